Background: an optimization exercise with open tools, aiming at a short achievable clock period and few clock cycles. Do not read the settings as production practice.
At most, simulation tests tie the RTL to the original design; equivalence was not proved.
Order is by start time. A run may have started before the one above it ended, and the first run may already hold edits.
The series may have gaps, and a smaller design here may also do less where the tests do not look.
No functional check of the RTL was part of runs 2 to 4, 6, 9, 11, 14 and 15.
Power figures rest on the tool's default switching activity, not on a simulated workload.

<file path="flow/run.sh">
#!/bin/bash
# synth_recipe.tcl (not shown) runs the flow's synth.tcl, then flattens the netlist and writes it again
# the make line also repeats each setting of config.mk as NAME=value (left out here)
make -C /OpenROAD-flow-scripts/flow DESIGN_CONFIG=/design/flow/config.mk WORK_HOME=/design/flow/orfs CLKGATE_MAP_FILE= SYNTH_SCRIPT=/design/flow/synth_recipe.tcl finish
</file>
<file path="flow/config.mk">
export PLATFORM = sky130hd
export DESIGN_NAME = pipelined_cpu
export DESIGN_NICKNAME = pipelined_cpu
export VERILOG_FILES = /design/flow/design.v
export SDC_FILE = /design/flow/constraint.sdc
export NUM_CORES = 4
export LEC_CHECK = 0
export CAP_MARGIN = 20
export CORE_MARGIN = 2
export CORE_UTILIZATION = 40
export SLEW_MARGIN = 20
</file>
<file path="flow/constraint.sdc">
create_clock -name core_clock -period 8.0 [get_ports {clk}]
set_input_delay 1.6000 -clock core_clock [delete_from_list [all_inputs] [get_ports {clk}]]
set_output_delay 1.6000 -clock core_clock [all_outputs]
set_load 0.01 [all_outputs]
</file>
<file path="flow/design.v">
`timescale 1ns / 1ps
module main_control(
    input [5:0] opcode,
    output RegDst,
    output ALUSrc,
    output MemtoReg,
    output RegWrite,
    output MemRead,
    output MemWrite,
    output Branch,
    output [2:0] ALUOp,
    output JumpSrc
    );
    assign RegDst = (opcode == 6'b100000) ? 1'b1 :  
                    (opcode == 6'b100010) ? 1'b1 :  
                    (opcode == 6'b100100) ? 1'b1 :  
                    (opcode == 6'b100101) ? 1'b1 :  
                    (opcode == 6'b101010) ? 1'b1 :  
                    (opcode == 6'b100011) ? 1'b0 :  
                    (opcode == 6'b101011) ? 1'b0 :  
                    (opcode == 6'b000100) ? 1'b0 :  
                    (opcode == 6'b000010) ? 1'b0 :  
                    (opcode == 6'b001000) ? 1'b0 :  
                    (opcode == 6'b001100) ? 1'b0 :  
                    (opcode == 6'b000000) ? 1'b0 :  
                    1'b0;  
    assign ALUSrc = (opcode == 6'b100000) ? 1'b0 :  
                    (opcode == 6'b100010) ? 1'b0 :  
                    (opcode == 6'b100100) ? 1'b0 :  
                    (opcode == 6'b100101) ? 1'b0 :  
                    (opcode == 6'b101010) ? 1'b0 :  
                    (opcode == 6'b100011) ? 1'b1 :  
                    (opcode == 6'b101011) ? 1'b1 :  
                    (opcode == 6'b000100) ? 1'b0 :  
                    (opcode == 6'b000010) ? 1'b0 :  
                    (opcode == 6'b001000) ? 1'b1 :  
                    (opcode == 6'b001100) ? 1'b1 :  
                    (opcode == 6'b000000) ? 1'b0 :  
                    1'b1;  
    assign MemtoReg = (opcode == 6'b100000) ? 1'b0 :  
                    (opcode == 6'b100010) ? 1'b0 :  
                    (opcode == 6'b100100) ? 1'b0 :  
                    (opcode == 6'b100101) ? 1'b0 :  
                    (opcode == 6'b101010) ? 1'b0 :  
                    (opcode == 6'b100011) ? 1'b1 :  
                    (opcode == 6'b101011) ? 1'b0 :  
                    (opcode == 6'b000100) ? 1'b0 :  
                    (opcode == 6'b000010) ? 1'b0 :  
                    (opcode == 6'b001000) ? 1'b0 :  
                    (opcode == 6'b001100) ? 1'b0 :  
                    (opcode == 6'b000000) ? 1'b0 :  
                    1'b0;  
    assign RegWrite = (opcode == 6'b100000) ? 1'b1 :  
                    (opcode == 6'b100010) ? 1'b1 :  
                    (opcode == 6'b100100) ? 1'b1 :  
                    (opcode == 6'b100101) ? 1'b1 :  
                    (opcode == 6'b101010) ? 1'b1 :  
                    (opcode == 6'b100011) ? 1'b1 :  
                    (opcode == 6'b101011) ? 1'b0 :  
                    (opcode == 6'b000100) ? 1'b0 :  
                    (opcode == 6'b000010) ? 1'b0 :  
                    (opcode == 6'b001000) ? 1'b1 :  
                    (opcode == 6'b001100) ? 1'b1 :  
                    (opcode == 6'b000000) ? 1'b1 :  
                    1'b1;  
    assign MemRead = (opcode == 6'b100000) ? 1'b0 :  
                    (opcode == 6'b100010) ? 1'b0 :  
                    (opcode == 6'b100100) ? 1'b0 :  
                    (opcode == 6'b100101) ? 1'b0:  
                    (opcode == 6'b101010) ? 1'b0 :  
                    (opcode == 6'b100011) ? 1'b1 :  
                    (opcode == 6'b101011) ? 1'b0 :  
                    (opcode == 6'b000100) ? 1'b0 :  
                    (opcode == 6'b000010) ? 1'b0 :  
                    (opcode == 6'b001000) ? 1'b0 :  
                    (opcode == 6'b001100) ? 1'b0 :  
                    (opcode == 6'b000000) ? 1'b0 :  
                    1'b0;  
    assign MemWrite = (opcode == 6'b100000) ? 1'b0 :  
                    (opcode == 6'b100010) ? 1'b0 :  
                    (opcode == 6'b100100) ? 1'b0 :  
                    (opcode == 6'b100101) ? 1'b0 :  
                    (opcode == 6'b101010) ? 1'b0 :  
                    (opcode == 6'b100011) ? 1'b0 :  
                    (opcode == 6'b101011) ? 1'b1 :  
                    (opcode == 6'b000100) ? 1'b0 :  
                    (opcode == 6'b000010) ? 1'b0 :  
                    (opcode == 6'b001000) ? 1'b0 :  
                    (opcode == 6'b001100) ? 1'b0 :  
                    (opcode == 6'b000000) ? 1'b0 :  
                    1'b0;  
    assign Branch = (opcode == 6'b100000) ? 1'b0 :  
                    (opcode == 6'b100010) ? 1'b0 :  
                    (opcode == 6'b100100) ? 1'b0 :  
                    (opcode == 6'b100101) ? 1'b0 :  
                    (opcode == 6'b101010) ? 1'b0 :  
                    (opcode == 6'b100011) ? 1'b0 :  
                    (opcode == 6'b101011) ? 1'b0 :  
                    (opcode == 6'b000100) ? 1'b1 :  
                    (opcode == 6'b000010) ? 1'b0 :  
                    (opcode == 6'b001000) ? 1'b0 :  
                    (opcode == 6'b001100) ? 1'b0 :  
                    (opcode == 6'b000000) ? 1'b0 :  
                    1'b0;  
    assign ALUOp = (opcode == 6'b100000) ? 3'b010 :  
                    (opcode == 6'b100010) ? 3'b010 :  
                    (opcode == 6'b100100) ? 3'b010 :  
                    (opcode == 6'b100101) ? 3'b010 :  
                    (opcode == 6'b101010) ? 3'b010 :  
                    (opcode == 6'b100011) ? 3'b000 :  
                    (opcode == 6'b101011) ? 3'b000 :  
                    (opcode == 6'b000100) ? 3'b001 :  
                    (opcode == 6'b000010) ? 3'b000 :  
                    (opcode == 6'b001000) ? 3'b100 :  
                    (opcode == 6'b001100) ? 3'b101 :  
                    (opcode == 6'b000000) ? 3'b110 :  
                    3'b111;  
    assign JumpSrc = (opcode == 6'b100000) ? 1'b0 :  
                    (opcode == 6'b100010) ? 1'b0 :  
                    (opcode == 6'b100100) ? 1'b0 :  
                    (opcode == 6'b100101) ? 1'b0 :  
                    (opcode == 6'b101010) ? 1'b0 :  
                    (opcode == 6'b100011) ? 1'b0 :  
                    (opcode == 6'b101011) ? 1'b0 :  
                    (opcode == 6'b000100) ? 1'b0 :  
                    (opcode == 6'b000010) ? 1'b1 :  
                    (opcode == 6'b001000) ? 1'b0 :  
                    (opcode == 6'b001100) ? 1'b0 :  
                    (opcode == 6'b000000) ? 1'b0 :  
                    1'b0;  
endmodule
module alu_control(
    input [2:0] ALUOp,
    input [5:0] f,
    output [2:0] op
    );
    assign op = (ALUOp == 3'b000) ? 3'b010 :
                (ALUOp == 3'b001) ? 3'b110 :
                ((ALUOp == 3'b010) | (ALUOp == 3'b011)) ? (
                    (f[3:0] == 4'b0000) ? 3'b010 :
                    (f[3:0] == 4'b0010) ? 3'b110 :
                    (f[3:0] == 4'b0100) ? 3'b000 :
                    (f[3:0] == 4'b0101) ? 3'b001 :
                    3'b111) :
                (ALUOp == 3'b100) ? 3'b010 :
                (ALUOp == 3'b101) ? 3'b000 : 
                (ALUOp == 3'b110) ? 3'b101 :
                3'b001; 
endmodule
module forwarding(
    input ex_mem_regwrite,
    input [4:0] ex_mem_rd,
    input [4:0] id_ex_rs,
    input [4:0] id_ex_rt,
    input mem_wb_regwrite,
    input [4:0] mem_wb_rd,
    output [1:0] fw_a,
    output [1:0] fw_b
);
    assign fw_a =   (ex_mem_regwrite & ~(ex_mem_rd == 5'd0) & (ex_mem_rd == id_ex_rs)) ? 2'b10 :
                    (mem_wb_regwrite & ~(mem_wb_rd == 5'd0) & (mem_wb_rd == id_ex_rs)) ? 2'b01 :
                    2'b00;
    assign fw_b =   (ex_mem_regwrite & ~(ex_mem_rd == 5'd0) & (ex_mem_rd == id_ex_rt)) ? 2'b10 :
                    (mem_wb_regwrite & ~(mem_wb_rd == 5'd0) & (mem_wb_rd == id_ex_rt)) ? 2'b01 :
                    2'b00;
endmodule
module hazard_detection(
    input id_ex_memread,
    input [4:0] id_ex_rt,
    input [4:0] if_id_rs,
    input [4:0] if_id_rt,
    output [2:0] stall
);
    assign stall = (id_ex_memread & ((id_ex_rt == if_id_rs) | (id_ex_rt == if_id_rt))) ? 3'b001 : 3'b110;
endmodule
`timescale 1ns / 1ps
module alu(
    input [31:0] a,
    input [31:0] b,
    input [2:0] c,
    output [31:0] o,
    output z
    );
    wire [31:0]w1;
    wire [31:0]w2;
    wire [31:0]w3;                
    wire [31:0]w4;
    wire [31:0]w5;
    wire [31:0]w6;
    wire z1,z2;
    wire of1,of2;
    and32 and1(a,b,w1);
    add32 add1(a,b,w2,of1);
    or32 or1(a,b,w3);
    sub32 sub1(a,b,w4,of2);
    sll32 sll1(a,b,w5);
    assign w6 = {31'd0, (a[31] != b[31]) ? a[31] : w4[31]};
    assign z1 = (o==32'd0)?1'b1:1'b0;
    assign z2 = (o>32'd0)?1'b0:1'b1;
    mux32_8 mux_32_8_alu(w1,w3,w2,32'h00000000, 32'h00000000, w5, w4,w6, {c[2],c[1],c[0]},o);
    mux1_8 mux1_8_alu(z1,z1,z1,1'b0,1'b0,1'b0,z1,z2,c[2:0],z);
endmodule
module sll32(
    input [31:0] a,
    input [31:0] shamt,
    output [31:0] o
);
    assign o = a << shamt;
endmodule
module add32(
    input signed [31:0] a,
    input signed [31:0] b,
    output signed [31:0] o,
   output of
    );
    assign o = a+b;
    assign of = (a[31] == b[31]) & (a[31] != o[31]);
endmodule
module sub32(
    input signed [31:0] a,
    input signed [31:0] b,
    output signed [31:0] o,
   output of
    );
    assign o = a-b;
   assign of = (a[31] != b[31]) & (a[31] != o[31]);
endmodule
module and32(
    input [31:0] a,
    input [31:0] b,
    output [31:0] o
    );
    assign o = a&b;
endmodule
module or32(
    input [31:0] a,
    input [31:0] b,
    output [31:0] o
    );
    assign o = a|b;
endmodule
module sign_extend(
    input [15:0] data,
    output [31:0] exdata
    );
    wire signed [31:0] w1;
    assign w1[31:16] = data;
    assign w1[15:0] = 16'd0;
    assign exdata = w1>>>16;
endmodule 
module mux5_2(input [4:0]in0,input [4:0]in1,input sel,output [4:0]out);
    assign out = sel ? in1 : in0;
endmodule
module mux32_2(input [31:0]in0,input [31:0]in1, input sel, output [31:0] out);
    assign out = sel ? in1 : in0;
endmodule
module mux32_4(input [31:0]in0, input [31:0]in1, input [31:0]in2, input [31:0]in3, input [1:0]sel, output [31:0] out);
    assign out = sel[1] ? (sel[0] ? in3 : in2) : (sel[0]? in1 : in0);
endmodule
module mux32_8(input [31:0]in0, input [31:0]in1, input [31:0]in2, input [31:0]in3, input [31:0]in4, input [31:0]in5, input [31:0]in6, input [31:0]in7,  input [2:0]sel, output [31:0] out);
    assign out = sel[2] ? (sel[1] ? (sel[0] ? in7 : in6) : (sel[0]? in5 : in4)) : (sel[1] ? (sel[0] ? in3 : in2) : (sel[0]? in1 : in0));
endmodule
module mux1_8(input in0, input in1, input in2, input in3, input in4, input in5, input in6, input in7,  input [2:0]sel, output out);
    assign out = sel[2] ? (sel[1] ? (sel[0] ? in7 : in6) : (sel[0]? in5 : in4)) : (sel[1] ? (sel[0] ? in3 : in2) : (sel[0]? in1 : in0));
endmodule
`timescale 1ns / 1ps
module reg_mem(
    input clk,
    input RegWrite,
    input [4:0] ReadReg1,
    input [4:0] ReadReg2,
    input [4:0] WriteReg,
    input [31:0] WriteData,
    output [31:0] ReadData1,
    output [31:0] ReadData2
    );
    reg [31:0] mem[31:0];
    wire bypass1, bypass2;
    assign bypass1 = RegWrite & (WriteReg == ReadReg1);
    assign bypass2 = RegWrite & (WriteReg == ReadReg2);
    assign ReadData1 = (ReadReg1 == 5'd0) ? 32'd0 : bypass1 ? WriteData : mem[ReadReg1];
    assign ReadData2 = (ReadReg2 == 5'd0) ? 32'd0 : bypass2 ? WriteData : mem[ReadReg2];
    always @(posedge clk) begin
        if (RegWrite) begin
            mem[WriteReg] <= WriteData;
        end
    end
endmodule
module reg32_cond(
    input clk,
    input rst,
    input cond,
    input [31:0] datain,
    output [31:0] dataout
);
    reg [31:0] reg32_data;
    always @(posedge clk) begin
        if (rst) begin
            reg32_data <= 32'd0;
        end
        else if (cond) begin
            reg32_data <= datain;
        end
    end
    assign dataout = reg32_data;
endmodule
`timescale 1ns / 1ps
module pipelined_cpu(
    input clk,
    input rst,
    output [31:0] imem_addr,
    input [31:0] imem_rdata,
    output [31:0] dmem_addr,
    output [31:0] dmem_wdata,
    output dmem_we,
    input [31:0] dmem_rdata
    );
    localparam [31:0] NOP = 32'h08000000;
    wire RegDst;
    wire ALUSrc;
    wire Branch;
    wire JumpSrc;
    wire MemtoReg;
    wire RegWrite;
    wire MemRead;
    wire MemWrite;
    wire [2:0] ALUOp;
    wire [31:0] New_PC;
    wire [31:0] PC_out;
    wire [31:0] inst;
    wire [31:0] PC_plus4;
    wire PC_of;
    wire [31:0] ReadData1;
    wire [31:0] ReadData2;
    wire [31:0] sign_extend_out;
    wire [31:0] Branch_target;
    wire [31:0] sign_extend_ls2;
    wire Branch_target_of;
    wire [31:0] ALU_result;
    wire ALU_zero;
    wire [2:0] op;
    wire [4:0] write_register_addr;
    wire PCSrc;
    wire [31:0] mem_read_data;
    wire [31:0] write_reg_data;
    reg [63:0] IF_ID;
    reg [153:0] ID_EX;
    reg [106:0] EX_MEM;
    reg [70:0] MEM_WB;
    wire PC_write, IF_ID_write, clear_control;
    hazard_detection hzd(ID_EX[144], ID_EX[9:5], IF_ID[25:21], IF_ID[20:16], {PC_write, IF_ID_write, clear_control});
    wire [1:0] fw_a, fw_b;
    wire [31:0] ALU_in_1;
    wire [31:0] ALU_in_2;
    wire [31:0] fw_rt_data;
    wire kill;
    forwarding fw_logic(EX_MEM[105], EX_MEM[4:0], ID_EX[153:149], ID_EX[9:5], MEM_WB[70], MEM_WB[4:0], fw_a, fw_b);
    mux32_2 PC_mux(PC_plus4, EX_MEM[101:70],PCSrc, New_PC);
    reg32_cond PC(clk, rst, PC_write | PCSrc, New_PC, PC_out);
    assign imem_addr = PC_out;
    assign inst = imem_rdata;
    add32 PC_increment(PC_out, 32'd4, PC_plus4, PC_of);
    reg_mem reg_mem_1(clk, MEM_WB[70], IF_ID[25:21], IF_ID[20:16], MEM_WB[4:0], write_reg_data, ReadData1, ReadData2);
    sign_extend sign_extend_1(IF_ID[15:0], sign_extend_out);
    main_control mc1(IF_ID[31:26],RegDst, ALUSrc, MemtoReg, RegWrite, MemRead, MemWrite, Branch, ALUOp, JumpSrc);
    assign sign_extend_ls2 = ID_EX[41:10] << 2;
    add32 branch_target_calculator(ID_EX[137:106], sign_extend_ls2, Branch_target, Branch_target_of);
    mux32_4 FW_1_sel(ID_EX[105:74], write_reg_data, EX_MEM[68:37], 32'h00000000, fw_a, ALU_in_1);
    mux32_4 FW_2_sel(ID_EX[73:42], write_reg_data, EX_MEM[68:37], 32'h00000000, fw_b, fw_rt_data);
    mux32_2 ALUSrc_sel(fw_rt_data, ID_EX[41:10], ID_EX[147], ALU_in_2);
    alu_control alu_control_1(ID_EX[141:139], ID_EX[15:10], op);
    alu alu_1(ALU_in_1, ALU_in_2, op, ALU_result, ALU_zero);
    mux5_2 RegDst_sel(ID_EX[9:5], ID_EX[4:0], ID_EX[148], write_register_addr);
    assign PCSrc = EX_MEM[69] & EX_MEM[102];
    assign kill = rst | PCSrc;
    assign dmem_addr = EX_MEM[68:37];
    assign dmem_wdata = EX_MEM[36:5];
    assign dmem_we = EX_MEM[103];
    assign mem_read_data = dmem_rdata;
    mux32_2 MemtoReg_sel(MEM_WB[36:5], MEM_WB[68:37], MEM_WB[69], write_reg_data);
    always @(posedge clk) begin
        if (kill) begin
            IF_ID <= {PC_plus4, NOP};
        end
        else if (IF_ID_write) begin
            IF_ID <= {PC_plus4, inst};
        end
        if (kill | clear_control) begin
            ID_EX <= {IF_ID[25:21], 11'd0, IF_ID[63:32], ReadData1, ReadData2, sign_extend_out, IF_ID[20:11]};
        end
        else begin
            ID_EX <= {IF_ID[25:21], RegDst, ALUSrc, MemtoReg, RegWrite, MemRead, MemWrite, Branch, ALUOp, JumpSrc, IF_ID[63:32], ReadData1, ReadData2, sign_extend_out, IF_ID[20:11]};
        end
        if (kill) begin
            EX_MEM <= {5'd0, Branch_target, ALU_zero, ALU_result, fw_rt_data, write_register_addr};
        end
        else begin
            EX_MEM <= {ID_EX[146], ID_EX[145], ID_EX[144], ID_EX[143], ID_EX[142], Branch_target, ALU_zero, ALU_result, fw_rt_data, write_register_addr};
        end
        if (rst) begin
            MEM_WB <= {2'b00, mem_read_data, EX_MEM[68:37], EX_MEM[4:0]};
        end
        else begin
            MEM_WB <= {EX_MEM[105], EX_MEM[106], mem_read_data, EX_MEM[68:37], EX_MEM[4:0]};
        end
    end
endmodule
</file>
==> run_summary.xml, run 1 <==
<?xml version="1.0" encoding="UTF-8"?>
<metrics>
  <group name="drt">
    <metric name="total_routed_length" unit="mm">234</metric>
    <metric name="drc_errors" unit="">0</metric>
    <metric name="post_drt_via_cell_ratio" unit="">6.30</metric>
    <metric name="firstDrtPassIters" unit="">6</metric>
    <metric name="maxUsedRoutingLayer" unit="">met5</metric>
    <metric name="route.vias.total" unit="">47400</metric>
    <metric name="met2RoutedLength" unit="mm">108</metric>
    <metric name="met3_length" unit="mm">22.9</metric>
    <metric name="routedLengthMet1" unit="mm">94.7</metric>
    <metric name="postRouteAntennaNets" unit="">0</metric>
    <metric name="drt-initial-drc-count" unit="">6352</metric>
    <metric name="avgRoutedWirePerCell" unit="µm">31.1</metric>
  </group>
  <group name="power">
    <metric name="ir_worst_vdd" unit="mV">0.177</metric>
    <metric name="comb_power_share" unit="%">21.7</metric>
    <metric name="power.internal" unit="mW">14.5</metric>
    <metric name="power.total" unit="mW">21.0</metric>
    <metric name="power.share.sequential" unit="%">44.8</metric>
    <metric name="clockPowerShare" unit="%">33.4</metric>
    <metric name="netSwitchingPower" unit="mW">6.48</metric>
    <metric name="power_per_standard_cell_area" unit="nW/µm²">263</metric>
    <metric name="power_leakage" unit="nW">26.7</metric>
    <metric name="power_switching_share" unit="%">30.8</metric>
  </group>
  <group name="global_route">
    <metric name="grt_first_pass_wirelength" unit="mm">333</metric>
    <metric name="grt_pass1_vias" unit="">46000</metric>
    <metric name="grt_max_degree" unit="">96</metric>
    <metric name="globalRouteTotalUtil" unit="%">25.7</metric>
    <metric name="gr-total-overflow" unit="">0</metric>
    <metric name="antenna_found_initial" unit="">7</metric>
  </group>
  <group name="sta">
    <metric name="report.final.setup_viol" unit="">0</metric>
    <metric name="slew-limit-headroom" unit="%">17.5</metric>
    <metric name="fmaxAchievable" unit="MHz">130</metric>
    <metric name="post-route-min-period" unit="ps">7670</metric>
    <metric name="timing.final.max_slew_violations" unit="">0</metric>
    <metric name="worst_pin_slew" unit="ps">1230</metric>
    <metric name="period_share" unit="%">95.9</metric>
    <metric name="worst_clock_skew" unit="ps">40.5</metric>
    <metric name="hold_violations" unit="">0</metric>
  </group>
  <group name="layout">
    <metric name="n_fill_cell" unit="">15300</metric>
    <metric name="final_cell_count_no_fill" unit="">7520</metric>
    <metric name="nets" unit="">5266</metric>
    <metric name="most-common-layout-cells" unit="">1,056 x sky130_fd_sc_hd__edfxtp_1, 485 x sky130_fd_sc_hd__mux4_2, 361 x sky130_fd_sc_hd__dfxtp_1, 272 x sky130_fd_sc_hd__nor2_1, 265 x sky130_fd_sc_hd__mux2i_1</metric>
    <metric name="drive_above_1_share" unit="%">22.5</metric>
    <metric name="syn2layout_area_growth" unit="%">14.3</metric>
    <metric name="final_common_cell" unit="">sky130_fd_sc_hd__edfxtp_1</metric>
  </group>
  <group name="cts">
    <metric name="numCtsBuffers" unit="">152</metric>
    <metric name="clkTransAtPathRegs" unit="ps">60</metric>
    <metric name="cts_htree_levels" unit="">4</metric>
    <metric name="cts_sinks" unit="">1428</metric>
    <metric name="cts_post_setup_buffers_inserted" unit="">0</metric>
    <metric name="insertion_delay" unit="ps">790</metric>
    <metric name="clock_tree_buf_depth" unit="">3</metric>
    <metric name="cts_root_buf" unit="">sky130_fd_sc_hd__clkbuf_16</metric>
    <metric name="hold_buffers" unit="">0</metric>
    <metric name="tritoncts_clock_tree" unit="">yes</metric>
  </group>
  <group name="floorplan">
    <metric name="design.die.area" unit="µm²">178000</metric>
    <metric name="die_height" unit="µm">422</metric>
    <metric name="initial_utilization" unit="%">40.3</metric>
    <metric name="core_region_area" unit="µm²">174000</metric>
    <metric name="placementRows" unit="">153</metric>
    <metric name="dieWidth" unit="µm">422</metric>
    <metric name="i_o_pin_count" unit="">163</metric>
  </group>
  <group name="synthesis">
    <metric name="synth-seq-cells" unit="">1428</metric>
    <metric name="gate_count_after_technology_mapping" unit="">4933</metric>
    <metric name="synth-seq-area-share" unit="%">56.0</metric>
    <metric name="avgSynthCellArea" unit="µm²">14.2</metric>
    <metric name="async_reset_ff_share" unit="%">0</metric>
    <metric name="count_of_different_cell_masters_after_synthesis" unit="">87</metric>
    <metric name="synth_enable_flop_cells" unit="">1056</metric>
    <metric name="ys.warnings.count" unit="">3</metric>
    <metric name="synth.cell_area" unit="µm²">70000</metric>
    <metric name="synthFlopType" unit="">sky130_fd_sc_hd__edfxtp_1</metric>
  </group>
  <group name="status">
    <metric name="status" unit="">complete, no violations</metric>
  </group>
  <group name="placed_design">
    <metric name="placed_cells_incl_taps" unit="">7241</metric>
    <metric name="port_buffers" unit="">162</metric>
    <metric name="hpwl" unit="mm">146</metric>
    <metric name="placer_congestion_estimate" unit="">0.962</metric>
  </group>
  <group name="setup_path">
    <metric name="worstReg2RegStart" unit="">MEM_WB[2]</metric>
    <metric name="worst-path-buf-inv" unit="">3</metric>
    <metric name="worst_r2r_path_depth" unit="">32</metric>
    <metric name="slowest_stage" unit="">sky130_fd_sc_hd__or4_4</metric>
    <metric name="cpLargestDelayFamily" unit="">simple AND/OR/NAND/NOR gates</metric>
    <metric name="most_common_cell_on_crit_path" unit="">sky130_fd_sc_hd__buf_4</metric>
    <metric name="critical-path-max-stage-delay" unit="ps">580</metric>
    <metric name="timing.rr.end" unit="">EX_MEM[69]</metric>
    <metric name="timing.critical_path.from_type" unit="">flop</metric>
    <metric name="timing.reg2reg.setup_slack" unit="ps">330</metric>
    <metric name="cp-end-kind" unit="">flop</metric>
    <metric name="cp.arrival" unit="ps">8380</metric>
    <metric name="timing.critical_path.fanout_max" unit="">5</metric>
    <metric name="worstSetupPathType" unit="">reg2reg</metric>
    <metric name="crit_required" unit="ps">8710</metric>
    <metric name="setup.worst_path.start" unit="">MEM_WB[2]</metric>
  </group>
  <group name="hold_path">
    <metric name="worst_hold_path.num_cells" unit="">0</metric>
    <metric name="min-delay-path-class" unit="">reg2reg</metric>
    <metric name="hold_path_end" unit="">EX_MEM[71]</metric>
    <metric name="worstHoldStart" unit="">ID_EX[107]</metric>
  </group>
  <group name="run">
    <metric name="cap_viol_max_count" unit="">0</metric>
  </group>
</metrics>
## state kept, by name, summed over array words and instances, names as in the netlist
name and flops:
EX_MEM 106, ID_EX 131, IF_ID 64, MEM_WB 71, PC.reg32_data 32, reg_mem_1.mem 1024
## cell usage after synthesis, types with 20 or more instances
master / count / area share (%)
sky130_fd_sc_hd__a221oi_1: 48 / 0.60
sky130_fd_sc_hd__nor2b_1: 23 / 0.21
sky130_fd_sc_hd__a31oi_1: 20 / 0.18
sky130_fd_sc_hd__o22ai_1: 67 / 0.60
sky130_fd_sc_hd__buf_4: 66 / 0.71
sky130_fd_sc_hd__nor4_1: 37 / 0.33
sky130_fd_sc_hd__o31ai_1: 47 / 0.50
sky130_fd_sc_hd__clkbuf_1: 249 / 1.3
sky130_fd_sc_hd__a22o_1: 33 / 0.41
sky130_fd_sc_hd__a221o_1: 21 / 0.30
sky130_fd_sc_hd__or3_1: 41 / 0.37
sky130_fd_sc_hd__nor3_1: 114 / 0.82
sky130_fd_sc_hd__a21oi_1: 199 / 1.4
sky130_fd_sc_hd__ha_1: 125 / 2.2
sky130_fd_sc_hd__and3_1: 24 / 0.21
sky130_fd_sc_hd__xor2_1: 51 / 0.64
sky130_fd_sc_hd__xnor2_1: 87 / 1.1
sky130_fd_sc_hd__buf_1: 85 / 0.46
sky130_fd_sc_hd__o211ai_1: 39 / 0.42
sky130_fd_sc_hd__nand3_1: 47 / 0.34
sky130_fd_sc_hd__nand2b_1: 46 / 0.41
sky130_fd_sc_hd__o21ai_0: 144 / 1.0
sky130_fd_sc_hd__inv_1: 114 / 0.61
sky130_fd_sc_hd__mux2_2: 95 / 1.5
sky130_fd_sc_hd__a211oi_1: 117 / 1.3
sky130_fd_sc_hd__nand4_1: 32 / 0.29
sky130_fd_sc_hd__dfxtp_1: 372 / 11
sky130_fd_sc_hd__o221ai_1: 38 / 0.48
sky130_fd_sc_hd__edfxtp_1: 1056 / 45
sky130_fd_sc_hd__and2_1: 22 / 0.20
sky130_fd_sc_hd__mux4_2: 485 / 16
sky130_fd_sc_hd__nand2_1: 174 / 0.93
sky130_fd_sc_hd__mux2i_1: 266 / 3.8
sky130_fd_sc_hd__nor2_1: 307 / 1.6
## what timing repair did
item | in CTS | in global routing
gates resized for setup | 4 | 13
pin swaps | 0 | 5
setup endpoints to repair | 1 | 1
gates cloned | 0 | 0
## worst max path at each step
stage                  to  slack [ps]  cells after the start
5_1_grt        EX_MEM[69]         -20                     32
6_report       EX_MEM[69]         330                     32
2_1_floorplan  EX_MEM[69]         190                     33
3_5_place_dp   EX_MEM[69]        -380                     31
4_1_cts        EX_MEM[69]          50                     31
3_3_place_gp   EX_MEM[69]        -250                     31
## logic make-up (layout without fill, tap and decap cells)
kind of cell    count (synthesis)  in the layout  synth area share [%]
fa+ha+maj                     129            129                  2.35
buf+inv                       532            792                  3.26
flops                        1428           1428                  56.0
other cells                     0              2                     0
simple gates                  917            917                  6.31
mux                           848            848                  21.0
xor+xnor                      138            138                  1.73
compound gates                941            941                  9.40
## routing by layer
layer / global-route usage, % / vias up
met5: 0 / -
met4: 8.64 / 2
met3: 5.00 / 449
met2: 40.4 / 2622
met1: 35.7 / 24400
li1: - / 19900
## power by group through the flow
| stage | logic, mW | clock network [mW] | registers, mW |
|---|---|---|---|
| finish | 4.56 | 7.03 | 9.41 |
| global route | 4.86 | 7.39 | 9.42 |
| CTS | 4.47 | 7.11 | 9.40 |
| detailed placement | 4.45 | 0 | 9.54 |
| global placement | 4.42 | 0 | 9.55 |
| floorplan | 2.79 | 0 | 9.28 |
## area by class of cell
class                      count  area, µm²  area share [%]
clock buffer                 199       4190            5.23
timing repair buffer         398       3490            4.36
clock inverter                77        768           0.961
sequential                  1428      39200            49.0
multi-input combinational   2973      29000            36.2
tap                         2325       2910            3.64
antenna                        2       5.00         0.00626
inverter                     118        445           0.557
## per-stage QoR
stage / hold slack [ps] / worst slack [ps] / util (%) / setup TNS, ps / instance area [µm²]
floorplan: 310 / 194 / - / 0 / 70000
global placement: 310 / -246 / 43.1 / -246 / 74900
detailed placement: 312 / -379 / 43.1 / -379 / 74900
CTS: 326 / 45.8 / 45.9 / 0 / 79900
global route: 342 / -21.7 / 46.0 / -21.7 / 80000
finish: 326 / 332 / 46.0 / 0 / 80000
Testbench counts, summed over its fixed seeds: cycles 50,440.
==> run 2: changes to the inputs <==
==> flow/design.v (replaced) <==
`timescale 1ns / 1ps
module decode(
    input  [31:0] inst,
    output        uses_rs,
    output        uses_rt,
    output        alusrc,       
    output        is_load,
    output        is_store,
    output        is_branch,
    output        wr,           
    output [4:0]  dest,
    output [5:0]  fn            
    );
    wire [5:0] op = inst[31:26];
    wire [3:0] f  = inst[3:0];
    wire is_r    = (op == 6'b100000) | (op == 6'b100010) | (op == 6'b100100) |
                   (op == 6'b100101) | (op == 6'b101010);
    wire is_lw   = (op == 6'b100011);
    wire is_sw   = (op == 6'b101011);
    wire is_beq  = (op == 6'b000100);
    wire is_j    = (op == 6'b000010);
    wire is_addi = (op == 6'b001000);
    wire is_andi = (op == 6'b001100);
    wire is_sll  = (op == 6'b000000);
    wire is_ori  = ~(is_r | is_lw | is_sw | is_beq | is_j | is_addi | is_andi | is_sll);
    wire r_add = is_r & (f == 4'b0000);
    wire r_sub = is_r & (f == 4'b0010);
    wire r_and = is_r & (f == 4'b0100);
    wire r_or  = is_r & (f == 4'b0101);
    wire r_slt = is_r & ~(f == 4'b0000) & ~(f == 4'b0010) & ~(f == 4'b0100) & ~(f == 4'b0101);
    assign uses_rs   = ~is_j;
    assign uses_rt   = is_r | is_sw | is_beq | is_sll;
    assign alusrc    = is_lw | is_sw | is_addi | is_andi | is_ori;
    assign is_load   = is_lw;
    assign is_store  = is_sw;
    assign is_branch = is_beq;
    assign dest      = is_r ? inst[15:11] : inst[20:16];
    assign wr        = (is_r | is_lw | is_addi | is_andi | is_ori | is_sll) & (dest != 5'd0);
    assign fn        = {is_sll, r_slt, r_or | is_ori, r_and | is_andi, r_sub,
                        r_add | is_lw | is_sw | is_addi};
endmodule
`timescale 1ns / 1ps
module alu(
    input  [31:0] a,
    input  [31:0] b,
    input  [31:0] c,
    input  [5:0]  fn,
    output [31:0] o
    );
    wire [31:0] add, diff;
    add32k add_1(a, b, 1'b0, add);
    add32k sub_1(a, ~b, 1'b1, diff);
    wire        lt   = (a[31] != b[31]) ? a[31] : diff[31];
    wire [31:0] sh  = (c[31:5] != 27'd0) ? 32'd0 : (a << c[4:0]);
    assign o = ({32{fn[0]}} & add) |
               ({32{fn[1]}} & diff) |
               ({32{fn[2]}} & (a & b)) |
               ({32{fn[3]}} & (a | b)) |
               ({32{fn[4]}} & {31'd0, lt}) |
               ({32{fn[5]}} & sh);
endmodule
module add32k(
    input  [31:0] a,
    input  [31:0] b,
    input         cin,
    output [31:0] s
    );
    wire [31:0] p = a ^ b;
    wire [31:0] g0 = a & b;
    wire [31:0] g = {g0[31:1], g0[0] | (p[0] & cin)};
    wire [31:0] g1, p1, g2, p2, g3, p3, g4, p4, g5;
    genvar i;
    generate
        for (i = 0; i < 32; i = i + 1) begin : l1
            if (i >= 1) begin : x
                assign g1[i] = g[i] | (p[i] & g[i-1]);
                assign p1[i] = p[i] & p[i-1];
            end else begin : y
                assign g1[i] = g[i];
                assign p1[i] = p[i];
            end
        end
        for (i = 0; i < 32; i = i + 1) begin : l2
            if (i >= 2) begin : x
                assign g2[i] = g1[i] | (p1[i] & g1[i-2]);
                assign p2[i] = p1[i] & p1[i-2];
            end else begin : y
                assign g2[i] = g1[i];
                assign p2[i] = p1[i];
            end
        end
        for (i = 0; i < 32; i = i + 1) begin : l3
            if (i >= 4) begin : x
                assign g3[i] = g2[i] | (p2[i] & g2[i-4]);
                assign p3[i] = p2[i] & p2[i-4];
            end else begin : y
                assign g3[i] = g2[i];
                assign p3[i] = p2[i];
            end
        end
        for (i = 0; i < 32; i = i + 1) begin : l4
            if (i >= 8) begin : x
                assign g4[i] = g3[i] | (p3[i] & g3[i-8]);
                assign p4[i] = p3[i] & p3[i-8];
            end else begin : y
                assign g4[i] = g3[i];
                assign p4[i] = p3[i];
            end
        end
        for (i = 0; i < 32; i = i + 1) begin : l5
            if (i >= 16) begin : x
                assign g5[i] = g4[i] | (p4[i] & g4[i-16]);
            end else begin : y
                assign g5[i] = g4[i];
            end
        end
    endgenerate
    wire [31:0] c = {g5[30:0], cin};
    assign s = p ^ c;
endmodule
`timescale 1ns / 1ps
module reg_mem(
    input         clk,
    input         we,
    input  [4:0]  wa,
    input  [31:0] wd,
    input  [4:0]  ra1,
    input  [4:0]  ra2,
    output [31:0] rd1,
    output [31:0] rd2
    );
    reg [31:0] mem [31:1];
    always @(posedge clk) begin
        if (we & (wa != 5'd0)) mem[wa] <= wd;
    end
    assign rd1 = (ra1 == 5'd0) ? 32'd0 : (we & (wa == ra1)) ? wd : mem[ra1];
    assign rd2 = (ra2 == 5'd0) ? 32'd0 : (we & (wa == ra2)) ? wd : mem[ra2];
endmodule
module btb(
    input         clk,
    input         rst,
    input  [31:0] pc,
    output        pred_taken,
    output        hit,
    output [1:0]  ctr_out,
    output [31:0] pred_target,
    input         upd,          
    input  [31:0] upd_pc,
    input         upd_taken,
    input         upd_hit,      
    input  [1:0]  upd_ctr,      
    input  [31:0] upd_target
    );
    reg        valid [0:15];
    reg [1:0]  ctr   [0:15];
    reg [3:0]  tag   [0:15];
    reg [11:0] tgt   [0:15];    
    wire [3:0] ri = pc[5:2];
    wire [3:0] wi = upd_pc[5:2];
    assign hit         = valid[ri] & (tag[ri] == pc[9:6]);
    assign ctr_out     = ctr[ri];
    assign pred_taken  = hit & ctr[ri][1];
    assign pred_target = {pc[31:14], tgt[ri], 2'b00};
    wire [1:0] c     = upd_ctr;
    wire       alloc = upd & ~upd_hit & upd_taken;
    integer k;
    always @(posedge clk) begin
        if (upd & upd_taken) tgt[wi] <= upd_target[13:2];
        if (alloc) tag[wi] <= upd_pc[9:6];
        if (alloc) ctr[wi] <= 2'b10;
        else if (upd & upd_hit) begin
            if (upd_taken) ctr[wi] <= (c == 2'b11) ? 2'b11 : c + 2'b01;
            else           ctr[wi] <= (c == 2'b00) ? 2'b00 : c - 2'b01;
        end
        if (rst) begin
            for (k = 0; k < 16; k = k + 1) valid[k] <= 1'b0;
        end
        else if (alloc) valid[wi] <= 1'b1;
    end
endmodule
`timescale 1ns / 1ps
module pipelined_cpu(
    input clk,
    input rst,
    output [31:0] imem_addr,
    input [31:0] imem_rdata,
    output [31:0] dmem_addr,
    output [31:0] dmem_wdata,
    output dmem_we,
    input [31:0] dmem_rdata
    );
    reg [31:0] pc;
    reg        d_valid;
    reg [31:0] d_inst;
    reg [31:0] d_pc;
    reg        d_pred, d_hit;
    reg [1:0]  d_ctr;
    reg [31:0] d_ptgt;
    reg        e_valid;
    reg        e_load, e_store, e_branch, e_wr;
    reg [5:0]  e_fn;
    reg [4:0]  e_dest;
    reg [31:0] e_a, e_b, e_sd;
    reg        e_fa, e_fb, e_fs;
    reg        e_la, e_lb, e_ls;
    reg        e_pred, e_hit;
    reg [1:0]  e_ctr;
    reg [31:0] e_ptgt;
    reg [31:0] e_pc, e_pc4, e_target;
    reg        m_wr, m_load, m_store;
    reg [4:0]  m_dest;
    reg [31:0] m_res, m_sd;
    reg        m_branch, m_taken, m_hit;
    reg [1:0]  m_ctr;
    reg [31:0] m_pc, m_target;
    wire [31:0] m_wd = m_load ? dmem_rdata : m_res;
    assign dmem_addr  = m_res;
    assign dmem_wdata = m_sd;
    assign dmem_we    = m_store;
    wire [31:0] a  = e_la ? dmem_rdata : e_fa ? m_res : e_a;
    wire [31:0] b  = e_lb ? dmem_rdata : e_fb ? m_res : e_b;
    wire [31:0] sd = e_ls ? dmem_rdata : e_fs ? m_res : e_sd;
    wire [31:0] res;
    alu alu_1(a, b, sd, e_fn, res);
    wire eq       = (a == sd);    
    wire taken    = e_branch & eq;
    wire e_tgt_ok = (e_ptgt == e_target);
    wire mispred  = e_valid & (e_pred ? ~(taken & e_tgt_ok) : taken);
    wire [31:0] redirect = taken ? e_target : e_pc4;
    wire d_uses_rs, d_uses_rt, d_alusrc, d_load, d_store, d_branch, d_wr;
    wire [4:0] d_dest;
    wire [5:0] d_fn;
    decode dec(d_inst, d_uses_rs, d_uses_rt, d_alusrc, d_load, d_store, d_branch, d_wr,
               d_dest, d_fn);
    wire [4:0] rs = d_inst[25:21];
    wire [4:0] rt = d_inst[20:16];
    wire [31:0] rd1, rd2;
    reg_mem rf(clk, m_wr, m_dest, m_wd, rs, rt, rd1, rd2);
    wire [31:0] imm    = {{16{d_inst[15]}}, d_inst[15:0]};
    wire [31:0] d_pc4  = d_pc + 32'd4;
    wire [31:0] d_tgt  = d_pc4 + {imm[29:0], 2'b00};
    wire e_fwd_ok = e_valid & e_wr;
    wire hit_rs   = e_fwd_ok & (e_dest == rs);
    wire hit_rt   = e_fwd_ok & (e_dest == rt);
    wire        f_pred, f_hit;
    wire [1:0]  f_ctr;
    wire [31:0] f_ptgt;
    btb bp(clk, rst, pc, f_pred, f_hit, f_ctr, f_ptgt,
           m_branch, m_pc, m_taken, m_hit, m_ctr, m_target);
    assign imem_addr = pc;
    wire [31:0] pc4 = pc + 32'd4;
    always @(posedge clk) begin
        if (rst)          pc <= 32'd0;
        else if (mispred) pc <= redirect;
        else if (f_pred)  pc <= f_ptgt;
        else              pc <= pc4;
        if (rst | mispred) d_valid <= 1'b0;
        else               d_valid <= 1'b1;
        d_inst <= imem_rdata;
        d_pc   <= pc;
        d_pred <= f_pred;
        d_hit  <= f_hit;
        d_ctr  <= f_ctr;
        d_ptgt <= f_ptgt;
        e_valid  <= ~rst & ~mispred & d_valid;
        e_load   <= d_load;
        e_store  <= d_store;
        e_branch <= d_branch;
        e_wr     <= d_wr;
        e_fn     <= d_fn;
        e_dest   <= d_dest;
        e_a      <= rd1;
        e_b      <= d_alusrc ? imm : rd2;
        e_sd     <= rd2;
        e_fa     <= hit_rs & ~e_load;
        e_fb     <= hit_rt & ~e_load & ~d_alusrc;
        e_fs     <= hit_rt & ~e_load;
        e_la     <= hit_rs & e_load;
        e_lb     <= hit_rt & e_load & ~d_alusrc;
        e_ls     <= hit_rt & e_load;
        e_pred   <= d_pred;
        e_ptgt   <= d_ptgt;
        e_hit    <= d_hit;
        e_ctr    <= d_ctr;
        e_pc     <= d_pc;
        e_pc4    <= d_pc4;
        e_target <= d_tgt;
        m_wr     <= ~rst & e_valid & e_wr;
        m_load   <= e_load;
        m_store  <= ~rst & e_valid & e_store;
        m_branch <= ~rst & e_valid & e_branch;
        m_taken  <= taken;
        m_hit    <= e_hit;
        m_ctr    <= e_ctr;
        m_dest   <= e_dest;
        m_res    <= res;
        m_sd     <= sd;
        m_pc     <= e_pc;
        m_target <= e_target;
    end
endmodule
--- a/flow/config.mk
+++ b/flow/config.mk
@@ -5,7 +5,9 @@
 export SDC_FILE = /design/flow/constraint.sdc
 export NUM_CORES = 4
 export LEC_CHECK = 0
+export ABC_CLOCK_PERIOD_IN_PS = 2500
 export CAP_MARGIN = 20
 export CORE_MARGIN = 2
 export CORE_UTILIZATION = 40
+export SETUP_SLACK_MARGIN = 5
 export SLEW_MARGIN = 20
==> run 2 against run 1 <==
Effect of this change: still clean on timing, DRC and antenna; hold slack got worse by 4.7 ps; clock power rose by 24%; global-route usage fell by 0.56 points; count of clock-buffer cells in the layout rose by 42; worst setup slack improved by 3300 ps; die area rose by 15%; combinational power fell by 23%; clock skew rose by 19 ps; design area rose by 23%; largest power group unchanged.
==> run_summary.xml, run 2 <==
<?xml version="1.0" encoding="UTF-8"?>
<metrics>
  <group name="layout">
    <metric name="biggestRegsByFlops" unit="">rf.mem: 992 flops, bp.tgt: 192 flops, bp.tag: 64 flops</metric>
    <metric name="drive_above_1_share" unit="%">36.3</metric>
    <metric name="final_common_cell" unit="">sky130_fd_sc_hd__edfxtp_1</metric>
    <metric name="nets" unit="">5934</metric>
    <metric name="n_fill_cell" unit="">16900</metric>
    <metric name="final_cell_area" unit="µm²">98200</metric>
    <metric name="most-common-layout-cells" unit="">1,280 x sky130_fd_sc_hd__edfxtp_1, 625 x sky130_fd_sc_hd__mux4_2, 354 x sky130_fd_sc_hd__dfxtp_1, 340 x sky130_fd_sc_hd__nor2_1, 303 x sky130_fd_sc_hd__buf_4</metric>
    <metric name="syn2layout_area_growth" unit="%">21.4</metric>
    <metric name="top_register" unit="">rf.mem</metric>
    <metric name="largest_register_ff_count" unit="">992</metric>
  </group>
  <group name="global_route">
    <metric name="gr-total-overflow" unit="">0</metric>
    <metric name="grt_first_pass_wirelength" unit="mm">373</metric>
    <metric name="grt_pass1_vias" unit="">51300</metric>
    <metric name="grt_max_degree" unit="">96</metric>
    <metric name="antenna_found_initial" unit="">14</metric>
    <metric name="globalRouteTotalUtil" unit="%">25.1</metric>
  </group>
  <group name="cts">
    <metric name="clock_tree_buf_depth" unit="">3</metric>
    <metric name="numCtsBuffers" unit="">184</metric>
    <metric name="cts_htree_levels" unit="">4</metric>
    <metric name="cts_root_buf" unit="">sky130_fd_sc_hd__clkbuf_16</metric>
    <metric name="clkTransAtPathRegs" unit="ps">70</metric>
    <metric name="hold_buffers" unit="">0</metric>
    <metric name="cts_sinks" unit="">1728</metric>
    <metric name="insertion_delay" unit="ps">830</metric>
    <metric name="tritoncts_clock_tree" unit="">yes</metric>
  </group>
  <group name="synthesis">
    <metric name="synth.cell_area" unit="µm²">80900</metric>
    <metric name="ys.warnings.count" unit="">3</metric>
    <metric name="cell_types_with_the_highest_counts_after_synthesis" unit="">1,280 x sky130_fd_sc_hd__edfxtp_1, 625 x sky130_fd_sc_hd__mux4_2, 448 x sky130_fd_sc_hd__dfxtp_1</metric>
    <metric name="netlist.top_cell.by_area" unit="">sky130_fd_sc_hd__edfxtp_1</metric>
    <metric name="synth_top_area_share" unit="%">47.5</metric>
    <metric name="avgSynthCellArea" unit="µm²">15.2</metric>
    <metric name="synth-seq-area-share" unit="%">58.6</metric>
    <metric name="post-synth-top-count-cell" unit="">sky130_fd_sc_hd__edfxtp_1</metric>
    <metric name="count_of_different_cell_masters_after_synthesis" unit="">87</metric>
    <metric name="synthFlopType" unit="">sky130_fd_sc_hd__edfxtp_1</metric>
    <metric name="synth-seq-cells" unit="">1728</metric>
    <metric name="synth_enable_flop_cells" unit="">1280</metric>
    <metric name="ys_top_cells_by_area" unit="">sky130_fd_sc_hd__edfxtp_1 48%, sky130_fd_sc_hd__mux4_2 17%, sky130_fd_sc_hd__dfxtp_1 11%, sky130_fd_sc_hd__mux2i_1 4.0%, sky130_fd_sc_hd__ha_1 2.0%</metric>
    <metric name="async_reset_ff_share" unit="%">0</metric>
    <metric name="gate_count_after_technology_mapping" unit="">5316</metric>
  </group>
  <group name="setup_path">
    <metric name="cp-end-kind" unit="">flop</metric>
    <metric name="setup.worst_path.end" unit="">m_res[31]</metric>
    <metric name="worstSetupPathType" unit="">in2reg</metric>
    <metric name="worst_r2r_path_depth" unit="">16</metric>
    <metric name="timing.reg2reg.setup_slack" unit="ps">3660</metric>
    <metric name="timing.critical_path.fanout_max" unit="">4</metric>
    <metric name="crit_required" unit="ps">8720</metric>
    <metric name="timing.rr.end" unit="">m_res[31]</metric>
    <metric name="worstReg2RegStart" unit="">e_fb</metric>
    <metric name="timing.critical_path.from_type" unit="">primary input</metric>
    <metric name="setup.worst_path.start" unit="">dmem_rdata[4]</metric>
    <metric name="cp.arrival" unit="ps">5100</metric>
  </group>
  <group name="power">
    <metric name="ir_worst_vdd" unit="mV">0.179</metric>
    <metric name="power_switching_share" unit="%">26.7</metric>
    <metric name="power_leakage" unit="nW">33.4</metric>
    <metric name="comb_power_share" unit="%">15.6</metric>
    <metric name="netSwitchingPower" unit="mW">6.01</metric>
    <metric name="power_per_standard_cell_area" unit="nW/µm²">229</metric>
    <metric name="power.internal" unit="mW">16.5</metric>
    <metric name="power.share.sequential" unit="%">45.7</metric>
    <metric name="clockPowerShare" unit="%">38.6</metric>
  </group>
  <group name="drt">
    <metric name="drc_errors" unit="">0</metric>
    <metric name="post_drt_via_cell_ratio" unit="">6.12</metric>
    <metric name="postRouteAntennaNets" unit="">0</metric>
    <metric name="firstDrtPassIters" unit="">8</metric>
    <metric name="drt-initial-drc-count" unit="">6557</metric>
    <metric name="avgRoutedWirePerCell" unit="µm">30.8</metric>
    <metric name="route.vias.total" unit="">52500</metric>
    <metric name="total_routed_length" unit="mm">264</metric>
  </group>
  <group name="floorplan">
    <metric name="design.die.area" unit="µm²">206000</metric>
    <metric name="placementRows" unit="">165</metric>
    <metric name="core_region_area" unit="µm²">201000</metric>
    <metric name="i_o_pin_count" unit="">163</metric>
    <metric name="initial_utilization" unit="%">40.1</metric>
    <metric name="die_height" unit="µm">454</metric>
    <metric name="dieWidth" unit="µm">454</metric>
  </group>
  <group name="sta">
    <metric name="post-route-min-period" unit="ps">4380</metric>
    <metric name="report.final.setup_viol" unit="">0</metric>
    <metric name="fmaxAchievable" unit="MHz">228</metric>
    <metric name="grt_setup_unrepaired" unit="">true</metric>
    <metric name="slew-limit-headroom" unit="%">26.2</metric>
    <metric name="period_share" unit="%">54.7</metric>
    <metric name="worst_clock_skew" unit="ps">59.5</metric>
    <metric name="timing.final.max_slew_violations" unit="">0</metric>
    <metric name="setup-tns-final" unit="ps">0</metric>
    <metric name="hold_violations" unit="">0</metric>
    <metric name="worst_pin_slew" unit="ps">1100</metric>
  </group>
  <group name="placed_design">
    <metric name="hpwl" unit="mm">157</metric>
    <metric name="port_buffers" unit="">162</metric>
    <metric name="placer_congestion_estimate" unit="">0.916</metric>
    <metric name="detailed_place.area" unit="µm²">85700</metric>
  </group>
  <group name="hold_path">
    <metric name="min-delay-path-class" unit="">reg2reg</metric>
  </group>
  <group name="run">
    <metric name="cap_viol_max_count" unit="">0</metric>
  </group>
  <group name="status">
    <metric name="status" unit="">complete, no violations</metric>
  </group>
</metrics>
-- run 2: cell count changes after synthesis, sizes merged, moves of 59 or more --
cell / change
mux2i: +64
o22ai: -59
nand2: +99
mux4: +140
nor3: -90
dfxtp: +76
nor2: +86
edfxtp: +224
-- run 2: metrics by stage --
| stage | hold slack, ps | cells | worst slack (ps) | power (mW) | util [%] |
|---|---|---|---|---|---|
| after floorplan | 310 | 5316 | 3020 | 12.2 | - |
| after global placement | 310 | 7874 | 1800 | 13.3 | 42.5 |
| after detailed placement | 312 | 7875 | 1710 | 13.3 | 42.5 |
| after CTS | 324 | 8487 | 3760 | 22.4 | 47.9 |
| after global routing | 324 | 8576 | 3590 | 23.2 | 48.7 |
| final | 321 | 8579 | 3620 | 22.5 | 48.7 |
-- run 2: area by class of cell --
cell class | count | area (µm²) | share of cell area [%]
sequential | 1728 | 47700 | 48.6
multi-input combinational | 3075 | 34300 | 34.9
antenna | 6 | 15.0 | 0.0153
timing repair buffer | 597 | 6050 | 6.16
clock buffer | 241 | 5050 | 5.14
tap | 2672 | 3340 | 3.40
clock inverter | 109 | 1140 | 1.16
inverter | 149 | 599 | 0.610
timing repair inverter | 2 | 10.0 | 0.0102
-- run 2: timing repair --
item / CTS / global route
setup endpoints to repair: 778 / 307
pin swaps: 109 / 94
setup buffers: 241 / 76
gates resized for setup: 1088 / 188
gates cloned: 21 / 8
-- run 2: worst min-delay path by stage --
| stage | start | to | slack [ps] | cells past startpoint |
|---|---|---|---|---|
| 2_1_floorplan | d_ctr[0] | e_ctr[0] | 310 | 0 |
| 3_5_place_dp | d_ptgt[2] | e_ptgt[2] | 310 | 0 |
| 5_1_grt | e_pc[2] | m_pc[2] | 320 | 0 |
| 4_1_cts | e_pc[2] | m_pc[2] | 320 | 0 |
| 6_report | e_pc[2] | m_pc[2] | 320 | 0 |
| 3_3_place_gp | e_ctr[1] | m_ctr[1] | 310 | 0 |
-- run 2: kinds of logic (layout without fill, tap and decap cells) --
kind of cell	after synthesis	in the layout	share of synthesized area [%]
AO/OA/AOI/OAI	757	760	6.30
XOR/XNOR	182	182	1.99
adder cells (fa/ha/maj)	132	132	2.08
buffers and inverters	518	1098	2.77
flip-flops	1728	1728	58.6
multiplexers	1060	1060	23.0
other	0	6	0
AND/OR/NAND/NOR	939	941	5.23
-- run 2: power groups by stage --
| stage | registers, mW | logic (mW) | clock network (mW) |
|---|---|---|---|
| 5_1_grt | 10.3 | 3.70 | 9.19 |
| 3_5_place_dp | 10.5 | 2.82 | 0 |
| 2_1_floorplan | 10.4 | 1.84 | 0 |
| 4_1_cts | 10.3 | 3.29 | 8.81 |
| 3_3_place_gp | 10.5 | 2.81 | 0 |
| 6_report | 10.3 | 3.52 | 8.69 |
-- run 2: critical path, cell delays in order --
cell and delay [ps]:
sky130_fd_sc_hd__buf_8 110, sky130_fd_sc_hd__nand2_2 40, sky130_fd_sc_hd__o21a_1 190, sky130_fd_sc_hd__ha_4 250, sky130_fd_sc_hd__nor3_4 170, sky130_fd_sc_hd__o21ai_2 110, sky130_fd_sc_hd__a31oi_4 210, sky130_fd_sc_hd__a221o_1 210
sky130_fd_sc_hd__a311o_2 270, sky130_fd_sc_hd__a211oi_4 100, sky130_fd_sc_hd__nor4b_2 320, sky130_fd_sc_hd__nor2_1 70, sky130_fd_sc_hd__o41a_1 460, sky130_fd_sc_hd__fa_2 560, sky130_fd_sc_hd__o221ai_1 110, sky130_fd_sc_hd__a221o_1 310
-- run 2: per-layer routing --
layer	vias up	global-route usage, %	routed length (µm)
met1	27500	35.1	107000
met5	-	0	13
met4	4	8.05	9410
met2	2707	39.2	122000
li1	21900	-	-
met3	483	5.32	25100
==> run 3: changes to the inputs <==
--- a/flow/design.v
+++ b/flow/design.v
@@ -202,7 +202,6 @@
     reg [4:0]  e_dest;
     reg [31:0] e_a, e_b, e_sd;
     reg        e_fa, e_fb, e_fs;
-    reg        e_la, e_lb, e_ls;
     reg        e_pred, e_hit;
     reg [1:0]  e_ctr;
     reg [31:0] e_ptgt;
@@ -217,16 +216,17 @@
     assign dmem_addr  = m_res;
     assign dmem_wdata = m_sd;
     assign dmem_we    = m_store;
-    wire [31:0] a  = e_la ? dmem_rdata : e_fa ? m_res : e_a;
-    wire [31:0] b  = e_lb ? dmem_rdata : e_fb ? m_res : e_b;
-    wire [31:0] sd = e_ls ? dmem_rdata : e_fs ? m_res : e_sd;
+    wire [31:0] a  = e_fa ? m_res : e_a;
+    wire [31:0] b  = e_fb ? m_res : e_b;
+    wire [31:0] sd = e_fs ? m_res : e_sd;
     wire [31:0] res;
     alu alu_1(a, b, sd, e_fn, res);
     wire eq       = (a == sd);    
     wire taken    = e_branch & eq;
     wire e_tgt_ok = (e_ptgt == e_target);
-    wire mispred  = e_valid & (e_pred ? ~(taken & e_tgt_ok) : taken);
-    wire [31:0] redirect = taken ? e_target : e_pc4;
+    wire mp_eq  = e_valid & (e_pred ? ~(e_branch & e_tgt_ok) : e_branch);
+    wire mp_ne  = e_valid & e_pred;
+    wire mispred = eq ? mp_eq : mp_ne;
     wire d_uses_rs, d_uses_rt, d_alusrc, d_load, d_store, d_branch, d_wr;
     wire [4:0] d_dest;
     wire [5:0] d_fn;
@@ -239,30 +239,35 @@
     wire [31:0] imm    = {{16{d_inst[15]}}, d_inst[15:0]};
     wire [31:0] d_pc4  = d_pc + 32'd4;
     wire [31:0] d_tgt  = d_pc4 + {imm[29:0], 2'b00};
-    wire e_fwd_ok = e_valid & e_wr;
+    wire e_fwd_ok = e_valid & e_wr & ~e_load;
     wire hit_rs   = e_fwd_ok & (e_dest == rs);
     wire hit_rt   = e_fwd_ok & (e_dest == rt);
+    wire stall = e_valid & e_load & e_wr &
+                 ((d_uses_rs & (e_dest == rs)) | (d_uses_rt & (e_dest == rt)));
     wire        f_pred, f_hit;
     wire [1:0]  f_ctr;
     wire [31:0] f_ptgt;
     btb bp(clk, rst, pc, f_pred, f_hit, f_ctr, f_ptgt,
            m_branch, m_pc, m_taken, m_hit, m_ctr, m_target);
     assign imem_addr = pc;
-    wire [31:0] pc4 = pc + 32'd4;
+    wire [31:0] pc4   = pc + 32'd4;
+    wire [31:0] fpath = stall ? pc : f_pred ? f_ptgt : pc4;
+    wire [31:0] npc_eq = mp_eq ? (e_branch ? e_target : e_pc4) : fpath;
+    wire [31:0] npc_ne = mp_ne ? e_pc4 : fpath;
     always @(posedge clk) begin
-        if (rst)          pc <= 32'd0;
-        else if (mispred) pc <= redirect;
-        else if (f_pred)  pc <= f_ptgt;
-        else              pc <= pc4;
+        if (rst) pc <= 32'd0;
+        else     pc <= {eq ? npc_eq[31:2] : npc_ne[31:2], 2'b00};
         if (rst | mispred) d_valid <= 1'b0;
-        else               d_valid <= 1'b1;
-        d_inst <= imem_rdata;
-        d_pc   <= pc;
-        d_pred <= f_pred;
-        d_hit  <= f_hit;
-        d_ctr  <= f_ctr;
-        d_ptgt <= f_ptgt;
-        e_valid  <= ~rst & ~mispred & d_valid;
+        else if (~stall)   d_valid <= 1'b1;
+        if (~stall) begin
+            d_inst <= imem_rdata;
+            d_pc   <= pc;
+            d_pred <= f_pred;
+            d_hit  <= f_hit;
+            d_ctr  <= f_ctr;
+            d_ptgt <= f_ptgt;
+        end
+        e_valid  <= ~rst & ~mispred & ~stall & d_valid;
         e_load   <= d_load;
         e_store  <= d_store;
         e_branch <= d_branch;
@@ -272,12 +277,9 @@
         e_a      <= rd1;
         e_b      <= d_alusrc ? imm : rd2;
         e_sd     <= rd2;
-        e_fa     <= hit_rs & ~e_load;
-        e_fb     <= hit_rt & ~e_load & ~d_alusrc;
-        e_fs     <= hit_rt & ~e_load;
-        e_la     <= hit_rs & e_load;
-        e_lb     <= hit_rt & e_load & ~d_alusrc;
-        e_ls     <= hit_rt & e_load;
+        e_fa     <= hit_rs;
+        e_fb     <= hit_rt & ~d_alusrc;
+        e_fs     <= hit_rt;
         e_pred   <= d_pred;
         e_ptgt   <= d_ptgt;
         e_hit    <= d_hit;
==> run 3 against run 2 <==
Effect of this change: count of clock-buffer cells in the layout grew 9; largest power group unchanged; total power increased by 1.2%; highest routed layer unchanged; critical path depth grew 1; largest cell class unchanged; sequential power about the same; routed wire length up 4.8%; cell count is 0.29% lower; non-clock buffer count increased by 17; register-to-register slack better by 250 ps; core utilization grew 0.31 points; clock skew is 29 ps lower.
==> run_summary.xml, run 3 <==
<?xml version="1.0" encoding="UTF-8"?>
<metrics>
  <group name="layout">
    <metric name="most-common-layout-cells" unit="">1,358 x sky130_fd_sc_hd__edfxtp_1, 638 x sky130_fd_sc_hd__mux4_2, 307 x sky130_fd_sc_hd__buf_4, 293 x sky130_fd_sc_hd__dfxtp_1, 268 x sky130_fd_sc_hd__nor2_1</metric>
    <metric name="top_register" unit="">rf.mem</metric>
    <metric name="nets" unit="">5923</metric>
    <metric name="drive_above_1_share" unit="%">34.6</metric>
    <metric name="largest_register_ff_count" unit="">992</metric>
    <metric name="syn2layout_area_growth" unit="%">21.7</metric>
    <metric name="final_common_cell" unit="">sky130_fd_sc_hd__edfxtp_1</metric>
    <metric name="biggestRegsByFlops" unit="">rf.mem: 992 flops, bp.tgt: 192 flops, bp.tag: 64 flops</metric>
  </group>
  <group name="synthesis">
    <metric name="cell_types_with_the_highest_counts_after_synthesis" unit="">1,358 x sky130_fd_sc_hd__edfxtp_1, 638 x sky130_fd_sc_hd__mux4_2, 366 x sky130_fd_sc_hd__dfxtp_1</metric>
    <metric name="netlist.top_cell.by_area" unit="">sky130_fd_sc_hd__edfxtp_1</metric>
    <metric name="ys_top_cells_by_area" unit="">sky130_fd_sc_hd__edfxtp_1 50%, sky130_fd_sc_hd__mux4_2 18%, sky130_fd_sc_hd__dfxtp_1 9.0%, sky130_fd_sc_hd__mux2i_1 3.4%, sky130_fd_sc_hd__ha_1 1.9%</metric>
    <metric name="synth-seq-cells" unit="">1724</metric>
    <metric name="synth-seq-area-share" unit="%">59.0</metric>
    <metric name="synth_top_area_share" unit="%">50.0</metric>
    <metric name="gate_count_after_technology_mapping" unit="">5284</metric>
    <metric name="avgSynthCellArea" unit="µm²">15.4</metric>
    <metric name="synth.cell_area" unit="µm²">81500</metric>
    <metric name="async_reset_ff_share" unit="%">0</metric>
    <metric name="post-synth-top-count-cell" unit="">sky130_fd_sc_hd__edfxtp_1</metric>
    <metric name="synth_enable_flop_cells" unit="">1358</metric>
    <metric name="ys.warnings.count" unit="">3</metric>
    <metric name="count_of_different_cell_masters_after_synthesis" unit="">99</metric>
    <metric name="synthFlopType" unit="">sky130_fd_sc_hd__edfxtp_1</metric>
  </group>
  <group name="run">
    <metric name="cap_viol_max_count" unit="">0</metric>
  </group>
  <group name="setup_path">
    <metric name="slowest_stage" unit="">sky130_fd_sc_hd__fa_1</metric>
    <metric name="path_cells" unit="">buf_4 -&gt; buf_12 -&gt; mux2i_4 -&gt; ha_4 -&gt; or3_4 -&gt; a211oi_4 -&gt; o31ai_4 -&gt; a31oi_4 -&gt; o31ai_4 -&gt; o211ai_1 -&gt; a221oi_2 -&gt; fa_1 -&gt; o22ai_1 -&gt; a221oi_1 -&gt; o21ai_1 -&gt; a21oi_1 -&gt; o21ai_1</metric>
    <metric name="setup.worst_path.start" unit="">e_fa</metric>
    <metric name="critical-path-max-stage-delay" unit="ps">490</metric>
    <metric name="worstReg2RegStart" unit="">e_fa</metric>
    <metric name="crit_required" unit="ps">8710</metric>
    <metric name="worstSetupPathType" unit="">reg2reg</metric>
    <metric name="cp-end-kind" unit="">flop</metric>
    <metric name="timing.reg2reg.setup_slack" unit="ps">3910</metric>
    <metric name="worst_r2r_path_depth" unit="">17</metric>
    <metric name="cp.arrival" unit="ps">4800</metric>
    <metric name="timing.critical_path.from_type" unit="">flop</metric>
    <metric name="timing.rr.end" unit="">m_res[31]</metric>
    <metric name="timing.critical_path.fanout_max" unit="">6</metric>
    <metric name="worst-path-buf-inv" unit="">2</metric>
    <metric name="cpLargestDelayFamily" unit="">compound AO/OA/AOI/OAI gates</metric>
  </group>
  <group name="sta">
    <metric name="fmaxAchievable" unit="MHz">244</metric>
    <metric name="setup-tns-final" unit="ps">0</metric>
    <metric name="post-route-min-period" unit="ps">4090</metric>
    <metric name="timing.final.max_slew_violations" unit="">0</metric>
    <metric name="worst_clock_skew" unit="ps">30.6</metric>
    <metric name="period_share" unit="%">51.2</metric>
    <metric name="hold_violations" unit="">0</metric>
    <metric name="slew-limit-headroom" unit="%">18.1</metric>
    <metric name="worst_pin_slew" unit="ps">1230</metric>
    <metric name="grt_setup_unrepaired" unit="">true</metric>
    <metric name="report.final.setup_viol" unit="">0</metric>
  </group>
  <group name="drt">
    <metric name="total_routed_length" unit="mm">277</metric>
    <metric name="avgRoutedWirePerCell" unit="µm">32.4</metric>
    <metric name="firstDrtPassIters" unit="">7</metric>
    <metric name="drc_errors" unit="">0</metric>
    <metric name="postRouteAntennaNets" unit="">0</metric>
    <metric name="drt-initial-drc-count" unit="">6825</metric>
    <metric name="post_drt_via_cell_ratio" unit="">6.23</metric>
    <metric name="route.vias.total" unit="">53300</metric>
  </group>
  <group name="power">
    <metric name="power.internal" unit="mW">16.7</metric>
    <metric name="power_per_standard_cell_area" unit="nW/µm²">229</metric>
    <metric name="power_leakage" unit="nW">33.8</metric>
    <metric name="power_switching_share" unit="%">26.7</metric>
    <metric name="power.total" unit="mW">22.8</metric>
    <metric name="clockPowerShare" unit="%">38.7</metric>
    <metric name="power.share.sequential" unit="%">45.9</metric>
    <metric name="netSwitchingPower" unit="mW">6.08</metric>
    <metric name="comb_power_share" unit="%">15.4</metric>
    <metric name="ir_worst_vdd" unit="mV">0.160</metric>
  </group>
  <group name="hold_path">
    <metric name="min-delay-path-class" unit="">reg2reg</metric>
    <metric name="hold_path_end" unit="">m_pc[8]</metric>
    <metric name="worstHoldStart" unit="">e_pc[8]</metric>
    <metric name="worst_hold_path.num_cells" unit="">0</metric>
  </group>
  <group name="floorplan">
    <metric name="design.die.area" unit="µm²">207000</metric>
    <metric name="core_region_area" unit="µm²">202000</metric>
    <metric name="initial_utilization" unit="%">40.3</metric>
    <metric name="i_o_pin_count" unit="">163</metric>
    <metric name="die_height" unit="µm">456</metric>
    <metric name="placementRows" unit="">165</metric>
    <metric name="dieWidth" unit="µm">456</metric>
  </group>
  <group name="cts">
    <metric name="cts_htree_levels" unit="">4</metric>
    <metric name="cts_sinks" unit="">1724</metric>
    <metric name="clock_tree_buf_depth" unit="">3</metric>
    <metric name="cts_root_buf" unit="">sky130_fd_sc_hd__clkbuf_16</metric>
    <metric name="numCtsBuffers" unit="">181</metric>
    <metric name="tritoncts_clock_tree" unit="">yes</metric>
    <metric name="clkTransAtPathRegs" unit="ps">70</metric>
    <metric name="insertion_delay" unit="ps">850</metric>
  </group>
  <group name="global_route">
    <metric name="grt_max_degree" unit="">72</metric>
    <metric name="antenna_found_initial" unit="">12</metric>
    <metric name="grt_first_pass_wirelength" unit="mm">389</metric>
    <metric name="gr-total-overflow" unit="">0</metric>
    <metric name="globalRouteTotalUtil" unit="%">26.0</metric>
    <metric name="grt_pass1_vias" unit="">52100</metric>
  </group>
  <group name="placed_design">
    <metric name="placer_congestion_estimate" unit="">0.926</metric>
    <metric name="port_buffers" unit="">160</metric>
    <metric name="hpwl" unit="mm">162</metric>
  </group>
  <group name="status">
    <metric name="status" unit="">complete, no violations</metric>
  </group>
</metrics>
==> run 3: per-layer routing <==
layer | part of all wire, % | track usage [%] | up-vias
met5 | 0.016 | 0 | -
met3 | 9.2 | 4.85 | 542
met2 | 48 | 42.1 | 2884
met1 | 39 | 34.7 | 27900
met4 | 4.4 | 10.3 | 8
li1 | - | - | 22000
==> run 3: repair_timing <==
action / CTS / global route
hold buffers: 0 / 0
gates cloned: 27 / 9
setup endpoints to repair: 658 / 399
buffers inserted: 254 / 65
resized for setup: 1076 / 138
pin swaps: 150 / 110
==> run 3: final cells by class <==
| cell class | instances | area, µm² |
|---|---|---|
| multi-input cells | 3027 | 34100 |
| clock buffers | 250 | 5110 |
| flip-flops and latches | 1724 | 48400 |
| clock inverters | 86 | 1110 |
| diodes | 3 | 7.51 |
| fillers | 16800 | 103000 |
| repair buffers | 614 | 6470 |
| well taps | 2672 | 3340 |
| repair inverters | 4 | 25.0 |
| inverters | 174 | 677 |
==> run 3: stage by stage <==
step / utilization (%) / setup slack, ps / area, µm² / hold WS (ps) / std cells
CTS: 48.4 / 3960 / 97900 / 331 / 8476
finish: 49.0 / 3910 / 99200 / 331 / 8554
floorplan: - / 4010 / 81800 / 310 / 5285
detailed placement: 42.7 / 2760 / 86300 / 319 / 7859
global placement: 42.6 / 2700 / 86300 / 315 / 7858
global route: 49.0 / 3710 / 99200 / 343 / 8552
==> run 3: worst max path at each step <==
stage	cells after the start	slack, ps	end
final	17	3910	m_res[31]
after detailed placement	16	2760	m_res[31]
after CTS	16	3960	m_res[31]
after floorplan	21	4010	m_res[31]
after global placement	10	2700	pc[10]
after global routing	17	3710	m_res[31]
==> run 3: power groups by stage <==
stage,clock [mW],combinational (mW),sequential [mW]
2_1_floorplan,0,1.82,10.5
3_3_place_gp,0,2.78,10.6
3_5_place_dp,0,2.80,10.7
4_1_cts,8.90,3.32,10.4
5_1_grt,9.26,3.69,10.4
6_report,8.81,3.51,10.4
==> run 3: cells by family (layout without fill, tap and decap cells) <==
family	after synthesis	in the layout	share of synthesized area, %
DFF	1724	1724	59.0
adders and majority gates	132	132	2.06
buffers and inverters	540	1128	2.87
other	1	5	0.00460
xor gates and xnor gates	177	177	1.91
AOI/OAI and AO/OA	844	844	7.23
and+or+nand+nor	898	904	5.10
muxes	968	968	21.8
==> run 4: changes to the inputs <==
--- a/flow/design.v
+++ b/flow/design.v
@@ -52,12 +52,11 @@
     add32k sub_1(a, ~b, 1'b1, diff);
     wire        lt   = (a[31] != b[31]) ? a[31] : diff[31];
     wire [31:0] sh  = (c[31:5] != 27'd0) ? 32'd0 : (a << c[4:0]);
-    assign o = ({32{fn[0]}} & add) |
-               ({32{fn[1]}} & diff) |
-               ({32{fn[2]}} & (a & b)) |
-               ({32{fn[3]}} & (a | b)) |
-               ({32{fn[4]}} & {31'd0, lt}) |
-               ({32{fn[5]}} & sh);
+    wire [31:0] early = ({32{fn[2]}} & (a & b)) |
+                        ({32{fn[3]}} & (a | b)) |
+                        ({32{fn[4]}} & {31'd0, lt}) |
+                        ({32{fn[5]}} & sh);
+    assign o = fn[0] ? add : fn[1] ? diff : early;
 endmodule
 module add32k(
     input  [31:0] a,
@@ -116,7 +115,11 @@
         end
     endgenerate
     wire [31:0] c = {g5[30:0], cin};
-    assign s = p ^ c;
+    generate
+        for (i = 0; i < 32; i = i + 1) begin : sm
+            assign s[i] = c[i] ? ~p[i] : p[i];
+        end
+    endgenerate
 endmodule
 `timescale 1ns / 1ps
 module reg_mem(
@@ -189,10 +192,10 @@
     output dmem_we,
     input [31:0] dmem_rdata
     );
-    reg [31:0] pc;
+    reg [31:2] pc;      
     reg        d_valid;
     reg [31:0] d_inst;
-    reg [31:0] d_pc;
+    reg [31:0] d_pc, d_pc4;
     reg        d_pred, d_hit;
     reg [1:0]  d_ctr;
     reg [31:0] d_ptgt;
@@ -237,7 +240,6 @@
     wire [31:0] rd1, rd2;
     reg_mem rf(clk, m_wr, m_dest, m_wd, rs, rt, rd1, rd2);
     wire [31:0] imm    = {{16{d_inst[15]}}, d_inst[15:0]};
-    wire [31:0] d_pc4  = d_pc + 32'd4;
     wire [31:0] d_tgt  = d_pc4 + {imm[29:0], 2'b00};
     wire e_fwd_ok = e_valid & e_wr & ~e_load;
     wire hit_rs   = e_fwd_ok & (e_dest == rs);
@@ -247,21 +249,22 @@
     wire        f_pred, f_hit;
     wire [1:0]  f_ctr;
     wire [31:0] f_ptgt;
-    btb bp(clk, rst, pc, f_pred, f_hit, f_ctr, f_ptgt,
+    btb bp(clk, rst, {pc, 2'b00}, f_pred, f_hit, f_ctr, f_ptgt,
            m_branch, m_pc, m_taken, m_hit, m_ctr, m_target);
-    assign imem_addr = pc;
-    wire [31:0] pc4   = pc + 32'd4;
-    wire [31:0] fpath = stall ? pc : f_pred ? f_ptgt : pc4;
+    assign imem_addr = {pc, 2'b00};
+    wire [31:0] pc4   = {pc + 30'd1, 2'b00};
+    wire [31:0] fpath = stall ? {pc, 2'b00} : f_pred ? f_ptgt : pc4;
     wire [31:0] npc_eq = mp_eq ? (e_branch ? e_target : e_pc4) : fpath;
     wire [31:0] npc_ne = mp_ne ? e_pc4 : fpath;
     always @(posedge clk) begin
-        if (rst) pc <= 32'd0;
-        else     pc <= {eq ? npc_eq[31:2] : npc_ne[31:2], 2'b00};
+        if (rst) pc <= 30'd0;
+        else     pc <= eq ? npc_eq[31:2] : npc_ne[31:2];
         if (rst | mispred) d_valid <= 1'b0;
         else if (~stall)   d_valid <= 1'b1;
         if (~stall) begin
             d_inst <= imem_rdata;
-            d_pc   <= pc;
+            d_pc   <= {pc, 2'b00};
+            d_pc4  <= pc4;
             d_pred <= f_pred;
             d_hit  <= f_hit;
             d_ctr  <= f_ctr;
==> run 4 against run 3 <==
Effect of this change: cell count is 0.30% lower; critical endpoint unchanged; die area is 0.33% higher; sequential power hardly changed; hold slack worse by 31 ps; synthesized cell count hardly changed; first-iteration DRC count is 4.4% lower; critical path type unchanged; sequential share of layout area is 1.3 points higher; clock skew is 43 ps higher; core utilization is 0.84 points lower; flip-flop and latch count is 26 higher; critical path depth is 1 higher; highest routed layer unchanged.
==> run_summary.xml, run 4 <==
<?xml version="1.0" encoding="UTF-8"?>
<metrics>
  <group name="cts">
    <metric name="cts_htree_levels" unit="">4</metric>
    <metric name="clkTransAtPathRegs" unit="ps">60</metric>
    <metric name="cts_root_buf" unit="">sky130_fd_sc_hd__clkbuf_16</metric>
    <metric name="clock_tree_buf_depth" unit="">3</metric>
    <metric name="numCtsBuffers" unit="">183</metric>
    <metric name="hold_buffers" unit="">0</metric>
    <metric name="cts_sinks" unit="">1750</metric>
    <metric name="tritoncts_clock_tree" unit="">yes</metric>
    <metric name="insertion_delay" unit="ps">860</metric>
  </group>
  <group name="synthesis">
    <metric name="post-synth-top-count-cell" unit="">sky130_fd_sc_hd__edfxtp_1</metric>
    <metric name="count_of_different_cell_masters_after_synthesis" unit="">88</metric>
    <metric name="ys.warnings.count" unit="">3</metric>
    <metric name="synth.cell_area" unit="µm²">81800</metric>
    <metric name="cell_types_with_the_highest_counts_after_synthesis" unit="">1,384 x sky130_fd_sc_hd__edfxtp_1, 651 x sky130_fd_sc_hd__mux4_2, 388 x sky130_fd_sc_hd__nor2_1</metric>
    <metric name="avgSynthCellArea" unit="µm²">15.5</metric>
    <metric name="synth-seq-area-share" unit="%">59.8</metric>
    <metric name="async_reset_ff_share" unit="%">0</metric>
    <metric name="synthFlopType" unit="">sky130_fd_sc_hd__edfxtp_1</metric>
    <metric name="netlist.top_cell.by_area" unit="">sky130_fd_sc_hd__edfxtp_1</metric>
    <metric name="synth-seq-cells" unit="">1750</metric>
    <metric name="gate_count_after_technology_mapping" unit="">5279</metric>
    <metric name="synth_top_area_share" unit="%">50.8</metric>
    <metric name="ys_top_cells_by_area" unit="">sky130_fd_sc_hd__edfxtp_1 51%, sky130_fd_sc_hd__mux4_2 18%, sky130_fd_sc_hd__dfxtp_1 9.0%, sky130_fd_sc_hd__mux2i_1 2.9%, sky130_fd_sc_hd__ha_1 1.9%</metric>
    <metric name="synth_enable_flop_cells" unit="">1384</metric>
  </group>
  <group name="placed_design">
    <metric name="detailed_place.area" unit="µm²">86800</metric>
    <metric name="placer_congestion_estimate" unit="">0.891</metric>
    <metric name="port_buffers" unit="">160</metric>
    <metric name="placed_cells_incl_taps" unit="">7875</metric>
    <metric name="hpwl" unit="mm">163</metric>
  </group>
  <group name="global_route">
    <metric name="grt_pass1_vias" unit="">51800</metric>
    <metric name="grt_max_degree" unit="">153</metric>
    <metric name="gr-total-overflow" unit="">0</metric>
    <metric name="antenna_found_initial" unit="">9</metric>
    <metric name="grt_first_pass_wirelength" unit="mm">388</metric>
    <metric name="globalRouteTotalUtil" unit="%">25.9</metric>
  </group>
  <group name="power">
    <metric name="ir_worst_vdd" unit="mV">0.239</metric>
    <metric name="power_per_standard_cell_area" unit="nW/µm²">233</metric>
    <metric name="power_leakage" unit="nW">33.6</metric>
  </group>
  <group name="sta">
    <metric name="grt_setup_unrepaired" unit="">true</metric>
    <metric name="worst_pin_slew" unit="ps">1270</metric>
    <metric name="post-route-min-period" unit="ps">4270</metric>
    <metric name="period_share" unit="%">53.4</metric>
    <metric name="fmaxAchievable" unit="MHz">234</metric>
    <metric name="slew-limit-headroom" unit="%">14.8</metric>
    <metric name="report.final.setup_viol" unit="">0</metric>
    <metric name="hold_violations" unit="">0</metric>
    <metric name="setup-tns-final" unit="ps">0</metric>
    <metric name="timing.final.max_slew_violations" unit="">0</metric>
    <metric name="worst_clock_skew" unit="ps">73.8</metric>
  </group>
  <group name="drt">
    <metric name="postRouteAntennaNets" unit="">0</metric>
    <metric name="drc_errors" unit="">0</metric>
    <metric name="route.vias.total" unit="">53000</metric>
    <metric name="drt-initial-drc-count" unit="">6528</metric>
    <metric name="post_drt_via_cell_ratio" unit="">6.22</metric>
    <metric name="avgRoutedWirePerCell" unit="µm">32.6</metric>
    <metric name="total_routed_length" unit="mm">278</metric>
    <metric name="firstDrtPassIters" unit="">6</metric>
  </group>
  <group name="status">
    <metric name="status" unit="">complete, no violations</metric>
  </group>
  <group name="hold_path">
    <metric name="min-delay-path-class" unit="">reg2reg</metric>
    <metric name="worst_hold_path.num_cells" unit="">0</metric>
  </group>
  <group name="floorplan">
    <metric name="die_height" unit="µm">456</metric>
    <metric name="initial_utilization" unit="%">40.1</metric>
    <metric name="dieWidth" unit="µm">456</metric>
    <metric name="placementRows" unit="">166</metric>
    <metric name="design.die.area" unit="µm²">208000</metric>
    <metric name="i_o_pin_count" unit="">163</metric>
    <metric name="core_region_area" unit="µm²">204000</metric>
  </group>
  <group name="run">
    <metric name="cap_viol_max_count" unit="">0</metric>
  </group>
  <group name="layout">
    <metric name="nets" unit="">5883</metric>
    <metric name="final_cell_count_no_fill" unit="">8528</metric>
    <metric name="top_register" unit="">rf.mem</metric>
    <metric name="final_cell_area" unit="µm²">98300</metric>
    <metric name="final_common_cell" unit="">sky130_fd_sc_hd__edfxtp_1</metric>
    <metric name="largest_register_ff_count" unit="">992</metric>
    <metric name="syn2layout_area_growth" unit="%">20.2</metric>
    <metric name="most-common-layout-cells" unit="">1,384 x sky130_fd_sc_hd__edfxtp_1, 651 x sky130_fd_sc_hd__mux4_2, 335 x sky130_fd_sc_hd__nor2_1, 301 x sky130_fd_sc_hd__buf_4, 292 x sky130_fd_sc_hd__dfxtp_1</metric>
    <metric name="biggestRegsByFlops" unit="">rf.mem: 992 flops, bp.tgt: 192 flops, bp.tag: 64 flops</metric>
    <metric name="drive_above_1_share" unit="%">33.7</metric>
  </group>
  <group name="setup_path">
    <metric name="worstSetupPathType" unit="">reg2reg</metric>
    <metric name="timing.critical_path.fanout_max" unit="">5</metric>
    <metric name="worst_r2r_path_depth" unit="">18</metric>
    <metric name="cp.arrival" unit="ps">5060</metric>
    <metric name="cp-end-kind" unit="">flop</metric>
    <metric name="crit_required" unit="ps">8790</metric>
    <metric name="timing.critical_path.from_type" unit="">flop</metric>
  </group>
</metrics>
run 4: per-stage QoR:
step / hold slack (ps) / util, % / setup slack (ps) / power, mW
floorplan: 310 / - / 3810 / 12.6
global placement: 312 / 42.6 / 2660 / 13.9
detailed placement: 313 / 42.6 / 2650 / 13.9
CTS: 295 / 47.4 / 3710 / 22.7
global route: 327 / 48.2 / 3610 / 23.5
finish: 300 / 48.2 / 3730 / 22.9
run 4: what timing repair did:
action,4_1_cts,5_1_grt
gates cloned,24,11
setup buffers,199,81
gates resized for setup,901,168
endpoints found under the hold margin,0,0
pin swaps,72,68
setup endpoints to repair,707,319
run 4: report_power, final:
part           internal, mW  total [mW]  switching [mW]
registers              10.3        10.7           0.336
clock network          4.75        8.51            3.75
logic                  1.47        3.69            2.21
run 4: final cells by class:
| type | instances | area (µm²) |
|---|---|---|
| antenna | 1 | 2.50 |
| clock buffer | 225 | 4880 |
| clock inverter | 112 | 1070 |
| fill | 17200 | 106000 |
| inverter | 163 | 632 |
| multi-input combinational | 3005 | 33100 |
| sequential | 1750 | 49200 |
| tap | 2688 | 3360 |
| timing repair buffer | 583 | 6150 |
| timing repair inverter | 1 | 7.51 |
run 4: critical path, stage by stage, from the launching register on:
cell and delay [ps]:
sky130_fd_sc_hd__dfxtp_4 390, sky130_fd_sc_hd__buf_12 140, sky130_fd_sc_hd__buf_6 170, sky130_fd_sc_hd__mux2i_4 340
sky130_fd_sc_hd__inv_1 140, sky130_fd_sc_hd__ha_1 270, sky130_fd_sc_hd__nor3_2 220, sky130_fd_sc_hd__o221ai_1 170
sky130_fd_sc_hd__o311ai_1 140, sky130_fd_sc_hd__nor2_1 70, sky130_fd_sc_hd__a311o_1 410, sky130_fd_sc_hd__a211oi_4 330
sky130_fd_sc_hd__a21boi_1 110, sky130_fd_sc_hd__or3b_4 400, sky130_fd_sc_hd__a21oi_4 140, sky130_fd_sc_hd__fa_2 440
sky130_fd_sc_hd__a32oi_1 170, sky130_fd_sc_hd__nor2_1 60, sky130_fd_sc_hd__a21oi_1 120
run 4: path summary, 6_finish.rpt:
path / startpoint / end / slack, ps
max: e_fa / m_res[31] / 3730
max reg2reg: e_fa / m_res[31] / 3730
min: d_ptgt[7] / e_ptgt[7] / 300
min reg2reg: d_ptgt[7] / e_ptgt[7] / 300
run 4: logic make-up after synthesis:
logic type / count (synthesis) / share of synthesized area, %
adders and majority gates: 131 / 2.04
AOI/OAI and AO/OA: 864 / 6.92
muxes: 971 / 22.0
xor gates and xnor gates: 163 / 1.74
and+or+nand+nor: 868 / 4.77
DFF: 1750 / 59.8
buffers and inverters: 531 / 2.72
other: 1 / 0.00458
run 4: routing by layer:
metal,global-route usage [%],share of wire [%],vias to the layer above
li1,-,-,21900
met1,34.6,39,27800
met5,0,0.014,-
met3,5.28,9.1,585
met4,11.1,4.9,6
met2,41.3,47,2773
==> run 5: changes to the inputs <==
==> flow/design.v (replaced) <==
`timescale 1ns / 1ps
module decode(
    input  [31:0] inst,
    output        uses_rs,
    output        uses_rt,
    output        alusrc,       
    output        is_load,
    output        is_store,
    output        is_branch,
    output        wr,           
    output [4:0]  dest,
    output [4:0]  fn            
    ,output       sub           
    );
    wire [5:0] op = inst[31:26];
    wire [3:0] f  = inst[3:0];
    wire is_r    = (op == 6'b100000) | (op == 6'b100010) | (op == 6'b100100) |
                   (op == 6'b100101) | (op == 6'b101010);
    wire is_lw   = (op == 6'b100011);
    wire is_sw   = (op == 6'b101011);
    wire is_beq  = (op == 6'b000100);
    wire is_j    = (op == 6'b000010);
    wire is_addi = (op == 6'b001000);
    wire is_andi = (op == 6'b001100);
    wire is_sll  = (op == 6'b000000);
    wire is_ori  = ~(is_r | is_lw | is_sw | is_beq | is_j | is_addi | is_andi | is_sll);
    wire r_add = is_r & (f == 4'b0000);
    wire r_sub = is_r & (f == 4'b0010);
    wire r_and = is_r & (f == 4'b0100);
    wire r_or  = is_r & (f == 4'b0101);
    wire r_slt = is_r & ~(f == 4'b0000) & ~(f == 4'b0010) & ~(f == 4'b0100) & ~(f == 4'b0101);
    assign uses_rs   = ~is_j;
    assign uses_rt   = is_r | is_sw | is_beq | is_sll;
    assign alusrc    = is_lw | is_sw | is_addi | is_andi | is_ori;
    assign is_load   = is_lw;
    assign is_store  = is_sw;
    assign is_branch = is_beq;
    assign dest      = is_r ? inst[15:11] : inst[20:16];
    assign wr        = (is_r | is_lw | is_addi | is_andi | is_ori | is_sll) & (dest != 5'd0);
    assign sub       = r_sub | r_slt;
    assign fn        = {is_sll, r_slt, r_or | is_ori, r_and | is_andi,
                        r_add | r_sub | is_lw | is_sw | is_addi};
endmodule
`timescale 1ns / 1ps
module alu(
    input  [31:0] a,
    input  [31:0] b,
    input  [4:0]  fn,
    input         sub,
    output [31:0] o
    );
    wire [31:0] bx  = sub ? ~b : b;
    wire [31:0] sum = a + bx + {31'd0, sub};
    wire        lt  = (a[31] != b[31]) ? a[31] : sum[31];
    wire [31:0] sh  = (b[31:5] != 27'd0) ? 32'd0 : (a << b[4:0]);
    assign o = ({32{fn[0]}} & sum) |
               ({32{fn[1]}} & (a & b)) |
               ({32{fn[2]}} & (a | b)) |
               ({32{fn[3]}} & {31'd0, lt}) |
               ({32{fn[4]}} & sh);
endmodule
`timescale 1ns / 1ps
module reg_mem(
    input         clk,
    input         we,
    input  [4:0]  wa,
    input  [31:0] wd,
    input  [4:0]  ra1,
    input  [4:0]  ra2,
    output [31:0] rd1,
    output [31:0] rd2
    );
    reg [31:0] mem [31:1];
    always @(posedge clk) begin
        if (we & (wa != 5'd0)) mem[wa] <= wd;
    end
    assign rd1 = (ra1 == 5'd0) ? 32'd0 : (we & (wa == ra1)) ? wd : mem[ra1];
    assign rd2 = (ra2 == 5'd0) ? 32'd0 : (we & (wa == ra2)) ? wd : mem[ra2];
endmodule
module btb(
    input         clk,
    input         rst,
    input  [31:0] pc,
    output        pred_taken,
    output [31:0] pred_target,
    input         upd,          
    input  [31:0] upd_pc,
    input         upd_taken,
    input  [31:0] upd_target
    );
    reg        valid [0:15];
    reg [1:0]  ctr   [0:15];
    reg [7:0]  tag   [0:15];
    reg [29:0] tgt   [0:15];
    wire [3:0] ri = pc[5:2];
    wire [3:0] wi = upd_pc[5:2];
    assign pred_taken  = valid[ri] & ctr[ri][1] & (tag[ri] == pc[13:6]);
    assign pred_target = {tgt[ri], 2'b00};
    wire       hit = valid[wi] & (tag[wi] == upd_pc[13:6]);
    wire [1:0] c   = ctr[wi];
    integer k;
    always @(posedge clk) begin
        if (rst) begin
            for (k = 0; k < 16; k = k + 1) valid[k] <= 1'b0;
        end
        else if (upd) begin
            if (hit) begin
                if (upd_taken) ctr[wi] <= (c == 2'b11) ? 2'b11 : c + 2'b01;
                else           ctr[wi] <= (c == 2'b00) ? 2'b00 : c - 2'b01;
            end
            else if (upd_taken) begin
                valid[wi] <= 1'b1;
                ctr[wi]   <= 2'b10;
                tag[wi]   <= upd_pc[13:6];
            end
            if (upd_taken) tgt[wi] <= upd_target[31:2];
        end
    end
endmodule
`timescale 1ns / 1ps
module pipelined_cpu(
    input clk,
    input rst,
    output [31:0] imem_addr,
    input [31:0] imem_rdata,
    output [31:0] dmem_addr,
    output [31:0] dmem_wdata,
    output dmem_we,
    input [31:0] dmem_rdata
    );
    reg [31:0] pc;
    reg        d_valid;
    reg [31:0] d_inst;
    reg [31:0] d_pc;
    reg        d_pred;
    reg [31:0] d_ptgt;
    reg        e_valid;
    reg        e_load, e_store, e_branch, e_wr, e_sub;
    reg [4:0]  e_fn;
    reg [4:0]  e_dest;
    reg [31:0] e_a, e_b, e_sd;
    reg        e_fa, e_fb, e_fs;
    reg        e_pred, e_tgt_ok;
    reg [31:0] e_pc, e_pc4, e_target;
    reg        m_wr, m_load, m_store;
    reg [4:0]  m_dest;
    reg [31:0] m_res, m_sd;
    reg        m_branch, m_taken;
    reg [31:0] m_pc, m_target;
    wire [31:0] m_wd = m_load ? dmem_rdata : m_res;
    assign dmem_addr  = m_res;
    assign dmem_wdata = m_sd;
    assign dmem_we    = m_store;
    wire [31:0] a  = e_fa ? m_res : e_a;
    wire [31:0] b  = e_fb ? m_res : e_b;
    wire [31:0] sd = e_fs ? m_res : e_sd;
    wire [31:0] res;
    alu alu_1(a, b, e_fn, e_sub, res);
    wire eq       = (a == b);
    wire taken    = e_branch & eq;
    wire mispred  = e_valid & (e_pred ? ~(taken & e_tgt_ok) : taken);
    wire [31:0] redirect = taken ? e_target : e_pc4;
    wire d_uses_rs, d_uses_rt, d_alusrc, d_load, d_store, d_branch, d_wr, d_sub;
    wire [4:0] d_dest, d_fn;
    decode dec(d_inst, d_uses_rs, d_uses_rt, d_alusrc, d_load, d_store, d_branch, d_wr,
               d_dest, d_fn, d_sub);
    wire [4:0] rs = d_inst[25:21];
    wire [4:0] rt = d_inst[20:16];
    wire [31:0] rd1, rd2;
    reg_mem rf(clk, m_wr, m_dest, m_wd, rs, rt, rd1, rd2);
    wire [31:0] imm    = {{16{d_inst[15]}}, d_inst[15:0]};
    wire [31:0] d_pc4  = d_pc + 32'd4;
    wire [31:0] d_tgt  = d_pc4 + {imm[29:0], 2'b00};
    wire e_fwd_ok = e_valid & e_wr & ~e_load;
    wire hit_rs   = e_fwd_ok & (e_dest == rs);
    wire hit_rt   = e_fwd_ok & (e_dest == rt);
    wire stall = e_valid & e_load & e_wr &
                 ((d_uses_rs & (e_dest == rs)) | (d_uses_rt & (e_dest == rt)));
    wire        f_pred;
    wire [31:0] f_ptgt;
    btb bp(clk, rst, pc, f_pred, f_ptgt, m_branch, m_pc, m_taken, m_target);
    assign imem_addr = pc;
    wire [31:0] pc4 = pc + 32'd4;
    always @(posedge clk) begin
        if (rst)          pc <= 32'd0;
        else if (mispred) pc <= redirect;
        else if (stall)   pc <= pc;
        else if (f_pred)  pc <= f_ptgt;
        else              pc <= pc4;
        if (rst | mispred) d_valid <= 1'b0;
        else if (~stall)   d_valid <= 1'b1;
        if (~stall) begin
            d_inst <= imem_rdata;
            d_pc   <= pc;
            d_pred <= f_pred;
            d_ptgt <= f_ptgt;
        end
        e_valid  <= ~rst & ~mispred & ~stall & d_valid;
        e_load   <= d_load;
        e_store  <= d_store;
        e_branch <= d_branch;
        e_wr     <= d_wr;
        e_sub    <= d_sub;
        e_fn     <= d_fn;
        e_dest   <= d_dest;
        e_a      <= rd1;
        e_b      <= d_alusrc ? imm : rd2;
        e_sd     <= rd2;
        e_fa     <= hit_rs;
        e_fb     <= hit_rt & ~d_alusrc;
        e_fs     <= hit_rt;
        e_pred   <= d_pred;
        e_tgt_ok <= (d_ptgt == d_tgt);
        e_pc     <= d_pc;
        e_pc4    <= d_pc4;
        e_target <= d_tgt;
        m_wr     <= ~rst & e_valid & e_wr;
        m_load   <= e_load;
        m_store  <= ~rst & e_valid & e_store;
        m_branch <= ~rst & e_valid & e_branch;
        m_taken  <= taken;
        m_dest   <= e_dest;
        m_res    <= res;
        m_sd     <= sd;
        m_pc     <= e_pc;
        m_target <= e_target;
    end
endmodule
==> run 5 against run 4 <==
Effect of this change: largest power group unchanged; combinational power about the same; largest cell class unchanged; critical path type unchanged; sequential power up 17%; critical endpoint is now e_tgt_ok; sequential share of layout area increased by 0.24 points; cell count up 13%.
==> run_summary.xml, run 5 <==
<?xml version="1.0" encoding="UTF-8"?>
<metrics>
  <group name="sta">
    <metric name="timing.hold.ws" unit="ps">326</metric>
    <metric name="post-route-min-period" unit="ps">4040</metric>
    <metric name="period_share" unit="%">50.6</metric>
    <metric name="fmaxAchievable" unit="MHz">247</metric>
    <metric name="setup-tns-final" unit="ps">0</metric>
    <metric name="timing.final.max_slew_violations" unit="">0</metric>
    <metric name="worst_clock_skew" unit="ps">74.6</metric>
    <metric name="hold_violations" unit="">0</metric>
    <metric name="report.final.setup_viol" unit="">0</metric>
    <metric name="slew-limit-headroom" unit="%">19.7</metric>
    <metric name="grt_setup_unrepaired" unit="">true</metric>
    <metric name="worst_pin_slew" unit="ps">1200</metric>
  </group>
  <group name="synthesis">
    <metric name="synth_top_area_share" unit="%">54.8</metric>
    <metric name="post_synth_fa_ha_maj_area_fraction" unit="%">1.76</metric>
    <metric name="ys.warnings.count" unit="">3</metric>
    <metric name="post_synth_mux_area_share" unit="%">22.8</metric>
    <metric name="synth-xor-area-share" unit="%">1.99</metric>
    <metric name="avgSynthCellArea" unit="µm²">16.8</metric>
    <metric name="largest_family_of_logic_cells_by_synthesized_area" unit="">multiplexers</metric>
    <metric name="synth.cell_area" unit="µm²">94600</metric>
    <metric name="synthFlopType" unit="">sky130_fd_sc_hd__edfxtp_1</metric>
    <metric name="synth-seq-area-share" unit="%">62.5</metric>
    <metric name="synth_enable_flop_cells" unit="">1727</metric>
    <metric name="netlist.top_cell.by_area" unit="">sky130_fd_sc_hd__edfxtp_1</metric>
    <metric name="gate_count_after_technology_mapping" unit="">5641</metric>
    <metric name="post-synth-top-count-cell" unit="">sky130_fd_sc_hd__edfxtp_1</metric>
    <metric name="async_reset_ff_share" unit="%">0</metric>
    <metric name="synthSimpleGateAreaFrac" unit="%">4.04</metric>
    <metric name="synth-seq-cells" unit="">2092</metric>
    <metric name="count_of_different_cell_masters_after_synthesis" unit="">83</metric>
    <metric name="cell_types_with_the_highest_counts_after_synthesis" unit="">1,727 x sky130_fd_sc_hd__edfxtp_1, 798 x sky130_fd_sc_hd__mux4_2, 365 x sky130_fd_sc_hd__dfxtp_1</metric>
    <metric name="compound_cell_area_share_of_the_yosys_netlist" unit="%">4.86</metric>
    <metric name="ys_top_cells_by_area" unit="">sky130_fd_sc_hd__edfxtp_1 55%, sky130_fd_sc_hd__mux4_2 19%, sky130_fd_sc_hd__dfxtp_1 7.7%, sky130_fd_sc_hd__mux2i_1 2.5%, sky130_fd_sc_hd__ha_1 1.7%</metric>
  </group>
  <group name="drt">
    <metric name="route.vias.total" unit="">59700</metric>
    <metric name="avgRoutedWirePerCell" unit="µm">33.7</metric>
    <metric name="post_drt_via_cell_ratio" unit="">6.22</metric>
    <metric name="postRouteAntennaNets" unit="">0</metric>
    <metric name="total_routed_length" unit="mm">323</metric>
    <metric name="drt-initial-drc-count" unit="">7719</metric>
    <metric name="drc_errors" unit="">0</metric>
    <metric name="firstDrtPassIters" unit="">7</metric>
  </group>
  <group name="layout">
    <metric name="drive_above_1_share" unit="%">41.0</metric>
    <metric name="final_cell_area" unit="µm²">118000</metric>
    <metric name="n_fill_cell" unit="">19000</metric>
    <metric name="top_register" unit="">rf.mem</metric>
    <metric name="syn2layout_area_growth" unit="%">25.1</metric>
    <metric name="most-common-layout-cells" unit="">1,727 x sky130_fd_sc_hd__edfxtp_1, 798 x sky130_fd_sc_hd__mux4_2, 356 x sky130_fd_sc_hd__buf_4, 267 x sky130_fd_sc_hd__dfxtp_1, 259 x sky130_fd_sc_hd__nor2_1</metric>
    <metric name="final_common_cell" unit="">sky130_fd_sc_hd__edfxtp_1</metric>
    <metric name="final_cell_count_no_fill" unit="">9601</metric>
    <metric name="largest_register_ff_count" unit="">992</metric>
    <metric name="nets" unit="">6452</metric>
    <metric name="seqCellArea" unit="µm²">59500</metric>
    <metric name="biggestRegsByFlops" unit="">rf.mem: 992 flops, bp.tgt: 480 flops, bp.tag: 128 flops</metric>
    <metric name="multi_input_comb_area" unit="µm²">38200</metric>
  </group>
  <group name="cts">
    <metric name="hold_buffers" unit="">0</metric>
    <metric name="numCtsBuffers" unit="">215</metric>
    <metric name="cts_htree_levels" unit="">4</metric>
    <metric name="insertion_delay" unit="ps">910</metric>
    <metric name="clock_tree_buf_depth" unit="">3</metric>
    <metric name="cts_sinks" unit="">2092</metric>
    <metric name="tritoncts_clock_tree" unit="">yes</metric>
    <metric name="cts_root_buf" unit="">sky130_fd_sc_hd__clkbuf_16</metric>
    <metric name="clkTransAtPathRegs" unit="ps">70</metric>
  </group>
  <group name="status">
    <metric name="status" unit="">complete, no violations</metric>
  </group>
  <group name="floorplan">
    <metric name="i_o_pin_count" unit="">163</metric>
    <metric name="dieWidth" unit="µm">490</metric>
    <metric name="core_region_area" unit="µm²">235000</metric>
    <metric name="placementRows" unit="">178</metric>
    <metric name="design.die.area" unit="µm²">240000</metric>
    <metric name="initial_utilization" unit="%">40.2</metric>
    <metric name="die_height" unit="µm">490</metric>
  </group>
  <group name="power">
    <metric name="power_per_standard_cell_area" unit="nW/µm²">227</metric>
    <metric name="power_leakage" unit="nW">39.3</metric>
    <metric name="ir_worst_vdd" unit="mV">0.212</metric>
  </group>
  <group name="placed_design">
    <metric name="hpwl" unit="mm">187</metric>
    <metric name="detailed_place.area" unit="µm²">101000</metric>
    <metric name="port_buffers" unit="">162</metric>
    <metric name="placer_congestion_estimate" unit="">0.924</metric>
    <metric name="placed_cells_incl_taps" unit="">8691</metric>
  </group>
  <group name="global_route">
    <metric name="globalRouteTotalUtil" unit="%">25.9</metric>
    <metric name="antenna_found_initial" unit="">6</metric>
    <metric name="grt_first_pass_wirelength" unit="mm">443</metric>
    <metric name="grt_pass1_vias" unit="">57600</metric>
    <metric name="grt_max_degree" unit="">93</metric>
    <metric name="gr-total-overflow" unit="">0</metric>
  </group>
  <group name="setup_path">
    <metric name="timing.critical_path.from_type" unit="">flop</metric>
    <metric name="cp.arrival" unit="ps">4860</metric>
    <metric name="worstSetupPathType" unit="">reg2reg</metric>
    <metric name="timing.critical_path.fanout_max" unit="">6</metric>
    <metric name="crit_required" unit="ps">8820</metric>
    <metric name="cp-end-kind" unit="">flop</metric>
  </group>
  <group name="run">
    <metric name="cap_viol_max_count" unit="">0</metric>
  </group>
  <group name="hold_path">
    <metric name="min-delay-path-class" unit="">reg2reg</metric>
  </group>
</metrics>
run 5: cell types whose count changed after synthesis, moves of 29 or more:
cell,previous run,this run
sky130_fd_sc_hd__mux2_2,68,105
sky130_fd_sc_hd__a22oi_1,45,5
sky130_fd_sc_hd__o21ai_0,173,124
sky130_fd_sc_hd__edfxtp_1,1384,1727
sky130_fd_sc_hd__clkbuf_1,221,250
sky130_fd_sc_hd__a221o_1,46,8
sky130_fd_sc_hd__nand2_1,193,240
sky130_fd_sc_hd__xnor2_1,102,135
sky130_fd_sc_hd__mux4_2,651,798
sky130_fd_sc_hd__nor2_1,388,359
run 5: critical path: stages, from the launching register on:
cell and delay, ps:
sky130_fd_sc_hd__edfxtp_1 470, sky130_fd_sc_hd__nand3_4 130, sky130_fd_sc_hd__nor3_4 260, sky130_fd_sc_hd__and2_4 240, sky130_fd_sc_hd__nand4_1 150, sky130_fd_sc_hd__xnor2_2 210, sky130_fd_sc_hd__ha_4 340, sky130_fd_sc_hd__nand2_1 100
sky130_fd_sc_hd__o211ai_1 390, sky130_fd_sc_hd__inv_1 110, sky130_fd_sc_hd__and3_1 180, sky130_fd_sc_hd__or4_1 560, sky130_fd_sc_hd__a311oi_2 270, sky130_fd_sc_hd__nand4_1 180, sky130_fd_sc_hd__nor4_2 160, sky130_fd_sc_hd__and4b_1 210
run 5: kinds of logic after synthesis:
logic type      count (synthesis)
compound gates                714
xor+xnor                      205
fa+ha+maj                     132
buf+inv                       501
flops                        2092
mux                          1141
simple gates                  856
run 5: path summary, 6_finish.rpt:
kind | end | slack, ps | from | cells past startpoint
worst max-delay path | e_tgt_ok | 3960 | d_pc[2] | 15
worst min-delay path | m_pc[11] | 330 | e_pc[11] | 0
worst max register to register | e_tgt_ok | 3960 | d_pc[2] | 15
worst min register to register | m_pc[11] | 330 | e_pc[11] | 0
run 5: area by class of cell:
cell class / instances / share of cell area, %
clock inverter: 122 / 1.43
timing repair inverter: 3 / 0.0169
timing repair buffer: 757 / 7.33
multi-input combinational: 3056 / 32.2
sequential: 2092 / 50.2
antenna: 5 / 0.0106
clock buffer: 287 / 5.00
tap: 3150 / 3.33
inverter: 129 / 0.425
run 5: metrics by stage:
stage	total power [mW]	utilization (%)	setup WS, ps
after floorplan	14.4	-	4450
after global placement	15.6	42.9	2810
after detailed placement	15.6	42.9	2670
after CTS	26.6	48.9	4110
after global routing	27.6	50.4	3750
final	26.9	50.4	3960
run 5: power by group:
part	switching [mW]	internal, mW	leakage, nW
Clock	4.51	6.17	3.70
Sequential	0.299	12.2	18.6
Combinational	2.11	1.56	16.9
run 5: routing by layer:
metal / up-vias / GRT usage, % / share of wire (%)
met5: - / 0 / 0
met4: 0 / 10.4 / 4.7
met3: 590 / 4.42 / 9.6
met2: 3352 / 39.7 / 46
met1: 31700 / 36.8 / 40
li1: 24100 / - / -
run 5: what timing repair did:
item,4_1_cts,5_1_grt
buffers inserted,294,144
setup endpoints to repair,1375,821
gates cloned,39,19
endpoints found under the hold margin,0,0
resized for setup,1169,372
pin swaps,125,131
Testbench counts for the RTL of run 5, summed over its fixed seeds: cycles 37,505.
==> run 6: changes to the inputs <==
==> flow/design.v (replaced) <==
`timescale 1ns / 1ps
module decode(
    input  [31:0] inst,
    output        uses_rs,
    output        uses_rt,
    output        alusrc,       
    output        is_load,
    output        is_store,
    output        is_branch,
    output        wr,           
    output [4:0]  dest,
    output [5:0]  fn            
    );
    wire [5:0] op = inst[31:26];
    wire [3:0] f  = inst[3:0];
    wire is_r    = (op == 6'b100000) | (op == 6'b100010) | (op == 6'b100100) |
                   (op == 6'b100101) | (op == 6'b101010);
    wire is_lw   = (op == 6'b100011);
    wire is_sw   = (op == 6'b101011);
    wire is_beq  = (op == 6'b000100);
    wire is_j    = (op == 6'b000010);
    wire is_addi = (op == 6'b001000);
    wire is_andi = (op == 6'b001100);
    wire is_sll  = (op == 6'b000000);
    wire is_ori  = ~(is_r | is_lw | is_sw | is_beq | is_j | is_addi | is_andi | is_sll);
    wire r_add = is_r & (f == 4'b0000);
    wire r_sub = is_r & (f == 4'b0010);
    wire r_and = is_r & (f == 4'b0100);
    wire r_or  = is_r & (f == 4'b0101);
    wire r_slt = is_r & ~(f == 4'b0000) & ~(f == 4'b0010) & ~(f == 4'b0100) & ~(f == 4'b0101);
    assign uses_rs   = ~is_j;
    assign uses_rt   = is_r | is_sw | is_beq | is_sll;
    assign alusrc    = is_lw | is_sw | is_addi | is_andi | is_ori;
    assign is_load   = is_lw;
    assign is_store  = is_sw;
    assign is_branch = is_beq;
    assign dest      = is_r ? inst[15:11] : inst[20:16];
    assign wr        = (is_r | is_lw | is_addi | is_andi | is_ori | is_sll) & (dest != 5'd0);
    assign fn        = {is_sll, r_slt, r_or | is_ori, r_and | is_andi, r_sub,
                        r_add | is_lw | is_sw | is_addi};
endmodule
`timescale 1ns / 1ps
module alu(
    input  [31:0] a,
    input  [31:0] b,
    input  [5:0]  fn,
    output [31:0] o,
    output        eq
    );
    wire        sub  = fn[1] | fn[4];
    wire [31:0] sum  = a + (sub ? ~b : b) + {31'd0, sub};
    wire        lt   = (a[31] != b[31]) ? a[31] : sum[31];
    wire [31:0] sh   = (b[31:5] != 27'd0) ? 32'd0 : (a << b[4:0]);
    wire [31:0] early = ({32{fn[2]}} & (a & b)) |
                        ({32{fn[3]}} & (a | b)) |
                        ({32{fn[4]}} & {31'd0, lt}) |
                        ({32{fn[5]}} & sh);
    assign o  = (fn[0] | fn[1]) ? sum : early;
    assign eq = (a == b);
endmodule
`timescale 1ns / 1ps
module reg_mem(
    input         clk,
    input         we,
    input  [4:0]  wa,
    input  [31:0] wd,
    input  [4:0]  ra1,
    input  [4:0]  ra2,
    output [31:0] rd1,
    output [31:0] rd2
    );
    reg [31:0] mem [31:1];
    always @(posedge clk) begin
        if (we & (wa != 5'd0)) mem[wa] <= wd;
    end
    assign rd1 = (ra1 == 5'd0) ? 32'd0 : (we & (wa == ra1)) ? wd : mem[ra1];
    assign rd2 = (ra2 == 5'd0) ? 32'd0 : (we & (wa == ra2)) ? wd : mem[ra2];
endmodule
module btb(
    input         clk,
    input         rst,
    input  [31:0] pc,
    output        pred_taken,
    output        hit,
    output [1:0]  ctr_out,
    output [31:0] pred_target,
    input         upd,          
    input  [31:0] upd_pc,
    input         upd_taken,
    input         upd_hit,      
    input  [1:0]  upd_ctr,      
    input  [31:0] upd_target
    );
    reg        valid [0:15];
    reg [1:0]  ctr   [0:15];
    reg [3:0]  tag   [0:15];
    reg [11:0] tgt   [0:15];    
    wire [3:0] ri = pc[5:2];
    wire [3:0] wi = upd_pc[5:2];
    assign hit         = valid[ri] & (tag[ri] == pc[9:6]);
    assign ctr_out     = ctr[ri];
    assign pred_taken  = hit & ctr[ri][1];
    assign pred_target = {pc[31:14], tgt[ri], 2'b00};
    wire [1:0] c     = upd_ctr;
    wire       alloc = upd & ~upd_hit & upd_taken;
    integer k;
    always @(posedge clk) begin
        if (upd & upd_taken) tgt[wi] <= upd_target[13:2];
        if (alloc) tag[wi] <= upd_pc[9:6];
        if (alloc) ctr[wi] <= 2'b10;
        else if (upd & upd_hit) begin
            if (upd_taken) ctr[wi] <= (c == 2'b11) ? 2'b11 : c + 2'b01;
            else           ctr[wi] <= (c == 2'b00) ? 2'b00 : c - 2'b01;
        end
        if (rst) begin
            for (k = 0; k < 16; k = k + 1) valid[k] <= 1'b0;
        end
        else if (alloc) valid[wi] <= 1'b1;
    end
endmodule
`timescale 1ns / 1ps
module pipelined_cpu(
    input clk,
    input rst,
    output [31:0] imem_addr,
    input [31:0] imem_rdata,
    output [31:0] dmem_addr,
    output [31:0] dmem_wdata,
    output dmem_we,
    input [31:0] dmem_rdata
    );
    reg [31:2] pc;      
    reg        d_valid;
    reg [31:0] d_inst;
    reg [31:0] d_pc, d_pc4;
    reg        d_pred, d_hit;
    reg [1:0]  d_ctr;
    reg [31:0] d_ptgt;
    reg        e_valid;
    reg        e_load, e_store, e_branch, e_wr;
    reg [5:0]  e_fn;
    reg [4:0]  e_dest;
    reg [31:0] e_a, e_b, e_sd;
    reg        e_fa, e_fb, e_fs;
    reg        e_pred, e_hit;
    reg [1:0]  e_ctr;
    reg [31:0] e_ptgt;
    reg [31:0] e_pc, e_pc4, e_target;
    reg        m_wr, m_load, m_store;
    reg [4:0]  m_dest;
    reg [31:0] m_res, m_sd;
    reg        m_branch, m_taken, m_hit;
    reg [1:0]  m_ctr;
    reg [31:0] m_pc, m_target;
    wire [31:0] m_wd = m_load ? dmem_rdata : m_res;
    assign dmem_addr  = m_res;
    assign dmem_wdata = m_sd;
    assign dmem_we    = m_store;
    wire [31:0] a  = e_fa ? m_res : e_a;
    wire [31:0] b  = e_fb ? m_res : e_b;
    wire [31:0] sd = e_fs ? m_res : e_sd;
    wire [31:0] res;
    wire        eq;
    alu alu_1(a, b, e_fn, res, eq);
    wire taken    = e_branch & eq;
    wire e_tgt_ok = (e_ptgt == e_target);
    wire mp_eq  = e_valid & (e_pred ? ~(e_branch & e_tgt_ok) : e_branch);
    wire mp_ne  = e_valid & e_pred;
    wire mispred = eq ? mp_eq : mp_ne;
    wire d_uses_rs, d_uses_rt, d_alusrc, d_load, d_store, d_branch, d_wr;
    wire [4:0] d_dest;
    wire [5:0] d_fn;
    decode dec(d_inst, d_uses_rs, d_uses_rt, d_alusrc, d_load, d_store, d_branch, d_wr,
               d_dest, d_fn);
    wire [4:0] rs = d_inst[25:21];
    wire [4:0] rt = d_inst[20:16];
    wire [31:0] rd1, rd2;
    reg_mem rf(clk, m_wr, m_dest, m_wd, rs, rt, rd1, rd2);
    wire [31:0] imm    = {{16{d_inst[15]}}, d_inst[15:0]};
    wire [31:0] d_tgt  = d_pc4 + {imm[29:0], 2'b00};
    wire e_fwd_ok = e_valid & e_wr & ~e_load;
    wire hit_rs   = e_fwd_ok & (e_dest == rs);
    wire hit_rt   = e_fwd_ok & (e_dest == rt);
    wire stall = e_valid & e_load & e_wr &
                 ((d_uses_rs & (e_dest == rs)) | (d_uses_rt & (e_dest == rt)));
    wire        f_pred, f_hit;
    wire [1:0]  f_ctr;
    wire [31:0] f_ptgt;
    btb bp(clk, rst, {pc, 2'b00}, f_pred, f_hit, f_ctr, f_ptgt,
           m_branch, m_pc, m_taken, m_hit, m_ctr, m_target);
    assign imem_addr = {pc, 2'b00};
    wire [31:0] pc4   = {pc + 30'd1, 2'b00};
    wire [31:0] fpath = stall ? {pc, 2'b00} : f_pred ? f_ptgt : pc4;
    wire [31:0] npc_eq = mp_eq ? (e_branch ? e_target : e_pc4) : fpath;
    wire [31:0] npc_ne = mp_ne ? e_pc4 : fpath;
    always @(posedge clk) begin
        if (rst) pc <= 30'd0;
        else     pc <= eq ? npc_eq[31:2] : npc_ne[31:2];
        if (rst | mispred) d_valid <= 1'b0;
        else if (~stall)   d_valid <= 1'b1;
        if (~stall) begin
            d_inst <= imem_rdata;
            d_pc   <= {pc, 2'b00};
            d_pc4  <= pc4;
            d_pred <= f_pred;
            d_hit  <= f_hit;
            d_ctr  <= f_ctr;
            d_ptgt <= f_ptgt;
        end
        e_valid  <= ~rst & ~mispred & ~stall & d_valid;
        e_load   <= d_load;
        e_store  <= d_store;
        e_branch <= d_branch;
        e_wr     <= d_wr;
        e_fn     <= d_fn;
        e_dest   <= d_dest;
        e_a      <= rd1;
        e_b      <= d_alusrc ? imm : rd2;
        e_sd     <= rd2;
        e_fa     <= hit_rs;
        e_fb     <= hit_rt & ~d_alusrc;
        e_fs     <= hit_rt;
        e_pred   <= d_pred;
        e_ptgt   <= d_ptgt;
        e_hit    <= d_hit;
        e_ctr    <= d_ctr;
        e_pc     <= d_pc;
        e_pc4    <= d_pc4;
        e_target <= d_tgt;
        m_wr     <= ~rst & e_valid & e_wr;
        m_load   <= e_load;
        m_store  <= ~rst & e_valid & e_store;
        m_branch <= ~rst & e_valid & e_branch;
        m_taken  <= taken;
        m_hit    <= e_hit;
        m_ctr    <= e_ctr;
        m_dest   <= e_dest;
        m_res    <= res;
        m_sd     <= sd;
        m_pc     <= e_pc;
        m_target <= e_target;
    end
endmodule
==> run 6 against run 5 <==
Effect of this change: still clean on timing, DRC and antenna; non-clock buffer count decreased by 176; sequential power shrank 16%; combinational power is 12% lower; cell count shrank 14%; total power decreased by 17%; routed wire length down 17%; critical path depth did not move; via count decreased by 15%; flip-flop and latch count decreased by 342; highest routed layer is now met5.
==> run_summary.xml, run 6 <==
<?xml version="1.0" encoding="UTF-8"?>
<metrics>
  <group name="setup_path">
    <metric name="slowest_stage" unit="">sky130_fd_sc_hd__dfxtp_4</metric>
    <metric name="timing.critical_path.from_type" unit="">flop</metric>
    <metric name="timing.critical_path.fanout_max" unit="">9</metric>
    <metric name="critical-path-max-stage-delay" unit="ps">370</metric>
    <metric name="worst-path-buf-inv" unit="">5</metric>
    <metric name="cp.arrival" unit="ps">4250</metric>
    <metric name="path_cells" unit="">buf_12 -&gt; buf_16 -&gt; buf_4 -&gt; mux2i_2 -&gt; ha_1 -&gt; nor4_4 -&gt; nand2_2 -&gt; nor4_4 -&gt; o32ai_4 -&gt; buf_6 -&gt; o21bai_4 -&gt; buf_12 -&gt; nor2_4 -&gt; o21ai_1 -&gt; o211ai_1</metric>
    <metric name="worstSetupPathType" unit="">reg2reg</metric>
    <metric name="cpLargestDelayFamily" unit="">simple AND/OR/NAND/NOR gates</metric>
    <metric name="crit_required" unit="ps">8660</metric>
    <metric name="cp-end-kind" unit="">flop</metric>
  </group>
  <group name="placed_design">
    <metric name="port_buffers" unit="">160</metric>
    <metric name="hpwl" unit="mm">156</metric>
    <metric name="placer_congestion_estimate" unit="">0.922</metric>
  </group>
  <group name="layout">
    <metric name="nets" unit="">5680</metric>
    <metric name="top_register" unit="">rf.mem</metric>
    <metric name="most-common-layout-cells" unit="">1,384 x sky130_fd_sc_hd__edfxtp_1, 595 x sky130_fd_sc_hd__mux4_2, 302 x sky130_fd_sc_hd__buf_4, 286 x sky130_fd_sc_hd__dfxtp_1, 279 x sky130_fd_sc_hd__nor2_1</metric>
    <metric name="largest_register_ff_count" unit="">992</metric>
    <metric name="final_common_cell" unit="">sky130_fd_sc_hd__edfxtp_1</metric>
    <metric name="postLayoutCoreUtil" unit="%">48.6</metric>
    <metric name="n_fill_cell" unit="">16600</metric>
    <metric name="biggestRegsByFlops" unit="">rf.mem: 992 flops, bp.tgt: 192 flops, bp.tag: 64 flops</metric>
    <metric name="drive_above_1_share" unit="%">33.5</metric>
    <metric name="syn2layout_area_growth" unit="%">21.1</metric>
    <metric name="multi_input_comb_area" unit="µm²">31700</metric>
    <metric name="seqCellArea" unit="µm²">49200</metric>
  </group>
  <group name="synthesis">
    <metric name="ys.warnings.count" unit="">3</metric>
    <metric name="synth.cell_area" unit="µm²">80000</metric>
    <metric name="synthFlopType" unit="">sky130_fd_sc_hd__edfxtp_1</metric>
    <metric name="netlist.top_cell.by_area" unit="">sky130_fd_sc_hd__edfxtp_1</metric>
    <metric name="ys_top_cells_by_area" unit="">sky130_fd_sc_hd__edfxtp_1 52%, sky130_fd_sc_hd__mux4_2 17%, sky130_fd_sc_hd__dfxtp_1 9.2%, sky130_fd_sc_hd__mux2i_1 4.2%, sky130_fd_sc_hd__ha_1 2.0%</metric>
    <metric name="synth_enable_flop_cells" unit="">1384</metric>
    <metric name="synth-seq-area-share" unit="%">61.1</metric>
    <metric name="avgSynthCellArea" unit="µm²">15.8</metric>
    <metric name="async_reset_ff_share" unit="%">0</metric>
    <metric name="synth-seq-cells" unit="">1750</metric>
    <metric name="cell_types_with_the_highest_counts_after_synthesis" unit="">1,384 x sky130_fd_sc_hd__edfxtp_1, 595 x sky130_fd_sc_hd__mux4_2, 366 x sky130_fd_sc_hd__dfxtp_1</metric>
    <metric name="count_of_different_cell_masters_after_synthesis" unit="">85</metric>
    <metric name="synth_top_area_share" unit="%">52.0</metric>
    <metric name="post-synth-top-count-cell" unit="">sky130_fd_sc_hd__edfxtp_1</metric>
    <metric name="gate_count_after_technology_mapping" unit="">5060</metric>
  </group>
  <group name="global_route">
    <metric name="antenna_found_initial" unit="">13</metric>
    <metric name="grt_first_pass_wirelength" unit="mm">370</metric>
    <metric name="globalRouteTotalUtil" unit="%">25.4</metric>
    <metric name="gr-total-overflow" unit="">0</metric>
    <metric name="grt_max_degree" unit="">91</metric>
    <metric name="grt_pass1_vias" unit="">49200</metric>
  </group>
  <group name="power">
    <metric name="power_leakage" unit="nW">33.1</metric>
    <metric name="power_per_standard_cell_area" unit="nW/µm²">231</metric>
    <metric name="ir_worst_vdd" unit="mV">0.217</metric>
  </group>
  <group name="sta">
    <metric name="grt_setup_unrepaired" unit="">true</metric>
    <metric name="slew-limit-headroom" unit="%">26.6</metric>
    <metric name="hold_violations" unit="">0</metric>
    <metric name="post-route-min-period" unit="ps">3590</metric>
    <metric name="worst_clock_skew" unit="ps">73.1</metric>
    <metric name="fmaxAchievable" unit="MHz">279</metric>
    <metric name="setup-tns-final" unit="ps">0</metric>
    <metric name="timing.final.max_slew_violations" unit="">0</metric>
    <metric name="report.final.setup_viol" unit="">0</metric>
    <metric name="worst_pin_slew" unit="ps">1100</metric>
    <metric name="period_share" unit="%">44.9</metric>
  </group>
  <group name="floorplan">
    <metric name="i_o_pin_count" unit="">163</metric>
    <metric name="initial_utilization" unit="%">40.1</metric>
    <metric name="placementRows" unit="">164</metric>
    <metric name="core_region_area" unit="µm²">199000</metric>
    <metric name="dieWidth" unit="µm">451</metric>
    <metric name="design.die.area" unit="µm²">204000</metric>
    <metric name="die_height" unit="µm">451</metric>
  </group>
  <group name="drt">
    <metric name="postRouteAntennaNets" unit="">0</metric>
    <metric name="drt-initial-drc-count" unit="">6321</metric>
    <metric name="drc_errors" unit="">0</metric>
    <metric name="firstDrtPassIters" unit="">6</metric>
    <metric name="route.vias.total" unit="">50700</metric>
    <metric name="total_routed_length" unit="mm">268</metric>
    <metric name="avgRoutedWirePerCell" unit="µm">32.3</metric>
    <metric name="post_drt_via_cell_ratio" unit="">6.11</metric>
  </group>
  <group name="cts">
    <metric name="cts_htree_levels" unit="">4</metric>
    <metric name="insertion_delay" unit="ps">830</metric>
    <metric name="numCtsBuffers" unit="">184</metric>
    <metric name="clkTransAtPathRegs" unit="ps">60</metric>
    <metric name="clock_tree_buf_depth" unit="">3</metric>
    <metric name="tritoncts_clock_tree" unit="">yes</metric>
    <metric name="cts_sinks" unit="">1750</metric>
    <metric name="cts_root_buf" unit="">sky130_fd_sc_hd__clkbuf_16</metric>
  </group>
  <group name="status">
    <metric name="status" unit="">complete, no violations</metric>
  </group>
  <group name="run">
    <metric name="cap_viol_max_count" unit="">0</metric>
  </group>
  <group name="hold_path">
    <metric name="min-delay-path-class" unit="">reg2reg</metric>
  </group>
</metrics>
-- run 6: cell count changes after synthesis, sizes merged, moves of 43 or more --
cell,delta
a211oi,+65
a21oi,-55
mux2i,+96
mux2,-43
xnor2,-57
edfxtp,-343
mux4,-203
-- run 6: cells by family after synthesis --
| kind of cell | Yosys count | synth area share (%) |
|---|---|---|
| buffers and inverters | 462 | 2.47 |
| AND/OR/NAND/NOR | 841 | 4.72 |
| XOR/XNOR | 180 | 1.97 |
| AO/OA/AOI/OAI | 707 | 5.90 |
| flip-flops | 1750 | 61.1 |
| multiplexers | 991 | 21.8 |
| adder cells (fa/ha/maj) | 128 | 2.02 |
| other | 1 | 0.00469 |
-- run 6: power by group --
part           internal [mW]  total [mW]  switching, mW
Sequential              10.2        10.5          0.276
Clock                   4.89        8.60           3.71
Combinational           1.33        3.22           1.89
Total                   16.5        22.3           5.87
-- run 6: final timing paths --
kind,from,endpoint,slack (ps),cells past startpoint
hold reg to reg,e_pc[5],bp.upd_pc[5],310,0
setup / recovery,e_fa,pc[8],4410,15
setup reg to reg,e_fa,pc[8],4410,15
hold / removal,e_pc[5],bp.upd_pc[5],310,0
-- run 6: through the flow --
step / instance area (µm²) / setup WS (ps) / instances / hold slack (ps) / total power [mW]
after floorplan: 80300 / 4750 / 5061 / 310 / 12.2
after global placement: 84900 / 2890 / 7633 / 311 / 13.2
after detailed placement: 84900 / 2890 / 7635 / 312 / 13.2
after CTS: 94800 / 4440 / 8197 / 315 / 22.2
after global routing: 96900 / 4300 / 8296 / 327 / 23.0
final: 96900 / 4410 / 8298 / 310 / 22.3
-- run 6: what timing repair did --
| item | in CTS | in global routing |
|---|---|---|
| buffers inserted | 204 | 81 |
| resized for setup | 890 | 218 |
| setup endpoints to repair | 696 | 417 |
| gates cloned | 20 | 17 |
| pin swaps | 61 | 61 |
| hold buffers | 0 | 0 |
-- run 6: worst register-to-register path: cells and delay by family, from the launching register on --
family	cells	cell delay, ps
compound gates	4	740
fa+ha+maj	1	350
buf+inv	5	760
flops	1	370
mux	1	280
simple gates	4	910
-- run 6: layer usage --
metal	share of wire (%)	track usage [%]	up-vias
li1	-	-	21000
met1	39	33.9	26600
met2	48	41.5	2549
met3	8.4	4.47	483
met4	4.1	9.34	8
met5	0.091	0.734	-
-- run 6: area by class of cell --
class	instances	share of cell area (%)
clock inverters	92	0.970
well taps	2656	3.43
flip-flops and latches	1750	50.7
repair buffers	581	6.28
inverters	112	0.492
multi-input cells	2851	32.7
clock buffers	246	5.30
repair inverters	7	0.0529
diodes	3	0.00775
==> run 7: changes to the inputs <==
--- a/flow/design.v
+++ b/flow/design.v
@@ -44,8 +44,7 @@
     input  [31:0] a,
     input  [31:0] b,
     input  [5:0]  fn,
-    output [31:0] o,
-    output        eq
+    output [31:0] o
     );
     wire        sub  = fn[1] | fn[4];
     wire [31:0] sum  = a + (sub ? ~b : b) + {31'd0, sub};
@@ -56,7 +55,6 @@
                         ({32{fn[4]}} & {31'd0, lt}) |
                         ({32{fn[5]}} & sh);
     assign o  = (fn[0] | fn[1]) ? sum : early;
-    assign eq = (a == b);
 endmodule
 `timescale 1ns / 1ps
 module reg_mem(
@@ -141,7 +139,7 @@
     reg [5:0]  e_fn;
     reg [4:0]  e_dest;
     reg [31:0] e_a, e_b, e_sd;
-    reg        e_fa, e_fb, e_fs;
+    reg        e_fa, e_fb, e_fs, e_eq;
     reg        e_pred, e_hit;
     reg [1:0]  e_ctr;
     reg [31:0] e_ptgt;
@@ -160,8 +158,8 @@
     wire [31:0] b  = e_fb ? m_res : e_b;
     wire [31:0] sd = e_fs ? m_res : e_sd;
     wire [31:0] res;
-    wire        eq;
-    alu alu_1(a, b, e_fn, res, eq);
+    alu alu_1(a, b, e_fn, res);
+    wire eq = e_fa ? (e_fs ? 1'b1 : (m_res == e_sd)) : (e_fs ? (e_a == m_res) : e_eq);
     wire taken    = e_branch & eq;
     wire e_tgt_ok = (e_ptgt == e_target);
     wire mp_eq  = e_valid & (e_pred ? ~(e_branch & e_tgt_ok) : e_branch);
@@ -217,6 +215,7 @@
         e_a      <= rd1;
         e_b      <= d_alusrc ? imm : rd2;
         e_sd     <= rd2;
+        e_eq     <= (rd1 == rd2);
         e_fa     <= hit_rs;
         e_fb     <= hit_rt & ~d_alusrc;
         e_fs     <= hit_rt;
==> run 7 against run 6 <==
Effect of this change: still clean; count of clock-buffer cells in the layout decreased by 5; via count grew 5.8%; clock skew fell by 12 ps; register-to-register slack improved by 80 ps; critical endpoint is now e_eq.
==> run_summary.xml, run 7 <==
<?xml version="1.0" encoding="UTF-8"?>
<metrics>
  <group name="status">
    <metric name="status" unit="">complete, no violations</metric>
  </group>
  <group name="synthesis">
    <metric name="post-synth-top-count-cell" unit="">sky130_fd_sc_hd__edfxtp_1</metric>
    <metric name="cell_types_with_the_highest_counts_after_synthesis" unit="">1,384 x sky130_fd_sc_hd__edfxtp_1, 478 x sky130_fd_sc_hd__mux4_2, 372 x sky130_fd_sc_hd__dfxtp_1</metric>
    <metric name="synth_top_area_share" unit="%">51.7</metric>
    <metric name="synthFlopType" unit="">sky130_fd_sc_hd__edfxtp_1</metric>
    <metric name="synth-seq-area-share" unit="%">61.0</metric>
    <metric name="synth.cell_area" unit="µm²">80400</metric>
    <metric name="ys_top_cells_by_area" unit="">sky130_fd_sc_hd__edfxtp_1 52%, sky130_fd_sc_hd__mux4_2 13%, sky130_fd_sc_hd__dfxtp_1 9.3%, sky130_fd_sc_hd__mux2i_1 2.7%, sky130_fd_sc_hd__mux2_2 2.3%</metric>
    <metric name="netlist.top_cell.by_area" unit="">sky130_fd_sc_hd__edfxtp_1</metric>
    <metric name="synth-seq-cells" unit="">1756</metric>
    <metric name="gate_count_after_technology_mapping" unit="">5300</metric>
    <metric name="avgSynthCellArea" unit="µm²">15.2</metric>
    <metric name="ys.warnings.count" unit="">3</metric>
    <metric name="count_of_different_cell_masters_after_synthesis" unit="">88</metric>
    <metric name="async_reset_ff_share" unit="%">0</metric>
    <metric name="synth_enable_flop_cells" unit="">1384</metric>
  </group>
  <group name="placed_design">
    <metric name="detailed_place.area" unit="µm²">84900</metric>
    <metric name="placed_cells_incl_taps" unit="">7853</metric>
    <metric name="port_buffers" unit="">160</metric>
    <metric name="dp_slack" unit="ps">3440</metric>
    <metric name="placer_congestion_estimate" unit="">0.932</metric>
    <metric name="hpwl" unit="mm">162</metric>
  </group>
  <group name="setup_path">
    <metric name="timing.critical_path.fanout_max" unit="">45</metric>
    <metric name="crit_required" unit="ps">8730</metric>
    <metric name="timing.critical_path.from_type" unit="">flop</metric>
    <metric name="worstSetupPathType" unit="">reg2reg</metric>
    <metric name="cp.arrival" unit="ps">4250</metric>
    <metric name="cp-end-kind" unit="">flop</metric>
  </group>
  <group name="sta">
    <metric name="timing.hold.ws" unit="ps">328</metric>
    <metric name="post-route-min-period" unit="ps">3510</metric>
    <metric name="fmaxAchievable" unit="MHz">285</metric>
    <metric name="worst_pin_slew" unit="ps">1080</metric>
    <metric name="setup_ws" unit="ps">4490</metric>
    <metric name="worst_clock_skew" unit="ps">61.1</metric>
    <metric name="slew-limit-headroom" unit="%">27.7</metric>
    <metric name="report.final.setup_viol" unit="">0</metric>
    <metric name="hold_violations" unit="">0</metric>
    <metric name="grt_setup_unrepaired" unit="">true</metric>
    <metric name="timing.final.max_slew_violations" unit="">0</metric>
    <metric name="setup-tns-final" unit="ps">0</metric>
    <metric name="period_share" unit="%">43.9</metric>
  </group>
  <group name="layout">
    <metric name="postLayoutCoreUtil" unit="%">49.0</metric>
    <metric name="biggestRegsByFlops" unit="">rf.mem: 992 flops, bp.tgt: 192 flops, bp.tag: 64 flops</metric>
    <metric name="top_register" unit="">rf.mem</metric>
    <metric name="nets" unit="">5911</metric>
    <metric name="most-common-layout-cells" unit="">1,384 x sky130_fd_sc_hd__edfxtp_1, 478 x sky130_fd_sc_hd__mux4_2, 324 x sky130_fd_sc_hd__buf_4, 290 x sky130_fd_sc_hd__dfxtp_1, 263 x sky130_fd_sc_hd__nor2_1</metric>
    <metric name="final_cell_area" unit="µm²">97900</metric>
    <metric name="final_common_cell" unit="">sky130_fd_sc_hd__edfxtp_1</metric>
    <metric name="largest_register_ff_count" unit="">992</metric>
    <metric name="drive_above_1_share" unit="%">34.1</metric>
    <metric name="syn2layout_area_growth" unit="%">21.8</metric>
    <metric name="final_cell_count_no_fill" unit="">8594</metric>
  </group>
  <group name="cts">
    <metric name="clkTransAtPathRegs" unit="ps">60</metric>
    <metric name="tritoncts_clock_tree" unit="">yes</metric>
    <metric name="insertion_delay" unit="ps">820</metric>
    <metric name="cts_sinks" unit="">1756</metric>
    <metric name="clock_tree_buf_depth" unit="">3</metric>
    <metric name="cts_root_buf" unit="">sky130_fd_sc_hd__clkbuf_16</metric>
    <metric name="cts_htree_levels" unit="">4</metric>
    <metric name="numCtsBuffers" unit="">180</metric>
  </group>
  <group name="global_route">
    <metric name="grt_max_degree" unit="">73</metric>
    <metric name="globalRouteTotalUtil" unit="%">26.7</metric>
    <metric name="grt_first_pass_wirelength" unit="mm">390</metric>
    <metric name="grt_pass1_vias" unit="">52700</metric>
    <metric name="antenna_found_initial" unit="">9</metric>
    <metric name="gr-total-overflow" unit="">0</metric>
  </group>
  <group name="floorplan">
    <metric name="dieWidth" unit="µm">452</metric>
    <metric name="core_region_area" unit="µm²">200000</metric>
    <metric name="initial_utilization" unit="%">40.3</metric>
    <metric name="placementRows" unit="">164</metric>
    <metric name="die_height" unit="µm">452</metric>
    <metric name="i_o_pin_count" unit="">163</metric>
    <metric name="design.die.area" unit="µm²">205000</metric>
  </group>
  <group name="drt">
    <metric name="route.vias.total" unit="">53600</metric>
    <metric name="post_drt_via_cell_ratio" unit="">6.24</metric>
    <metric name="drt-initial-drc-count" unit="">6634</metric>
    <metric name="avgRoutedWirePerCell" unit="µm">32.6</metric>
    <metric name="firstDrtPassIters" unit="">6</metric>
    <metric name="total_routed_length" unit="mm">280</metric>
    <metric name="postRouteAntennaNets" unit="">0</metric>
    <metric name="drc_errors" unit="">0</metric>
  </group>
  <group name="power">
    <metric name="power_per_standard_cell_area" unit="nW/µm²">228</metric>
    <metric name="power_switching_share" unit="%">27.1</metric>
    <metric name="clockPowerShare" unit="%">36.8</metric>
    <metric name="power.total" unit="mW">22.3</metric>
    <metric name="power_leakage" unit="nW">33.3</metric>
    <metric name="power.share.sequential" unit="%">47.3</metric>
    <metric name="power.internal" unit="mW">16.2</metric>
    <metric name="netSwitchingPower" unit="mW">6.03</metric>
    <metric name="ir_worst_vdd" unit="mV">0.230</metric>
    <metric name="comb_power_share" unit="%">15.9</metric>
  </group>
  <group name="hold_path">
    <metric name="min-delay-path-class" unit="">reg2reg</metric>
  </group>
  <group name="run">
    <metric name="cap_viol_max_count" unit="">0</metric>
  </group>
</metrics>
-- run 7: changes by cell type after synthesis, moves of 56 or more --
| cell | previous run | this run |
|---|---|---|
| sky130_fd_sc_hd__o22ai_1 | 33 | 112 |
| sky130_fd_sc_hd__mux2i_1 | 334 | 213 |
| sky130_fd_sc_hd__ha_1 | 125 | 65 |
| sky130_fd_sc_hd__a22o_1 | 7 | 76 |
| sky130_fd_sc_hd__xnor2_1 | 78 | 177 |
| sky130_fd_sc_hd__mux2_2 | 62 | 165 |
| sky130_fd_sc_hd__a22oi_1 | 40 | 96 |
| sky130_fd_sc_hd__mux4_2 | 595 | 478 |
-- run 7: path summary, 6_finish.rpt --
kind,from,to,slack [ps],cells past startpoint
setup / recovery,flop,e_eq,4490,10
hold / removal,e_pc[2],bp.upd_pc[2],330,0
setup reg to reg,flop,e_eq,4490,10
hold reg to reg,e_pc[2],bp.upd_pc[2],330,0
-- run 7: per-layer routing --
metal  up-vias  track usage (%)  share of wire [%]
met5         -                0                  0
met4         0             15.7                6.6
met3       727             5.46                9.5
met2      3153             41.8                 46
met1     27600             34.4                 38
li1      22100                -                  -
-- run 7: worst max-delay path, cell delays in order (launching register included) --
cell                       delay, ps
sky130_fd_sc_hd__dfxtp_4         460
sky130_fd_sc_hd__buf_12          330
sky130_fd_sc_hd__nand2b_1        360
sky130_fd_sc_hd__buf_6           320
sky130_fd_sc_hd__o22ai_1         140
sky130_fd_sc_hd__o31ai_2         420
sky130_fd_sc_hd__o21a_1          350
sky130_fd_sc_hd__xor2_1          110
sky130_fd_sc_hd__nor4_1          240
sky130_fd_sc_hd__nand4_1         290
sky130_fd_sc_hd__nor4_2          340
-- run 7: cells by family after synthesis --
family | synth area share, %
DFF | 61.0
AOI/OAI and AO/OA | 8.81
muxes | 18.4
and+or+nand+nor | 4.87
buffers and inverters | 2.88
xor gates and xnor gates | 3.00
adders and majority gates | 1.07
other | 0.00467
-- run 7: layout make-up --
class / instances / area (µm²)
flip-flops and latches: 1756 / 49300
well taps: 2656 / 3320
clock inverters: 93 / 832
multi-input cells: 3090 / 31800
diodes: 8 / 20.0
clock buffers: 241 / 4850
repair buffers: 667 / 7450
repair inverters: 7 / 51.3
inverters: 76 / 344
fillers: 16700 / 102000
-- run 7: repair_timing --
action	4_1_cts	5_1_grt
hold buffers	0	0
setup buffers	268	73
pin swaps	89	142
endpoints found under the setup margin	507	285
gates cloned	50	7
resized for setup	994	207
-- run 7: power by group through the flow --
stage,combinational [mW],sequential [mW],clock (mW)
global placement,2.63,10.8,0
detailed placement,2.64,10.8,0
CTS,3.30,10.5,8.29
finish,3.54,10.5,8.20
floorplan,1.73,10.6,0
global route,3.67,10.5,8.64
Testbench counts for the RTL of run 7, summed over its fixed seeds: cycles 37,505.
==> run 8: changes to the inputs <==
--- a/flow/design.v
+++ b/flow/design.v
@@ -140,6 +140,7 @@
     reg [4:0]  e_dest;
     reg [31:0] e_a, e_b, e_sd;
     reg        e_fa, e_fb, e_fs, e_eq;
+    reg        e_la, e_lb, e_ls;
     reg        e_pred, e_hit;
     reg [1:0]  e_ctr;
     reg [31:0] e_ptgt;
@@ -154,12 +155,15 @@
     assign dmem_addr  = m_res;
     assign dmem_wdata = m_sd;
     assign dmem_we    = m_store;
-    wire [31:0] a  = e_fa ? m_res : e_a;
-    wire [31:0] b  = e_fb ? m_res : e_b;
-    wire [31:0] sd = e_fs ? m_res : e_sd;
+    wire [31:0] a  = e_la ? dmem_rdata : e_fa ? m_res : e_a;
+    wire [31:0] b  = e_lb ? dmem_rdata : e_fb ? m_res : e_b;
+    wire [31:0] sd = e_ls ? dmem_rdata : e_fs ? m_res : e_sd;
     wire [31:0] res;
     alu alu_1(a, b, e_fn, res);
-    wire eq = e_fa ? (e_fs ? 1'b1 : (m_res == e_sd)) : (e_fs ? (e_a == m_res) : e_eq);
+    wire eq = e_fa ? (e_fs ? 1'b1 : (m_res == e_sd)) :
+              e_la ? (e_ls ? 1'b1 : (dmem_rdata == e_sd)) :
+              e_fs ? (e_a == m_res) :
+              e_ls ? (e_a == dmem_rdata) : e_eq;
     wire taken    = e_branch & eq;
     wire e_tgt_ok = (e_ptgt == e_target);
     wire mp_eq  = e_valid & (e_pred ? ~(e_branch & e_tgt_ok) : e_branch);
@@ -176,11 +180,9 @@
     reg_mem rf(clk, m_wr, m_dest, m_wd, rs, rt, rd1, rd2);
     wire [31:0] imm    = {{16{d_inst[15]}}, d_inst[15:0]};
     wire [31:0] d_tgt  = d_pc4 + {imm[29:0], 2'b00};
-    wire e_fwd_ok = e_valid & e_wr & ~e_load;
+    wire e_fwd_ok = e_valid & e_wr;
     wire hit_rs   = e_fwd_ok & (e_dest == rs);
     wire hit_rt   = e_fwd_ok & (e_dest == rt);
-    wire stall = e_valid & e_load & e_wr &
-                 ((d_uses_rs & (e_dest == rs)) | (d_uses_rt & (e_dest == rt)));
     wire        f_pred, f_hit;
     wire [1:0]  f_ctr;
     wire [31:0] f_ptgt;
@@ -188,15 +190,15 @@
            m_branch, m_pc, m_taken, m_hit, m_ctr, m_target);
     assign imem_addr = {pc, 2'b00};
     wire [31:0] pc4   = {pc + 30'd1, 2'b00};
-    wire [31:0] fpath = stall ? {pc, 2'b00} : f_pred ? f_ptgt : pc4;
+    wire [31:0] fpath = f_pred ? f_ptgt : pc4;
     wire [31:0] npc_eq = mp_eq ? (e_branch ? e_target : e_pc4) : fpath;
     wire [31:0] npc_ne = mp_ne ? e_pc4 : fpath;
     always @(posedge clk) begin
         if (rst) pc <= 30'd0;
         else     pc <= eq ? npc_eq[31:2] : npc_ne[31:2];
         if (rst | mispred) d_valid <= 1'b0;
-        else if (~stall)   d_valid <= 1'b1;
-        if (~stall) begin
+        else               d_valid <= 1'b1;
+        begin
             d_inst <= imem_rdata;
             d_pc   <= {pc, 2'b00};
             d_pc4  <= pc4;
@@ -205,7 +207,7 @@
             d_ctr  <= f_ctr;
             d_ptgt <= f_ptgt;
         end
-        e_valid  <= ~rst & ~mispred & ~stall & d_valid;
+        e_valid  <= ~rst & ~mispred & d_valid;
         e_load   <= d_load;
         e_store  <= d_store;
         e_branch <= d_branch;
@@ -216,9 +218,12 @@
         e_b      <= d_alusrc ? imm : rd2;
         e_sd     <= rd2;
         e_eq     <= (rd1 == rd2);
-        e_fa     <= hit_rs;
-        e_fb     <= hit_rt & ~d_alusrc;
-        e_fs     <= hit_rt;
+        e_fa     <= hit_rs & ~e_load;
+        e_fb     <= hit_rt & ~e_load & ~d_alusrc;
+        e_fs     <= hit_rt & ~e_load;
+        e_la     <= hit_rs & e_load;
+        e_lb     <= hit_rt & e_load & ~d_alusrc;
+        e_ls     <= hit_rt & e_load;
         e_pred   <= d_pred;
         e_ptgt   <= d_ptgt;
         e_hit    <= d_hit;
==> run 8 against run 7 <==
Effect of this change: clock skew down 20 ps; die area is 1.5% higher; sequential share of layout area shrank 1.7 points; non-clock buffer count is 34 higher; critical endpoint unchanged; sequential power is essentially flat; first-iteration DRC count increased by 26%; global-route usage is 2.7 points higher; synthesized cell count rose by 9.3%.
==> run_summary.xml, run 8 <==
<?xml version="1.0" encoding="UTF-8"?>
<metrics>
  <group name="status">
    <metric name="status" unit="">complete, no violations</metric>
  </group>
  <group name="layout">
    <metric name="largest_register_ff_count" unit="">992</metric>
    <metric name="biggestRegsByFlops" unit="">rf.mem: 992 flops, bp.tgt: 192 flops, bp.tag: 64 flops</metric>
    <metric name="syn2layout_area_growth" unit="%">21.3</metric>
    <metric name="drive_above_1_share" unit="%">31.1</metric>
    <metric name="final_common_cell" unit="">sky130_fd_sc_hd__edfxtp_1</metric>
    <metric name="most-common-layout-cells" unit="">1,280 x sky130_fd_sc_hd__edfxtp_1, 390 x sky130_fd_sc_hd__mux4_2, 381 x sky130_fd_sc_hd__buf_4, 380 x sky130_fd_sc_hd__mux2i_1, 379 x sky130_fd_sc_hd__dfxtp_1</metric>
    <metric name="nets" unit="">6386</metric>
    <metric name="final_cell_count_no_fill" unit="">9079</metric>
    <metric name="top_register" unit="">rf.mem</metric>
  </group>
  <group name="sta">
    <metric name="period_share" unit="%">44.4</metric>
    <metric name="timing.final.max_slew_violations" unit="">0</metric>
    <metric name="worst_clock_skew" unit="ps">41.2</metric>
    <metric name="fmaxAchievable" unit="MHz">282</metric>
    <metric name="timing.hold.ws" unit="ps">319</metric>
    <metric name="setup-tns-final" unit="ps">0</metric>
    <metric name="grt_setup_unrepaired" unit="">true</metric>
    <metric name="hold_violations" unit="">0</metric>
    <metric name="worst_pin_slew" unit="ps">1120</metric>
    <metric name="slew-limit-headroom" unit="%">23.4</metric>
    <metric name="report.final.setup_viol" unit="">0</metric>
    <metric name="post-route-min-period" unit="ps">3550</metric>
    <metric name="setup_ws" unit="ps">4450</metric>
  </group>
  <group name="drt">
    <metric name="route.vias.total" unit="">58600</metric>
    <metric name="drc_errors" unit="">0</metric>
    <metric name="avgRoutedWirePerCell" unit="µm">34.7</metric>
    <metric name="post_drt_via_cell_ratio" unit="">6.46</metric>
    <metric name="total_routed_length" unit="mm">315</metric>
    <metric name="drt-initial-drc-count" unit="">8331</metric>
    <metric name="postRouteAntennaNets" unit="">0</metric>
    <metric name="firstDrtPassIters" unit="">8</metric>
  </group>
  <group name="setup_path">
    <metric name="setup.worst_path.end" unit="">e_eq</metric>
    <metric name="timing.rr.end" unit="">e_eq</metric>
    <metric name="worst_r2r_path_depth" unit="">11</metric>
    <metric name="worstReg2RegStart" unit="">d_inst[22]</metric>
    <metric name="critical-path-max-stage-delay" unit="ps">590</metric>
    <metric name="cp.arrival" unit="ps">4300</metric>
    <metric name="slowest_stage" unit="">sky130_fd_sc_hd__a211oi_2</metric>
    <metric name="worstSetupPathType" unit="">reg2reg</metric>
    <metric name="path_cells" unit="">buf_4 -&gt; nand2b_4 -&gt; buf_8 -&gt; o221ai_1 -&gt; a21oi_1 -&gt; nor3_1 -&gt; nor3_1 -&gt; a211oi_2 -&gt; xnor2_1 -&gt; nand4_1 -&gt; nor4_2</metric>
    <metric name="cp-end-kind" unit="">flop</metric>
    <metric name="most_common_cell_on_crit_path" unit="">sky130_fd_sc_hd__nor3_1</metric>
    <metric name="timing.reg2reg.setup_slack" unit="ps">4450</metric>
    <metric name="timing.critical_path.from_type" unit="">flop</metric>
    <metric name="setup.worst_path.start" unit="">d_inst[22]</metric>
    <metric name="timing.critical_path.fanout_max" unit="">17</metric>
    <metric name="crit_required" unit="ps">8750</metric>
  </group>
  <group name="synthesis">
    <metric name="post-synth-top-count-cell" unit="">sky130_fd_sc_hd__edfxtp_1</metric>
    <metric name="avgSynthCellArea" unit="µm²">14.1</metric>
    <metric name="netlist.top_cell.by_area" unit="">sky130_fd_sc_hd__edfxtp_1</metric>
    <metric name="synth.cell_area" unit="µm²">81600</metric>
    <metric name="synthSimpleGateAreaFrac" unit="%">6.22</metric>
    <metric name="post_synth_fa_ha_maj_area_fraction" unit="%">1.06</metric>
    <metric name="ys_top_cells_by_area" unit="">sky130_fd_sc_hd__edfxtp_1 47%, sky130_fd_sc_hd__dfxtp_1 12%, sky130_fd_sc_hd__mux4_2 11%, sky130_fd_sc_hd__mux2i_1 5.1%, sky130_fd_sc_hd__xnor2_1 2.1%</metric>
    <metric name="synth-xor-area-share" unit="%">3.63</metric>
    <metric name="count_of_different_cell_masters_after_synthesis" unit="">107</metric>
    <metric name="largest_family_of_logic_cells_by_synthesized_area" unit="">multiplexers</metric>
    <metric name="cell_types_with_the_highest_counts_after_synthesis" unit="">1,280 x sky130_fd_sc_hd__edfxtp_1, 469 x sky130_fd_sc_hd__dfxtp_1, 412 x sky130_fd_sc_hd__mux2i_1</metric>
    <metric name="synth_enable_flop_cells" unit="">1280</metric>
    <metric name="synth-seq-area-share" unit="%">58.6</metric>
    <metric name="ys.warnings.count" unit="">3</metric>
    <metric name="synthFlopType" unit="">sky130_fd_sc_hd__edfxtp_1</metric>
    <metric name="async_reset_ff_share" unit="%">0</metric>
    <metric name="post_synth_mux_area_share" unit="%">17.9</metric>
    <metric name="synth_top_area_share" unit="%">47.1</metric>
    <metric name="gate_count_after_technology_mapping" unit="">5791</metric>
    <metric name="compound_cell_area_share_of_the_yosys_netlist" unit="%">9.02</metric>
    <metric name="synth-seq-cells" unit="">1749</metric>
  </group>
  <group name="global_route">
    <metric name="grt_first_pass_wirelength" unit="mm">434</metric>
    <metric name="globalRouteTotalUtil" unit="%">29.4</metric>
    <metric name="grt_pass1_vias" unit="">56700</metric>
    <metric name="antenna_found_initial" unit="">6</metric>
    <metric name="gr-total-overflow" unit="">0</metric>
    <metric name="grt_max_degree" unit="">68</metric>
  </group>
  <group name="cts">
    <metric name="insertion_delay" unit="ps">860</metric>
    <metric name="cts_sinks" unit="">1749</metric>
    <metric name="hold_buffers" unit="">0</metric>
    <metric name="tritoncts_clock_tree" unit="">yes</metric>
    <metric name="cts_htree_levels" unit="">4</metric>
    <metric name="clkTransAtPathRegs" unit="ps">60</metric>
    <metric name="clock_tree_buf_depth" unit="">3</metric>
    <metric name="cts_root_buf" unit="">sky130_fd_sc_hd__clkbuf_16</metric>
    <metric name="numCtsBuffers" unit="">174</metric>
  </group>
  <group name="floorplan">
    <metric name="die_height" unit="µm">456</metric>
    <metric name="core_region_area" unit="µm²">203000</metric>
    <metric name="dieWidth" unit="µm">456</metric>
    <metric name="i_o_pin_count" unit="">163</metric>
    <metric name="initial_utilization" unit="%">40.3</metric>
    <metric name="design.die.area" unit="µm²">208000</metric>
    <metric name="placementRows" unit="">165</metric>
  </group>
  <group name="placed_design">
    <metric name="hpwl" unit="mm">185</metric>
    <metric name="port_buffers" unit="">160</metric>
    <metric name="dp_slack" unit="ps">1950</metric>
    <metric name="placed_cells_incl_taps" unit="">8345</metric>
    <metric name="placer_congestion_estimate" unit="">0.958</metric>
  </group>
  <group name="run">
    <metric name="cap_viol_max_count" unit="">0</metric>
  </group>
  <group name="power">
    <metric name="power_leakage" unit="nW">34.1</metric>
    <metric name="ir_worst_vdd" unit="mV">0.198</metric>
    <metric name="power_per_standard_cell_area" unit="nW/µm²">227</metric>
    <metric name="power.total" unit="mW">22.5</metric>
  </group>
  <group name="hold_path">
    <metric name="min-delay-path-class" unit="">reg2reg</metric>
  </group>
</metrics>
[run 8: timing repair]
item / 4_1_cts / 5_1_grt
pin swaps: 124 / 100
setup buffers: 271 / 80
setup endpoints to repair: 864 / 155
gates resized for setup: 1178 / 179
gates cloned: 47 / 6
[run 8: final cells by class]
| type | instances | area, µm² |
|---|---|---|
| Fill cell | 17100 | 104000 |
| Sequential cell | 1749 | 48100 |
| Multi-Input combinational cell | 3534 | 33600 |
| Timing Repair Buffer | 701 | 7710 |
| Clock buffer | 225 | 4830 |
| Tap cell | 2672 | 3340 |
| Clock inverter | 98 | 972 |
| Inverter | 90 | 362 |
| Antenna cell | 7 | 17.5 |
| Timing Repair inverter | 3 | 16.3 |
[run 8: power by group]
group	total, mW	leakage [nW]	switching (mW)	internal [mW]
Clock	8.36	2.86	3.67	4.69
Combinational	3.68	15.8	2.26	1.42
Sequential	10.5	15.4	0.301	10.2
Total	22.5	34.1	6.22	16.3
[run 8: worst min-delay path by stage]
stage / from / endpoint / slack [ps] / depth (start not counted)
after floorplan: e_pc[2] / bp.upd_pc[2] / 310 / 0
after global placement: d_ptgt[14] / e_ptgt[14] / 310 / 0
after detailed placement: d_ptgt[12] / e_ptgt[12] / 310 / 0
after CTS: e_pc[6] / bp.upd_pc[6] / 320 / 0
after global routing: d_ptgt[16] / e_ptgt[16] / 330 / 0
final: e_pc[6] / bp.upd_pc[6] / 320 / 0
[run 8: through the flow]
| step | util (%) | cell area, µm² |
|---|---|---|
| floorplan | - | 82100 |
| global placement | 42.4 | 85800 |
| detailed placement | 42.4 | 85900 |
| CTS | 48.1 | 97400 |
| global route | 48.8 | 98900 |
| finish | 48.8 | 98900 |
[run 8: logic make-up after synthesis]
logic type | count (synthesis)
AOI/OAI and AO/OA | 1075
xor gates and xnor gates | 338
adders and majority gates | 68
buffers and inverters | 514
DFF | 1749
muxes | 941
other | 1
and+or+nand+nor | 1105
[run 8: worst max-delay path, delay by kind of cell, from the launching register on]
kind            cells  cell delay [ps]
buf+inv             2              540
compound gates      3              920
flops               1              510
xor+xnor            1              190
simple gates        5             1250
[run 8: metal layers]
metal  wire, µm  part of all wire, %  up-vias  track usage, %
li1           -                    -    23600               -
met1     117000                   37    29900            37.9
met2     139000                   44     4165            44.6
met3      38000                   12      992            8.00
met4      21500                  6.8        0            17.0
met5          0                    0        -               0
Testbench counts for the RTL of run 8, summed over its fixed seeds: cycles 34,530.
==> run 9: changes to the inputs <==
--- a/flow/design.v
+++ b/flow/design.v
@@ -139,13 +139,16 @@
     reg [5:0]  e_fn;
     reg [4:0]  e_dest;
     reg [31:0] e_a, e_b, e_sd;
-    reg        e_fa, e_fb, e_fs, e_eq;
+    reg        e_fa, e_fb, e_fs;
     reg        e_la, e_lb, e_ls;
     reg        e_pred, e_hit;
     reg [1:0]  e_ctr;
     reg [31:0] e_ptgt;
     reg [31:0] e_pc, e_pc4, e_target;
     reg        m_wr, m_load, m_store;
+    reg        w_wr;
+    reg [4:0]  w_dest;
+    reg [31:0] w_wd;
     reg [4:0]  m_dest;
     reg [31:0] m_res, m_sd;
     reg        m_branch, m_taken, m_hit;
@@ -163,7 +166,7 @@
     wire eq = e_fa ? (e_fs ? 1'b1 : (m_res == e_sd)) :
               e_la ? (e_ls ? 1'b1 : (dmem_rdata == e_sd)) :
               e_fs ? (e_a == m_res) :
-              e_ls ? (e_a == dmem_rdata) : e_eq;
+              e_ls ? (e_a == dmem_rdata) : (e_a == e_sd);
     wire taken    = e_branch & eq;
     wire e_tgt_ok = (e_ptgt == e_target);
     wire mp_eq  = e_valid & (e_pred ? ~(e_branch & e_tgt_ok) : e_branch);
@@ -176,8 +179,10 @@
                d_dest, d_fn);
     wire [4:0] rs = d_inst[25:21];
     wire [4:0] rt = d_inst[20:16];
-    wire [31:0] rd1, rd2;
-    reg_mem rf(clk, m_wr, m_dest, m_wd, rs, rt, rd1, rd2);
+    wire [31:0] rf1, rf2;
+    reg_mem rf(clk, w_wr, w_dest, w_wd, rs, rt, rf1, rf2);
+    wire [31:0] rd1 = (m_wr & (m_dest == rs)) ? m_wd : rf1;
+    wire [31:0] rd2 = (m_wr & (m_dest == rt)) ? m_wd : rf2;
     wire [31:0] imm    = {{16{d_inst[15]}}, d_inst[15:0]};
     wire [31:0] d_tgt  = d_pc4 + {imm[29:0], 2'b00};
     wire e_fwd_ok = e_valid & e_wr;
@@ -217,7 +222,6 @@
         e_a      <= rd1;
         e_b      <= d_alusrc ? imm : rd2;
         e_sd     <= rd2;
-        e_eq     <= (rd1 == rd2);
         e_fa     <= hit_rs & ~e_load;
         e_fb     <= hit_rt & ~e_load & ~d_alusrc;
         e_fs     <= hit_rt & ~e_load;
@@ -243,5 +247,8 @@
         m_sd     <= sd;
         m_pc     <= e_pc;
         m_target <= e_target;
+        w_wr     <= ~rst & m_wr;
+        w_dest   <= m_dest;
+        w_wd     <= m_wd;
     end
 endmodule
==> run 9 against run 8 <==
Effect of this change: still clean; clock power is 2.8% higher; routed wire length is 12% lower; core utilization is 0.19 points lower; die area is 0.18% higher; total power is 0.82% higher; combinational power is 12% lower; critical path depth is 1 higher; synthesized cell count is 3.9% lower; largest power group unchanged.
==> run_summary.xml, run 9 <==
<?xml version="1.0" encoding="UTF-8"?>
<metrics>
  <group name="sta">
    <metric name="timing.final.max_slew_violations" unit="">0</metric>
    <metric name="timing.hold.ws" unit="ps">321</metric>
    <metric name="worst_pin_slew" unit="ps">1180</metric>
    <metric name="slew-limit-headroom" unit="%">20.7</metric>
    <metric name="grt_setup_unrepaired" unit="">true</metric>
    <metric name="setup-tns-final" unit="ps">0</metric>
    <metric name="period_share" unit="%">46.4</metric>
    <metric name="worst_clock_skew" unit="ps">64.2</metric>
    <metric name="report.final.setup_viol" unit="">0</metric>
    <metric name="fmaxAchievable" unit="MHz">270</metric>
    <metric name="post-route-min-period" unit="ps">3710</metric>
    <metric name="hold_violations" unit="">0</metric>
    <metric name="setup_ws" unit="ps">4290</metric>
  </group>
  <group name="placed_design">
    <metric name="dp_slack" unit="ps">2130</metric>
    <metric name="hpwl" unit="mm">159</metric>
    <metric name="port_buffers" unit="">160</metric>
    <metric name="placed_cells_incl_taps" unit="">8121</metric>
    <metric name="placer_congestion_estimate" unit="">0.938</metric>
  </group>
  <group name="cts">
    <metric name="cts_root_buf" unit="">sky130_fd_sc_hd__clkbuf_16</metric>
    <metric name="cts_htree_levels" unit="">4</metric>
    <metric name="hold_buffers" unit="">0</metric>
    <metric name="tritoncts_clock_tree" unit="">yes</metric>
    <metric name="cts_sinks" unit="">1786</metric>
    <metric name="clock_tree_buf_depth" unit="">3</metric>
    <metric name="insertion_delay" unit="ps">860</metric>
    <metric name="clkTransAtPathRegs" unit="ps">60</metric>
    <metric name="numCtsBuffers" unit="">190</metric>
  </group>
  <group name="setup_path">
    <metric name="worst-path-buf-inv" unit="">3</metric>
    <metric name="timing.rr.end" unit="">pc[30]</metric>
    <metric name="timing.critical_path.from_type" unit="">primary input</metric>
    <metric name="critical_path_depth" unit="">12</metric>
    <metric name="cpLargestDelayFamily" unit="">simple AND/OR/NAND/NOR gates</metric>
    <metric name="worstReg2RegStart" unit="">e_fs</metric>
    <metric name="worstSetupPathType" unit="">in2reg</metric>
    <metric name="worst_r2r_path_depth" unit="">11</metric>
    <metric name="path_cells" unit="">buf_8 -&gt; mux2i_1 -&gt; o21ai_1 -&gt; xnor2_2 -&gt; nand4_1 -&gt; or4_4 -&gt; o21ai_4 -&gt; buf_12 -&gt; mux2i_4 -&gt; nor2_4 -&gt; buf_6 -&gt; a221o_1</metric>
    <metric name="cp.arrival" unit="ps">4420</metric>
    <metric name="timing.reg2reg.setup_slack" unit="ps">4430</metric>
    <metric name="cp-end-kind" unit="">flop</metric>
    <metric name="setup.worst_path.end" unit="">pc[30]</metric>
    <metric name="setup.worst_path.start" unit="">dmem_rdata[21]</metric>
    <metric name="slowest_stage" unit="">sky130_fd_sc_hd__or4_4</metric>
    <metric name="crit_required" unit="ps">8710</metric>
    <metric name="timing.critical_path.fanout_max" unit="">5</metric>
    <metric name="critical-path-max-stage-delay" unit="ps">560</metric>
  </group>
  <group name="drt">
    <metric name="routedLengthMet1" unit="mm">109</metric>
    <metric name="post_drt_via_cell_ratio" unit="">6.12</metric>
    <metric name="met2RoutedLength" unit="mm">132</metric>
    <metric name="postRouteAntennaNets" unit="">0</metric>
    <metric name="firstDrtPassIters" unit="">6</metric>
    <metric name="maxUsedRoutingLayer" unit="">met5</metric>
    <metric name="drc_errors" unit="">0</metric>
    <metric name="route.vias.total" unit="">54000</metric>
    <metric name="avgRoutedWirePerCell" unit="µm">31.3</metric>
    <metric name="drt-initial-drc-count" unit="">6235</metric>
    <metric name="total_routed_length" unit="mm">276</metric>
    <metric name="met3_length" unit="mm">21.8</metric>
  </group>
  <group name="synthesis">
    <metric name="synth-seq-cells" unit="">1786</metric>
    <metric name="synthFlopType" unit="">sky130_fd_sc_hd__edfxtp_1</metric>
    <metric name="avgSynthCellArea" unit="µm²">14.7</metric>
    <metric name="async_reset_ff_share" unit="%">0</metric>
    <metric name="synth.cell_area" unit="µm²">81700</metric>
    <metric name="synth_top_area_share" unit="%">47.0</metric>
    <metric name="synth_enable_flop_cells" unit="">1280</metric>
    <metric name="ys_top_cells_by_area" unit="">sky130_fd_sc_hd__edfxtp_1 47%, sky130_fd_sc_hd__mux4_2 15%, sky130_fd_sc_hd__dfxtp_1 12%, sky130_fd_sc_hd__mux2i_1 4.6%, sky130_fd_sc_hd__xnor2_1 1.8%</metric>
    <metric name="gate_count_after_technology_mapping" unit="">5568</metric>
    <metric name="post-synth-top-count-cell" unit="">sky130_fd_sc_hd__edfxtp_1</metric>
    <metric name="netlist.top_cell.by_area" unit="">sky130_fd_sc_hd__edfxtp_1</metric>
    <metric name="synth-seq-area-share" unit="%">59.4</metric>
    <metric name="count_of_different_cell_masters_after_synthesis" unit="">77</metric>
    <metric name="ys.warnings.count" unit="">3</metric>
    <metric name="cell_types_with_the_highest_counts_after_synthesis" unit="">1,280 x sky130_fd_sc_hd__edfxtp_1, 535 x sky130_fd_sc_hd__mux4_2, 506 x sky130_fd_sc_hd__dfxtp_1</metric>
  </group>
  <group name="hold_path">
    <metric name="min-delay-path-class" unit="">reg2reg</metric>
    <metric name="worstHoldStart" unit="">e_pc[5]</metric>
    <metric name="worst_hold_path.num_cells" unit="">0</metric>
  </group>
  <group name="power">
    <metric name="ir_worst_vdd" unit="mV">0.234</metric>
    <metric name="power_switching_share" unit="%">26.9</metric>
    <metric name="power.share.sequential" unit="%">47.9</metric>
    <metric name="power_per_standard_cell_area" unit="nW/µm²">230</metric>
    <metric name="power_leakage" unit="nW">33.6</metric>
    <metric name="comb_power_share" unit="%">14.2</metric>
    <metric name="clockPowerShare" unit="%">37.9</metric>
    <metric name="netSwitchingPower" unit="mW">6.09</metric>
    <metric name="power.internal" unit="mW">16.6</metric>
  </group>
  <group name="floorplan">
    <metric name="initial_utilization" unit="%">40.3</metric>
    <metric name="placementRows" unit="">165</metric>
    <metric name="die_height" unit="µm">456</metric>
    <metric name="design.die.area" unit="µm²">208000</metric>
    <metric name="i_o_pin_count" unit="">163</metric>
    <metric name="dieWidth" unit="µm">456</metric>
    <metric name="core_region_area" unit="µm²">203000</metric>
  </group>
  <group name="global_route">
    <metric name="grt_pass1_vias" unit="">53200</metric>
    <metric name="globalRouteTotalUtil" unit="%">25.7</metric>
    <metric name="grt_max_degree" unit="">67</metric>
    <metric name="antenna_found_initial" unit="">15</metric>
    <metric name="gr-total-overflow" unit="">0</metric>
    <metric name="grt_first_pass_wirelength" unit="mm">387</metric>
  </group>
  <group name="layout">
    <metric name="postLayoutCoreUtil" unit="%">48.7</metric>
    <metric name="syn2layout_area_growth" unit="%">20.7</metric>
    <metric name="biggestRegsByFlops" unit="">rf.mem: 992 flops, bp.tgt: 192 flops, bp.tag: 64 flops</metric>
    <metric name="final_common_cell" unit="">sky130_fd_sc_hd__edfxtp_1</metric>
    <metric name="final_cell_count_no_fill" unit="">8817</metric>
    <metric name="largest_register_ff_count" unit="">992</metric>
    <metric name="drive_above_1_share" unit="%">31.0</metric>
    <metric name="most-common-layout-cells" unit="">1,280 x sky130_fd_sc_hd__edfxtp_1, 535 x sky130_fd_sc_hd__mux4_2, 399 x sky130_fd_sc_hd__dfxtp_1, 347 x sky130_fd_sc_hd__mux2i_1, 324 x sky130_fd_sc_hd__nor2_1</metric>
    <metric name="nets" unit="">6093</metric>
    <metric name="top_register" unit="">rf.mem</metric>
  </group>
  <group name="run">
    <metric name="cap_viol_max_count" unit="">0</metric>
  </group>
  <group name="status">
    <metric name="status" unit="">complete, no violations</metric>
  </group>
</metrics>
-- run 9: power groups by stage --
stage | clock, mW | combinational (mW) | sequential [mW]
3_5_place_dp | 0 | 2.48 | 11.1
5_1_grt | 9.07 | 3.36 | 10.9
3_3_place_gp | 0 | 2.48 | 11.1
2_1_floorplan | 0 | 1.59 | 10.9
6_report | 8.59 | 3.22 | 10.9
4_1_cts | 8.68 | 2.98 | 10.9
-- run 9: logic make-up (layout without fill, tap and decap cells) --
| family | Yosys count | in the layout | synth area share [%] |
|---|---|---|---|
| flip-flops | 1786 | 1786 | 59.4 |
| AND/OR/NAND/NOR | 1024 | 1026 | 5.60 |
| multiplexers | 1016 | 1016 | 21.0 |
| AO/OA/AOI/OAI | 921 | 923 | 7.46 |
| buffers and inverters | 466 | 1014 | 2.36 |
| XOR/XNOR | 286 | 286 | 3.06 |
| adder cells (fa/ha/maj) | 68 | 68 | 1.06 |
| other | 1 | 26 | 0.00459 |
-- run 9: worst reg2reg max path, delay by kind of cell, from the launching register on --
kind / cells / cell delay [ps]
mux: 1 / 360
buf+inv: 3 / 630
flops: 1 / 530
compound gates: 3 / 660
xor+xnor: 1 / 390
simple gates: 3 / 880
-- run 9: cell type report --
| cell class | count | area [µm²] |
|---|---|---|
| multi-input cells | 3321 | 33600 |
| flip-flops and latches | 1786 | 48900 |
| clock buffers | 260 | 5190 |
| diodes | 24 | 60.1 |
| clock inverters | 93 | 826 |
| fillers | 17200 | 104000 |
| inverters | 74 | 310 |
| well taps | 2672 | 3340 |
| repair buffers | 587 | 6390 |
-- run 9: worst min path at each step --
stage | slack, ps | end
2_1_floorplan | 310 | bp.upd_pc[2]
3_3_place_gp | 310 | e_pc[2]
3_5_place_dp | 310 | e_ptgt[10]
4_1_cts | 320 | bp.upd_pc[5]
5_1_grt | 330 | bp.upd_pc[5]
6_report | 320 | bp.upd_pc[5]
-- run 9: repair_timing --
action / in CTS / in global routing
gates cloned: 34 / 5
setup endpoints to repair: 283 / 219
buffers inserted: 200 / 78
resized for setup: 1098 / 161
pin swaps: 86 / 69
-- run 9: through the flow --
| stage | area [µm²] | total power, mW |
|---|---|---|
| 5_1_grt | 98600 | 23.3 |
| 6_report | 98600 | 22.7 |
| 2_1_floorplan | 82100 | 12.4 |
| 4_1_cts | 97200 | 22.5 |
| 3_3_place_gp | 86600 | 13.6 |
| 3_5_place_dp | 86700 | 13.6 |
-- run 9: per-layer routing --
| metal | up-vias | global-route usage [%] |
|---|---|---|
| li1 | 22800 | - |
| met1 | 28000 | 34.3 |
| met2 | 2641 | 41.4 |
| met3 | 545 | 3.98 |
| met4 | 2 | 12.1 |
| met5 | - | 0 |
==> run 10: changes to the inputs <==
--- a/flow/design.v
+++ b/flow/design.v
@@ -139,16 +139,13 @@
     reg [5:0]  e_fn;
     reg [4:0]  e_dest;
     reg [31:0] e_a, e_b, e_sd;
-    reg        e_fa, e_fb, e_fs;
+    reg        e_fa, e_fb, e_fs, e_eq;
     reg        e_la, e_lb, e_ls;
     reg        e_pred, e_hit;
     reg [1:0]  e_ctr;
     reg [31:0] e_ptgt;
     reg [31:0] e_pc, e_pc4, e_target;
     reg        m_wr, m_load, m_store;
-    reg        w_wr;
-    reg [4:0]  w_dest;
-    reg [31:0] w_wd;
     reg [4:0]  m_dest;
     reg [31:0] m_res, m_sd;
     reg        m_branch, m_taken, m_hit;
@@ -166,7 +163,7 @@
     wire eq = e_fa ? (e_fs ? 1'b1 : (m_res == e_sd)) :
               e_la ? (e_ls ? 1'b1 : (dmem_rdata == e_sd)) :
               e_fs ? (e_a == m_res) :
-              e_ls ? (e_a == dmem_rdata) : (e_a == e_sd);
+              e_ls ? (e_a == dmem_rdata) : e_eq;
     wire taken    = e_branch & eq;
     wire e_tgt_ok = (e_ptgt == e_target);
     wire mp_eq  = e_valid & (e_pred ? ~(e_branch & e_tgt_ok) : e_branch);
@@ -179,10 +176,8 @@
                d_dest, d_fn);
     wire [4:0] rs = d_inst[25:21];
     wire [4:0] rt = d_inst[20:16];
-    wire [31:0] rf1, rf2;
-    reg_mem rf(clk, w_wr, w_dest, w_wd, rs, rt, rf1, rf2);
-    wire [31:0] rd1 = (m_wr & (m_dest == rs)) ? m_wd : rf1;
-    wire [31:0] rd2 = (m_wr & (m_dest == rt)) ? m_wd : rf2;
+    wire [31:0] rd1, rd2;
+    reg_mem rf(clk, m_wr, m_dest, m_wd, rs, rt, rd1, rd2);
     wire [31:0] imm    = {{16{d_inst[15]}}, d_inst[15:0]};
     wire [31:0] d_tgt  = d_pc4 + {imm[29:0], 2'b00};
     wire e_fwd_ok = e_valid & e_wr;
@@ -222,6 +217,7 @@
         e_a      <= rd1;
         e_b      <= d_alusrc ? imm : rd2;
         e_sd     <= rd2;
+        e_eq     <= (rd1 == rd2);
         e_fa     <= hit_rs & ~e_load;
         e_fb     <= hit_rt & ~e_load & ~d_alusrc;
         e_fs     <= hit_rt & ~e_load;
@@ -247,8 +243,5 @@
         m_sd     <= sd;
         m_pc     <= e_pc;
         m_target <= e_target;
-        w_wr     <= ~rst & m_wr;
-        w_dest   <= m_dest;
-        w_wd     <= m_wd;
     end
 endmodule
==> flow/flow/run.sh (new file) <==
#!/bin/bash
# The standard layout, with one change: after placement, the port buffers that placement
# inserted as delay cells (clkdlybuf/dlygate) are swapped for plain buffers, which are faster,
# and the placement is legalised again. Every tool's output goes to its own log here.
set -euo pipefail
bash standard.sh place > place.log 2>&1
R=orfs/results/$FLOW_PLATFORM/pipelined_cpu/base
ODB_IN=$R/3_place.odb openroad -no_init -exit flow/fixio.tcl > fixio.log 2>&1
bash standard.sh finish > finish.log 2>&1
==> flow/flow/fixio.tcl (new file) <==
# Swap delay-cell port buffers for plain buffers and legalise the placement.
read_db $::env(ODB_IN)
set db [ord::get_db]
set block [ord::get_db_block]
set n 0
foreach bt [$block getBTerms] {
  if {[$bt getName] eq "clk"} { continue }
  set net [$bt getNet]
  if {$net eq "NULL"} { continue }
  set out [expr {[$bt getIoType] eq "OUTPUT"}]
  foreach it [$net getITerms] {
    set inst [$it getInst]
    set m [[$inst getMaster] getName]
    if {[string match "sky130_fd_sc_hd__clkdlybuf*" $m] || [string match "sky130_fd_sc_hd__dlygate*" $m] || [string match "sky130_fd_sc_hd__dlymetal*" $m]} {
      set new [expr {$out ? "sky130_fd_sc_hd__buf_4" : "sky130_fd_sc_hd__buf_8"}]
      $inst swapMaster [$db findMaster $new]
      puts "swapped [$inst getName] $m -> $new"
      incr n
    }
  }
}
puts "swapped $n port buffers"
detailed_placement
check_placement -verbose
write_db $::env(ODB_IN)
==> flow/standard.sh (new file) <==
#!/bin/bash
# synth_recipe.tcl (not shown) runs the flow's synth.tcl, then flattens the netlist and writes it again
# the make line also repeats each setting of config.mk as NAME=value (left out here)
make -C /OpenROAD-flow-scripts/flow DESIGN_CONFIG=/design/flow/config.mk WORK_HOME=/design/flow/orfs CLKGATE_MAP_FILE= SYNTH_SCRIPT=/design/flow/synth_recipe.tcl "${@:-finish}"
removed: flow/run.sh
==> run 10 against run 9 <==
Effect of this change: count of clock-buffer cells in the layout fell by 9; clock power decreased by 4.5%; area after synthesis shrank 0.18%; highest routed layer unchanged; global-route usage rose by 3.1 points; critical path type is now reg2reg; register-to-register slack got worse by 30 ps; cell count rose by 2.3%; core utilization is essentially flat; sequential share of layout area shrank 0.73 points.
==> run_summary.xml, run 10 <==
<?xml version="1.0" encoding="UTF-8"?>
<metrics>
  <group name="power">
    <metric name="clockPowerShare" unit="%">36.7</metric>
    <metric name="power.internal" unit="mW">16.2</metric>
    <metric name="power.share.sequential" unit="%">47.0</metric>
    <metric name="power_per_standard_cell_area" unit="nW/µm²">227</metric>
    <metric name="comb_power_share" unit="%">16.3</metric>
    <metric name="ir_worst_vdd" unit="mV">0.204</metric>
    <metric name="power_leakage" unit="nW">33.8</metric>
    <metric name="power_switching_share" unit="%">27.3</metric>
    <metric name="netSwitchingPower" unit="mW">6.11</metric>
  </group>
  <group name="synthesis">
    <metric name="cell_types_with_the_highest_counts_after_synthesis" unit="">1,280 x sky130_fd_sc_hd__edfxtp_1, 469 x sky130_fd_sc_hd__dfxtp_1, 412 x sky130_fd_sc_hd__mux2i_1</metric>
    <metric name="gate_count_after_technology_mapping" unit="">5791</metric>
    <metric name="synthFlopType" unit="">sky130_fd_sc_hd__edfxtp_1</metric>
    <metric name="synth-seq-cells" unit="">1749</metric>
    <metric name="async_reset_ff_share" unit="%">0</metric>
    <metric name="count_of_different_cell_masters_after_synthesis" unit="">107</metric>
    <metric name="synth-seq-area-share" unit="%">58.6</metric>
    <metric name="synth.cell_area" unit="µm²">81600</metric>
    <metric name="ys_top_cells_by_area" unit="">sky130_fd_sc_hd__edfxtp_1 47%, sky130_fd_sc_hd__dfxtp_1 12%, sky130_fd_sc_hd__mux4_2 11%, sky130_fd_sc_hd__mux2i_1 5.1%, sky130_fd_sc_hd__xnor2_1 2.1%</metric>
    <metric name="post-synth-top-count-cell" unit="">sky130_fd_sc_hd__edfxtp_1</metric>
    <metric name="netlist.top_cell.by_area" unit="">sky130_fd_sc_hd__edfxtp_1</metric>
    <metric name="synth_top_area_share" unit="%">47.1</metric>
    <metric name="synth_enable_flop_cells" unit="">1280</metric>
    <metric name="ys.warnings.count" unit="">3</metric>
    <metric name="avgSynthCellArea" unit="µm²">14.1</metric>
  </group>
  <group name="global_route">
    <metric name="grt_pass1_vias" unit="">56000</metric>
    <metric name="globalRouteTotalUtil" unit="%">28.8</metric>
    <metric name="grt_first_pass_wirelength" unit="mm">426</metric>
    <metric name="grt_max_degree" unit="">68</metric>
    <metric name="antenna_found_initial" unit="">6</metric>
    <metric name="gr-total-overflow" unit="">0</metric>
  </group>
  <group name="floorplan">
    <metric name="design.die.area" unit="µm²">208000</metric>
    <metric name="i_o_pin_count" unit="">163</metric>
    <metric name="dieWidth" unit="µm">456</metric>
    <metric name="initial_utilization" unit="%">40.3</metric>
    <metric name="die_height" unit="µm">456</metric>
    <metric name="core_region_area" unit="µm²">203000</metric>
    <metric name="placementRows" unit="">165</metric>
  </group>
  <group name="setup_path">
    <metric name="cp.arrival" unit="ps">4380</metric>
    <metric name="timing.critical_path.from_type" unit="">flop</metric>
    <metric name="timing.critical_path.fanout_max" unit="">22</metric>
    <metric name="cp-end-kind" unit="">flop</metric>
    <metric name="worstSetupPathType" unit="">reg2reg</metric>
    <metric name="crit_required" unit="ps">8780</metric>
  </group>
  <group name="cts">
    <metric name="tritoncts_clock_tree" unit="">yes</metric>
    <metric name="cts_root_buf" unit="">sky130_fd_sc_hd__clkbuf_16</metric>
    <metric name="cts_htree_levels" unit="">4</metric>
    <metric name="numCtsBuffers" unit="">175</metric>
    <metric name="hold_buffers" unit="">0</metric>
    <metric name="clkTransAtPathRegs" unit="ps">60</metric>
    <metric name="clock_tree_buf_depth" unit="">3</metric>
    <metric name="cts_sinks" unit="">1749</metric>
    <metric name="insertion_delay" unit="ps">870</metric>
  </group>
  <group name="drt">
    <metric name="total_routed_length" unit="mm">311</metric>
    <metric name="route.vias.total" unit="">57700</metric>
    <metric name="postRouteAntennaNets" unit="">0</metric>
    <metric name="firstDrtPassIters" unit="">8</metric>
    <metric name="drc_errors" unit="">0</metric>
    <metric name="drt-initial-drc-count" unit="">7915</metric>
    <metric name="post_drt_via_cell_ratio" unit="">6.40</metric>
    <metric name="avgRoutedWirePerCell" unit="µm">34.4</metric>
  </group>
  <group name="layout">
    <metric name="nets" unit="">6335</metric>
    <metric name="final_common_cell" unit="">sky130_fd_sc_hd__edfxtp_1</metric>
    <metric name="biggestRegsByFlops" unit="">rf.mem: 992 flops, bp.tgt: 192 flops, bp.tag: 64 flops</metric>
    <metric name="largest_register_ff_count" unit="">992</metric>
    <metric name="most-common-layout-cells" unit="">1,280 x sky130_fd_sc_hd__edfxtp_1, 404 x sky130_fd_sc_hd__buf_4, 387 x sky130_fd_sc_hd__mux4_2, 379 x sky130_fd_sc_hd__mux2i_1, 379 x sky130_fd_sc_hd__dfxtp_1</metric>
    <metric name="top_register" unit="">rf.mem</metric>
    <metric name="syn2layout_area_growth" unit="%">20.7</metric>
    <metric name="seqCellArea" unit="µm²">48100</metric>
    <metric name="postLayoutCoreUtil" unit="%">48.6</metric>
    <metric name="multi_input_comb_area" unit="µm²">33400</metric>
    <metric name="n_fill_cell" unit="">17100</metric>
    <metric name="drive_above_1_share" unit="%">30.7</metric>
  </group>
  <group name="status">
    <metric name="status" unit="">complete, no violations</metric>
  </group>
  <group name="sta">
    <metric name="slew-limit-headroom" unit="%">16.9</metric>
    <metric name="timing.hold.ws" unit="ps">316</metric>
    <metric name="grt_setup_unrepaired" unit="">true</metric>
    <metric name="setup-tns-final" unit="ps">0</metric>
    <metric name="worst_clock_skew" unit="ps">58.4</metric>
    <metric name="period_share" unit="%">45.0</metric>
    <metric name="fmaxAchievable" unit="MHz">278</metric>
    <metric name="timing.final.max_slew_violations" unit="">0</metric>
    <metric name="report.final.setup_viol" unit="">0</metric>
    <metric name="post-route-min-period" unit="ps">3600</metric>
    <metric name="worst_pin_slew" unit="ps">1210</metric>
    <metric name="hold_violations" unit="">0</metric>
  </group>
  <group name="placed_design">
    <metric name="port_buffers" unit="">160</metric>
    <metric name="hpwl" unit="mm">185</metric>
    <metric name="placer_congestion_estimate" unit="">0.958</metric>
  </group>
  <group name="hold_path">
    <metric name="min-delay-path-class" unit="">reg2reg</metric>
  </group>
  <group name="run">
    <metric name="cap_viol_max_count" unit="">0</metric>
  </group>
</metrics>
[run 10: cell types whose count changed in the layout (fill, tap and decap cells not counted), sizes merged, moves of 37 or more]
cell    before  now
buf        523  620
dfxtp      506  469
nor2       388  341
nand2      307  357
nand3       63  100
mux2        90  130
o221ai       4   86
mux4       548  399
[run 10: cell families after synthesis]
group | Yosys count | share of synthesized area [%]
simple gates | 1105 | 6.22
buf+inv | 514 | 3.51
fa+ha+maj | 68 | 1.06
mux | 941 | 17.9
flops | 1749 | 58.6
compound gates | 1075 | 9.02
other cells | 1 | 0.00460
xor+xnor | 338 | 3.63
[run 10: final cells by class]
type,count,area share [%]
clock buffer,251,5.09
inverter,90,0.365
multi-input combinational,3533,33.9
antenna,4,0.0102
timing repair inverter,3,0.0165
clock inverter,71,0.685
tap,2672,3.39
timing repair buffer,650,7.67
sequential,1749,48.8
[run 10: per-stage QoR]
step | cell area, µm² | setup slack (ps) | std cells | power [mW]
2_1_floorplan | 82100 | 3930 | 5792 | 12.4
3_3_place_gp | 85800 | 1830 | 8343 | 13.5
3_5_place_dp | 85900 | 1950 | 8345 | 13.6
4_1_cts | 96700 | 4480 | 8933 | 22.1
5_1_grt | 98500 | 4360 | 9021 | 22.9
6_report | 98500 | 4400 | 9023 | 22.3
[run 10: layer usage]
layer / up-vias / GRT usage (%) / routed length, µm
met3: 892 / 7.76 / 36700
met5: - / 0 / 91
li1: 23500 / - / -
met2: 3868 / 43.6 / 138000
met1: 29500 / 37.3 / 116000
met4: 4 / 16.5 / 20200
[run 10: path summary, 6_finish.rpt]
path                    from    endpoint  slack (ps)  depth (start not counted)
setup reg to reg  d_inst[23]        e_eq        4400                         14
hold / removal    d_ptgt[12]  e_ptgt[12]         320                          0
setup / recovery  d_inst[23]        e_eq        4400                         14
hold reg to reg   d_ptgt[12]  e_ptgt[12]         320                          0
[run 10: critical path, stage by stage (launching register included)]
cell	delay, ps
sky130_fd_sc_hd__dfxtp_4	520
sky130_fd_sc_hd__buf_16	280
sky130_fd_sc_hd__xnor2_1	190
sky130_fd_sc_hd__nand4_1	180
sky130_fd_sc_hd__nor2_1	130
sky130_fd_sc_hd__buf_4	310
sky130_fd_sc_hd__nor2_1	100
sky130_fd_sc_hd__buf_6	150
sky130_fd_sc_hd__buf_12	160
sky130_fd_sc_hd__nand3_1	130
sky130_fd_sc_hd__o21ai_1	340
sky130_fd_sc_hd__xnor2_1	300
sky130_fd_sc_hd__nand4_1	110
sky130_fd_sc_hd__or4_4	440
sky130_fd_sc_hd__nor4_2	130
[run 10: repair_timing]
action,4_1_cts,5_1_grt
resized for setup,524,230
gates cloned,38,9
buffers inserted,228,77
endpoints found under the setup margin,527,222
pin swaps,100,126
[run 10: power by group through the flow]
| stage | Combinational [mW] | Clock, mW | Sequential [mW] |
|---|---|---|---|
| 3_3_place_gp | 2.82 | 0 | 10.7 |
| 2_1_floorplan | 1.86 | 0 | 10.5 |
| 5_1_grt | 3.76 | 8.60 | 10.5 |
| 3_5_place_dp | 2.84 | 0 | 10.7 |
| 4_1_cts | 3.34 | 8.27 | 10.5 |
| 6_report | 3.63 | 8.20 | 10.5 |
Testbench counts for the RTL of run 10, summed over its fixed seeds: cycles 34,530.
==> run 11: changes to the inputs <==
--- a/flow/design.v
+++ b/flow/design.v
@@ -139,7 +139,7 @@
     reg [5:0]  e_fn;
     reg [4:0]  e_dest;
     reg [31:0] e_a, e_b, e_sd;
-    reg        e_fa, e_fb, e_fs, e_eq;
+    reg        e_fa, e_fb, e_fs;
     reg        e_la, e_lb, e_ls;
     reg        e_pred, e_hit;
     reg [1:0]  e_ctr;
@@ -161,9 +161,7 @@
     wire [31:0] res;
     alu alu_1(a, b, e_fn, res);
     wire eq = e_fa ? (e_fs ? 1'b1 : (m_res == e_sd)) :
-              e_la ? (e_ls ? 1'b1 : (dmem_rdata == e_sd)) :
-              e_fs ? (e_a == m_res) :
-              e_ls ? (e_a == dmem_rdata) : e_eq;
+              e_fs ? (e_a == m_res) : (e_a == e_sd);
     wire taken    = e_branch & eq;
     wire e_tgt_ok = (e_ptgt == e_target);
     wire mp_eq  = e_valid & (e_pred ? ~(e_branch & e_tgt_ok) : e_branch);
@@ -183,6 +181,7 @@
     wire e_fwd_ok = e_valid & e_wr;
     wire hit_rs   = e_fwd_ok & (e_dest == rs);
     wire hit_rt   = e_fwd_ok & (e_dest == rt);
+    wire stall = e_valid & e_load & e_wr & d_branch & ((e_dest == rs) | (e_dest == rt));
     wire        f_pred, f_hit;
     wire [1:0]  f_ctr;
     wire [31:0] f_ptgt;
@@ -190,15 +189,15 @@
            m_branch, m_pc, m_taken, m_hit, m_ctr, m_target);
     assign imem_addr = {pc, 2'b00};
     wire [31:0] pc4   = {pc + 30'd1, 2'b00};
-    wire [31:0] fpath = f_pred ? f_ptgt : pc4;
+    wire [31:0] fpath = stall ? {pc, 2'b00} : f_pred ? f_ptgt : pc4;
     wire [31:0] npc_eq = mp_eq ? (e_branch ? e_target : e_pc4) : fpath;
     wire [31:0] npc_ne = mp_ne ? e_pc4 : fpath;
     always @(posedge clk) begin
         if (rst) pc <= 30'd0;
         else     pc <= eq ? npc_eq[31:2] : npc_ne[31:2];
         if (rst | mispred) d_valid <= 1'b0;
-        else               d_valid <= 1'b1;
-        begin
+        else if (~stall)   d_valid <= 1'b1;
+        if (~stall) begin
             d_inst <= imem_rdata;
             d_pc   <= {pc, 2'b00};
             d_pc4  <= pc4;
@@ -207,7 +206,7 @@
             d_ctr  <= f_ctr;
             d_ptgt <= f_ptgt;
         end
-        e_valid  <= ~rst & ~mispred & d_valid;
+        e_valid  <= ~rst & ~mispred & ~stall & d_valid;
         e_load   <= d_load;
         e_store  <= d_store;
         e_branch <= d_branch;
@@ -217,7 +216,6 @@
         e_a      <= rd1;
         e_b      <= d_alusrc ? imm : rd2;
         e_sd     <= rd2;
-        e_eq     <= (rd1 == rd2);
         e_fa     <= hit_rs & ~e_load;
         e_fb     <= hit_rt & ~e_load & ~d_alusrc;
         e_fs     <= hit_rt & ~e_load;
==> flow/run.sh (new file) <==
#!/bin/bash
# synth_recipe.tcl (not shown) runs the flow's synth.tcl, then flattens the netlist and writes it again
# the make line also repeats each setting of config.mk as NAME=value (left out here)
make -C /OpenROAD-flow-scripts/flow DESIGN_CONFIG=/design/flow/config.mk WORK_HOME=/design/flow/orfs CLKGATE_MAP_FILE= SYNTH_SCRIPT=/design/flow/synth_recipe.tcl finish
removed: flow/flow/run.sh
removed: flow/flow/fixio.tcl
removed: flow/standard.sh
==> run 11 against run 10 <==
Effect of this change: synthesized cell count decreased by 9.8%; via count decreased by 8.3%; clock power increased by 4.6%; non-clock buffer count decreased by 39; hold slack got worse by 9.8 ps; clock skew decreased by 4.3 ps; core utilization increased by 0.073 points.
==> run_summary.xml, run 11 <==
<?xml version="1.0" encoding="UTF-8"?>
<metrics>
  <group name="power">
    <metric name="power.share.sequential" unit="%">46.7</metric>
    <metric name="power_switching_share" unit="%">26.6</metric>
    <metric name="power_leakage" unit="nW">33.2</metric>
    <metric name="comb_power_share" unit="%">15.2</metric>
    <metric name="clockPowerShare" unit="%">38.1</metric>
    <metric name="power.total" unit="mW">22.5</metric>
    <metric name="power.internal" unit="mW">16.5</metric>
    <metric name="netSwitchingPower" unit="mW">5.98</metric>
    <metric name="power_per_standard_cell_area" unit="nW/µm²">229</metric>
    <metric name="ir_worst_vdd" unit="mV">0.228</metric>
  </group>
  <group name="synthesis">
    <metric name="ys.warnings.count" unit="">3</metric>
    <metric name="synth_enable_flop_cells" unit="">1384</metric>
    <metric name="avgSynthCellArea" unit="µm²">15.5</metric>
    <metric name="synthFlopType" unit="">sky130_fd_sc_hd__edfxtp_1</metric>
    <metric name="ys_top_cells_by_area" unit="">sky130_fd_sc_hd__edfxtp_1 51%, sky130_fd_sc_hd__mux4_2 16%, sky130_fd_sc_hd__dfxtp_1 9.1%, sky130_fd_sc_hd__mux2i_1 4.0%, sky130_fd_sc_hd__a211oi_1 1.9%</metric>
    <metric name="synth.cell_area" unit="µm²">81000</metric>
    <metric name="cell_types_with_the_highest_counts_after_synthesis" unit="">1,384 x sky130_fd_sc_hd__edfxtp_1, 582 x sky130_fd_sc_hd__mux4_2, 369 x sky130_fd_sc_hd__dfxtp_1</metric>
    <metric name="gate_count_after_technology_mapping" unit="">5226</metric>
    <metric name="netlist.top_cell.by_area" unit="">sky130_fd_sc_hd__edfxtp_1</metric>
    <metric name="async_reset_ff_share" unit="%">0</metric>
    <metric name="synth_top_area_share" unit="%">51.3</metric>
    <metric name="post-synth-top-count-cell" unit="">sky130_fd_sc_hd__edfxtp_1</metric>
    <metric name="count_of_different_cell_masters_after_synthesis" unit="">91</metric>
    <metric name="synth-seq-cells" unit="">1753</metric>
    <metric name="synth-seq-area-share" unit="%">60.4</metric>
  </group>
  <group name="hold_path">
    <metric name="min-delay-path-class" unit="">reg2reg</metric>
  </group>
  <group name="drt">
    <metric name="postRouteAntennaNets" unit="">0</metric>
    <metric name="drt-initial-drc-count" unit="">6483</metric>
    <metric name="route.vias.total" unit="">53000</metric>
    <metric name="firstDrtPassIters" unit="">6</metric>
    <metric name="total_routed_length" unit="mm">280</metric>
    <metric name="drc_errors" unit="">0</metric>
    <metric name="post_drt_via_cell_ratio" unit="">6.23</metric>
    <metric name="avgRoutedWirePerCell" unit="µm">32.9</metric>
  </group>
  <group name="cts">
    <metric name="cts_sinks" unit="">1753</metric>
    <metric name="insertion_delay" unit="ps">840</metric>
    <metric name="clkTransAtPathRegs" unit="ps">60</metric>
    <metric name="tritoncts_clock_tree" unit="">yes</metric>
    <metric name="clock_tree_buf_depth" unit="">3</metric>
    <metric name="cts_htree_levels" unit="">4</metric>
    <metric name="cts_root_buf" unit="">sky130_fd_sc_hd__clkbuf_16</metric>
    <metric name="numCtsBuffers" unit="">186</metric>
    <metric name="hold_buffers" unit="">0</metric>
  </group>
  <group name="run">
    <metric name="cap_viol_max_count" unit="">0</metric>
  </group>
  <group name="layout">
    <metric name="final_cell_count_no_fill" unit="">8497</metric>
    <metric name="drive_above_1_share" unit="%">34.5</metric>
    <metric name="nets" unit="">5795</metric>
    <metric name="top_register" unit="">rf.mem</metric>
    <metric name="syn2layout_area_growth" unit="%">21.2</metric>
    <metric name="biggestRegsByFlops" unit="">rf.mem: 992 flops, bp.tgt: 192 flops, bp.tag: 64 flops</metric>
    <metric name="largest_register_ff_count" unit="">992</metric>
    <metric name="final_common_cell" unit="">sky130_fd_sc_hd__edfxtp_1</metric>
    <metric name="most-common-layout-cells" unit="">1,384 x sky130_fd_sc_hd__edfxtp_1, 587 x sky130_fd_sc_hd__mux4_2, 301 x sky130_fd_sc_hd__buf_4, 294 x sky130_fd_sc_hd__mux2i_1, 288 x sky130_fd_sc_hd__dfxtp_1</metric>
  </group>
  <group name="global_route">
    <metric name="grt_max_degree" unit="">70</metric>
    <metric name="grt_first_pass_wirelength" unit="mm">385</metric>
    <metric name="gr-total-overflow" unit="">0</metric>
    <metric name="globalRouteTotalUtil" unit="%">26.3</metric>
    <metric name="antenna_found_initial" unit="">13</metric>
    <metric name="grt_pass1_vias" unit="">51400</metric>
  </group>
  <group name="placed_design">
    <metric name="placer_congestion_estimate" unit="">0.936</metric>
    <metric name="port_buffers" unit="">160</metric>
    <metric name="hpwl" unit="mm">159</metric>
    <metric name="placed_cells_incl_taps" unit="">7808</metric>
  </group>
  <group name="sta">
    <metric name="report.final.setup_viol" unit="">0</metric>
    <metric name="grt_setup_unrepaired" unit="">true</metric>
    <metric name="fmaxAchievable" unit="MHz">287</metric>
    <metric name="period_share" unit="%">43.6</metric>
    <metric name="slew-limit-headroom" unit="%">19.2</metric>
    <metric name="setup-tns-final" unit="ps">0</metric>
    <metric name="worst_pin_slew" unit="ps">1180</metric>
    <metric name="hold_violations" unit="">0</metric>
    <metric name="post-route-min-period" unit="ps">3480</metric>
    <metric name="worst_clock_skew" unit="ps">54.1</metric>
    <metric name="timing.final.max_slew_violations" unit="">0</metric>
    <metric name="timing.hold.ws" unit="ps">306</metric>
  </group>
  <group name="floorplan">
    <metric name="design.die.area" unit="µm²">206000</metric>
    <metric name="initial_utilization" unit="%">40.2</metric>
    <metric name="dieWidth" unit="µm">454</metric>
    <metric name="placementRows" unit="">165</metric>
    <metric name="die_height" unit="µm">454</metric>
    <metric name="core_region_area" unit="µm²">202000</metric>
    <metric name="i_o_pin_count" unit="">163</metric>
  </group>
  <group name="setup_path">
    <metric name="timing.critical_path.from_type" unit="">primary input</metric>
    <metric name="worstSetupPathType" unit="">in2reg</metric>
    <metric name="cp-end-kind" unit="">flop</metric>
    <metric name="crit_required" unit="ps">8720</metric>
    <metric name="cp.arrival" unit="ps">4210</metric>
    <metric name="timing.critical_path.fanout_max" unit="">4</metric>
  </group>
  <group name="status">
    <metric name="status" unit="">complete, no violations</metric>
  </group>
</metrics>
-- run 11: routing by layer --
layer | track usage (%) | up-vias | share of wire, %
met1 | 35.9 | 27900 | 40
met3 | 5.58 | 478 | 9.5
met2 | 41.2 | 2846 | 46
met5 | 0 | - | 0.010
li1 | - | 21800 | -
met4 | 10.4 | 4 | 4.5
-- run 11: area by class of cell --
type,count,area (µm²)
fill,16800,103000
sequential,1753,49200
multi-input combinational,3032,32600
timing repair buffer,611,6660
clock buffer,235,5090
tap,2672,3340
clock inverter,108,931
inverter,76,323
antenna,8,20.0
timing repair inverter,2,16.3
-- run 11: stage by stage --
stage,area [µm²],setup slack (ps),util [%]
floorplan,81200,3820,-
detailed placement,85800,2290,42.5
global route,98200,4470,48.7
finish,98300,4520,48.7
CTS,96600,4560,47.9
global placement,85800,2210,42.5
-- run 11: logic make-up (layout without fill, tap and decap cells) --
kind of cell	Yosys count	after routing	share of synthesized area, %
other	1	10	0.00463
xor gates and xnor gates	244	244	2.64
DFF	1753	1753	60.4
muxes	1030	1030	22.0
adders and majority gates	68	68	1.07
buffers and inverters	446	1032	2.37
AOI/OAI and AO/OA	795	795	6.56
and+or+nand+nor	889	893	4.92
-- run 11: power by group through the flow --
stage	sequential [mW]	clock, mW	combinational (mW)
after global routing	10.5	9.03	3.57
after detailed placement	10.7	0	2.69
after CTS	10.5	8.68	3.19
after floorplan	10.6	0	1.69
final	10.5	8.58	3.41
after global placement	10.7	0	2.68
-- run 11: final timing paths --
| path | startpoint | end | slack (ps) | cells after the start |
|---|---|---|---|---|
| max | dmem_rdata[4] | m_res[28] | 4520 | 16 |
| min | d_ptgt[14] | e_ptgt[14] | 310 | 0 |
| max reg2reg | e_la | m_res[0] | 4580 | 13 |
| min reg2reg | d_ptgt[14] | e_ptgt[14] | 310 | 0 |
-- run 11: repair_timing --
action                     4_1_cts  5_1_grt
resized for setup             1156      164
pin swaps                      153      128
setup endpoints to repair      718      269
gates cloned                    29       17
buffers inserted               226       66
-- run 11: critical path, stage by stage --
cell                       delay (ps)
sky130_fd_sc_hd__buf_4            160
sky130_fd_sc_hd__nand2_1           70
sky130_fd_sc_hd__o21ai_1           50
sky130_fd_sc_hd__buf_4            160
sky130_fd_sc_hd__xnor2_1          140
sky130_fd_sc_hd__ha_1             370
sky130_fd_sc_hd__a21o_1           210
sky130_fd_sc_hd__a31oi_4           60
sky130_fd_sc_hd__a22oi_2          280
sky130_fd_sc_hd__a31oi_4          200
sky130_fd_sc_hd__nand2b_4         180
sky130_fd_sc_hd__a211o_1          270
sky130_fd_sc_hd__buf_4            150
sky130_fd_sc_hd__buf_6            110
sky130_fd_sc_hd__xor2_2           130
sky130_fd_sc_hd__a21oi_1           70
==> run 12: changes to the inputs <==
--- a/flow/design.v
+++ b/flow/design.v
@@ -161,7 +161,9 @@
     wire [31:0] res;
     alu alu_1(a, b, e_fn, res);
     wire eq = e_fa ? (e_fs ? 1'b1 : (m_res == e_sd)) :
-              e_fs ? (e_a == m_res) : (e_a == e_sd);
+              e_la ? (e_ls ? 1'b1 : (dmem_rdata == e_sd)) :
+              e_fs ? (e_a == m_res) :
+              e_ls ? (e_a == dmem_rdata) : (e_a == e_sd);
     wire taken    = e_branch & eq;
     wire e_tgt_ok = (e_ptgt == e_target);
     wire mp_eq  = e_valid & (e_pred ? ~(e_branch & e_tgt_ok) : e_branch);
@@ -181,7 +183,6 @@
     wire e_fwd_ok = e_valid & e_wr;
     wire hit_rs   = e_fwd_ok & (e_dest == rs);
     wire hit_rt   = e_fwd_ok & (e_dest == rt);
-    wire stall = e_valid & e_load & e_wr & d_branch & ((e_dest == rs) | (e_dest == rt));
     wire        f_pred, f_hit;
     wire [1:0]  f_ctr;
     wire [31:0] f_ptgt;
@@ -189,15 +190,15 @@
            m_branch, m_pc, m_taken, m_hit, m_ctr, m_target);
     assign imem_addr = {pc, 2'b00};
     wire [31:0] pc4   = {pc + 30'd1, 2'b00};
-    wire [31:0] fpath = stall ? {pc, 2'b00} : f_pred ? f_ptgt : pc4;
+    wire [31:0] fpath = f_pred ? f_ptgt : pc4;
     wire [31:0] npc_eq = mp_eq ? (e_branch ? e_target : e_pc4) : fpath;
     wire [31:0] npc_ne = mp_ne ? e_pc4 : fpath;
     always @(posedge clk) begin
         if (rst) pc <= 30'd0;
         else     pc <= eq ? npc_eq[31:2] : npc_ne[31:2];
         if (rst | mispred) d_valid <= 1'b0;
-        else if (~stall)   d_valid <= 1'b1;
-        if (~stall) begin
+        else               d_valid <= 1'b1;
+        begin
             d_inst <= imem_rdata;
             d_pc   <= {pc, 2'b00};
             d_pc4  <= pc4;
@@ -206,7 +207,7 @@
             d_ctr  <= f_ctr;
             d_ptgt <= f_ptgt;
         end
-        e_valid  <= ~rst & ~mispred & ~stall & d_valid;
+        e_valid  <= ~rst & ~mispred & d_valid;
         e_load   <= d_load;
         e_store  <= d_store;
         e_branch <= d_branch;
==> run 12 against run 11 <==
Effect of this change: sequential share of layout area fell by 1.1 points; core utilization rose by 0.36 points; area after synthesis fell by 0.70%; highest routed layer unchanged; design area fell by 0.17%; via count rose by 3.5%.
==> run_summary.xml, run 12 <==
<?xml version="1.0" encoding="UTF-8"?>
<metrics>
  <group name="hold_path">
    <metric name="min-delay-path-class" unit="">reg2reg</metric>
  </group>
  <group name="power">
    <metric name="ir_worst_vdd" unit="mV">0.190</metric>
    <metric name="power_per_standard_cell_area" unit="nW/µm²">228</metric>
    <metric name="power.total" unit="mW">22.4</metric>
    <metric name="power_leakage" unit="nW">33.1</metric>
  </group>
  <group name="global_route">
    <metric name="gr-total-overflow" unit="">0</metric>
    <metric name="grt_pass1_vias" unit="">52600</metric>
    <metric name="grt_first_pass_wirelength" unit="mm">387</metric>
    <metric name="antenna_found_initial" unit="">9</metric>
    <metric name="globalRouteTotalUtil" unit="%">26.3</metric>
    <metric name="grt_max_degree" unit="">70</metric>
  </group>
  <group name="synthesis">
    <metric name="synth-seq-cells" unit="">1748</metric>
    <metric name="post-synth-top-count-cell" unit="">sky130_fd_sc_hd__edfxtp_1</metric>
    <metric name="count_of_different_cell_masters_after_synthesis" unit="">84</metric>
    <metric name="synthFlopType" unit="">sky130_fd_sc_hd__edfxtp_1</metric>
    <metric name="synth_enable_flop_cells" unit="">1280</metric>
    <metric name="async_reset_ff_share" unit="%">0</metric>
    <metric name="synth-seq-area-share" unit="%">59.4</metric>
    <metric name="cell_types_with_the_highest_counts_after_synthesis" unit="">1,280 x sky130_fd_sc_hd__edfxtp_1, 469 x sky130_fd_sc_hd__mux4_2, 468 x sky130_fd_sc_hd__dfxtp_1</metric>
    <metric name="ys_top_cells_by_area" unit="">sky130_fd_sc_hd__edfxtp_1 48%, sky130_fd_sc_hd__mux4_2 13%, sky130_fd_sc_hd__dfxtp_1 12%, sky130_fd_sc_hd__mux2i_1 5.6%, sky130_fd_sc_hd__a211oi_1 3.3%</metric>
    <metric name="avgSynthCellArea" unit="µm²">14.5</metric>
    <metric name="ys.warnings.count" unit="">3</metric>
    <metric name="synth.cell_area" unit="µm²">80500</metric>
    <metric name="netlist.top_cell.by_area" unit="">sky130_fd_sc_hd__edfxtp_1</metric>
    <metric name="synth_top_area_share" unit="%">47.8</metric>
    <metric name="gate_count_after_technology_mapping" unit="">5531</metric>
  </group>
  <group name="run">
    <metric name="cap_viol_max_count" unit="">0</metric>
  </group>
  <group name="layout">
    <metric name="n_fill_cell" unit="">16900</metric>
    <metric name="final_cell_area" unit="µm²">98100</metric>
    <metric name="syn2layout_area_growth" unit="%">21.9</metric>
    <metric name="final_common_cell" unit="">sky130_fd_sc_hd__edfxtp_1</metric>
    <metric name="drive_above_1_share" unit="%">31.1</metric>
    <metric name="top_register" unit="">rf.mem</metric>
    <metric name="nets" unit="">6092</metric>
    <metric name="biggestRegsByFlops" unit="">rf.mem: 992 flops, bp.tgt: 192 flops, bp.tag: 64 flops</metric>
    <metric name="largest_register_ff_count" unit="">992</metric>
    <metric name="most-common-layout-cells" unit="">1,280 x sky130_fd_sc_hd__edfxtp_1, 469 x sky130_fd_sc_hd__mux4_2, 421 x sky130_fd_sc_hd__mux2i_1, 380 x sky130_fd_sc_hd__dfxtp_1, 325 x sky130_fd_sc_hd__buf_4</metric>
  </group>
  <group name="placed_design">
    <metric name="placer_congestion_estimate" unit="">0.923</metric>
    <metric name="port_buffers" unit="">160</metric>
    <metric name="detailed_place.area" unit="µm²">85400</metric>
    <metric name="dp_slack" unit="ps">2240</metric>
    <metric name="hpwl" unit="mm">158</metric>
  </group>
  <group name="drt">
    <metric name="postRouteAntennaNets" unit="">0</metric>
    <metric name="post_drt_via_cell_ratio" unit="">6.24</metric>
    <metric name="firstDrtPassIters" unit="">6</metric>
    <metric name="route.vias.total" unit="">54800</metric>
    <metric name="drc_errors" unit="">0</metric>
    <metric name="avgRoutedWirePerCell" unit="µm">32.0</metric>
    <metric name="total_routed_length" unit="mm">281</metric>
    <metric name="drt-initial-drc-count" unit="">6372</metric>
  </group>
  <group name="floorplan">
    <metric name="placementRows" unit="">164</metric>
    <metric name="dieWidth" unit="µm">453</metric>
    <metric name="die_height" unit="µm">453</metric>
    <metric name="i_o_pin_count" unit="">163</metric>
    <metric name="design.die.area" unit="µm²">205000</metric>
    <metric name="core_region_area" unit="µm²">200000</metric>
    <metric name="initial_utilization" unit="%">40.3</metric>
  </group>
  <group name="sta">
    <metric name="hold_violations" unit="">0</metric>
    <metric name="grt_setup_unrepaired" unit="">true</metric>
    <metric name="timing.hold.ws" unit="ps">301</metric>
    <metric name="slew-limit-headroom" unit="%">29.2</metric>
    <metric name="report.final.setup_viol" unit="">0</metric>
    <metric name="timing.final.max_slew_violations" unit="">0</metric>
    <metric name="period_share" unit="%">43.7</metric>
    <metric name="post-route-min-period" unit="ps">3490</metric>
    <metric name="setup_ws" unit="ps">4510</metric>
    <metric name="setup-tns-final" unit="ps">0</metric>
    <metric name="fmaxAchievable" unit="MHz">286</metric>
    <metric name="worst_clock_skew" unit="ps">50.4</metric>
    <metric name="worst_pin_slew" unit="ps">1060</metric>
  </group>
  <group name="setup_path">
    <metric name="slowest_stage" unit="">sky130_fd_sc_hd__nor4_4</metric>
    <metric name="path_cells" unit="">buf_8 -&gt; mux2i_1 -&gt; o21ai_1 -&gt; xor2_2 -&gt; nor4_4 -&gt; nand4_1 -&gt; buf_4 -&gt; nor3_4 -&gt; o32ai_2 -&gt; and2_4 -&gt; buf_12 -&gt; a221o_1</metric>
    <metric name="critical-path-max-stage-delay" unit="ps">350</metric>
    <metric name="crit_required" unit="ps">8720</metric>
    <metric name="timing.critical_path.fanout_max" unit="">7</metric>
    <metric name="cp-end-kind" unit="">flop</metric>
    <metric name="timing.critical_path.from_type" unit="">primary input</metric>
    <metric name="worstSetupPathType" unit="">in2reg</metric>
    <metric name="cp.arrival" unit="ps">4210</metric>
  </group>
  <group name="cts">
    <metric name="clock_tree_buf_depth" unit="">3</metric>
    <metric name="insertion_delay" unit="ps">850</metric>
    <metric name="cts_root_buf" unit="">sky130_fd_sc_hd__clkbuf_16</metric>
    <metric name="clkTransAtPathRegs" unit="ps">60</metric>
    <metric name="numCtsBuffers" unit="">185</metric>
    <metric name="cts_htree_levels" unit="">4</metric>
    <metric name="cts_sinks" unit="">1748</metric>
    <metric name="tritoncts_clock_tree" unit="">yes</metric>
  </group>
  <group name="status">
    <metric name="status" unit="">complete, no violations</metric>
  </group>
</metrics>
run 12: cell types whose count changed in the layout (fill, tap and decap cells not counted), sizes merged, moves of 99 or more:
cell,change
a211oi,+149
dfxtp,+99
edfxtp,-104
mux2i,+127
mux4,-121
o21ai,+107
run 12: critical path: cells and delay by family:
kind,cells,cell delay [ps]
AND/OR/NAND/NOR,4,1170
AO/OA/AOI/OAI,3,560
multiplexers,1,120
buffers and inverters,3,490
XOR/XNOR,1,250
run 12: worst paths after layout:
kind	start	cells past startpoint	to	slack, ps
worst max register to register	pc[2]	15	pc[22]	4600
worst min-delay path	e_pc[2]	0	bp.upd_pc[2]	300
worst min register to register	e_pc[2]	0	bp.upd_pc[2]	300
worst max-delay path	dmem_rdata[9]	12	pc[8]	4510
run 12: kinds of logic after synthesis:
kind of cell	synth area share, %
AND/OR/NAND/NOR	4.95
flip-flops	59.4
multiplexers	19.6
adder cells (fa/ha/maj)	1.07
AO/OA/AOI/OAI	9.53
buffers and inverters	2.47
other	0.00466
XOR/XNOR	2.95
run 12: area by class of cell:
type | count | area (µm²) | area share [%]
flip-flops and latches | 1748 | 48100 | 49.1
multi-input cells | 3312 | 33300 | 34.0
repair buffers | 633 | 6920 | 7.05
clock buffers | 246 | 5080 | 5.18
well taps | 2656 | 3320 | 3.39
clock inverters | 101 | 986 | 1.01
inverters | 77 | 332 | 0.338
repair inverters | 2 | 13.8 | 0.0140
diodes | 2 | 5.00 | 0.00510
run 12: per-stage QoR:
step / util (%) / std cells
after floorplan: - / 5532
after global placement: 42.7 / 8074
after detailed placement: 42.7 / 8075
after CTS: 47.9 / 8665
after global routing: 49.1 / 8776
final: 49.1 / 8777
run 12: per-layer routing:
layer	up-vias	wire length, µm	track usage [%]
li1	22900	-	-
met1	28300	112000	35.5
met2	3004	130000	41.4
met3	561	25900	5.33
met4	2	13300	10.7
met5	-	13	0
run 12: where the power goes:
part	switching (mW)	leakage, nW	internal (mW)	total (mW)
Combinational	2.03	14.7	1.35	3.38
Sequential	0.253	15.4	10.1	10.4
Clock	3.75	2.96	4.84	8.58
Total	6.03	33.1	16.3	22.4
run 12: what timing repair did:
| action | in CTS | in global routing |
|---|---|---|
| hold buffers | 0 | 0 |
| resized for setup | 1129 | 240 |
| buffers inserted | 208 | 91 |
| setup endpoints to repair | 1013 | 373 |
| cloned | 35 | 17 |
| pin swaps | 127 | 133 |
Testbench counts for the RTL of run 12, summed over its fixed seeds: cycles 34,530.
==> run 13: changes to the inputs <==
--- a/flow/config.mk
+++ b/flow/config.mk
@@ -9,5 +9,5 @@
 export CAP_MARGIN = 20
 export CORE_MARGIN = 2
 export CORE_UTILIZATION = 40
-export SETUP_SLACK_MARGIN = 5
+export SETUP_SLACK_MARGIN = 4.5
 export SLEW_MARGIN = 20
==> run 13 against run 12 <==
Effect of this change: largest power group unchanged; critical path depth is 9 lower; hold slack better by 4.0 ps; non-clock buffer count is 229 lower; design area is 3.9% lower; via count is 4.4% lower; cell count is 2.7% lower; clock power is 2.9% higher; synthesized cell count stayed put; die area stayed put.
==> run_summary.xml, run 13 <==
<?xml version="1.0" encoding="UTF-8"?>
<metrics>
  <group name="status">
    <metric name="status" unit="">complete, no violations</metric>
  </group>
  <group name="drt">
    <metric name="total_routed_length" unit="mm">262</metric>
    <metric name="avgRoutedWirePerCell" unit="µm">30.7</metric>
    <metric name="drc_errors" unit="">0</metric>
    <metric name="firstDrtPassIters" unit="">5</metric>
    <metric name="post_drt_via_cell_ratio" unit="">6.13</metric>
    <metric name="drt-initial-drc-count" unit="">5796</metric>
    <metric name="postRouteAntennaNets" unit="">0</metric>
    <metric name="route.vias.total" unit="">52400</metric>
  </group>
  <group name="sta">
    <metric name="post-route-min-period" unit="ps">3570</metric>
    <metric name="period_share" unit="%">44.7</metric>
    <metric name="worst_clock_skew" unit="ps">52.1</metric>
    <metric name="timing.final.max_slew_violations" unit="">0</metric>
    <metric name="fmaxAchievable" unit="MHz">280</metric>
    <metric name="slew-limit-headroom" unit="%">22.2</metric>
    <metric name="setup-tns-final" unit="ps">0</metric>
    <metric name="hold_violations" unit="">0</metric>
    <metric name="worst_pin_slew" unit="ps">1130</metric>
    <metric name="report.final.setup_viol" unit="">0</metric>
    <metric name="grt_setup_unrepaired" unit="">true</metric>
  </group>
  <group name="global_route">
    <metric name="antenna_found_initial" unit="">7</metric>
    <metric name="grt_max_degree" unit="">145</metric>
    <metric name="grt_first_pass_wirelength" unit="mm">371</metric>
    <metric name="globalRouteTotalUtil" unit="%">25.0</metric>
    <metric name="gr-total-overflow" unit="">0</metric>
    <metric name="grt_pass1_vias" unit="">51800</metric>
  </group>
  <group name="power">
    <metric name="power_leakage" unit="nW">31.1</metric>
    <metric name="power_per_standard_cell_area" unit="nW/µm²">236</metric>
    <metric name="ir_worst_vdd" unit="mV">0.168</metric>
  </group>
  <group name="layout">
    <metric name="largest_register_ff_count" unit="">992</metric>
    <metric name="postLayoutCoreUtil" unit="%">47.2</metric>
    <metric name="most-common-layout-cells" unit="">1,280 x sky130_fd_sc_hd__edfxtp_1, 469 x sky130_fd_sc_hd__mux4_2, 443 x sky130_fd_sc_hd__mux2i_1, 390 x sky130_fd_sc_hd__dfxtp_1, 318 x sky130_fd_sc_hd__a211oi_1</metric>
    <metric name="biggestRegsByFlops" unit="">rf.mem: 992 flops, bp.tgt: 192 flops, bp.tag: 64 flops</metric>
    <metric name="syn2layout_area_growth" unit="%">17.2</metric>
    <metric name="n_fill_cell" unit="">17200</metric>
    <metric name="final_common_cell" unit="">sky130_fd_sc_hd__edfxtp_1</metric>
    <metric name="drive_above_1_share" unit="%">24.0</metric>
    <metric name="top_register" unit="">rf.mem</metric>
    <metric name="final_cell_count_no_fill" unit="">8537</metric>
    <metric name="nets" unit="">5854</metric>
    <metric name="final_cell_area" unit="µm²">94300</metric>
  </group>
  <group name="cts">
    <metric name="tritoncts_clock_tree" unit="">yes</metric>
    <metric name="numCtsBuffers" unit="">182</metric>
    <metric name="cts_sinks" unit="">1748</metric>
    <metric name="insertion_delay" unit="ps">850</metric>
    <metric name="hold_buffers" unit="">0</metric>
    <metric name="clock_tree_buf_depth" unit="">3</metric>
    <metric name="cts_htree_levels" unit="">4</metric>
    <metric name="clkTransAtPathRegs" unit="ps">60</metric>
    <metric name="cts_root_buf" unit="">sky130_fd_sc_hd__clkbuf_16</metric>
  </group>
  <group name="synthesis">
    <metric name="async_reset_ff_share" unit="%">0</metric>
    <metric name="synth_top_area_share" unit="%">47.8</metric>
    <metric name="ys_top_cells_by_area" unit="">sky130_fd_sc_hd__edfxtp_1 48%, sky130_fd_sc_hd__mux4_2 13%, sky130_fd_sc_hd__dfxtp_1 12%, sky130_fd_sc_hd__mux2i_1 5.6%, sky130_fd_sc_hd__a211oi_1 3.3%</metric>
    <metric name="gate_count_after_technology_mapping" unit="">5531</metric>
    <metric name="synth.cell_area" unit="µm²">80500</metric>
    <metric name="ys.warnings.count" unit="">3</metric>
    <metric name="netlist.top_cell.by_area" unit="">sky130_fd_sc_hd__edfxtp_1</metric>
    <metric name="synthFlopType" unit="">sky130_fd_sc_hd__edfxtp_1</metric>
    <metric name="cell_types_with_the_highest_counts_after_synthesis" unit="">1,280 x sky130_fd_sc_hd__edfxtp_1, 469 x sky130_fd_sc_hd__mux4_2, 468 x sky130_fd_sc_hd__dfxtp_1</metric>
    <metric name="synth-seq-cells" unit="">1748</metric>
    <metric name="post-synth-top-count-cell" unit="">sky130_fd_sc_hd__edfxtp_1</metric>
    <metric name="avgSynthCellArea" unit="µm²">14.5</metric>
    <metric name="synth-seq-area-share" unit="%">59.4</metric>
    <metric name="count_of_different_cell_masters_after_synthesis" unit="">84</metric>
    <metric name="synth_enable_flop_cells" unit="">1280</metric>
  </group>
  <group name="floorplan">
    <metric name="core_region_area" unit="µm²">200000</metric>
    <metric name="dieWidth" unit="µm">453</metric>
    <metric name="placementRows" unit="">164</metric>
    <metric name="die_height" unit="µm">453</metric>
    <metric name="initial_utilization" unit="%">40.3</metric>
    <metric name="design.die.area" unit="µm²">205000</metric>
    <metric name="i_o_pin_count" unit="">163</metric>
  </group>
  <group name="placed_design">
    <metric name="hpwl" unit="mm">159</metric>
    <metric name="detailed_place.area" unit="µm²">85300</metric>
    <metric name="port_buffers" unit="">160</metric>
    <metric name="placer_congestion_estimate" unit="">0.936</metric>
    <metric name="placed_cells_incl_taps" unit="">8079</metric>
  </group>
  <group name="setup_path">
    <metric name="timing.rr.end" unit="">rf.mem[11][23]</metric>
    <metric name="timing.reg2reg.setup_slack" unit="ps">4430</metric>
    <metric name="crit_required" unit="ps">8440</metric>
    <metric name="cp-end-kind" unit="">flop</metric>
    <metric name="worstReg2RegStart" unit="">m_wr</metric>
    <metric name="worstSetupPathType" unit="">reg2reg</metric>
    <metric name="timing.critical_path.fanout_max" unit="">18</metric>
    <metric name="cp.arrival" unit="ps">4020</metric>
    <metric name="timing.critical_path.from_type" unit="">flop</metric>
    <metric name="worst_r2r_path_depth" unit="">3</metric>
  </group>
  <group name="hold_path">
    <metric name="min-delay-path-class" unit="">reg2reg</metric>
    <metric name="hold_path_end" unit="">e_pc[3]</metric>
    <metric name="worst_hold_path.num_cells" unit="">0</metric>
    <metric name="worstHoldStart" unit="">d_pc[3]</metric>
  </group>
  <group name="run">
    <metric name="cap_viol_max_count" unit="">0</metric>
  </group>
</metrics>
run 13: cell counts after synthesis:
No cell type changed its count.
run 13: worst max-delay path by stage:
stage,startpoint,depth (start not counted),end,slack [ps]
6_report,m_wr,3,rf.mem[11][23],4430
5_1_grt,e_fb,16,m_res[30],4450
4_1_cts,m_wr,3,rf.mem[9][23],4450
3_5_place_dp,dmem_rdata[9],10,pc[27],2080
3_3_place_gp,dmem_rdata[9],10,pc[27],2140
2_1_floorplan,dmem_rdata[0],17,m_res[24],3900
run 13: per-layer routing:
metal	share of wire, %	vias up	global-route usage [%]
met4	4.3	2	10.6
met3	8.9	528	5.53
met5	0.0027	-	0
li1	-	22400	-
met2	47	2534	39.2
met1	40	26900	33.5
run 13: what timing repair did:
item	CTS	global route
pin swaps	37	58
endpoints found under the setup margin	220	124
buffers inserted	60	35
gates cloned	12	4
resized for setup	408	161
run 13: through the flow:
| stage | hold WS (ps) | power (mW) | setup WS, ps |
|---|---|---|---|
| after floorplan | 310 | 12.1 | 3900 |
| after global placement | 310 | 13.2 | 2140 |
| after detailed placement | 312 | 13.3 | 2080 |
| after CTS | 309 | 22.2 | 4450 |
| after global routing | 310 | 22.9 | 4450 |
| final | 305 | 22.2 | 4430 |
run 13: cells by family (layout without fill, tap and decap cells):
kind of cell,count (synthesis),in the layout,synth area share [%]
AO/OA/AOI/OAI,1118,1120,9.53
other,1,6,0.00466
AND/OR/NAND/NOR,861,862,4.95
multiplexers,983,983,19.6
buffers and inverters,481,823,2.47
XOR/XNOR,271,271,2.95
adder cells (fa/ha/maj),68,68,1.07
flip-flops,1748,1748,59.4
run 13: worst max-delay path: stages (launching register included):
cell and delay [ps]:
sky130_fd_sc_hd__dfxtp_1 760, sky130_fd_sc_hd__nand3_1 790, sky130_fd_sc_hd__nor2_4 990, sky130_fd_sc_hd__buf_4 580
run 13: final cells by class:
class | count | area, µm² | area share [%]
Tap cell | 2656 | 3320 | 3.52
Timing Repair inverter | 2 | 11.3 | 0.0119
Clock inverter | 94 | 1060 | 1.12
Clock buffer | 246 | 5220 | 5.54
Multi-Input combinational cell | 3306 | 32100 | 34.1
Inverter | 77 | 322 | 0.341
Antenna cell | 4 | 10.0 | 0.0106
Timing Repair Buffer | 404 | 4190 | 4.44
Sequential cell | 1748 | 48000 | 50.9
run 13: report_power, final:
group          leakage [nW]  switching [mW]  internal [mW]  total, mW
sequential             15.4           0.307           10.1       10.5
clock                  3.07            3.68           5.15       8.83
combinational          12.7            1.81           1.11       2.92
total                  31.1            5.80           16.4       22.2
==> run 14: changes to the inputs <==
--- a/flow/design.v
+++ b/flow/design.v
@@ -44,9 +44,10 @@
     input  [31:0] a,
     input  [31:0] b,
     input  [5:0]  fn,
+    input         sub,       
+    input         arith,     
     output [31:0] o
     );
-    wire        sub  = fn[1] | fn[4];
     wire [31:0] sum  = a + (sub ? ~b : b) + {31'd0, sub};
     wire        lt   = (a[31] != b[31]) ? a[31] : sum[31];
     wire [31:0] sh   = (b[31:5] != 27'd0) ? 32'd0 : (a << b[4:0]);
@@ -54,7 +55,7 @@
                         ({32{fn[3]}} & (a | b)) |
                         ({32{fn[4]}} & {31'd0, lt}) |
                         ({32{fn[5]}} & sh);
-    assign o  = (fn[0] | fn[1]) ? sum : early;
+    assign o  = arith ? sum : early;
 endmodule
 `timescale 1ns / 1ps
 module reg_mem(
@@ -137,6 +138,7 @@
     reg        e_valid;
     reg        e_load, e_store, e_branch, e_wr;
     reg [5:0]  e_fn;
+    reg        e_sub, e_arith;
     reg [4:0]  e_dest;
     reg [31:0] e_a, e_b, e_sd;
     reg        e_fa, e_fb, e_fs;
@@ -159,11 +161,9 @@
     wire [31:0] b  = e_lb ? dmem_rdata : e_fb ? m_res : e_b;
     wire [31:0] sd = e_ls ? dmem_rdata : e_fs ? m_res : e_sd;
     wire [31:0] res;
-    alu alu_1(a, b, e_fn, res);
+    alu alu_1(a, b, e_fn, e_sub, e_arith, res);
     wire eq = e_fa ? (e_fs ? 1'b1 : (m_res == e_sd)) :
-              e_la ? (e_ls ? 1'b1 : (dmem_rdata == e_sd)) :
-              e_fs ? (e_a == m_res) :
-              e_ls ? (e_a == dmem_rdata) : (e_a == e_sd);
+              e_fs ? (e_a == m_res) : (e_a == e_sd);
     wire taken    = e_branch & eq;
     wire e_tgt_ok = (e_ptgt == e_target);
     wire mp_eq  = e_valid & (e_pred ? ~(e_branch & e_tgt_ok) : e_branch);
@@ -183,6 +183,7 @@
     wire e_fwd_ok = e_valid & e_wr;
     wire hit_rs   = e_fwd_ok & (e_dest == rs);
     wire hit_rt   = e_fwd_ok & (e_dest == rt);
+    wire stall = e_valid & e_load & e_wr & d_branch & ((e_dest == rs) | (e_dest == rt));
     wire        f_pred, f_hit;
     wire [1:0]  f_ctr;
     wire [31:0] f_ptgt;
@@ -190,15 +191,15 @@
            m_branch, m_pc, m_taken, m_hit, m_ctr, m_target);
     assign imem_addr = {pc, 2'b00};
     wire [31:0] pc4   = {pc + 30'd1, 2'b00};
-    wire [31:0] fpath = f_pred ? f_ptgt : pc4;
+    wire [31:0] fpath = stall ? {pc, 2'b00} : f_pred ? f_ptgt : pc4;
     wire [31:0] npc_eq = mp_eq ? (e_branch ? e_target : e_pc4) : fpath;
     wire [31:0] npc_ne = mp_ne ? e_pc4 : fpath;
     always @(posedge clk) begin
         if (rst) pc <= 30'd0;
         else     pc <= eq ? npc_eq[31:2] : npc_ne[31:2];
         if (rst | mispred) d_valid <= 1'b0;
-        else               d_valid <= 1'b1;
-        begin
+        else if (~stall)   d_valid <= 1'b1;
+        if (~stall) begin
             d_inst <= imem_rdata;
             d_pc   <= {pc, 2'b00};
             d_pc4  <= pc4;
@@ -207,12 +208,14 @@
             d_ctr  <= f_ctr;
             d_ptgt <= f_ptgt;
         end
-        e_valid  <= ~rst & ~mispred & d_valid;
+        e_valid  <= ~rst & ~mispred & ~stall & d_valid;
         e_load   <= d_load;
         e_store  <= d_store;
         e_branch <= d_branch;
         e_wr     <= d_wr;
         e_fn     <= d_fn;
+        e_sub    <= d_fn[1] | d_fn[4];
+        e_arith  <= d_fn[0] | d_fn[1];
         e_dest   <= d_dest;
         e_a      <= rd1;
         e_b      <= d_alusrc ? imm : rd2;
--- a/flow/config.mk
+++ b/flow/config.mk
@@ -9,5 +9,5 @@
 export CAP_MARGIN = 20
 export CORE_MARGIN = 2
 export CORE_UTILIZATION = 40
-export SETUP_SLACK_MARGIN = 4.5
+export SETUP_SLACK_MARGIN = 5
 export SLEW_MARGIN = 20
==> run 14 against run 13 <==
Effect of this change: still clean; core utilization up 1.8 points; non-clock buffer count up 189; routed wire length up 5.0%; first-iteration DRC count up 19%; critical path depth up 13; total power up 1.9%; critical path type is now in2reg; largest power group unchanged.
==> run_summary.xml, run 14 <==
<?xml version="1.0" encoding="UTF-8"?>
<metrics>
  <group name="sta">
    <metric name="grt_setup_unrepaired" unit="">true</metric>
    <metric name="period_share" unit="%">46.5</metric>
    <metric name="report.final.setup_viol" unit="">0</metric>
    <metric name="worst_pin_slew" unit="ps">1140</metric>
    <metric name="slew-limit-headroom" unit="%">21.9</metric>
    <metric name="setup-tns-final" unit="ps">0</metric>
    <metric name="post-route-min-period" unit="ps">3720</metric>
    <metric name="worst_clock_skew" unit="ps">59.9</metric>
    <metric name="timing.final.max_slew_violations" unit="">0</metric>
    <metric name="hold_violations" unit="">0</metric>
    <metric name="fmaxAchievable" unit="MHz">269</metric>
  </group>
  <group name="drt">
    <metric name="route.vias.total" unit="">52500</metric>
    <metric name="post_drt_via_cell_ratio" unit="">6.21</metric>
    <metric name="routedLengthMet1" unit="mm">112</metric>
    <metric name="avgRoutedWirePerCell" unit="µm">32.6</metric>
    <metric name="total_routed_length" unit="mm">275</metric>
    <metric name="drt-initial-drc-count" unit="">6909</metric>
    <metric name="met3_length" unit="mm">25.5</metric>
    <metric name="drc_errors" unit="">0</metric>
    <metric name="maxUsedRoutingLayer" unit="">met5</metric>
    <metric name="met2RoutedLength" unit="mm">126</metric>
    <metric name="firstDrtPassIters" unit="">6</metric>
    <metric name="postRouteAntennaNets" unit="">0</metric>
  </group>
  <group name="setup_path">
    <metric name="worstSetupPathType" unit="">in2reg</metric>
    <metric name="timing.critical_path.fanout_max" unit="">5</metric>
    <metric name="timing.critical_path.from_type" unit="">primary input</metric>
    <metric name="cp.arrival" unit="ps">4390</metric>
    <metric name="crit_required" unit="ps">8680</metric>
    <metric name="cp-end-kind" unit="">flop</metric>
  </group>
  <group name="run">
    <metric name="cap_viol_max_count" unit="">0</metric>
  </group>
  <group name="floorplan">
    <metric name="initial_utilization" unit="%">40.3</metric>
    <metric name="placementRows" unit="">164</metric>
    <metric name="core_region_area" unit="µm²">200000</metric>
    <metric name="dieWidth" unit="µm">453</metric>
    <metric name="design.die.area" unit="µm²">206000</metric>
    <metric name="i_o_pin_count" unit="">163</metric>
    <metric name="die_height" unit="µm">453</metric>
  </group>
  <group name="power">
    <metric name="comb_power_share" unit="%">14.1</metric>
    <metric name="clockPowerShare" unit="%">39.4</metric>
    <metric name="ir_worst_vdd" unit="mV">0.189</metric>
    <metric name="power.internal" unit="mW">16.7</metric>
    <metric name="power_per_standard_cell_area" unit="nW/µm²">231</metric>
    <metric name="power.share.sequential" unit="%">46.5</metric>
    <metric name="power_switching_share" unit="%">26.2</metric>
    <metric name="power_leakage" unit="nW">33.3</metric>
    <metric name="netSwitchingPower" unit="mW">5.92</metric>
  </group>
  <group name="synthesis">
    <metric name="count_of_different_cell_masters_after_synthesis" unit="">88</metric>
    <metric name="synth-seq-cells" unit="">1753</metric>
    <metric name="cell_types_with_the_highest_counts_after_synthesis" unit="">1,384 x sky130_fd_sc_hd__edfxtp_1, 583 x sky130_fd_sc_hd__mux4_2, 369 x sky130_fd_sc_hd__dfxtp_1</metric>
    <metric name="gate_count_after_technology_mapping" unit="">5203</metric>
    <metric name="ys_top_cells_by_area" unit="">sky130_fd_sc_hd__edfxtp_1 51%, sky130_fd_sc_hd__mux4_2 16%, sky130_fd_sc_hd__dfxtp_1 9.1%, sky130_fd_sc_hd__mux2i_1 4.2%, sky130_fd_sc_hd__a211oi_1 1.8%</metric>
    <metric name="synth.cell_area" unit="µm²">80800</metric>
    <metric name="ys.warnings.count" unit="">3</metric>
    <metric name="synth-seq-area-share" unit="%">60.6</metric>
    <metric name="synthFlopType" unit="">sky130_fd_sc_hd__edfxtp_1</metric>
    <metric name="avgSynthCellArea" unit="µm²">15.5</metric>
    <metric name="netlist.top_cell.by_area" unit="">sky130_fd_sc_hd__edfxtp_1</metric>
    <metric name="post-synth-top-count-cell" unit="">sky130_fd_sc_hd__edfxtp_1</metric>
    <metric name="synth_top_area_share" unit="%">51.4</metric>
    <metric name="async_reset_ff_share" unit="%">0</metric>
    <metric name="synth_enable_flop_cells" unit="">1384</metric>
  </group>
  <group name="layout">
    <metric name="nets" unit="">5749</metric>
    <metric name="final_common_cell" unit="">sky130_fd_sc_hd__edfxtp_1</metric>
    <metric name="largest_register_ff_count" unit="">992</metric>
    <metric name="biggestRegsByFlops" unit="">rf.mem: 992 flops, bp.tgt: 192 flops, bp.tag: 64 flops</metric>
    <metric name="drive_above_1_share" unit="%">33.5</metric>
    <metric name="syn2layout_area_growth" unit="%">21.5</metric>
    <metric name="most-common-layout-cells" unit="">1,384 x sky130_fd_sc_hd__edfxtp_1, 583 x sky130_fd_sc_hd__mux4_2, 313 x sky130_fd_sc_hd__mux2i_1, 287 x sky130_fd_sc_hd__dfxtp_1, 286 x sky130_fd_sc_hd__buf_4</metric>
    <metric name="top_register" unit="">rf.mem</metric>
    <metric name="final_cell_count_no_fill" unit="">8443</metric>
  </group>
  <group name="global_route">
    <metric name="gr-total-overflow" unit="">0</metric>
    <metric name="antenna_found_initial" unit="">17</metric>
    <metric name="globalRouteTotalUtil" unit="%">25.9</metric>
    <metric name="grt_max_degree" unit="">80</metric>
    <metric name="grt_first_pass_wirelength" unit="mm">380</metric>
    <metric name="grt_pass1_vias" unit="">50700</metric>
  </group>
  <group name="cts">
    <metric name="hold_buffers" unit="">0</metric>
    <metric name="tritoncts_clock_tree" unit="">yes</metric>
    <metric name="clkTransAtPathRegs" unit="ps">60</metric>
    <metric name="numCtsBuffers" unit="">188</metric>
    <metric name="insertion_delay" unit="ps">850</metric>
    <metric name="cts_root_buf" unit="">sky130_fd_sc_hd__clkbuf_16</metric>
    <metric name="cts_sinks" unit="">1753</metric>
    <metric name="clock_tree_buf_depth" unit="">3</metric>
    <metric name="cts_htree_levels" unit="">4</metric>
  </group>
  <group name="placed_design">
    <metric name="port_buffers" unit="">160</metric>
    <metric name="placer_congestion_estimate" unit="">0.911</metric>
    <metric name="placed_cells_incl_taps" unit="">7759</metric>
    <metric name="hpwl" unit="mm">159</metric>
  </group>
  <group name="hold_path">
    <metric name="min-delay-path-class" unit="">reg2reg</metric>
  </group>
  <group name="status">
    <metric name="status" unit="">complete, no violations</metric>
  </group>
</metrics>
## run 14: cell count changes after synthesis, moves of 38 or more
cell / before / now
sky130_fd_sc_hd__a211oi_1: 350 / 191
sky130_fd_sc_hd__mux4_2: 469 / 583
sky130_fd_sc_hd__mux2i_1: 452 / 340
sky130_fd_sc_hd__o21ai_0: 248 / 138
sky130_fd_sc_hd__edfxtp_1: 1280 / 1384
sky130_fd_sc_hd__dfxtp_1: 468 / 369
sky130_fd_sc_hd__a221oi_1: 99 / 33
sky130_fd_sc_hd__nand2_1: 236 / 287
sky130_fd_sc_hd__xnor2_1: 165 / 117
sky130_fd_sc_hd__clkbuf_1: 268 / 225
sky130_fd_sc_hd__nor2b_1: 50 / 12
## run 14: area by class of cell
| type | instances | area, µm² |
|---|---|---|
| tap | 2656 | 3320 |
| inverter | 64 | 283 |
| clock inverter | 113 | 1230 |
| sequential | 1753 | 49200 |
| multi-input combinational | 3018 | 32400 |
| antenna | 5 | 12.5 |
| fill | 16700 | 102000 |
| timing repair buffer | 593 | 6520 |
| timing repair inverter | 1 | 8.76 |
| clock buffer | 240 | 5090 |
## run 14: repair_timing
action                     4_1_cts  5_1_grt
pin swaps                       89       74
setup buffers                  202       75
gates resized for setup       1091      191
cloned                          26       22
setup endpoints to repair      866      393
## run 14: power groups by stage
stage	sequential (mW)	combinational [mW]	clock, mW
detailed placement	10.8	2.59	0
global placement	10.8	2.59	0
finish	10.5	3.19	8.91
global route	10.5	3.36	9.37
CTS	10.5	3.01	9.01
floorplan	10.6	1.64	0
## run 14: cell families after synthesis
family,share of synthesized area (%)
compound gates,6.57
flops,60.6
other cells,0.00464
xor+xnor,2.63
mux,21.9
buf+inv,2.29
simple gates,4.97
fa+ha+maj,1.02
## run 14: path summary, 6_finish.rpt
path	startpoint	slack [ps]	cells past startpoint	end
max	dmem_rdata[0]	4280	16	m_res[24]
min	d_ptgt[5]	290	0	e_ptgt[5]
max reg2reg	e_lb	4390	16	m_res[24]
min reg2reg	d_ptgt[5]	290	0	e_ptgt[5]
## run 14: critical path, cell delays in order
cell,delay [ps]
sky130_fd_sc_hd__buf_8,80
sky130_fd_sc_hd__nand2b_4,110
sky130_fd_sc_hd__a21boi_4,210
sky130_fd_sc_hd__buf_12,120
sky130_fd_sc_hd__mux2_4,300
sky130_fd_sc_hd__fa_2,420
sky130_fd_sc_hd__a21oi_2,160
sky130_fd_sc_hd__o211a_1,210
sky130_fd_sc_hd__or3_4,160
sky130_fd_sc_hd__o31ai_4,70
sky130_fd_sc_hd__a221o_1,400
sky130_fd_sc_hd__buf_6,150
sky130_fd_sc_hd__o21ai_2,90
sky130_fd_sc_hd__nand2b_1,70
sky130_fd_sc_hd__xnor2_1,150
sky130_fd_sc_hd__a22oi_1,90
## run 14: metrics by stage
step | hold WS (ps) | setup WS [ps] | utilization [%] | cell area, µm² | power [mW]
after floorplan | 310 | 3530 | - | 81000 | 12.2
after global placement | 312 | 2280 | 42.7 | 85500 | 13.3
after detailed placement | 312 | 2260 | 42.7 | 85600 | 13.4
after CTS | 299 | 4330 | 48.0 | 96200 | 22.5
after global routing | 313 | 4190 | 49.0 | 98100 | 23.3
final | 293 | 4280 | 49.0 | 98100 | 22.6
## run 14: per-layer routing
layer  vias up  track usage (%)
met2      2748             39.6
met5         -                0
li1      21700                -
met4         4             10.2
met3       511             5.01
met1     27500             36.3
==> run 15: changes to the inputs <==
--- a/flow/design.v
+++ b/flow/design.v
@@ -163,7 +163,9 @@
     wire [31:0] res;
     alu alu_1(a, b, e_fn, e_sub, e_arith, res);
     wire eq = e_fa ? (e_fs ? 1'b1 : (m_res == e_sd)) :
-              e_fs ? (e_a == m_res) : (e_a == e_sd);
+              e_la ? (e_ls ? 1'b1 : (dmem_rdata == e_sd)) :
+              e_fs ? (e_a == m_res) :
+              e_ls ? (e_a == dmem_rdata) : (e_a == e_sd);
     wire taken    = e_branch & eq;
     wire e_tgt_ok = (e_ptgt == e_target);
     wire mp_eq  = e_valid & (e_pred ? ~(e_branch & e_tgt_ok) : e_branch);
@@ -183,7 +185,6 @@
     wire e_fwd_ok = e_valid & e_wr;
     wire hit_rs   = e_fwd_ok & (e_dest == rs);
     wire hit_rt   = e_fwd_ok & (e_dest == rt);
-    wire stall = e_valid & e_load & e_wr & d_branch & ((e_dest == rs) | (e_dest == rt));
     wire        f_pred, f_hit;
     wire [1:0]  f_ctr;
     wire [31:0] f_ptgt;
@@ -191,15 +192,15 @@
            m_branch, m_pc, m_taken, m_hit, m_ctr, m_target);
     assign imem_addr = {pc, 2'b00};
     wire [31:0] pc4   = {pc + 30'd1, 2'b00};
-    wire [31:0] fpath = stall ? {pc, 2'b00} : f_pred ? f_ptgt : pc4;
+    wire [31:0] fpath = f_pred ? f_ptgt : pc4;
     wire [31:0] npc_eq = mp_eq ? (e_branch ? e_target : e_pc4) : fpath;
     wire [31:0] npc_ne = mp_ne ? e_pc4 : fpath;
     always @(posedge clk) begin
         if (rst) pc <= 30'd0;
         else     pc <= eq ? npc_eq[31:2] : npc_ne[31:2];
         if (rst | mispred) d_valid <= 1'b0;
-        else if (~stall)   d_valid <= 1'b1;
-        if (~stall) begin
+        else               d_valid <= 1'b1;
+        begin
             d_inst <= imem_rdata;
             d_pc   <= {pc, 2'b00};
             d_pc4  <= pc4;
@@ -208,7 +209,7 @@
             d_ctr  <= f_ctr;
             d_ptgt <= f_ptgt;
         end
-        e_valid  <= ~rst & ~mispred & ~stall & d_valid;
+        e_valid  <= ~rst & ~mispred & d_valid;
         e_load   <= d_load;
         e_store  <= d_store;
         e_branch <= d_branch;
==> run 15 against run 14 <==
Effect of this change: flip-flop and latch count down 5; core utilization down 0.59 points; fmax down 5.0%; sequential power about the same; sequential share of layout area down 0.46 points; critical path type unchanged; count of clock-buffer cells in the layout up 8; synthesized cell count up 7.2%; combinational power up 2%; die area down 0.17%.
==> run_summary.xml, run 15 <==
<?xml version="1.0" encoding="UTF-8"?>
<metrics>
  <group name="cts">
    <metric name="clock_tree_buf_depth" unit="">3</metric>
    <metric name="numCtsBuffers" unit="">184</metric>
    <metric name="clkTransAtPathRegs" unit="ps">60</metric>
    <metric name="cts_sinks" unit="">1748</metric>
    <metric name="cts_htree_levels" unit="">4</metric>
    <metric name="insertion_delay" unit="ps">850</metric>
    <metric name="cts_root_buf" unit="">sky130_fd_sc_hd__clkbuf_16</metric>
    <metric name="tritoncts_clock_tree" unit="">yes</metric>
  </group>
  <group name="synthesis">
    <metric name="gate_count_after_technology_mapping" unit="">5576</metric>
    <metric name="synth-seq-cells" unit="">1748</metric>
    <metric name="avgSynthCellArea" unit="µm²">14.5</metric>
    <metric name="synth_enable_flop_cells" unit="">1280</metric>
    <metric name="synthFlopType" unit="">sky130_fd_sc_hd__edfxtp_1</metric>
    <metric name="netlist.top_cell.by_area" unit="">sky130_fd_sc_hd__edfxtp_1</metric>
    <metric name="post-synth-top-count-cell" unit="">sky130_fd_sc_hd__edfxtp_1</metric>
    <metric name="cell_types_with_the_highest_counts_after_synthesis" unit="">1,280 x sky130_fd_sc_hd__edfxtp_1, 481 x sky130_fd_sc_hd__mux2i_1, 473 x sky130_fd_sc_hd__mux4_2</metric>
    <metric name="count_of_different_cell_masters_after_synthesis" unit="">83</metric>
    <metric name="ys_top_cells_by_area" unit="">sky130_fd_sc_hd__edfxtp_1 48%, sky130_fd_sc_hd__mux4_2 13%, sky130_fd_sc_hd__dfxtp_1 12%, sky130_fd_sc_hd__mux2i_1 6.0%, sky130_fd_sc_hd__nor2_1 1.8%</metric>
    <metric name="synth.cell_area" unit="µm²">80600</metric>
    <metric name="synth-seq-area-share" unit="%">59.3</metric>
    <metric name="async_reset_ff_share" unit="%">0</metric>
    <metric name="synth_top_area_share" unit="%">47.7</metric>
    <metric name="ys.warnings.count" unit="">3</metric>
  </group>
  <group name="sta">
    <metric name="worst_clock_skew" unit="ps">75.7</metric>
    <metric name="worst_pin_slew" unit="ps">1260</metric>
    <metric name="hold_violations" unit="">0</metric>
    <metric name="slew-limit-headroom" unit="%">15.2</metric>
    <metric name="timing.final.max_slew_violations" unit="">0</metric>
    <metric name="fmaxAchievable" unit="MHz">256</metric>
    <metric name="setup-tns-final" unit="ps">0</metric>
    <metric name="grt_setup_unrepaired" unit="">true</metric>
    <metric name="report.final.setup_viol" unit="">0</metric>
    <metric name="timing.hold.ws" unit="ps">315</metric>
    <metric name="post-route-min-period" unit="ps">3910</metric>
    <metric name="period_share" unit="%">48.9</metric>
  </group>
  <group name="layout">
    <metric name="seqCellArea" unit="µm²">48100</metric>
    <metric name="nets" unit="">6049</metric>
    <metric name="final_common_cell" unit="">sky130_fd_sc_hd__edfxtp_1</metric>
    <metric name="biggestRegsByFlops" unit="">rf.mem: 992 flops, bp.tgt: 192 flops, bp.tag: 64 flops</metric>
    <metric name="most-common-layout-cells" unit="">1,280 x sky130_fd_sc_hd__edfxtp_1, 477 x sky130_fd_sc_hd__mux4_2, 445 x sky130_fd_sc_hd__mux2i_1, 375 x sky130_fd_sc_hd__dfxtp_1, 335 x sky130_fd_sc_hd__nor2_1</metric>
    <metric name="syn2layout_area_growth" unit="%">20.1</metric>
    <metric name="drive_above_1_share" unit="%">28.8</metric>
    <metric name="multi_input_comb_area" unit="µm²">32900</metric>
    <metric name="top_register" unit="">rf.mem</metric>
    <metric name="n_fill_cell" unit="">17100</metric>
    <metric name="largest_register_ff_count" unit="">992</metric>
  </group>
  <group name="setup_path">
    <metric name="cp.arrival" unit="ps">4620</metric>
    <metric name="crit_required" unit="ps">8710</metric>
    <metric name="critical-path-max-stage-delay" unit="ps">360</metric>
    <metric name="path_cells" unit="">buf_12 -&gt; mux2_8 -&gt; a21oi_4 -&gt; inv_2 -&gt; fa_2 -&gt; a21o_1 -&gt; a21bo_2 -&gt; o311a_4 -&gt; o2111ai_4 -&gt; o211ai_1 -&gt; buf_4 -&gt; buf_6 -&gt; a21o_1 -&gt; a21oi_2 -&gt; xor2_1 -&gt; a21oi_1</metric>
    <metric name="worstSetupPathType" unit="">in2reg</metric>
    <metric name="slowest_stage" unit="">sky130_fd_sc_hd__fa_2</metric>
    <metric name="most_common_cell_on_crit_path" unit="">sky130_fd_sc_hd__a21o_1</metric>
    <metric name="timing.critical_path.fanout_max" unit="">4</metric>
    <metric name="timing.critical_path.from_type" unit="">primary input</metric>
    <metric name="timing.reg2reg.setup_slack" unit="ps">4120</metric>
    <metric name="cp-end-kind" unit="">flop</metric>
  </group>
  <group name="floorplan">
    <metric name="die_height" unit="µm">453</metric>
    <metric name="design.die.area" unit="µm²">205000</metric>
    <metric name="placementRows" unit="">164</metric>
    <metric name="initial_utilization" unit="%">40.3</metric>
    <metric name="dieWidth" unit="µm">453</metric>
    <metric name="core_region_area" unit="µm²">200000</metric>
    <metric name="i_o_pin_count" unit="">163</metric>
  </group>
  <group name="drt">
    <metric name="postRouteAntennaNets" unit="">0</metric>
    <metric name="avgRoutedWirePerCell" unit="µm">32.1</metric>
    <metric name="firstDrtPassIters" unit="">8</metric>
    <metric name="post_drt_via_cell_ratio" unit="">6.14</metric>
    <metric name="drc_errors" unit="">0</metric>
    <metric name="total_routed_length" unit="mm">281</metric>
    <metric name="drt-initial-drc-count" unit="">6479</metric>
    <metric name="route.vias.total" unit="">53700</metric>
  </group>
  <group name="global_route">
    <metric name="grtUsageMet3" unit="%">5.49</metric>
    <metric name="globalRouteTotalUtil" unit="%">26.9</metric>
    <metric name="grt.busiest_layer" unit="">met2</metric>
    <metric name="grt_pass1_vias" unit="">52800</metric>
    <metric name="grt_max_degree" unit="">71</metric>
    <metric name="antenna_found_initial" unit="">10</metric>
    <metric name="grt.met2_usage" unit="%">42.7</metric>
    <metric name="grt_first_pass_wirelength" unit="mm">394</metric>
    <metric name="gr-usage-met1" unit="%">35.3</metric>
    <metric name="gr-total-overflow" unit="">0</metric>
  </group>
  <group name="run">
    <metric name="cap_viol_max_count" unit="">0</metric>
  </group>
  <group name="power">
    <metric name="power_per_standard_cell_area" unit="nW/µm²">232</metric>
    <metric name="ir_worst_vdd" unit="mV">0.256</metric>
    <metric name="power_leakage" unit="nW">33.2</metric>
  </group>
  <group name="placed_design">
    <metric name="placer_congestion_estimate" unit="">0.932</metric>
    <metric name="port_buffers" unit="">160</metric>
    <metric name="hpwl" unit="mm">164</metric>
  </group>
  <group name="hold_path">
    <metric name="min-delay-path-class" unit="">reg2reg</metric>
  </group>
  <group name="status">
    <metric name="status" unit="">complete, no violations</metric>
  </group>
</metrics>
## run 15: cells by family (layout without fill, tap and decap cells)
kind of cell    after synthesis  count (layout)  synth area share [%]
compound gates              947             948                  7.59
xor+xnor                    279             279                  3.04
fa+ha+maj                    65              65                  1.02
buf+inv                     432             925                  2.29
flops                      1748            1748                  59.3
mux                        1063            1065                  21.0
other cells                   1               6               0.00465
simple gates               1041            1045                  5.76
## run 15: worst max-delay path, delay by kind of cell
kind                       cells  cell delay (ps)
adders and majority gates      1              360
xor gates and xnor gates       1              160
muxes                          1              310
buffers and inverters          4              510
AOI/OAI and AO/OA              9             1680
## run 15: what timing repair did
action,CTS,global route
buffers inserted,197,40
gates cloned,35,4
setup endpoints to repair,378,155
hold buffers,0,0
resized for setup,1094,154
pin swaps,88,63
## run 15: area by class of cell
class	instances	share of cell area, %
clock buffers	248	5.35
repair inverters	1	0.00517
multi-input cells	3404	34.0
inverters	35	0.140
well taps	2656	3.43
repair buffers	545	6.35
flip-flops and latches	1748	49.7
diodes	4	0.0103
clock inverters	96	1.08
## run 15: routing by layer
metal / part of all wire, % / vias up
met2: 47 / 2687
li1: - / 22600
met4: 5.4 / 2
met3: 8.9 / 578
met5: 0.0046 / -
met1: 39 / 27800
## run 15: final timing paths
| kind | from | end | cells past startpoint |
|---|---|---|---|
| worst max-delay path | dmem_rdata[0] | m_res[20] | 16 |
| worst min-delay path | d_pc[7] | e_pc[7] | 0 |
| worst max register to register | e_fb | m_res[20] | 19 |
| worst min register to register | d_pc[7] | e_pc[7] | 0 |
## run 15: report_power, final
group	switching, mW	internal (mW)	total [mW]
sequential	0.296	10.2	10.5
clock	3.68	5.10	8.79
combinational	1.96	1.28	3.25
total	5.94	16.5	22.5
## run 15: stage by stage
step	area [µm²]	setup WS, ps	cells	utilization, %	total power [mW]
floorplan	80900	3370	5577	-	12.2
global placement	85300	2030	8107	42.6	13.3
detailed placement	85400	2100	8112	42.7	13.4
CTS	95900	4060	8688	47.9	22.4
global route	96900	4040	8736	48.4	23.1
finish	96900	4090	8737	48.4	22.5

==> re-timing with driven ports <==
The results above use ideal ports. As a check the final layouts listed here were re-extracted and re-timed, cells and wires unchanged. Step 1, drivers: a clkbuf_16 drives clk and a buf_2 each remaining input, both assumed. Step 2 adds t to the input delays and takes it off the output delays; t is the mean of the earliest and latest rising clock arrival at the registers after step 1. Input paths then give back, and output paths get back, about the clock's delay inside the block. Three values: no drivers, after step 1, after step 2; two values: the first two.
run	t (ns)	setup slack, ns	worst setup path after step 2	latest minus earliest clock arrival (ns)	slew at the worst register clock pin (ns)
run 1	0.853	0.332 / 0.332 / 0.332	register to register	0.046 / 0.047	0.07 / 0.07
run 2	0.922	3.621 / 3.590 / 2.668	input to register	0.087 / 0.088	0.07 / 0.07
run 3	0.918	3.906 / 3.906 / 3.906	register to register	0.040 / 0.041	0.07 / 0.07
run 4	0.911	3.726 / 3.726 / 3.726	register to register	0.089 / 0.089	0.08 / 0.08
run 5	0.964	3.955 / 3.955 / 3.955	register to register	0.076 / 0.076	0.07 / 0.07
run 6	0.911	4.410 / 4.410 / 4.095	input to register	0.094 / 0.094	0.07 / 0.07
run 7	0.879	4.487 / 4.487 / 3.738	input to register	0.070 / 0.071	0.07 / 0.07
run 8	0.945	4.449 / 4.417 / 3.615	input to register	0.043 / 0.044	0.07 / 0.07
run 9	0.912	4.292 / 4.251 / 3.339	input to register	0.072 / 0.072	0.07 / 0.07
run 10	0.931	4.400 / 4.400 / 3.555	input to register	0.059 / 0.059	0.07 / 0.07
run 11	0.910	4.515 / 4.571 / 3.661	input to register	0.073 / 0.073	0.07 / 0.07
run 12	0.916	4.508 / 4.529 / 3.613	input to register	0.070 / 0.070	0.07 / 0.07
run 13	0.906	4.428 / 4.428 / 3.553	input to register	0.056 / 0.056	0.08 / 0.08
run 14	0.910	4.283 / 4.287 / 3.377	input to register	0.072 / 0.072	0.07 / 0.07
run 15	0.897	4.087 / 4.122 / 3.225	input to register	0.083 / 0.084	0.07 / 0.07
After both steps every run listed still meets setup and hold.
